This design comes from an exercise in tuning for small area, a short achievable clock period and few clock cycles per item on the open sky130 flow, not from production work.
Where RTL was checked, it was by simulation tests only, not by an equivalence proof against the original.
Runs are listed by start time; runs that overlapped did not see each other's results, and the first one shown may already differ from the original design.
The series may have gaps, and a smaller design here may also do less where the tests do not look.
No functional check of the RTL was part of runs 5, 8, 10 and 12 to 14.
Power and IR drop assume default switching activity.

==> design/flow/design.v <==
module dffhr (d, r, clk, q);
  parameter WIDTH = 1;
  input 			r;
  input 			clk;
  input 	[WIDTH-1:0] 	d;
  output 	[WIDTH-1:0] 	q;
  reg 		[WIDTH-1:0] 	q;
  always @ (posedge clk) 
    if ( r ) 
      q <= {WIDTH{1'b0}};
    else
      q <= d;
endmodule  
module sha1_round (cv_in, w, round, cv_out);
   input [159:0] cv_in;
   input [31:0]  w;
   input [6:0]   round;
   output [159:0] cv_out;
   reg [31:0]     k;
   reg [31:0]     f;
   wire [31:0]    a_shift;
   wire [31:0]    b_shift;
   wire [31:0]    add_result;
   wire [31:0]    a = cv_in[159:128];
   wire [31:0]    b = cv_in[127:96];
   wire [31:0]    c = cv_in[95:64];
   wire [31:0]    d = cv_in[63:32];
   wire [31:0]    e = cv_in[31:0];
   always @(round)
     begin
        k = 32'd0;
        if ((round >= 7'd0) && (round <= 7'd19))
          k = 32'h5A827999;
        if ((round >= 7'd20) && (round <= 7'd39))
          k = 32'h6ED9EBA1;
        if ((round >= 7'd40) && (round <= 7'd59))
          k = 32'h8F1BBCDC;
        if ((round >= 7'd60) && (round <= 7'd79))
          k = 32'hCA62C1D6;
     end  
   always @(round or b or c or d)
     begin
        f = 32'd0;
        if ((round >= 7'd0) && (round <= 7'd19))
          f = ((b & c) | (~b & d));
        if ((round >= 7'd20) && (round <= 7'd39))
          f = (b ^ c ^ d);
        if ((round >= 7'd40) && (round <= 7'd59))
          f = ((b & c) | (b & d) | (c & d));
        if ((round >= 7'd60) && (round <= 7'd79))
          f = (b ^ c ^ d);
     end  
   assign a_shift = {a[26:0], a[31:27]};
   assign b_shift = {b[1:0], b[31:2]};
   assign add_result = (a_shift + ((f + k) + (e + w)));
   assign cv_out = {add_result, a, b_shift, c, d};
endmodule  
module sha1_exec(clk, reset, start, data_in, load_in, cv, 
  use_prev_cv, busy, out_valid, cv_next);
   input clk, reset;     
   input start;
   input [31:0] data_in;
   input load_in;
   input [159:0] cv;
   input use_prev_cv;
   output        busy;
   output        out_valid;
   output [159:0] cv_next;  
   reg            busy;         
   reg            out_valid;    
   reg [6:0]      rnd_cnt_d;    
   wire [6:0]     rnd_cnt_q;    
   wire [159:0]   rnd_d;        
   wire [159:0]   rnd_q;
   wire [159:0]   sha1_round_wire;   
   wire [159:0]   cv_d;         
   wire [159:0]   cv_q;         
   wire [159:0]   cv_next_d;    
   wire [159:0]   cv_next_q;
   parameter      IDLE = 2'b00;
   parameter      CALC = 2'b01;
   parameter      VALID_OUT = 2'b10;
   parameter      VALID_OUT2 = 2'b11;
   wire [1:0]     state; 
   reg [1:0]      next_state;
   wire [511:0]   w_d;
   wire [511:0]   w_q;
   wire [511:0]   w_temp;
   wire [31:0]    w;    
   wire [31:0]    w_gen_temp = w_temp[511:480] ^ w_temp[447:416] ^ 
                  w_temp[255:224] ^ w_temp[95:64];  
   wire [31:0]    w_gen = {w_gen_temp[30:0], w_gen_temp[31]};
   assign         w_d = ((load_in == 1'b1) ? w_temp :
                  ((rnd_cnt_q < 7'd15) ? w_temp : 
                  {w_gen, w_temp[479:0]}));
   assign w_temp = (state == CALC) ? {w_q[479:0], w_q[511:480]} : 
     ((load_in == 1'b1) ? {w_q[479:0], data_in} : w_q);
   assign w = w_q[511:480];
   sha1_round sha1_round(.cv_in(rnd_q), .w(w), .round(rnd_cnt_q),
                           .cv_out(sha1_round_wire));
   assign         rnd_d = ((state == CALC) ? sha1_round_wire : 
     (use_prev_cv == 1'b1) ? cv_next_q : cv);
   assign         cv_d = ((state == CALC) ? cv_q : 
     (use_prev_cv == 1'b1) ? cv_next_q : cv);
   assign         cv_next_d = (state == VALID_OUT) ? 
                                ({cv_q[159:128] + rnd_q[159:128],
                                  cv_q[127:96] + rnd_q[127:96],
                                  cv_q[95:64] + rnd_q[95:64],
                                  cv_q[63:32] + rnd_q[63:32],
                                  cv_q[31:0] + rnd_q[31:0]}) :
                                  (cv_next_q);
   assign         cv_next = cv_next_q;
   always @(state or start or rnd_cnt_q)
     begin
        out_valid = 1'b0;       
        busy = 1'b0;
        rnd_cnt_d = 7'b0000000;
        case (state)
          IDLE : begin
             out_valid = 1'b0;
             rnd_cnt_d = 7'b0000000;
             if (start) begin
                busy = 1'b1;
                next_state = CALC;
             end
             else begin
                busy = 1'b1;
                next_state = IDLE;
             end
          end  
          CALC : begin
             busy = 1'b1;
             out_valid = 1'b0;
             if (start) begin
                next_state = IDLE;
                rnd_cnt_d = 7'd0000000;
             end
             else if (rnd_cnt_q == 7'd79) begin
                next_state = VALID_OUT;
                rnd_cnt_d = 7'd0000000;
             end
             else begin
                next_state = CALC;
                rnd_cnt_d = rnd_cnt_q + 7'd0000001;
             end
          end  
          VALID_OUT : begin
             busy = 1'b1;
             out_valid = 1'b0;       
             if (start) begin
                next_state = IDLE;
                rnd_cnt_d = 7'd0000000;
             end else begin
                next_state = VALID_OUT2;
             end
          end     
          VALID_OUT2 : begin
             busy = 1'b0;
             out_valid = 1'b1;
             if (start) begin
                next_state = CALC;
             end
             else begin
                next_state = IDLE;
             end
          end
          default : begin
             next_state = IDLE;
          end
        endcase
     end          
   dffhr #(7) rnd_cnt_reg (.d(rnd_cnt_d), .q(rnd_cnt_q),
                           .clk(clk), .r(reset));
   dffhr #(2) state_reg (.d(next_state), .q(state), 
                         .clk(clk), .r(reset)); 
   dffhr #(512) w_reg (.d(w_d), .q(w_q), .clk(clk), .r(reset));
   dffhr #(160) cv_reg (.d(cv_d), .q(cv_q), .clk(clk), .r(reset));
   dffhr #(160) rnd_reg (.d(rnd_d), .q(rnd_q), .clk(clk), .r(reset));
   dffhr #(160) cv_next_reg (.d(cv_next_d), .q(cv_next_q),
                             .clk(clk), .r(reset));   
endmodule  
module sequencer (
	input clk_i,
	input rst_i,
	input [511:0] data_i,
	input start_i,
	input out_valid_i,
	output reg start_o,
	output reg load_o,
    output reg out_valid_o,
	output reg busy_o,
	output [31:0] data_o
);
	parameter      IDLE = 3'b000;
	parameter      TX = 3'b001;
	parameter      START = 3'b010;
	parameter      WAIT = 3'b011;
    parameter      DONE = 3'b100;
	reg [2:0]     state; 
	reg [2:0]      next_state;
	reg cnt_ce;
	reg cnt_tc;
	always @(posedge clk_i, negedge rst_i)
	begin
		if (rst_i == 1'b0) begin
			state <= IDLE;
		end else begin
			state <= next_state;
		end
	end
	always @(state, start_i, out_valid_i, cnt_tc) begin
		case (state)
				IDLE : begin
					if (start_i == 1'b1) begin
						next_state = TX;
					end else begin
						next_state = IDLE;
					end
				end  
				TX : begin
					if (cnt_tc == 1'b1) begin
						next_state = START;
					end else begin
						next_state = TX;
					end
				end  
				START : begin
					next_state = WAIT;
				end  
				WAIT : begin
					if (out_valid_i == 1'b1) begin
						next_state = DONE;
					end else begin
						next_state = WAIT;
					end
				end  
				DONE : begin
					if (start_i == 1'b0) begin
						next_state = IDLE;
					end else begin
						next_state = DONE;
					end
				end  
				default : begin
					next_state = IDLE;
				end
			endcase
	end
	always @(state)
	begin
		start_o = 1'b0;       
		load_o = 1'b0;
		cnt_ce = 1'b0;
        out_valid_o = 1'b0;
		busy_o = 1'b0;
		case (state)
				IDLE : begin
					start_o = 1'b0;       
					load_o = 1'b0;
					cnt_ce = 1'b0;
				end  
				TX : begin       
					load_o = 1'b1;
					cnt_ce = 1'b1;
					busy_o = 1'b1;
				end  
				START : begin
					start_o = 1'b1;  
					load_o = 1'b0;
					cnt_ce = 1'b0;
					busy_o = 1'b1;
				end  
				WAIT : begin
					start_o = 1'b0;  
					busy_o = 1'b1;
				end  
                DONE : begin
                    out_valid_o = 1'b1;  
				end  
				default : begin
					start_o = 1'b0;       
					load_o = 1'b0;
				end
			endcase
	end  
reg [3:0] cnt;
always @(posedge clk_i, negedge rst_i) begin
	if (rst_i == 0) begin
		cnt <= 4'hF;
		cnt_tc <= 1'b0;
	end else if (cnt_ce == 1'b1) begin
		cnt <= cnt - 1;
		if (cnt == 4'd1) begin
			cnt_tc <= 1'b1;
		end else begin
			cnt_tc <= 1'b0;
		end
	end
end
	assign data_o = data_i[cnt*32 +: 32];
endmodule
module top (
	input clk, 
	input rstn,
	input start,
	input use_prev_cv,
	input [511:0] data_i,
	input [159:0] cv,
	output busy,
	output out_valid,
	output [159:0] cv_next
	);
	wire load_int;
	wire start_int;
	wire out_valid_int;
	wire [31:0] data_int;
	sha1_exec sha1_exec (.clk(clk), .reset(~rstn), .start(start_int),
                        .data_in(data_int), .load_in(load_int),
                        .cv(cv), .use_prev_cv(use_prev_cv), .busy(), 
                        .out_valid(out_valid_int), .cv_next(cv_next));
	sequencer sequencer (.clk_i(clk), .rst_i(rstn), .data_i(data_i), .start_i(start),
						.out_valid_i(out_valid_int), .start_o(start_int), .load_o(load_int), .data_o(data_int), .out_valid_o(out_valid), .busy_o(busy));
endmodule
==> design/flow/run.sh <==
#!/bin/bash
# synth_recipe.tcl (not shown) runs the flow's synth.tcl, then flattens the netlist and writes it again
# the make line also repeats each setting of config.mk as NAME=value (left out here)
make -C /OpenROAD-flow-scripts/flow DESIGN_CONFIG=/design/flow/config.mk WORK_HOME=/design/flow/orfs CLKGATE_MAP_FILE= SYNTH_SCRIPT=/design/flow/synth_recipe.tcl finish
==> design/flow/config.mk <==
export PLATFORM = sky130hd
export DESIGN_NAME = top
export DESIGN_NICKNAME = top
export VERILOG_FILES = /design/flow/design.v
export SDC_FILE = /design/flow/constraint.sdc
export NUM_CORES = 4
export LEC_CHECK = 0
export CAP_MARGIN = 20
export CORE_MARGIN = 2
export CORE_UTILIZATION = 40
export SLEW_MARGIN = 20
==> design/flow/constraint.sdc <==
create_clock -name core_clock -period 6.0 [get_ports {clk}]
set_input_delay 1.2000 -clock core_clock [delete_from_list [all_inputs] [get_ports {clk}]]
set_output_delay 1.2000 -clock core_clock [all_outputs]
set_load 0.01 [all_outputs]
==> flow_summary.yaml, run 1 <==
clock_network:
  clockRootBuffer: "clkbuf_16"
  clk_pin_slew_ps: 60
  tritoncts_num_sinks: 1009
  h-tree-depth: 3
  cts_setup_buffers: 0
  cts_tree: "done"
  clock_latency_ps: 730
  cts_resized: 0
  cts_made_buffers: 111
  clockBufferDepth: 3
  ctsHoldBuffers: 0
critical_path:
  reg2regPathDepth: 21
  worstReg2RegStart: "sha1_exec.rnd_cnt_reg.q[0]"
  rrSetupSlack_ps: 490
  start_kind: "flop"
  end_kind: "flop"
  crit_type: "reg2reg"
  r2r-end: "sha1_exec.rnd_reg.q[157]"
  worstPathRequired_ps: 6590
  critPathArrivalTime_ps: 6110
  cp_max_fo: 6
power_and_ir_drop:
  power_mw: 22.8
  p_sw_mw: 8.32
  ir_drop_mv: 0.421
  pwr-share-comb: 0.338
  p_leak_nw: 26.0
  power.internal_mw: 14.4
  netSwitchingFraction: 0.365
  power_frac_clock: 0.320
  power_density_nw_per_um2: 334
  seq_power_share: 0.342
final_layout:
  layout-drive-gt1-share: 0.0839
  largest_reg_flops: 512
  largest-register: "sha1_exec.w_reg.q"
  final_area_um2: 68200
  area_growth_pct: 25.5
  seq_area_um2: 20300
  nNetsFinal: 8021
  fillers: 12800
  multi_input_area_um2: 31100
logic_synthesis:
  ys_ff_latch: 1009
  synth_edf_count: 0
  synth_most_common_cell: "nand2_1"
  synth.distinct_cells: 86
  syn_inst: 6400
  syn_area_per_cell_um2: 8.50
  async_flop_share: 0.00793
  synth_top_area_frac: 0.368
  synthFlopType: "dfxtp_1"
  yosysTopAreaCell: "dfxtp_1"
  synth_common_cells: "nand2_1 (1,216), dfxtp_1 (1,001), a21oi_1 (974), inv_1 (435), nor2_1 (388)"
  syn_nets: 7399
  yosysWarnings: 7
  syn-cell-area_um2: 54400
  netlist_top_cells_area: "dfxtp_1 (37%), a21oi_1 (9.0%), nand2_1 (8.4%)"
  seq_area_frac_synth: 0.372
floorplanning:
  dieArea_um2: 139000
  placementRows: 135
  die_x_um: 373
  core_region_area_um2: 135000
  die_h_um: 373
  initial_core_util: 0.402
  num_io_pins: 838
global_routing:
  use_met2: 0.503
  grt_use_met3: 0.0379
  track_usage: 0.309
  grt_use_met1: 0.424
  grt_pass1_wl_um: 319000
  antenna_found_initial: 38
  grt-busiest-layer: "met2"
  grt_max_degree: 195
  grt_overflow: 0
  grt_pass1_vias: 46200
drt:
  first_pass_iters: 8
  postRouteAntennaNets: 0
  routed_wl_um: 221000
  viasPerCell: 5.45
  drc: 0
  dr_total_vias: 48600
  drt_iter0_drc: 4361
  wl_per_cell_um: 24.8
timing:
  tns_ps: 0
  setup_viol: 0
  finalCriticalPeriod_ps: 5510
  slew_headroom: 0.312
  rsz0062_at_grt: "false"
  period_share: 0.918
  slew_violations: 0
  hold_viol_final: 0
  max_clock_freq_ghz: 0.181
  worst_pin_slew_ps: 1030
  finalClockSkew_ps: 37.6
  worst_slack_ps: 489
place:
  dpl.hpwl_um: 175000
  gp_congestion: 0.950
  portBuffers: 837
  preCtsSetupSlack_ps: 259
  dpl_cell_area_um2: 64300
flow_run:
  max-cap-violations: 0
worst_hold_path:
  hold_path.class: "reg2reg"
  hp-start: "sha1_exec.w_reg.q[159]"
  worstHoldPathCells: 2
  holdPathEnd: "sha1_exec.w_reg.q[191]"
status:
  outcome: "timing/DRC/antenna clean"
power groups by stage:
stage / logic [mW] / registers (mW) / clock network, mW
after floorplan: 5.18 / 7.49 / 0
after global placement: 7.69 / 7.91 / 0
after detailed placement: 7.66 / 7.92 / 0
after CTS: 7.70 / 7.78 / 7.41
after global routing: 8.24 / 7.84 / 7.68
final: 7.69 / 7.78 / 7.29
layout by cell type (no fill, tap or decap), drive strengths merged, types with 117 or more instances in the layout:
cell type,n
nand2,1216
dfxtp,1001
a21oi,975
clkdlybuf4s50,835
inv,443
nor2,388
o21ai,322
xnor2,209
ha,200
mux4,160
clkbuf,156
mux2,140
fa,123
xor2,117
stage by stage:
stage	hold WS, ps	util	instances
after detailed placement	443	0.475	8690
after global placement	438	0.475	8690
after global routing	456	0.504	8908
final	430	0.504	8917
after floorplan	432	-	6400
after CTS	436	0.504	8899
worst max path at each step:
stage,endpoint,from,cells after the start
finish,sha1_exec.rnd_reg.q[157],sha1_exec.rnd_cnt_reg.q[0],21
global route,sha1_exec.rnd_reg.q[159],sha1_exec.rnd_cnt_reg.q[0],21
CTS,sha1_exec.rnd_reg.q[157],sha1_exec.rnd_cnt_reg.q[0],21
detailed placement,sha1_exec.rnd_reg.q[157],sha1_exec.rnd_cnt_reg.q[0],21
global placement,sha1_exec.rnd_reg.q[157],sha1_exec.rnd_cnt_reg.q[0],21
floorplan,sha1_exec.rnd_reg.q[157],sha1_exec.rnd_cnt_reg.q[0],21
cell families (layout without fill, tap and decap cells):
group	after synthesis	in the layout	synth area share
AO/OA/AOI/OAI	1681	1681	0.178
adder cells (fa/ha/maj)	323	323	0.0913
AND/OR/NAND/NOR	1843	1843	0.137
other	0	18	0
XOR/XNOR	326	326	0.0525
flip-flops	1009	1009	0.372
buffers and inverters	829	1547	0.0575
multiplexers	389	389	0.112
final cells by class:
cell class | instances | share of cell area
clock buffers | 156 | 0.0469
inverters | 436 | 0.0241
multi-input cells | 4562 | 0.456
repair buffers | 902 | 0.132
clock inverters | 53 | 0.0107
diodes | 18 | 0.000660
well taps | 1781 | 0.0327
flip-flops and latches | 1009 | 0.297
worst max-delay path: stages (launching register included):
cell and delay [ps]:
dfxtp_1 350, ha_1 270, o21bai_1 280, o21ai_0 130, and2_1 270, nor2_2 280, inv_1 140, nor2_1 230
fa_1 480, fa_1 490, inv_1 50, ha_1 340, a21oi_1 270, o21ai_0 200, a31oi_1 190, o21ai_1 150
o311a_1 410, o31ai_2 340, a21boi_0 170, xor2_1 170, a21oi_1 150, nor2_1 50
layer usage:
metal  vias to the layer above  wire [um]  part of all wire
met1                     23600      99700              0.45
met2                      1522     102000              0.46
met3                       253      11400             0.051
met4                         6       7790             0.035
met5                         -         44           0.00020
li1                      23200          -                 -
Testbench counts, summed over its fixed seeds: cycles 48,480, blocks 480.
==> run 2, diff against run 1 <==
==> design/flow/design.v (replaced) <==
module sha1_round (
  input  [31:0] au,
  input  [31:0] av,
  input  [31:0] b,
  input  [31:0] c,
  input  [31:0] d,
  input  [31:0] zs,
  input  [31:0] zc,
  input         f_ch,      
  input         f_maj,     
  output [31:0] au_n,
  output [31:0] av_n
);
  wire [27:0] lo  = {1'b0, au[26:0]} + {1'b0, av[26:0]};
  wire [4:0]  th0 = au[31:27] + av[31:27];
  wire [4:0]  th1 = au[31:27] + av[31:27] + 5'd1;
  wire [4:0]  th  = lo[27] ? th1 : th0;
  wire [31:0] f = f_ch  ? ((b & c) | (~b & d)) :
                  f_maj ? ((b & c) | (b & d) | (c & d)) : (b ^ c ^ d);
  wire [31:0] u = {au[26:0], th};
  wire [31:0] v = {av[26:0], 5'b0};
  wire [31:0] s1 = zs ^ zc ^ v;
  wire [31:0] c1 = {(zs[30:0] & zc[30:0]) | (zs[30:0] & v[30:0]) | (zc[30:0] & v[30:0]), 1'b0};
  wire [31:0] s2 = s1 ^ c1 ^ f;
  wire [31:0] c2 = {(s1[30:0] & c1[30:0]) | (s1[30:0] & f[30:0]) | (c1[30:0] & f[30:0]), 1'b0};
  assign au_n = s2 ^ c2 ^ u;
  assign av_n = {(s2[30:0] & c2[30:0]) | (s2[30:0] & u[30:0]) | (c2[30:0] & u[30:0]), 1'b0};
endmodule
module top (
  input          clk,
  input          rstn,
  input          start,
  input          use_prev_cv,
  input  [511:0] data_i,
  input  [159:0] cv,
  output         busy,
  output         out_valid,
  output [159:0] cv_next
);
  reg         busy_r, valid_r;
  reg [6:0]   cnt;              
  reg         ph_ch, ph_maj;    
  reg [1:0]   phn;              
  reg         x_en;             
  reg         en4, en3, en2, last;
  reg [511:0] win;              
  reg [31:0]  au, av, b, c, d;  
  reg [31:0]  zs, zc;           
  reg [31:0]  ha, hb;           
  reg [159:0] res;              
  wire idle = ~busy_r & ~valid_r;
  assign busy = busy_r;
  assign out_valid = valid_r;
  assign cv_next = res;
  wire [159:0] hv = use_prev_cv ? res : cv;
  function [31:0] kconst(input [1:0] p);
    case (p)
      2'd0: kconst = 32'h5A827999;
      2'd1: kconst = 32'h6ED9EBA1;
      2'd2: kconst = 32'h8F1BBCDC;
      default: kconst = 32'hCA62C1D6;
    endcase
  endfunction
  wire [31:0] au_n, av_n;
  sha1_round u_rnd (.au(au), .av(av), .b(b), .c(c), .d(d), .zs(zs), .zc(zc),
                    .f_ch(ph_ch), .f_maj(ph_maj), .au_n(au_n), .av_n(av_n));
  wire [31:0] a_full = au + av;
  wire [31:0] wx = win[511-32*13 -: 32] ^ win[511-32*8 -: 32] ^
                   win[511-32*2 -: 32] ^ win[511 -: 32];
  wire [31:0] wn = {wx[30:0], wx[31]};
  wire [31:0] kn = kconst(phn);
  wire [31:0] xg = x_en ? hb : 32'd0;
  wire [31:0] w1 = win[511-32 -: 32];
  wire [31:0] p1 = d ^ w1 ^ xg;
  wire [31:0] q1 = {(d[30:0] & w1[30:0]) | (d[30:0] & xg[30:0]) | (w1[30:0] & xg[30:0]), 1'b0};
  wire [31:0] zs_n = p1 ^ q1 ^ kn;
  wire [31:0] zc_n = {(p1[30:0] & q1[30:0]) | (p1[30:0] & kn[30:0]) | (q1[30:0] & kn[30:0]), 1'b0};
  wire [31:0] e0 = hv[31:0];
  wire [31:0] w0 = data_i[511:480];
  wire [31:0] k0 = kconst(2'd0);
  wire [31:0] zs_0 = e0 ^ w0 ^ k0;
  wire [31:0] zc_0 = {(e0[30:0] & w0[30:0]) | (e0[30:0] & k0[30:0]) | (w0[30:0] & k0[30:0]), 1'b0};
  wire [31:0] fx = last ? b : {b[1:0], b[31:2]};
  wire [31:0] fy = fx + ha;
  wire [6:0] cnt_n = idle ? 7'd0 : cnt + 7'd1;
  reg  [31:0] ha_n;
  always @* begin
    case (cnt[1:0])
      2'd0: ha_n = hv[31:0];       
      2'd1: ha_n = hv[63:32];      
      2'd2: ha_n = hv[95:64];      
      default: ha_n = hv[127:96];  
    endcase
  end
  always @(posedge clk or negedge rstn)
    if (!rstn) begin
      busy_r  <= 1'b0;
      valid_r <= 1'b0;
    end else begin
      busy_r  <= (idle & start) | (busy_r & ~last);
      valid_r <= (busy_r & last) | (valid_r & start);
    end
  always @(posedge clk) begin
    cnt    <= cnt_n;
    ph_ch  <= cnt_n < 7'd20;
    ph_maj <= cnt_n >= 7'd40 && cnt_n < 7'd60;
    phn    <= cnt_n < 7'd19 ? 2'd0 : cnt_n < 7'd39 ? 2'd1 : cnt_n < 7'd59 ? 2'd2 : 2'd3;
    x_en   <= cnt_n == 7'd78;
    en4    <= cnt_n == 7'd77;
    en3    <= cnt_n == 7'd78;
    en2    <= cnt_n == 7'd79;
    last   <= cnt_n == 7'd80;
    ha     <= ha_n;
    hb     <= hv[159:128];
    if (idle) begin
      win <= data_i;
      au  <= hv[159:128];
      av  <= 32'd0;
      b   <= hv[127:96];
      c   <= hv[95:64];
      d   <= hv[63:32];
      zs  <= zs_0;
      zc  <= zc_0;
    end else begin
      win <= {win[479:0], wn};
      au  <= au_n;
      av  <= av_n;
      b   <= a_full;
      c   <= {b[1:0], b[31:2]};
      d   <= c;
      zs  <= zs_n;
      zc  <= zc_n;
    end
    if (busy_r) begin
      if (en4)  res[31:0]    <= fy;
      if (en3)  res[63:32]   <= fy;
      if (en2)  res[95:64]   <= fy;
      if (last) res[127:96]  <= fy;
      if (last) res[159:128] <= a_full;
    end
  end
endmodule
--- a/design/flow/config.mk
+++ b/design/flow/config.mk
@@ -9,3 +9,4 @@
 export CORE_MARGIN = 2
 export CORE_UTILIZATION = 40
+export SETUP_SLACK_MARGIN = 3
 export SLEW_MARGIN = 20
==> run 2 against run 1 <==
  * Still clean
  * Register-to-register slack better by 2300 ps
  * First-iteration DRC count down 35%
  * Core utilization rose by 3.6 points
  * Die area down 21%
  * Critical path depth is 9 lower
  * Via count shrank 28%
  * Final cell count is 22% lower
  * Synthesized cell count fell by 28%
  * Clock power fell by 6.4%
  * Power up 24%
  * Sequential cell count decreased by 34
  * Worst hold slack worse by 16 ps
==> flow_summary.yaml, run 2 <==
status:
  outcome: "timing/DRC/antenna clean"
final_layout:
  top_regs: "win x512, res x160"
  layout_commonest_cell: "nand2_1"
  largest-register: "win"
  final_area_um2: 57200
  fin_cells: 6917
  mostFrequentLayoutCells: "nand2_1 (1,752), clkdlybuf4s50_1 (828), dfxtp_1 (805)"
  largest_reg_flops: 512
  fillers: 9861
  layout-drive-gt1-share: 0.0857
  nNetsFinal: 6384
  area_growth_pct: 33.6
logic_synthesis:
  async_flop_share: 0.00205
  ys_ff_latch: 975
  synth_edf_count: 160
  synth_top_area_frac: 0.380
  synth.distinct_cells: 58
  netlist_top_cells_area: "dfxtp_1 (38%), nand2_1 (15%), edfxtp_1 (11%)"
  syn_nets: 5591
  yosysTopAreaCell: "dfxtp_1"
  synthFlopType: "dfxtp_1"
  syn_inst: 4619
  yosysWarnings: 1
  synth_most_common_cell: "nand2_1"
  seq_area_frac_synth: 0.494
  synth_common_cells: "nand2_1 (1,755), dfxtp_1 (813), clkbuf_1 (201), o21ai_0 (182)"
  syn-cell-area_um2: 42800
  syn_area_per_cell_um2: 9.26
critical_path:
  slowest_stage: "dfxtp_4"
  cp_max_fo: 4
  critPathArrivalTime_ps: 3650
  path_buf_inv: 1
  worstReg2RegStart: "last"
  worstPathRequired_ps: 6440
  rrSetupSlack_ps: 2790
  critical_path.max_stage_delay_ps: 390
  critical-path-top-delay-family: "compound AO/OA/AOI/OAI gates"
  reg2regPathDepth: 12
  r2r-end: "res[24]"
  worstPathCellList: "buf_8 -> mux2_4 -> ha_4 -> fa_2 -> a21o_1 -> a21oi_4 -> o21ai_4 -> a21boi_4 -> a211oi_4 -> or3_1 -> a21oi_2 -> xnor2_2"
  crit_type: "reg2reg"
  cp-startpoint: "last"
  start_kind: "flop"
  end_kind: "flop"
clock_network:
  clock_latency_ps: 720
  ctsHoldBuffers: 0
  clk_pin_slew_ps: 60
  clockBufferDepth: 3
  cts_tree: "done"
  tritoncts_num_sinks: 975
  h-tree-depth: 3
  clockRootBuffer: "clkbuf_16"
  cts_made_buffers: 107
floorplanning:
  placementRows: 119
  dieArea_um2: 110000
  num_io_pins: 838
  core_region_area_um2: 106000
  initial_core_util: 0.405
  die_x_um: 331
  die_h_um: 331
timing:
  worst_pin_slew_ps: 1150
  period_share: 0.536
  finalClockSkew_ps: 52.7
  rsz0062_at_grt: "true"
  setup_viol: 0
  max_clock_freq_ghz: 0.311
  worst_slack_ps: 2790
  slew_violations: 0
  finalCriticalPeriod_ps: 3210
  slew_headroom: 0.228
  tns_ps: 0
  hold_viol_final: 0
power_and_ir_drop:
  p_leak_nw: 25.6
  ir_drop_mv: 0.274
  power_density_nw_per_um2: 494
  power_mw: 28.3
worst_hold_path:
  hp-start: "win[415]"
  worstHoldPathCells: 2
  holdPathEnd: "win[447]"
  hold_path.class: "reg2reg"
place:
  gp_congestion: 0.982
  dpl_cell_area_um2: 52400
  portBuffers: 837
  dpl.hpwl_um: 146000
  preCtsSetupSlack_ps: 2200
  dpl.cell_count: 6649
global_routing:
  antenna_found_initial: 36
  grt_pass1_vias: 34300
  grt_max_degree: 191
  grt_pass1_wl_um: 249000
  track_usage: 0.324
  grt_overflow: 0
drt:
  dr_total_vias: 34700
  viasPerCell: 5.02
  first_pass_iters: 7
  routed_wl_um: 182000
  postRouteAntennaNets: 0
  drt_iter0_drc: 2848
  wl_per_cell_um: 26.4
  drc: 0
flow_run:
  max-cap-violations: 0
-- run 2: worst max-delay path by stage --
stage | endpoint | cells past startpoint
after floorplan | res[120] | 13
after global placement | res[122] | 11
after detailed placement | res[89] | 10
after CTS | au[4] | 15
after global routing | res[56] | 12
final | res[24] | 12
-- run 2: power by group --
| part | switching [mW] | internal [mW] | leakage (nW) | total, mW |
|---|---|---|---|---|
| Combinational | 7.13 | 5.24 | 15.4 | 12.4 |
| Clock | 2.87 | 3.95 | 1.79 | 6.82 |
| Sequential | 0.984 | 8.10 | 8.36 | 9.08 |
-- run 2: cell type report --
class	count	area, um^2	area share
Clock buffer	161	3160	0.0553
Inverter	176	661	0.0116
Sequential cell	975	21100	0.370
Timing Repair Buffer	909	9080	0.159
Multi-Input combinational cell	3243	20900	0.365
Clock inverter	43	469	0.00821
Tap cell	1391	1740	0.0304
Antenna cell	19	47.5	0.000832
-- run 2: cell families after synthesis --
family,after synthesis,synth area share
flops,975,0.494
simple gates,2030,0.187
fa+ha+maj,296,0.117
xor+xnor,171,0.0350
buf+inv,401,0.0355
compound gates,486,0.0674
mux,260,0.0638
-- run 2: layer usage --
layer  global-route usage  part of all wire  up-vias
li1                     -                 -    16500
met1                0.389              0.39    16800
met2                0.568              0.51     1163
met3               0.0622             0.058      301
met4                0.136             0.045       22
met5                    0           0.00072        -
-- run 2: through the flow --
stage,hold slack [ps],utilization
CTS,417,0.537
floorplan,399,-
global placement,402,0.496
global route,428,0.541
detailed placement,404,0.496
finish,415,0.541
-- run 2: worst reg2reg max path: stages (launching register included) --
cell      delay, ps
dfxtp_4         390
buf_8           140
mux2_4          320
ha_4            170
fa_2            350
a21o_1          200
a21oi_4         170
o21ai_4          90
a21boi_4        290
a211oi_4        150
or3_1           380
a21oi_2         180
xnor2_2         110
-- run 2: what timing repair did --
action	4_1_cts	5_1_grt
endpoints found under the setup margin	170	95
pin swaps	49	34
buffers inserted	30	15
hold endpoints to repair	0	0
gates resized for setup	96	52
Testbench counts for the RTL of run 2, summed over its fixed seeds: cycles 39,840, blocks 480.
==> run 3, diff against run 2 <==
--- a/design/flow/design.v
+++ b/design/flow/design.v
@@ -48,4 +48,6 @@
   reg [31:0]  zs, zc;           
   reg [31:0]  ha, hb;           
+  reg [31:0]  fx;               
+  reg         pre_last;         
   reg [159:0] res;              
   wire idle = ~busy_r & ~valid_r;
@@ -66,10 +68,19 @@
                     .f_ch(ph_ch), .f_maj(ph_maj), .au_n(au_n), .av_n(av_n));
   wire [31:0] a_full = au + av;
-  wire [31:0] wx = win[511-32*13 -: 32] ^ win[511-32*8 -: 32] ^
-                   win[511-32*2 -: 32] ^ win[511 -: 32];
-  wire [31:0] wn = {wx[30:0], wx[31]};
+  wire [31:0] wx = win[32*13 +: 32] ^ win[32*8 +: 32] ^ win[32*2 +: 32] ^
+                   win[31:0];
+  wire        use_gen = ~idle & (cnt >= 7'd14);
+  wire [3:0]  wsel = idle ? 4'd1 : cnt[3:0] + 4'd2;
+  reg  [31:0] wd;
+  integer n;
+  always @* begin
+    wd = 32'd0;
+    for (n = 1; n < 16; n = n + 1)
+      wd = wd | (data_i[511-32*n -: 32] & {32{~use_gen && wsel == n}});
+  end
+  wire [31:0] wn = wd | ({wx[30:0], wx[31]} & {32{use_gen}});
   wire [31:0] kn = kconst(phn);
   wire [31:0] xg = x_en ? hb : 32'd0;
-  wire [31:0] w1 = win[511-32 -: 32];
+  wire [31:0] w1 = win[511:480];
   wire [31:0] p1 = d ^ w1 ^ xg;
   wire [31:0] q1 = {(d[30:0] & w1[30:0]) | (d[30:0] & xg[30:0]) | (w1[30:0] & xg[30:0]), 1'b0};
@@ -81,5 +92,4 @@
   wire [31:0] zs_0 = e0 ^ w0 ^ k0;
   wire [31:0] zc_0 = {(e0[30:0] & w0[30:0]) | (e0[30:0] & k0[30:0]) | (w0[30:0] & k0[30:0]), 1'b0};
-  wire [31:0] fx = last ? b : {b[1:0], b[31:2]};
   wire [31:0] fy = fx + ha;
   wire [6:0] cnt_n = idle ? 7'd0 : cnt + 7'd1;
@@ -111,8 +121,10 @@
     en2    <= cnt_n == 7'd79;
     last   <= cnt_n == 7'd80;
+    pre_last <= cnt_n == 7'd79;
+    fx     <= pre_last ? a_full : {a_full[1:0], a_full[31:2]};
     ha     <= ha_n;
     hb     <= hv[159:128];
     if (idle) begin
-      win <= data_i;
+      win <= {wn, data_i[511:480], win[479:32]};
       au  <= hv[159:128];
       av  <= 32'd0;
@@ -123,5 +135,5 @@
       zc  <= zc_0;
     end else begin
-      win <= {win[479:0], wn};
+      win <= {wn, win[511:32]};
       au  <= au_n;
       av  <= av_n;
==> run 3 against run 2 <==
  * Final cell count down 16%
  * Power up 24%
  * Wire length down 11%
  * Worst setup slack better by 15 ps
  * Clock skew down 24 ps
  * Sequential cell count up 32
  * Sequential share of layout area up 2.4 points
  * Still clean
  * Largest cell class unchanged
  * Largest power group unchanged
  * Synthesized cell count down 24%
  * Critical endpoint is now au[0]
  * Non-clock buffer count up 38
==> flow_summary.yaml, run 3 <==
logic_synthesis:
  synth.distinct_cells: 67
  syn_nets: 4485
  synth_common_cells: "dfxtp_1 (845), nand2_1 (402), inv_1 (187), fa_1 (176)"
  synth_adder_area_share: 0.125
  muxShareOfSynthArea: 0.0648
  synthFlopType: "dfxtp_1"
  yosysTopAreaCell: "dfxtp_1"
  synth_top_family_by_area: "adder cells"
  syn-cell-area_um2: 40200
  ys_ff_latch: 1007
  yosysWarnings: 1
  synth_edf_count: 160
  seq_area_frac_synth: 0.542
  async_flop_share: 0.00199
  synth-simple-area-share: 0.0869
  syn_inst: 3512
  synth_top_area_frac: 0.421
  synth_compound_area_frac: 0.112
  synth_most_common_cell: "dfxtp_1"
  syn_area_per_cell_um2: 11.4
  synthXorXnorAreaFrac: 0.0370
  netlist_top_cells_area: "dfxtp_1 (42%), edfxtp_1 (12%), fa_1 (8.8%)"
final_layout:
  nNetsFinal: 5386
  seq_area_um2: 21800
  fin_cells: 5813
  mostFrequentLayoutCells: "clkdlybuf4s50_1 (834), dfxtp_1 (832), nand2_1 (400)"
  largest-register: "win"
  layout-drive-gt1-share: 0.116
  largest_reg_flops: 512
  top_regs: "win x512, res x160"
  layout_commonest_cell: "clkdlybuf4s50_1"
  area_growth_pct: 37.7
  fillers: 8657
  multi_input_area_um2: 18000
clock_network:
  cts_tree: "done"
  tritoncts_num_sinks: 1007
  ctsHoldBuffers: 0
  clockBufferDepth: 3
  cts_made_buffers: 104
  clockRootBuffer: "clkbuf_16"
  h-tree-depth: 3
  clock_latency_ps: 680
  clk_pin_slew_ps: 60
timing:
  finalCriticalPeriod_ps: 3200
  slew_violations: 0
  setup_viol: 0
  rsz0062_at_grt: "true"
  tns_ps: 0
  slew_headroom: 0.237
  period_share: 0.533
  worst_pin_slew_ps: 1140
  finalClockSkew_ps: 28.5
  hold_viol_final: 0
  max_clock_freq_ghz: 0.313
global_routing:
  track_usage: 0.305
  antenna_found_initial: 27
  grt_max_degree: 192
  grt_pass1_vias: 30800
  grt_pass1_wl_um: 225000
  grt_overflow: 0
drt:
  routed_wl_um: 162000
  first_pass_iters: 8
  drc: 0
  viasPerCell: 5.32
  wl_per_cell_um: 27.9
  dr_total_vias: 30900
  postRouteAntennaNets: 0
  drt_iter0_drc: 2962
power_and_ir_drop:
  p_leak_nw: 22.8
  ir_drop_mv: 0.297
  power_density_nw_per_um2: 632
floorplanning:
  initial_core_util: 0.402
  die_x_um: 321
  num_io_pins: 838
  dieArea_um2: 103000
  core_region_area_um2: 99900
  placementRows: 116
  die_h_um: 321
critical_path:
  critical-path-top-delay-family: "adder cells"
  cp_max_fo: 6
  slowest_stage: "xor2_2"
  path_buf_inv: 3
  critPathArrivalTime_ps: 3770
  crit_type: "reg2reg"
  critical_path.max_stage_delay_ps: 410
  start_kind: "flop"
  worstPathCellList: "ha_4 -> inv_2 -> fa_2 -> nor2b_2 -> o31a_1 -> o31a_1 -> o2111ai_2 -> and3_4 -> nor3_4 -> buf_12 -> buf_4 -> xor2_2 -> ha_1 -> nand2_1 -> nand2_1"
  worstPathRequired_ps: 6570
  end_kind: "flop"
place:
  dpl.hpwl_um: 124000
  portBuffers: 837
  dpl.cell_count: 5517
  gp_congestion: 0.945
worst_hold_path:
  hold_path.class: "reg2reg"
flow_run:
  max-cap-violations: 0
status:
  outcome: "timing/DRC/antenna clean"
run 3: final timing paths:
check	startpoint	end	slack, ps	cells after the start
worst max register to register	au[1]	au[0]	2800	15
max in group asynchronous	rstn	busy_r	5160	1
worst min-delay path	win[340]	win[308]	310	0
worst max-delay path	au[1]	au[0]	2800	15
worst min register to register	win[340]	win[308]	310	0
min in group asynchronous	rstn	valid_r	680	1
run 3: cell type report:
class | count | area share
flip-flops and latches | 1007 | 0.394
multi-input cells | 2165 | 0.326
repair buffers | 947 | 0.173
clock buffers | 148 | 0.0550
well taps | 1298 | 0.0294
inverters | 188 | 0.0128
clock inverters | 42 | 0.00936
diodes | 18 | 0.000814
run 3: kinds of logic after synthesis:
| family | Yosys count |
|---|---|
| AND/OR/NAND/NOR | 777 |
| flip-flops | 1007 |
| AO/OA/AOI/OAI | 665 |
| buffers and inverters | 348 |
| adder cells (fa/ha/maj) | 297 |
| XOR/XNOR | 169 |
| multiplexers | 249 |
run 3: power breakdown:
| group | switching, mW | leakage, nW | internal [mW] | total, mW |
|---|---|---|---|---|
| clock | 2.73 | 1.74 | 3.96 | 6.70 |
| sequential | 1.69 | 8.58 | 10.4 | 12.1 |
| combinational | 9.23 | 12.5 | 6.93 | 16.2 |
run 3: layer usage:
metal | global-route usage | share of wire | up-vias
li1 | - | - | 14100
met1 | 0.401 | 0.43 | 15200
met2 | 0.496 | 0.47 | 1332
met3 | 0.0618 | 0.070 | 270
met4 | 0.118 | 0.036 | 6
met5 | 0 | 0.00025 | -
run 3: timing repair:
action | 4_1_cts | 5_1_grt
gates resized for setup | 79 | 77
gates cloned | 10 | 0
endpoints found under the setup margin | 98 | 100
pin swaps | 52 | 33
setup buffers | 50 | 27
run 3: stage by stage:
step / hold WS [ps] / power, mW / area [um^2] / utilization / worst slack (ps)
after CTS: 308 / 34.4 / 54700 / 0.547 / 2750
final: 307 / 35.0 / 55300 / 0.554 / 2800
after global routing: 320 / 37.5 / 55300 / 0.554 / 2670
after floorplan: 310 / 21.3 / 40200 / - / 2990
after detailed placement: 312 / 27.1 / 50000 / 0.501 / 1830
after global placement: 310 / 26.9 / 50000 / 0.501 / 1790
Testbench counts for the RTL of run 3, summed over its fixed seeds: cycles 39,840, blocks 480.
==> run 4, diff against run 3 <==
==> design/flow/flow/run.sh (new file) <==
#!/bin/bash
# The standard ORFS layout (standard.sh, unchanged synthesis), with one
# change: the I/O port buffers that placement inserts are buf_1 cells
# (buffer_ports -buffer_cell) rather than the default choice; repair_design
# still resizes them where a port drives a large load.
# Full make/tool output goes to standard.log; ORFS also keeps per-step logs
# under orfs/logs/.
set -uo pipefail
export BUFFER_PORTS_ARGS="-buffer_cell sky130_fd_sc_hd__buf_1"
bash standard.sh finish > standard.log 2>&1
status=$?
tail -n 20 standard.log
exit $status
==> design/flow/standard.sh (new file) <==
#!/bin/bash
# synth_recipe.tcl (not shown) runs the flow's synth.tcl, then flattens the netlist and writes it again
# the make line also repeats each setting of config.mk as NAME=value (left out here)
make -C /OpenROAD-flow-scripts/flow DESIGN_CONFIG=/design/flow/config.mk WORK_HOME=/design/flow/orfs CLKGATE_MAP_FILE= SYNTH_SCRIPT=/design/flow/synth_recipe.tcl "${@:-finish}"
removed: design/flow/run.sh
==> run 4 against run 3 <==
  * Non-clock buffer count is 8 lower
  * Cell area is 9.7% lower
  * Wire length is 2.6% lower
  * Count of clock-buffer cells in the layout is 9 lower
  * Sequential share of layout area is 4.2 points higher
  * First-iteration DRC count is 3.7% lower
  * Register-to-register slack hardly changed
  * Sequential power hardly changed
  * Clock skew is 2.0 ps higher
  * Die area stayed put
  * Still clean on timing, DRC and antenna
==> flow_summary.yaml, run 4 <==
place:
  portBuffers: 837
  dpl.cell_count: 5521
  gp_congestion: 0.952
  dpl.hpwl_um: 121000
  preCtsSetupSlack_ps: 1640
  dpl_cell_area_um2: 44900
critical_path:
  critical_path.max_stage_delay_ps: 530
  critPathArrivalTime_ps: 3830
  crit_type: "reg2reg"
  worstPathRequired_ps: 6630
  start_kind: "flop"
  slowest_stage: "fa_2"
  end_kind: "flop"
  worstPathCellList: "ha_4 -> inv_2 -> fa_2 -> nor2b_2 -> o31a_1 -> o31a_1 -> o2111ai_2 -> and3_4 -> nor3_4 -> buf_12 -> mux2_4 -> fa_2 -> nand2_1 -> nand2_1"
  cp_max_fo: 6
timing:
  period_share: 0.534
  worst_pin_slew_ps: 1140
  worst_slack_ps: 2800
  slew_violations: 0
  rsz0062_at_grt: "true"
  tns_ps: 0
  max_clock_freq_ghz: 0.312
  finalClockSkew_ps: 30.6
  finalCriticalPeriod_ps: 3200
  hold_viol_final: 0
  hold-worst-slack_ps: 294
  setup_viol: 0
  slew_headroom: 0.241
logic_synthesis:
  seq_area_frac_synth: 0.542
  ys_ff_latch: 1007
  synth_most_common_cell: "dfxtp_1"
  synth_common_cells: "dfxtp_1 (845), nand2_1 (402), inv_1 (187), fa_1 (176)"
  netlist_top_cells_area: "dfxtp_1 (42%), edfxtp_1 (12%), fa_1 (8.8%)"
  syn_inst: 3512
  yosysWarnings: 1
  synth_top_area_frac: 0.421
  syn-cell-area_um2: 40200
  synth_compound_area_frac: 0.112
  syn_area_per_cell_um2: 11.4
  syn_nets: 4485
  muxShareOfSynthArea: 0.0648
  synth.distinct_cells: 67
  yosysTopAreaCell: "dfxtp_1"
  synthFlopType: "dfxtp_1"
  synth_edf_count: 160
  synth_adder_area_share: 0.125
  synth_top_family_by_area: "adder cells"
  synth-simple-area-share: 0.0869
  async_flop_share: 0.00199
  synthXorXnorAreaFrac: 0.0370
drt:
  dr_wl_met2_um: 73700
  dr_wl_met3_um: 9890
  drt_iter0_drc: 2851
  drc: 0
  viasPerCell: 5.31
  top_layer_used: "met5"
  dr_total_vias: 30800
  wl_per_cell_um: 27.2
  routed_wl_um: 158000
  first_pass_iters: 6
  routedLengthMet1_um: 68200
  postRouteAntennaNets: 0
final_layout:
  final_area_um2: 49900
  top_regs: "win x512, res x160"
  largest_reg_flops: 512
  fin_util: 0.500
  area_growth_pct: 24.3
  nNetsFinal: 5377
  fillers: 9127
  fin_cells: 5809
  largest-register: "win"
  layout-drive-gt1-share: 0.118
  mostFrequentLayoutCells: "buf_1 (836), dfxtp_1 (830), nand2_1 (399)"
  layout_commonest_cell: "buf_1"
power_and_ir_drop:
  power_mw: 34.8
  p_leak_nw: 20.5
  ir_drop_mv: 0.343
  power_density_nw_per_um2: 697
worst_hold_path:
  hold_path.class: "in2async"
global_routing:
  track_usage: 0.299
  antenna_found_initial: 24
  grt_pass1_vias: 30800
  grt_overflow: 0
  grt_pass1_wl_um: 219000
  grt_max_degree: 87
floorplanning:
  initial_core_util: 0.402
  die_h_um: 321
  die_x_um: 321
  num_io_pins: 838
  core_region_area_um2: 99900
  placementRows: 116
  dieArea_um2: 103000
clock_network:
  clockBufferDepth: 3
  clock_latency_ps: 700
  cts_tree: "done"
  tritoncts_num_sinks: 1007
  cts_made_buffers: 104
  h-tree-depth: 3
  clockRootBuffer: "clkbuf_16"
  ctsHoldBuffers: 0
  clk_pin_slew_ps: 60
status:
  outcome: "timing/DRC/antenna clean"
flow_run:
  max-cap-violations: 0
==> run 4: where the power goes <==
| group | total [mW] | leakage, nW | internal (mW) | switching [mW] |
|---|---|---|---|---|
| Clock | 6.50 | 1.70 | 3.71 | 2.79 |
| Sequential | 12.1 | 8.58 | 10.4 | 1.68 |
| Combinational | 16.2 | 10.2 | 6.69 | 9.53 |
| Total | 34.8 | 20.5 | 20.8 | 14.0 |
==> run 4: logic make-up (layout without fill, tap and decap cells) <==
group,after synthesis,in the layout
other cells,0,17
xor+xnor,169,169
buf+inv,348,1323
simple gates,777,784
mux,249,249
compound gates,665,665
flops,1007,1007
fa+ha+maj,297,297
==> run 4: worst max-delay path, delay by kind of cell (launching register included) <==
| family | cells | cell delay, ps |
|---|---|---|
| buf+inv | 2 | 190 |
| simple gates | 5 | 670 |
| mux | 1 | 320 |
| compound gates | 3 | 590 |
| fa+ha+maj | 3 | 1020 |
| flops | 1 | 350 |
==> run 4: layout make-up <==
cell class                 instances  area, um^2  area share
antenna                           17        42.5    0.000852
clock buffer                     139        2970      0.0594
clock inverter                    57         507      0.0101
inverter                         188         708      0.0142
multi-input combinational       2164       18100       0.362
sequential                      1007       21800       0.437
tap                             1298        1620      0.0325
timing repair buffer             939        4200      0.0841
==> run 4: worst paths after layout <==
| kind | start | endpoint | slack [ps] | cells after the start |
|---|---|---|---|---|
| hold / removal | rstn | valid_r | 290 | 1 |
| setup / recovery | au[1] | au[1] | 2800 | 14 |
| max in group asynchronous | rstn | busy_r | 5560 | 1 |
| min in group core_clock | win[102] | win[70] | 320 | 0 |
| setup reg to reg | au[1] | au[1] | 2800 | 14 |
| hold reg to reg | win[102] | win[70] | 320 | 0 |
==> run 4: what timing repair did <==
action                     in CTS  in global routing
setup buffers                  50                 17
gates resized for setup        87                 68
setup endpoints to repair      92                102
pin swaps                      48                 35
gates cloned                    8                  0
==> run 4: layer usage <==
layer  GRT usage  up-vias
met5           0        -
met4       0.129        2
met3      0.0495      249
met2       0.485     1270
met1       0.395    15200
li1            -    14100
==> run 5, diff against run 4 <==
--- a/design/flow/design.v
+++ b/design/flow/design.v
@@ -10,13 +10,14 @@
   input         f_maj,     
   output [31:0] au_n,
-  output [31:0] av_n
+  output [31:0] av_n,
+  output [4:0]  a_top      
 );
   wire [27:0] lo  = {1'b0, au[26:0]} + {1'b0, av[26:0]};
+  wire        cl  = lo[27];
   wire [4:0]  th0 = au[31:27] + av[31:27];
   wire [4:0]  th1 = au[31:27] + av[31:27] + 5'd1;
-  wire [4:0]  th  = lo[27] ? th1 : th0;
+  assign a_top = cl ? th1 : th0;
   wire [31:0] f = f_ch  ? ((b & c) | (~b & d)) :
                   f_maj ? ((b & c) | (b & d) | (c & d)) : (b ^ c ^ d);
-  wire [31:0] u = {au[26:0], th};
   wire [31:0] v = {av[26:0], 5'b0};
   wire [31:0] s1 = zs ^ zc ^ v;
@@ -24,6 +25,13 @@
   wire [31:0] s2 = s1 ^ c1 ^ f;
   wire [31:0] c2 = {(s1[30:0] & c1[30:0]) | (s1[30:0] & f[30:0]) | (c1[30:0] & f[30:0]), 1'b0};
-  assign au_n = s2 ^ c2 ^ u;
-  assign av_n = {(s2[30:0] & c2[30:0]) | (s2[30:0] & u[30:0]) | (c2[30:0] & u[30:0]), 1'b0};
+  wire [31:0] u  = {au[26:0], 5'b0};
+  wire [31:0] s3 = s2 ^ c2 ^ u;
+  wire [31:0] c3 = {(s2[30:0] & c2[30:0]) | (s2[30:0] & u[30:0]) | (c2[30:0] & u[30:0]), 1'b0};
+  wire [4:0]  x0 = s2[4:0] ^ c2[4:0] ^ th0;
+  wire [4:0]  x1 = s2[4:0] ^ c2[4:0] ^ th1;
+  wire [4:0]  y0 = (s2[4:0] & c2[4:0]) | (s2[4:0] & th0) | (c2[4:0] & th0);
+  wire [4:0]  y1 = (s2[4:0] & c2[4:0]) | (s2[4:0] & th1) | (c2[4:0] & th1);
+  assign au_n = {s3[31:5], cl ? x1 : x0};
+  assign av_n = {c3[31:6], cl ? y1 : y0, 1'b0};
 endmodule
 module top (
@@ -65,7 +73,10 @@
   endfunction
   wire [31:0] au_n, av_n;
+  wire [4:0]  a_top;
   sha1_round u_rnd (.au(au), .av(av), .b(b), .c(c), .d(d), .zs(zs), .zc(zc),
-                    .f_ch(ph_ch), .f_maj(ph_maj), .au_n(au_n), .av_n(av_n));
-  wire [31:0] a_full = au + av;
+                    .f_ch(ph_ch), .f_maj(ph_maj), .au_n(au_n), .av_n(av_n),
+                    .a_top(a_top));
+  wire [26:0] a_low = au[26:0] + av[26:0];
+  wire [31:0] a_full = {a_top, a_low};
   wire [31:0] wx = win[32*13 +: 32] ^ win[32*8 +: 32] ^ win[32*2 +: 32] ^
                    win[31:0];
==> run 5 against run 4 <==
  * Clock skew fell by 3.9 ps
  * Final cell count shrank 0.15%
  * Worst hold slack gained 13 ps
  * Cell area is 0.63% lower
  * Largest cell class unchanged
==> flow_summary.yaml, run 5 <==
logic_synthesis:
  synth_most_common_cell: "dfxtp_1"
  netlist_top_cells_area: "dfxtp_1 (42%), edfxtp_1 (12%), fa_1 (8.5%)"
  synth_adder_area_share: 0.124
  synth_common_cells: "dfxtp_1 (845), nand2_1 (393), inv_1 (195), fa_1 (172), mux2i_1 (163)"
  syn_inst: 3534
  synthFlopType: "dfxtp_1"
  yosysWarnings: 1
  muxShareOfSynthArea: 0.0657
  synth_compound_area_frac: 0.117
  syn_nets: 4508
  yosysTopAreaCell: "dfxtp_1"
  synth_edf_count: 160
  synth-simple-area-share: 0.0836
  ys_ff_latch: 1007
  syn_area_per_cell_um2: 11.4
  synth.distinct_cells: 72
  synth_top_area_frac: 0.419
  synth_top_family_by_area: "adder cells"
  syn-cell-area_um2: 40400
  synthXorXnorAreaFrac: 0.0374
  seq_area_frac_synth: 0.539
  async_flop_share: 0.00199
drt:
  routedLengthMet1_um: 68200
  postRouteAntennaNets: 0
  dr_total_vias: 30800
  top_layer_used: "met5"
  drt_iter0_drc: 2616
  first_pass_iters: 6
  viasPerCell: 5.31
  wl_per_cell_um: 27.2
  drc: 0
  dr_wl_met2_um: 71600
  routed_wl_um: 158000
  dr_wl_met3_um: 10900
timing:
  slew_headroom: 0.290
  hold_viol_final: 0
  finalClockSkew_ps: 26.7
  worst_pin_slew_ps: 1070
  slew_violations: 0
  period_share: 0.506
  tns_ps: 0
  setup_viol: 0
  worst_slack_ps: 2960
  rsz0062_at_grt: "true"
  max_clock_freq_ghz: 0.329
  finalCriticalPeriod_ps: 3040
  hold-worst-slack_ps: 307
critical_path:
  reg2regPathDepth: 10
  rrSetupSlack_ps: 2960
  start_kind: "flop"
  end_kind: "flop"
  worstPathCellList: "ha_2 -> xor2_4 -> nor2_1 -> nand2_2 -> nor2_4 -> buf_4 -> a222oi_1 -> nand2_1 -> a221oi_4 -> nand3_1"
  critical-path-top-delay-family: "compound AO/OA/AOI/OAI gates"
  critical_path.max_stage_delay_ps: 560
  worstPathRequired_ps: 6530
  cp_max_fo: 32
  path_buf_inv: 1
  crit_type: "reg2reg"
  critPathArrivalTime_ps: 3570
  slowest_stage: "a222oi_1"
  critical_path_depth: 10
worst_hold_path:
  hold_path.class: "in2async"
power_and_ir_drop:
  ir_drop_mv: 0.398
  netSwitchingFraction: 0.394
  power_mw: 34.6
  p_sw_mw: 13.6
  power_density_nw_per_um2: 697
  power.internal_mw: 21.0
  p_leak_nw: 20.4
  power_frac_clock: 0.193
  seq_power_share: 0.351
  pwr-share-comb: 0.456
floorplanning:
  initial_core_util: 0.403
  dieArea_um2: 104000
  core_region_area_um2: 100000
  placementRows: 116
  die_x_um: 322
  die_h_um: 322
  num_io_pins: 838
clock_network:
  cts_tree: "done"
  tritoncts_num_sinks: 1007
  h-tree-depth: 3
  clockBufferDepth: 3
  ctsHoldBuffers: 0
  cts_made_buffers: 104
  clockRootBuffer: "clkbuf_16"
  clk_pin_slew_ps: 60
  clock_latency_ps: 680
place:
  gp_congestion: 0.970
  preCtsSetupSlack_ps: 1850
  dpl.hpwl_um: 124000
  portBuffers: 837
global_routing:
  grt_max_degree: 196
  grt_pass1_wl_um: 218000
  antenna_found_initial: 24
  grt_overflow: 0
  track_usage: 0.297
  grt_pass1_vias: 30100
final_layout:
  nNetsFinal: 5370
  largest_reg_flops: 512
  mostFrequentLayoutCells: "buf_1 (836), dfxtp_1 (835), nand2_1 (389)"
  largest-register: "win"
  layout_commonest_cell: "buf_1"
  area_growth_pct: 22.8
  top_regs: "win x512, res x160"
  fin_util: 0.495
  layout-drive-gt1-share: 0.103
status:
  outcome: "timing/DRC/antenna clean"
flow_run:
  max-cap-violations: 0
==> run 5: changes by cell type in the layout (fill, tap and decap cells not counted), sizes merged, moves of 9 or more <==
cell / previous run / this run
a22oi: 123 / 1
a221oi: 36 / 129
a22o: 3 / 65
xnor2: 117 / 154
xor2: 52 / 17
nand4: 40 / 6
nor2: 127 / 159
a222oi: 63 / 32
buf: 937 / 909
a21oi: 129 / 140
inv: 194 / 203
nand2: 402 / 393
o21a: 10 / 19
==> run 5: worst reg2reg max path: stages, from the launching register on <==
cell,delay (ps)
dfxtp_2,430
ha_2,290
xor2_4,240
nor2_1,80
nand2_2,190
nor2_4,80
buf_4,280
a222oi_1,580
nand2_1,200
a221oi_4,410
nand3_1,120
==> run 5: timing repair <==
action	4_1_cts	5_1_grt
gates resized for setup	69	47
cloned	1	0
setup buffers	24	12
endpoints found under the hold margin	0	0
pin swaps	24	21
setup endpoints to repair	161	113
==> run 5: per-layer routing <==
layer  track usage  vias up
met1         0.398    15100
met4         0.136        2
met5             0        -
met2         0.464     1386
met3        0.0563      278
li1              -    14000
==> run 5: cell type report <==
cell class | instances | area, um^2
diodes | 14 | 35.0
clock buffers | 135 | 2910
clock inverters | 63 | 668
fillers | 9220 | 50500
inverters | 198 | 748
multi-input cells | 2173 | 17900
flip-flops and latches | 1007 | 21800
well taps | 1298 | 1620
repair buffers | 912 | 3920
==> run 5: logic make-up after synthesis <==
group,Yosys count
flip-flops,1007
AND/OR/NAND/NOR,770
AO/OA/AOI/OAI,680
buffers and inverters,355
adder cells (fa/ha/maj),298
multiplexers,253
XOR/XNOR,171
==> run 5: through the flow <==
| step | std cells | cell area [um^2] |
|---|---|---|
| 2_1_floorplan | 3534 | 40400 |
| 3_3_place_gp | 5548 | 45000 |
| 3_5_place_dp | 5551 | 45100 |
| 4_1_cts | 5774 | 49300 |
| 5_1_grt | 5798 | 49600 |
| 6_report | 5800 | 49600 |
==> run 5: power by group through the flow <==
stage,logic [mW],clock network (mW),registers [mW]
2_1_floorplan,9.97,0,11.5
3_3_place_gp,14.5,0,12.2
3_5_place_dp,14.7,0,12.3
4_1_cts,15.5,6.78,12.2
5_1_grt,17.6,7.08,12.4
6_report,15.8,6.68,12.2
==> run 5: final timing paths <==
check	start	to
worst max-delay path	cnt[1]	win[497]
worst min-delay path	rstn	valid_r
worst max register to register	cnt[1]	win[497]
worst min register to register	win[361]	win[329]
max in group asynchronous	rstn	busy_r
min in group core_clock	win[361]	win[329]
==> run 6, diff against run 5 <==
--- a/design/flow/design.v
+++ b/design/flow/design.v
@@ -58,4 +58,6 @@
   reg [31:0]  fx;               
   reg         pre_last;         
+  reg [15:1]  tok;              
+  reg         use_gen;          
   reg [159:0] res;              
   wire idle = ~busy_r & ~valid_r;
@@ -81,6 +83,4 @@
   wire [31:0] wx = win[32*13 +: 32] ^ win[32*8 +: 32] ^ win[32*2 +: 32] ^
                    win[31:0];
-  wire        use_gen = ~idle & (cnt >= 7'd14);
-  wire [3:0]  wsel = idle ? 4'd1 : cnt[3:0] + 4'd2;
   reg  [31:0] wd;
   integer n;
@@ -88,5 +88,5 @@
     wd = 32'd0;
     for (n = 1; n < 16; n = n + 1)
-      wd = wd | (data_i[511-32*n -: 32] & {32{~use_gen && wsel == n}});
+      wd = wd | (data_i[511-32*n -: 32] & {32{tok[n]}});
   end
   wire [31:0] wn = wd | ({wx[30:0], wx[31]} & {32{use_gen}});
@@ -114,11 +114,18 @@
     endcase
   end
+  wire busy_n  = (idle & start) | (busy_r & ~last);
+  wire valid_n = (busy_r & last) | (valid_r & start);
+  wire idle_n  = ~busy_n & ~valid_n;
   always @(posedge clk or negedge rstn)
     if (!rstn) begin
       busy_r  <= 1'b0;
       valid_r <= 1'b0;
+      tok     <= 15'd1;
+      use_gen <= 1'b0;
     end else begin
-      busy_r  <= (idle & start) | (busy_r & ~last);
-      valid_r <= (busy_r & last) | (valid_r & start);
+      busy_r  <= busy_n;
+      valid_r <= valid_n;
+      tok     <= idle_n ? 15'd1 : {tok[14:1], 1'b0};
+      use_gen <= ~idle_n & (use_gen | tok[15]);
     end
   always @(posedge clk) begin
--- a/design/flow/config.mk
+++ b/design/flow/config.mk
@@ -9,4 +9,6 @@
 export CORE_MARGIN = 2
 export CORE_UTILIZATION = 40
+export CTS_CLUSTER_DIAMETER = 60
+export CTS_CLUSTER_SIZE = 30
 export SETUP_SLACK_MARGIN = 3
 export SLEW_MARGIN = 20
==> run 6 against run 5 <==
  * Critical path type unchanged
  * Area after synthesis rose by 1.3%
  * Largest cell class unchanged
  * Highest routed layer unchanged
  * Count of clock-buffer cells in the layout decreased by 51
  * Cell area decreased by 1.3%
  * Largest power group unchanged
  * Wire length up 6.7%
  * Sequential share of layout area grew 1.4 points
  * Synthesized cell count grew 0.85%
  * Power decreased by 7.1%
  * Global-route usage rose by 1.4 points
==> flow_summary.yaml, run 6 <==
final_layout:
  area_growth_pct: 19.7
  layout-drive-gt1-share: 0.0904
  top_regs: "win x512, res x160"
  multi_input_area_um2: 17700
  largest-register: "win"
  nNetsFinal: 5349
  seq_area_um2: 22200
  fin_util: 0.482
  largest_reg_flops: 512
  mostFrequentLayoutCells: "dfxtp_1 (836), buf_1 (836), nand2_1 (364)"
  fin_cells: 5837
  fillers: 9617
critical_path:
  path_buf_inv: 2
  cp_max_fo: 4
  slowest_stage: "xnor2_1"
  start_kind: "flop"
  worstPathRequired_ps: 6390
  rrSetupSlack_ps: 3030
  crit_type: "reg2reg"
  critPathArrivalTime_ps: 3360
  critical_path.max_stage_delay_ps: 420
  end_kind: "flop"
  critical-path-top-delay-family: "compound AO/OA/AOI/OAI gates"
  worstPathCellList: "ha_4 -> inv_2 -> fa_2 -> nor2b_4 -> o211ai_2 -> a211oi_4 -> o41a_4 -> buf_4 -> nor3b_1 -> nor2_1 -> xnor2_1"
drt:
  viasPerCell: 5.30
  dr_total_vias: 30900
  first_pass_iters: 6
  wl_per_cell_um: 28.8
  routed_wl_um: 168000
  drc: 0
  drt_iter0_drc: 2713
  postRouteAntennaNets: 0
logic_synthesis:
  synth_most_common_cell: "dfxtp_1"
  synth_common_cells: "dfxtp_1 (845), nand2_1 (364), inv_1 (197), a22oi_1 (183), fa_1 (172)"
  synth_edf_count: 160
  yosysWarnings: 1
  synth_top_family_by_area: "adder cells"
  seq_area_frac_synth: 0.542
  yosysTopAreaCell: "dfxtp_1"
  synth_top_area_frac: 0.413
  netlist_top_cells_area: "dfxtp_1 (41%), edfxtp_1 (12%), fa_1 (8.4%)"
  synth_adder_area_share: 0.123
  async_flop_share: 0.0176
  syn-cell-area_um2: 40900
  syn_nets: 4537
  synth_compound_area_frac: 0.119
  synth-simple-area-share: 0.0801
  muxShareOfSynthArea: 0.0647
  syn_inst: 3564
  syn_area_per_cell_um2: 11.5
  ys_ff_latch: 1023
  synth.distinct_cells: 83
  synthXorXnorAreaFrac: 0.0374
  synthFlopType: "dfxtp_1"
place:
  dpl.cell_count: 5633
  gp_congestion: 0.932
  portBuffers: 837
  dpl.hpwl_um: 133000
worst_hold_path:
  hold_path.class: "reg2reg"
timing:
  finalCriticalPeriod_ps: 2970
  max_clock_freq_ghz: 0.337
  setup_viol: 0
  rsz0062_at_grt: "false"
  slew_headroom: 0.261
  finalClockSkew_ps: 37.2
  hold_viol_final: 0
  period_share: 0.495
  tns_ps: 0
  slew_violations: 0
  worst_pin_slew_ps: 1100
clock_network:
  clockBufferDepth: 3
  cts_made_buffers: 75
  clock_latency_ps: 660
  clk_pin_slew_ps: 100
  tritoncts_num_sinks: 1023
  h-tree-depth: 3
  ctsHoldBuffers: 0
  cts_tree: "done"
  clockRootBuffer: "clkbuf_16"
floorplanning:
  core_region_area_um2: 102000
  die_h_um: 324
  dieArea_um2: 105000
  num_io_pins: 838
  die_x_um: 324
  initial_core_util: 0.403
  placementRows: 117
global_routing:
  grt_pass1_wl_um: 225000
  grt_pass1_vias: 29800
  antenna_found_initial: 60
  track_usage: 0.311
  grt_max_degree: 87
  grt_overflow: 0
power_and_ir_drop:
  power_density_nw_per_um2: 657
  p_leak_nw: 20.2
  power_mw: 32.2
  ir_drop_mv: 0.377
status:
  outcome: "timing/DRC/antenna clean"
flow_run:
  max-cap-violations: 0
-- run 6: changes by cell type in the layout (fill, tap and decap cells not counted), sizes merged, moves of 15 or more --
cell	before	now
diode	14	32
a22o	65	5
a221oi	129	7
a22oi	1	183
xor2	17	52
dfrtp	2	17
nand4	6	32
clkbuf	138	85
inv	203	223
xnor2	154	118
a211o	3	37
nand2	393	364
nor2	159	121
-- run 6: layout make-up --
| class | instances | area share |
|---|---|---|
| flip-flops and latches | 1023 | 0.453 |
| multi-input cells | 2171 | 0.362 |
| repair buffers | 907 | 0.0760 |
| clock buffers | 84 | 0.0410 |
| well taps | 1368 | 0.0350 |
| clock inverters | 54 | 0.0153 |
| inverters | 198 | 0.0152 |
| diodes | 32 | 0.00164 |
-- run 6: final timing paths --
kind	end	startpoint	cells past startpoint
setup reg to reg	res[18]	fx[0]	11
min in group asynchronous	tok[3]	rstn	2
hold / removal	win[84]	win[116]	0
setup / recovery	res[18]	fx[0]	11
hold reg to reg	win[84]	win[116]	0
max in group asynchronous	tok[1]	rstn	2
-- run 6: metrics by stage --
stage                     area (um^2)  hold WS [ps]  setup WS (ps)
after CTS                       48500           300           2980
after floorplan                 40900           310           3190
after global routing            49000           292           2960
after detailed placement        45500           312           2500
after global placement          45500           310           2480
final                           49000           295           3030
-- run 6: worst reg2reg max path, cell delays in order (launching register included) --
cell,delay [ps]
dfxtp_2,340
ha_4,150
inv_2,40
fa_2,360
nor2b_4,140
o211ai_2,120
a211oi_4,360
o41a_4,250
buf_4,150
nor3b_1,300
nor2_1,110
xnor2_1,420
-- run 6: cells by family after synthesis --
kind of cell | after synthesis
buffers and inverters | 370
AOI/OAI and AO/OA | 719
xor gates and xnor gates | 170
DFF | 1023
and+or+nand+nor | 731
adders and majority gates | 298
muxes | 253
-- run 6: what timing repair did --
item	in CTS	in global routing
setup buffers	19	15
gates cloned	0	0
endpoints found under the hold margin	0	0
setup endpoints to repair	66	116
pin swaps	13	26
resized for setup	25	43
-- run 6: where the power goes --
group          switching [mW]  internal (mW)  total, mW
clock                    2.91           2.72       5.63
combinational            8.16           6.21       14.4
sequential               1.79           10.4       12.2
-- run 6: layer usage --
metal | routed length [um] | up-vias | part of all wire | track usage
met4 | 8540 | 6 | 0.051 | 0.171
met3 | 10900 | 310 | 0.065 | 0.0534
met2 | 80800 | 1381 | 0.48 | 0.515
met5 | 34 | - | 0.00020 | 0
met1 | 68000 | 15200 | 0.40 | 0.386
li1 | - | 14000 | - | -
Testbench counts for the RTL of run 6, summed over its fixed seeds: cycles 39,840, blocks 480.
==> run 7, diff against run 6 <==
--- a/design/flow/config.mk
+++ b/design/flow/config.mk
@@ -9,6 +9,6 @@
 export CORE_MARGIN = 2
 export CORE_UTILIZATION = 40
-export CTS_CLUSTER_DIAMETER = 60
-export CTS_CLUSTER_SIZE = 30
+export CTS_CLUSTER_DIAMETER = 80
+export CTS_CLUSTER_SIZE = 24
 export SETUP_SLACK_MARGIN = 3
 export SLEW_MARGIN = 20
==> run 7 against run 6 <==
  * Critical path type unchanged
  * Wire length shrank 0.40%
  * Still clean on timing, DRC and antenna
  * Largest power group unchanged
  * Sequential share of layout area rose by 1.1 points
  * Sequential power about the same
  * Combinational power about the same
  * Clock power decreased by 26%
==> flow_summary.yaml, run 7 <==
drt:
  viasPerCell: 5.32
  drt_iter0_drc: 2736
  dr_total_vias: 30800
  routed_wl_um: 168000
  postRouteAntennaNets: 0
  first_pass_iters: 9
  drc: 0
  wl_per_cell_um: 29.0
timing:
  rsz0062_at_grt: "true"
  hold_viol_final: 0
  setup_viol: 0
  period_share: 0.497
  tns_ps: 0
  max_clock_freq_ghz: 0.335
  worst_pin_slew_ps: 1230
  slew_headroom: 0.182
  slew_violations: 0
  finalCriticalPeriod_ps: 2980
  finalClockSkew_ps: 49.0
global_routing:
  antenna_found_initial: 59
  grt_pass1_vias: 29600
  grt_overflow: 0
  grt_max_degree: 87
  track_usage: 0.309
  grt_pass1_wl_um: 224000
place:
  portBuffers: 837
  dpl.hpwl_um: 133000
  dpl_cell_area_um2: 45500
  gp_congestion: 0.932
  dpl.cell_count: 5633
final_layout:
  fin_util: 0.470
  largest_reg_flops: 512
  layout-drive-gt1-share: 0.0753
  layout_commonest_cell: "dfxtp_1"
  area_growth_pct: 16.8
  final_area_um2: 47800
  mostFrequentLayoutCells: "dfxtp_1 (839), buf_1 (836), nand2_1 (364)"
  top_regs: "win x512, res x160"
  nNetsFinal: 5324
  largest-register: "win"
  fin_cells: 5783
clock_network:
  cts_made_buffers: 53
  clockBufferDepth: 3
  tritoncts_num_sinks: 1023
  clk_pin_slew_ps: 100
  clock_latency_ps: 690
  clockRootBuffer: "clkbuf_16"
  ctsHoldBuffers: 0
  h-tree-depth: 2
  cts_tree: "done"
logic_synthesis:
  async_flop_share: 0.0176
  seq_area_frac_synth: 0.542
  synthFlopType: "dfxtp_1"
  synth_edf_count: 160
  synth.distinct_cells: 83
  synth_most_common_cell: "dfxtp_1"
  synth_top_area_frac: 0.413
  syn_nets: 4537
  syn_area_per_cell_um2: 11.5
  syn_inst: 3564
  ys_ff_latch: 1023
  yosysWarnings: 1
  yosysTopAreaCell: "dfxtp_1"
  synth_common_cells: "dfxtp_1 (845), nand2_1 (364), inv_1 (197), a22oi_1 (183), fa_1 (172)"
  syn-cell-area_um2: 40900
  netlist_top_cells_area: "dfxtp_1 (41%), edfxtp_1 (12%), fa_1 (8.4%)"
critical_path:
  critPathArrivalTime_ps: 3400
  cp-startpoint: "fx[0]"
  slowest_stage: "dfxtp_2"
  worstPathRequired_ps: 6420
  r2r-end: "res[92]"
  timing.critical_path.mode_cell: "a211oi_4"
  cp_max_fo: 4
  worstPathCellList: "ha_4 -> inv_2 -> fa_2 -> nor2b_4 -> o211ai_2 -> a211oi_4 -> o41a_4 -> a211oi_4 -> or2_4 -> a21o_4 -> a211o_1"
  crit_type: "reg2reg"
  rrSetupSlack_ps: 3020
  reg2regPathDepth: 11
  end_kind: "flop"
  critical_path.max_stage_delay_ps: 360
  start_kind: "flop"
  worstReg2RegStart: "fx[0]"
power_and_ir_drop:
  power_density_nw_per_um2: 640
  p_leak_nw: 19.7
  ir_drop_mv: 0.321
  power_mw: 30.6
floorplanning:
  die_x_um: 324
  die_h_um: 324
  placementRows: 117
  num_io_pins: 838
  dieArea_um2: 105000
  core_region_area_um2: 102000
  initial_core_util: 0.403
worst_hold_path:
  holdPathEnd: "win[269]"
  worstHoldPathCells: 0
  hp-start: "win[301]"
  hold_path.class: "reg2reg"
status:
  outcome: "timing/DRC/antenna clean"
flow_run:
  max-cap-violations: 0
[run 7: changes by cell type in the layout (fill, tap and decap cells not counted), moves of 3 or more]
| cell | previous run | this run |
|---|---|---|
| buf_4 | 66 | 63 |
| clkbuf_1 | 4 | 13 |
| clkbuf_16 | 79 | 56 |
| clkinv_4 | 4 | 1 |
| clkinv_8 | 15 | 3 |
| dfxtp_1 | 836 | 839 |
| dfxtp_2 | 7 | 4 |
| inv_12 | 7 | 1 |
| inv_6 | 8 | 1 |
| o21ai_1 | 3 | 7 |
[run 7: report_power, final]
part,switching [mW],internal [mW],total [mW]
combinational,8.12,6.14,14.3
clock,2.36,1.79,4.15
sequential,1.79,10.4,12.2
[run 7: what timing repair did]
item | 4_1_cts | 5_1_grt
pin swaps | 14 | 18
setup buffers | 22 | 9
gates cloned | 0 | 0
setup endpoints to repair | 73 | 98
resized for setup | 30 | 28
[run 7: worst max-delay path by stage]
stage / to / depth (start not counted)
floorplan: ha[23] / 6
CTS: res[28] / 11
finish: res[92] / 11
global route: au[1] / 10
detailed placement: res[95] / 9
global placement: res[95] / 9
[run 7: cell type report]
type	count	area, um^2
fillers	9739	53800
clock buffers	71	1480
repair buffers	904	3700
inverters	198	743
multi-input cells	2171	17700
diodes	31	77.6
clock inverters	17	185
flip-flops and latches	1023	22200
well taps	1368	1710
[run 7: kinds of logic (layout without fill, tap and decap cells)]
group                    after synthesis  in the layout  share of synthesized area
AO/OA/AOI/OAI                        719            719                      0.119
XOR/XNOR                             170            170                     0.0374
adder cells (fa/ha/maj)              298            298                      0.123
buffers and inverters                370           1190                     0.0342
flip-flops                          1023           1023                      0.542
multiplexers                         253            253                     0.0647
other                                  0             31                          0
AND/OR/NAND/NOR                      731            731                     0.0801
[run 7: critical path: cells and delay by family (launching register included)]
| family | cells | cell delay [ps] |
|---|---|---|
| AO/OA/AOI/OAI | 6 | 1390 |
| adder cells (fa/ha/maj) | 2 | 510 |
| AND/OR/NAND/NOR | 2 | 420 |
| flip-flops | 1 | 360 |
| buffers and inverters | 1 | 40 |
[run 7: per-layer routing]
metal	GRT usage	up-vias	share of wire
met3	0.0465	289	0.065
met4	0.185	2	0.057
met2	0.505	1342	0.48
met5	0	-	0.000054
met1	0.386	15200	0.40
li1	-	13900	-
[run 7: per-stage QoR]
step,hold slack [ps],worst slack [ps]
6_report,323,3020
3_3_place_gp,310,2480
2_1_floorplan,310,3190
4_1_cts,325,2980
5_1_grt,327,2940
3_5_place_dp,312,2500
==> run 8, diff against run 7 <==
--- a/design/flow/design.v
+++ b/design/flow/design.v
@@ -105,13 +105,15 @@
   wire [31:0] fy = fx + ha;
   wire [6:0] cnt_n = idle ? 7'd0 : cnt + 7'd1;
-  reg  [31:0] ha_n;
+  reg  [31:0] ha_c;
   always @* begin
     case (cnt[1:0])
-      2'd0: ha_n = hv[31:0];       
-      2'd1: ha_n = hv[63:32];      
-      2'd2: ha_n = hv[95:64];      
-      default: ha_n = hv[127:96];  
+      2'd0: ha_c = cv[31:0];       
+      2'd1: ha_c = cv[63:32];      
+      2'd2: ha_c = cv[95:64];      
+      default: ha_c = cv[127:96];  
     endcase
   end
+  wire [31:0] ha_r = (cnt[1:0] == 2'd0) ? res[31:0] : res[63:32];
+  wire [31:0] ha_n = use_prev_cv ? ha_r : ha_c;
   wire busy_n  = (idle & start) | (busy_r & ~last);
   wire valid_n = (busy_r & last) | (valid_r & start);
@@ -163,8 +165,5 @@
     end
     if (busy_r) begin
-      if (en4)  res[31:0]    <= fy;
-      if (en3)  res[63:32]   <= fy;
-      if (en2)  res[95:64]   <= fy;
-      if (last) res[127:96]  <= fy;
+      if (en4 | en3 | en2 | last) res[127:0] <= {fy, res[127:32]};
       if (last) res[159:128] <= a_full;
     end
==> run 8 against run 7 <==
  * Area after synthesis increased by 0.76%
  * Combinational power decreased by 4%
  * Critical path type unchanged
  * Worst hold slack got worse by 0.88 ps
  * Highest routed layer unchanged
  * Maximum frequency decreased by 2.0%
==> flow_summary.yaml, run 8 <==
global_routing:
  antenna_found_initial: 32
  grt_pass1_wl_um: 217000
  grt_overflow: 0
  grt_pass1_vias: 30100
  track_usage: 0.285
  grt_max_degree: 134
power_and_ir_drop:
  p_leak_nw: 19.9
  ir_drop_mv: 0.341
  power_density_nw_per_um2: 623
floorplanning:
  die_h_um: 325
  dieArea_um2: 106000
  num_io_pins: 838
  core_region_area_um2: 102000
  placementRows: 117
  die_x_um: 325
  initial_core_util: 0.404
critical_path:
  crit_type: "reg2reg"
  cp_max_fo: 5
  start_kind: "flop"
  slowest_stage: "xnor2_1"
  critical-path-top-delay-family: "XOR/XNOR gates"
  worstPathCellList: "ha_1 -> nand4_1 -> nor2_1 -> a211oi_4 -> buf_4 -> o21ai_0 -> a21o_1 -> a21oi_1 -> xnor2_1"
  path_buf_inv: 1
  critical_path.max_stage_delay_ps: 780
  worstPathRequired_ps: 6330
  critPathArrivalTime_ps: 3370
  end_kind: "flop"
place:
  dpl_cell_area_um2: 45700
  preCtsSetupSlack_ps: 2510
  gp_congestion: 0.991
  portBuffers: 837
  dpl.hpwl_um: 122000
timing:
  setup_viol: 0
  worst_pin_slew_ps: 1150
  hold-worst-slack_ps: 322
  period_share: 0.507
  worst_slack_ps: 2960
  finalClockSkew_ps: 43.2
  tns_ps: 0
  rsz0062_at_grt: "true"
  hold_viol_final: 0
  finalCriticalPeriod_ps: 3040
  slew_violations: 0
  max_clock_freq_ghz: 0.329
  slew_headroom: 0.227
clock_network:
  clockBufferDepth: 3
  cts_made_buffers: 55
  clockRootBuffer: "clkbuf_16"
  h-tree-depth: 2
  clock_latency_ps: 680
  clk_pin_slew_ps: 90
  cts_tree: "done"
  ctsHoldBuffers: 0
  tritoncts_num_sinks: 1023
drt:
  first_pass_iters: 10
  drc: 0
  viasPerCell: 5.33
  postRouteAntennaNets: 0
  routed_wl_um: 156000
  wl_per_cell_um: 27.1
  drt_iter0_drc: 3199
  dr_total_vias: 30700
logic_synthesis:
  seq_area_frac_synth: 0.538
  ys_ff_latch: 1023
  netlist_top_cells_area: "dfxtp_1 (41%), edfxtp_1 (12%), fa_1 (8.4%)"
  yosysTopAreaCell: "dfxtp_1"
  synthFlopType: "dfxtp_1"
  synth_edf_count: 160
  syn-cell-area_um2: 41200
  yosysWarnings: 1
  async_flop_share: 0.0176
  synth_top_area_frac: 0.410
  syn_inst: 3585
  syn_nets: 4558
  synth.distinct_cells: 68
  synth_common_cells: "dfxtp_1 (845), nand2_1 (379), a22oi_1 (189), inv_1 (185), fa_1 (172)"
  synth_most_common_cell: "dfxtp_1"
  syn_area_per_cell_um2: 11.5
final_layout:
  largest_reg_flops: 512
  top_regs: "win x512, res x160"
  nNetsFinal: 5315
  fillers: 9724
  final_area_um2: 48000
  layout-drive-gt1-share: 0.0763
  largest-register: "win"
  layout_commonest_cell: "buf_1"
  area_growth_pct: 16.4
  fin_util: 0.470
  mostFrequentLayoutCells: "buf_1 (836), dfxtp_1 (831), nand2_1 (378)"
status:
  outcome: "timing/DRC/antenna clean"
worst_hold_path:
  hold_path.class: "reg2reg"
flow_run:
  max-cap-violations: 0
-- run 8: logic make-up (layout without fill, tap and decap cells) --
family,Yosys count,count (layout),share of synthesized area
adder cells (fa/ha/maj),298,298,0.122
buffers and inverters,375,1168,0.0344
flip-flops,1023,1023,0.538
AND/OR/NAND/NOR,721,721,0.0774
other,0,14,0
XOR/XNOR,175,175,0.0380
multiplexers,265,265,0.0678
AO/OA/AOI/OAI,728,728,0.123
-- run 8: cell type report --
type	instances	area (um^2)	area share
flip-flops and latches	1023	22200	0.463
multi-input cells	2187	17900	0.374
repair buffers	887	3630	0.0756
well taps	1368	1710	0.0357
clock buffers	68	1460	0.0304
inverters	188	706	0.0147
clock inverters	25	287	0.00597
diodes	14	35.0	0.000730
-- run 8: worst paths after layout --
path	from	to	slack, ps	cells after the start
setup / recovery	av[6]	res[140]	2960	9
hold reg to reg	win[206]	win[174]	320	0
min in group asynchronous	rstn	valid_r	480	2
hold / removal	win[206]	win[174]	320	0
setup reg to reg	av[6]	res[140]	2960	9
max in group asynchronous	rstn	tok[1]	5210	2
-- run 8: through the flow --
| step | std cells | power, mW |
|---|---|---|
| 2_1_floorplan | 3585 | 20.2 |
| 3_3_place_gp | 5637 | 24.6 |
| 3_5_place_dp | 5637 | 24.8 |
| 4_1_cts | 5739 | 29.7 |
| 5_1_grt | 5758 | 32.2 |
| 6_report | 5760 | 29.9 |
-- run 8: what timing repair did --
action	in CTS	in global routing
buffers inserted	9	7
pin swaps	11	16
resized for setup	30	33
setup endpoints to repair	59	43
-- run 8: routing by layer --
metal  track usage  up-vias  share of wire
li1              -    14000              -
met1         0.384    15000           0.43
met2         0.462     1445           0.46
met3        0.0448      286          0.069
met4         0.107        6          0.040
met5             0        -        0.00028
-- run 8: where the power goes --
part / total [mW] / switching [mW] / internal (mW)
logic: 13.7 / 7.64 / 6.10
registers: 11.9 / 1.74 / 10.1
clock network: 4.29 / 2.41 / 1.88
total: 29.9 / 11.8 / 18.1
-- run 8: worst reg2reg max path: stages, from the launching register on --
cell      delay, ps
dfxtp_1         350
ha_1            430
nand4_1         120
nor2_1          200
a211oi_4         70
buf_4           150
o21ai_0         350
a21o_1          180
a21oi_1          70
xnor2_1         780
==> run 9, diff against run 8 <==
--- a/design/flow/design.v
+++ b/design/flow/design.v
@@ -105,15 +105,13 @@
   wire [31:0] fy = fx + ha;
   wire [6:0] cnt_n = idle ? 7'd0 : cnt + 7'd1;
-  reg  [31:0] ha_c;
+  reg  [31:0] ha_n;
   always @* begin
     case (cnt[1:0])
-      2'd0: ha_c = cv[31:0];       
-      2'd1: ha_c = cv[63:32];      
-      2'd2: ha_c = cv[95:64];      
-      default: ha_c = cv[127:96];  
+      2'd0: ha_n = hv[31:0];       
+      2'd1: ha_n = hv[63:32];      
+      2'd2: ha_n = hv[95:64];      
+      default: ha_n = hv[127:96];  
     endcase
   end
-  wire [31:0] ha_r = (cnt[1:0] == 2'd0) ? res[31:0] : res[63:32];
-  wire [31:0] ha_n = use_prev_cv ? ha_r : ha_c;
   wire busy_n  = (idle & start) | (busy_r & ~last);
   wire valid_n = (busy_r & last) | (valid_r & start);
@@ -165,5 +163,8 @@
     end
     if (busy_r) begin
-      if (en4 | en3 | en2 | last) res[127:0] <= {fy, res[127:32]};
+      if (en4)  res[31:0]    <= fy;
+      if (en3)  res[63:32]   <= fy;
+      if (en2)  res[95:64]   <= fy;
+      if (last) res[127:96]  <= fy;
       if (last) res[159:128] <= a_full;
     end
--- a/design/flow/config.mk
+++ b/design/flow/config.mk
@@ -8,5 +8,5 @@
 export CAP_MARGIN = 20
 export CORE_MARGIN = 2
-export CORE_UTILIZATION = 40
+export CORE_UTILIZATION = 55
 export CTS_CLUSTER_DIAMETER = 80
 export CTS_CLUSTER_SIZE = 24
==> run 9 against run 8 <==
  * Synthesized cell count is 0.59% lower
  * Via count is 3.3% higher
  * Area after synthesis is 0.75% lower
  * Largest power group unchanged
  * Wire length is 5.4% higher
==> flow_summary.yaml, run 9 <==
status:
  outcome: "timing/DRC/antenna clean"
logic_synthesis:
  synth_edf_count: 160
  synth.distinct_cells: 83
  synth_most_common_cell: "dfxtp_1"
  syn_area_per_cell_um2: 11.5
  syn-cell-area_um2: 40900
  synth_top_area_frac: 0.413
  yosysTopAreaCell: "dfxtp_1"
  netlist_top_cells_area: "dfxtp_1 (41%), edfxtp_1 (12%), fa_1 (8.4%)"
  ys_ff_latch: 1023
  async_flop_share: 0.0176
  synthFlopType: "dfxtp_1"
  seq_area_frac_synth: 0.542
  syn_nets: 4537
  syn_inst: 3564
  synth_common_cells: "dfxtp_1 (845), nand2_1 (364), inv_1 (197), a22oi_1 (183), fa_1 (172)"
  yosysWarnings: 1
global_routing:
  grt_overflow: 0
  antenna_found_initial: 80
  grt_pass1_wl_um: 224000
  track_usage: 0.417
  grt_pass1_vias: 30100
  grt_max_degree: 150
critical_path:
  end_kind: "flop"
  cp-startpoint: "au[1]"
  worstPathCellList: "ha_2 -> inv_1 -> fa_2 -> nor2b_2 -> o31a_1 -> o211ai_2 -> a31oi_4 -> o211ai_1 -> xnor2_4 -> buf_4 -> mux2_2"
  worstPathRequired_ps: 6550
  critical-path-top-delay-family: "compound AO/OA/AOI/OAI gates"
  crit_type: "reg2reg"
  start_kind: "flop"
  critical_path.max_stage_delay_ps: 380
  path_buf_inv: 2
  cp_max_fo: 4
  worstReg2RegStart: "au[1]"
  slowest_stage: "dfxtp_1"
  critPathArrivalTime_ps: 3510
floorplanning:
  die_x_um: 277
  dieArea_um2: 76600
  core_region_area_um2: 74100
  initial_core_util: 0.552
  die_h_um: 277
  num_io_pins: 838
  placementRows: 100
worst_hold_path:
  hold_path.class: "reg2reg"
  hp-start: "win[333]"
clock_network:
  h-tree-depth: 2
  clockRootBuffer: "clkbuf_16"
  tritoncts_num_sinks: 1023
  ctsHoldBuffers: 0
  cts_made_buffers: 52
  clk_pin_slew_ps: 100
  cts_tree: "done"
  clock_latency_ps: 670
  clockBufferDepth: 3
final_layout:
  mostFrequentLayoutCells: "dfxtp_1 (838), buf_1 (836), nand2_1 (364)"
  nNetsFinal: 5309
  layout_commonest_cell: "dfxtp_1"
  fin_cells: 5394
  final_area_um2: 47200
  fillers: 6335
  area_growth_pct: 15.3
  top_regs: "win x512, res x160"
  largest_reg_flops: 512
  seq_area_um2: 22200
  fin_util: 0.637
  layout-drive-gt1-share: 0.0714
  multi_input_area_um2: 17700
  largest-register: "win"
drt:
  drt_iter0_drc: 3668
  first_pass_iters: 7
  dr_total_vias: 31700
  routed_wl_um: 164000
  drc: 0
  viasPerCell: 5.88
  postRouteAntennaNets: 0
  wl_per_cell_um: 30.5
timing:
  tns_ps: 0
  hold-worst-slack_ps: 327
  period_share: 0.493
  hold_viol_final: 0
  slew_headroom: 0.286
  finalClockSkew_ps: 27.8
  finalCriticalPeriod_ps: 2960
  worst_slack_ps: 3040
  setup_viol: 0
  max_clock_freq_ghz: 0.338
  slew_violations: 0
  worst_pin_slew_ps: 1070
  rsz0062_at_grt: "true"
place:
  dpl.cell_count: 5233
  preCtsSetupSlack_ps: 2660
  dpl_cell_area_um2: 45000
  gp_congestion: 1.00
  portBuffers: 837
  dpl.hpwl_um: 131000
flow_run:
  max-cap-violations: 0
power_and_ir_drop:
  p_leak_nw: 19.6
  power_density_nw_per_um2: 642
  ir_drop_mv: 0.353
  power_mw: 30.3
[run 9: changes by cell type after synthesis, sizes merged, moves of 21 or more]
cell,delta
a222oi,-32
o22ai,+31
mux2,-27
nor3,+28
a21oi,+29
clkbuf,-21
a21o,-40
a211oi,-22
[run 9: path summary, 6_finish.rpt]
| check | endpoint | slack [ps] | depth (start not counted) |
|---|---|---|---|
| setup / recovery | fx[31] | 3040 | 11 |
| min in group asynchronous | valid_r | 510 | 2 |
| hold / removal | win[301] | 330 | 0 |
| hold reg to reg | win[301] | 330 | 0 |
| setup reg to reg | fx[31] | 3040 | 11 |
| max in group asynchronous | tok[1] | 5150 | 2 |
[run 9: layout make-up]
type / count / share of cell area
Clock inverter: 15 / 0.00342
Tap cell: 969 / 0.0257
Sequential cell: 1023 / 0.471
Inverter: 198 / 0.0158
Timing Repair Buffer: 890 / 0.0762
Multi-Input combinational cell: 2171 / 0.375
Antenna cell: 55 / 0.00292
Clock buffer: 73 / 0.0308
[run 9: repair_timing]
action / in CTS / in global routing
pin swaps: 15 / 11
setup buffers: 12 / 6
gates resized for setup: 29 / 24
setup endpoints to repair: 60 / 83
[run 9: kinds of logic after synthesis]
kind of cell    synth area share
simple gates              0.0801
buf+inv                   0.0342
compound gates             0.119
mux                       0.0647
fa+ha+maj                  0.123
xor+xnor                  0.0374
flops                      0.542
[run 9: where the power goes]
part	internal, mW	total [mW]	switching [mW]
clock network	1.75	4.08	2.33
logic	6.01	14.0	8.04
registers	10.4	12.2	1.81
[run 9: worst reg2reg max path: stages, from the launching register on]
cell and delay [ps]:
dfxtp_1 380, ha_2 230, inv_1 70, fa_2 370
nor2b_2 140, o31a_1 260, o211ai_2 170, a31oi_4 290
o211ai_1 240, xnor2_4 260, buf_4 200, mux2_2 260
[run 9: routing by layer]
metal  wire, um  vias to the layer above  track usage
li1           -                    13900            -
met1      63700                    15600        0.540
met2      73400                     1808        0.645
met3      15500                      380       0.0878
met4      11800                       24        0.259
met5        170                        -            0
Testbench counts for the RTL of run 9, summed over its fixed seeds: cycles 39,840, blocks 480.
==> run 10, diff against run 9 <==
--- a/design/flow/design.v
+++ b/design/flow/design.v
@@ -50,12 +50,11 @@
   reg         ph_ch, ph_maj;    
   reg [1:0]   phn;              
-  reg         x_en;             
-  reg         en4, en3, en2, last;
+  reg         en4, en3, en2, en1, last;
+  reg         fx_plain;         
   reg [511:0] win;              
   reg [31:0]  au, av, b, c, d;  
   reg [31:0]  zs, zc;           
-  reg [31:0]  ha, hb;           
+  reg [31:0]  ha;               
   reg [31:0]  fx;               
-  reg         pre_last;         
   reg [15:1]  tok;              
   reg         use_gen;          
@@ -92,24 +91,18 @@
   wire [31:0] wn = wd | ({wx[30:0], wx[31]} & {32{use_gen}});
   wire [31:0] kn = kconst(phn);
-  wire [31:0] xg = x_en ? hb : 32'd0;
-  wire [31:0] w1 = win[511:480];
-  wire [31:0] p1 = d ^ w1 ^ xg;
-  wire [31:0] q1 = {(d[30:0] & w1[30:0]) | (d[30:0] & xg[30:0]) | (w1[30:0] & xg[30:0]), 1'b0};
-  wire [31:0] zs_n = p1 ^ q1 ^ kn;
-  wire [31:0] zc_n = {(p1[30:0] & q1[30:0]) | (p1[30:0] & kn[30:0]) | (q1[30:0] & kn[30:0]), 1'b0};
-  wire [31:0] e0 = hv[31:0];
-  wire [31:0] w0 = data_i[511:480];
-  wire [31:0] k0 = kconst(2'd0);
-  wire [31:0] zs_0 = e0 ^ w0 ^ k0;
-  wire [31:0] zc_0 = {(e0[30:0] & w0[30:0]) | (e0[30:0] & k0[30:0]) | (w0[30:0] & k0[30:0]), 1'b0};
+  wire [31:0] ze = idle ? hv[31:0] : d;
+  wire [31:0] zw = idle ? data_i[511:480] : win[511:480];
+  wire [31:0] zs_n = ze ^ zw ^ kn;
+  wire [31:0] zc_n = {(ze[30:0] & zw[30:0]) | (ze[30:0] & kn[30:0]) | (zw[30:0] & kn[30:0]), 1'b0};
   wire [31:0] fy = fx + ha;
   wire [6:0] cnt_n = idle ? 7'd0 : cnt + 7'd1;
   reg  [31:0] ha_n;
   always @* begin
-    case (cnt[1:0])
-      2'd0: ha_n = hv[31:0];       
-      2'd1: ha_n = hv[63:32];      
-      2'd2: ha_n = hv[95:64];      
-      default: ha_n = hv[127:96];  
+    case (cnt)
+      7'd76: ha_n = hv[31:0];
+      7'd77: ha_n = hv[63:32];
+      7'd78: ha_n = hv[95:64];
+      7'd79: ha_n = hv[127:96];
+      default: ha_n = hv[159:128];
     endcase
   end
@@ -123,4 +116,5 @@
       tok     <= 15'd1;
       use_gen <= 1'b0;
+      phn     <= 2'd0;
     end else begin
       busy_r  <= busy_n;
@@ -128,4 +122,6 @@
       tok     <= idle_n ? 15'd1 : {tok[14:1], 1'b0};
       use_gen <= ~idle_n & (use_gen | tok[15]);
+      phn     <= idle_n ? 2'd0 :
+                 cnt_n < 7'd19 ? 2'd0 : cnt_n < 7'd39 ? 2'd1 : cnt_n < 7'd59 ? 2'd2 : 2'd3;
     end
   always @(posedge clk) begin
@@ -133,14 +129,14 @@
     ph_ch  <= cnt_n < 7'd20;
     ph_maj <= cnt_n >= 7'd40 && cnt_n < 7'd60;
-    phn    <= cnt_n < 7'd19 ? 2'd0 : cnt_n < 7'd39 ? 2'd1 : cnt_n < 7'd59 ? 2'd2 : 2'd3;
-    x_en   <= cnt_n == 7'd78;
     en4    <= cnt_n == 7'd77;
     en3    <= cnt_n == 7'd78;
     en2    <= cnt_n == 7'd79;
-    last   <= cnt_n == 7'd80;
-    pre_last <= cnt_n == 7'd79;
-    fx     <= pre_last ? a_full : {a_full[1:0], a_full[31:2]};
+    en1    <= cnt_n == 7'd80;
+    last   <= cnt_n == 7'd81;
+    fx_plain <= cnt_n == 7'd79 || cnt_n == 7'd80;
+    fx     <= fx_plain ? a_full : {a_full[1:0], a_full[31:2]};
     ha     <= ha_n;
-    hb     <= hv[159:128];
+    zs     <= zs_n;
+    zc     <= zc_n;
     if (idle) begin
       win <= {wn, data_i[511:480], win[479:32]};
@@ -150,6 +146,4 @@
       c   <= hv[95:64];
       d   <= hv[63:32];
-      zs  <= zs_0;
-      zc  <= zc_0;
     end else begin
       win <= {wn, win[511:32]};
@@ -159,6 +153,4 @@
       c   <= {b[1:0], b[31:2]};
       d   <= c;
-      zs  <= zs_n;
-      zc  <= zc_n;
     end
     if (busy_r) begin
@@ -166,6 +158,6 @@
       if (en3)  res[63:32]   <= fy;
       if (en2)  res[95:64]   <= fy;
-      if (last) res[127:96]  <= fy;
-      if (last) res[159:128] <= a_full;
+      if (en1)  res[127:96]  <= fy;
+      if (last) res[159:128] <= fy;
     end
   end
==> run 10 against run 9 <==
  * Critical endpoint is now au[1]
  * Largest power group unchanged
  * Clock skew is 2.2 ps lower
  * Worst setup slack worse by 240 ps
  * Wire length decreased by 5.6%
  * Area after synthesis decreased by 6.3%
  * Via count down 3.7%
==> flow_summary.yaml, run 10 <==
status:
  outcome: "timing/DRC/antenna clean"
floorplanning:
  die_h_um: 268
  die_x_um: 268
  core_region_area_um2: 68800
  placementRows: 96
  dieArea_um2: 71800
  initial_core_util: 0.557
  num_io_pins: 838
clock_network:
  clk_pin_slew_ps: 100
  h-tree-depth: 2
  tritoncts_num_sinks: 993
  cts_made_buffers: 50
  cts_tree: "done"
  clock_latency_ps: 650
  clockBufferDepth: 3
  clockRootBuffer: "clkbuf_16"
logic_synthesis:
  ys_ff_latch: 993
  synth_most_common_cell: "dfxtp_1"
  yosysWarnings: 1
  syn_area_per_cell_um2: 11.7
  syn-cell-area_um2: 38300
  synthXorXnorAreaFrac: 0.0417
  synth_compound_area_frac: 0.124
  yosysTopAreaCell: "dfxtp_1"
  seq_area_frac_synth: 0.563
  async_flop_share: 0.0201
  synth.distinct_cells: 67
  synth-simple-area-share: 0.0657
  synth_adder_area_share: 0.104
  synth_top_family_by_area: "compound AO/OA/AOI/OAI gates"
  synth_top_area_frac: 0.425
  syn_nets: 4197
  synth_common_cells: "dfxtp_1 (813), nand2_1 (230), mux2i_1 (201), a22oi_1 (190), inv_1 (190)"
  netlist_top_cells_area: "dfxtp_1 (42%), edfxtp_1 (13%), fa_1 (7.4%)"
  synth_edf_count: 160
  muxShareOfSynthArea: 0.0666
  syn_inst: 3288
  synthFlopType: "dfxtp_1"
place:
  dpl.hpwl_um: 121000
  dpl_cell_area_um2: 42400
  portBuffers: 837
  gp_congestion: 1.06
worst_hold_path:
  hp-start: "win[295]"
  holdPathEnd: "win[263]"
  worstHoldPathCells: 0
  hold_path.class: "reg2reg"
final_layout:
  final_area_um2: 44600
  mostFrequentLayoutCells: "buf_1 (836), dfxtp_1 (806), nand2_1 (228)"
  nNetsFinal: 4981
  largest_reg_flops: 512
  largest-register: "win"
  top_regs: "win x512, res x160"
  fin_util: 0.648
  area_growth_pct: 16.3
  fillers: 5529
  layout_commonest_cell: "buf_1"
  layout-drive-gt1-share: 0.0656
timing:
  period_share: 0.532
  finalCriticalPeriod_ps: 3190
  worst_pin_slew_ps: 1400
  hold_viol_final: 0
  tns_ps: 0
  rsz0062_at_grt: "true"
  slew_headroom: 0.0648
  setup_viol: 0
  finalClockSkew_ps: 25.6
  slew_violations: 0
  max_clock_freq_ghz: 0.313
drt:
  dr_total_vias: 30600
  drt_iter0_drc: 4118
  routed_wl_um: 155000
  first_pass_iters: 9
  wl_per_cell_um: 30.7
  drc: 0
  postRouteAntennaNets: 0
  viasPerCell: 6.05
critical_path:
  critPathArrivalTime_ps: 3690
  reg2regPathDepth: 14
  worstPathRequired_ps: 6500
  critical-path-top-delay-family: "compound AO/OA/AOI/OAI gates"
  worstPathCellList: "ha_4 -> inv_2 -> fa_2 -> and2b_1 -> o31ai_2 -> a22oi_2 -> a31oi_2 -> o31a_1 -> o21a_2 -> o21ai_4 -> buf_12 -> mux2i_4 -> xor2_1 -> mux2i_1"
  crit_type: "reg2reg"
  rrSetupSlack_ps: 2810
  end_kind: "flop"
  path_buf_inv: 2
  cp_max_fo: 5
  slowest_stage: "dfxtp_2"
  r2r-end: "au[1]"
  critical_path.max_stage_delay_ps: 370
  worstReg2RegStart: "av[1]"
  start_kind: "flop"
global_routing:
  antenna_found_initial: 40
  grt_max_degree: 177
  grt_pass1_wl_um: 211000
  track_usage: 0.418
  grt_pass1_vias: 29400
  grt_overflow: 0
power_and_ir_drop:
  p_leak_nw: 18.5
  ir_drop_mv: 0.348
  power_mw: 28.9
  power_density_nw_per_um2: 648
flow_run:
  max-cap-violations: 0
==> run 10: how the worst max path moves through the flow <==
stage | cells past startpoint | slack [ps] | from | to
after global routing | 14 | 2720 | av[1] | au[1]
after floorplan | 13 | 3010 | av[1] | au[4]
final | 14 | 2810 | av[1] | au[1]
after CTS | 14 | 2850 | au[1] | au[3]
after global placement | 7 | 2420 | use_prev_cv | zs[14]
after detailed placement | 7 | 2360 | use_prev_cv | zs[14]
==> run 10: power breakdown <==
part	internal, mW	switching (mW)	leakage, nW	total, mW
registers	10.1	1.55	8.52	11.6
logic	5.64	7.70	9.21	13.3
clock network	1.69	2.22	0.753	3.91
total	17.4	11.5	18.5	28.9
==> run 10: cells by family (layout without fill, tap and decap cells) <==
kind of cell,count (synthesis),count (layout)
DFF,993,993
AOI/OAI and AO/OA,730,730
and+or+nand+nor,550,551
buffers and inverters,358,1169
muxes,249,249
adders and majority gates,233,233
xor gates and xnor gates,175,175
other,0,24
==> run 10: metrics by stage <==
| step | std cells | worst slack [ps] | hold slack [ps] |
|---|---|---|---|
| floorplan | 3288 | 3010 | 310 |
| global placement | 4931 | 2420 | 310 |
| detailed placement | 4931 | 2360 | 312 |
| CTS | 5020 | 2850 | 324 |
| global route | 5049 | 2720 | 326 |
| finish | 5055 | 2810 | 325 |
==> run 10: final cells by class <==
type | count | area (um^2) | area share
Sequential cell | 993 | 21600 | 0.485
Multi-Input combinational cell | 1938 | 15800 | 0.355
Timing Repair Buffer | 898 | 3660 | 0.0820
Clock buffer | 67 | 1370 | 0.0306
Tap cell | 931 | 1160 | 0.0261
Inverter | 191 | 717 | 0.0161
Clock inverter | 13 | 179 | 0.00401
Antenna cell | 24 | 60.1 | 0.00135
==> run 10: timing repair <==
item,CTS,global route
endpoints found under the setup margin,113,115
gates cloned,0,1
pin swaps,19,27
setup buffers,9,8
hold buffers,0,0
resized for setup,35,45
==> run 10: metal layers <==
| metal | track usage | vias to the layer above | part of all wire |
|---|---|---|---|
| met2 | 0.661 | 2058 | 0.46 |
| met4 | 0.232 | 16 | 0.061 |
| met3 | 0.0850 | 392 | 0.098 |
| met5 | 0 | - | 0.00059 |
| met1 | 0.541 | 15000 | 0.38 |
| li1 | - | 13100 | - |
==> run 11, diff against run 10 <==
--- a/design/flow/design.v
+++ b/design/flow/design.v
@@ -91,8 +91,12 @@
   wire [31:0] wn = wd | ({wx[30:0], wx[31]} & {32{use_gen}});
   wire [31:0] kn = kconst(phn);
-  wire [31:0] ze = idle ? hv[31:0] : d;
-  wire [31:0] zw = idle ? data_i[511:480] : win[511:480];
-  wire [31:0] zs_n = ze ^ zw ^ kn;
-  wire [31:0] zc_n = {(ze[30:0] & zw[30:0]) | (ze[30:0] & kn[30:0]) | (zw[30:0] & kn[30:0]), 1'b0};
+  wire [31:0] w1 = win[511:480];
+  wire [31:0] zs_n = d ^ w1 ^ kn;
+  wire [31:0] zc_n = {(d[30:0] & w1[30:0]) | (d[30:0] & kn[30:0]) | (w1[30:0] & kn[30:0]), 1'b0};
+  wire [31:0] e0 = hv[31:0];
+  wire [31:0] w0 = data_i[511:480];
+  wire [31:0] k0 = kconst(2'd0);
+  wire [31:0] zs_0 = e0 ^ w0 ^ k0;
+  wire [31:0] zc_0 = {(e0[30:0] & w0[30:0]) | (e0[30:0] & k0[30:0]) | (w0[30:0] & k0[30:0]), 1'b0};
   wire [31:0] fy = fx + ha;
   wire [6:0] cnt_n = idle ? 7'd0 : cnt + 7'd1;
@@ -116,5 +120,4 @@
       tok     <= 15'd1;
       use_gen <= 1'b0;
-      phn     <= 2'd0;
     end else begin
       busy_r  <= busy_n;
@@ -122,6 +125,4 @@
       tok     <= idle_n ? 15'd1 : {tok[14:1], 1'b0};
       use_gen <= ~idle_n & (use_gen | tok[15]);
-      phn     <= idle_n ? 2'd0 :
-                 cnt_n < 7'd19 ? 2'd0 : cnt_n < 7'd39 ? 2'd1 : cnt_n < 7'd59 ? 2'd2 : 2'd3;
     end
   always @(posedge clk) begin
@@ -129,4 +130,5 @@
     ph_ch  <= cnt_n < 7'd20;
     ph_maj <= cnt_n >= 7'd40 && cnt_n < 7'd60;
+    phn    <= cnt_n < 7'd19 ? 2'd0 : cnt_n < 7'd39 ? 2'd1 : cnt_n < 7'd59 ? 2'd2 : 2'd3;
     en4    <= cnt_n == 7'd77;
     en3    <= cnt_n == 7'd78;
@@ -137,6 +139,4 @@
     fx     <= fx_plain ? a_full : {a_full[1:0], a_full[31:2]};
     ha     <= ha_n;
-    zs     <= zs_n;
-    zc     <= zc_n;
     if (idle) begin
       win <= {wn, data_i[511:480], win[479:32]};
@@ -146,4 +146,6 @@
       c   <= hv[95:64];
       d   <= hv[63:32];
+      zs  <= zs_0;
+      zc  <= zc_0;
     end else begin
       win <= {wn, win[511:32]};
@@ -153,4 +155,6 @@
       c   <= {b[1:0], b[31:2]};
       d   <= c;
+      zs  <= zs_n;
+      zc  <= zc_n;
     end
     if (busy_r) begin
--- a/design/flow/config.mk
+++ b/design/flow/config.mk
@@ -8,5 +8,5 @@
 export CAP_MARGIN = 20
 export CORE_MARGIN = 2
-export CORE_UTILIZATION = 55
+export CORE_UTILIZATION = 40
 export CTS_CLUSTER_DIAMETER = 80
 export CTS_CLUSTER_SIZE = 24
==> run 11 against run 10 <==
  * Still clean
  * Via count down 2.2%
  * Maximum frequency is 7.4% higher
  * Largest power group unchanged
  * Sequential share of layout area shrank 1.7 points
  * Sequential cell count stayed put
  * Register-to-register slack improved by 220 ps
  * Combinational power is essentially flat
  * Count of clock-buffer cells in the layout fell by 3
==> flow_summary.yaml, run 11 <==
logic_synthesis:
  ys_ff_latch: 993
  syn_nets: 4388
  netlist_top_cells_area: "dfxtp_1 (41%), edfxtp_1 (12%), fa_1 (7.1%)"
  muxShareOfSynthArea: 0.0649
  yosysTopAreaCell: "dfxtp_1"
  syn_inst: 3445
  synth_edf_count: 160
  synth_adder_area_share: 0.111
  async_flop_share: 0.0181
  synth_top_family_by_area: "compound AO/OA/AOI/OAI gates"
  synth_most_common_cell: "dfxtp_1"
  synth.distinct_cells: 76
  synth_compound_area_frac: 0.132
  synth_common_cells: "dfxtp_1 (815), nand2_1 (275), mux2i_1 (217), o21ai_0 (198), inv_1 (195)"
  synth_top_area_frac: 0.414
  synth-simple-area-share: 0.0704
  seq_area_frac_synth: 0.547
  synthFlopType: "dfxtp_1"
  yosysWarnings: 1
  syn-cell-area_um2: 39400
  syn_area_per_cell_um2: 11.4
  synthXorXnorAreaFrac: 0.0389
global_routing:
  antenna_found_initial: 23
  grt_max_degree: 131
  grt_pass1_vias: 29200
  grt_overflow: 0
  track_usage: 0.295
  grt_pass1_wl_um: 214000
timing:
  max_clock_freq_ghz: 0.336
  worst_pin_slew_ps: 1110
  finalClockSkew_ps: 40.7
  tns_ps: 0
  setup_viol: 0
  period_share: 0.495
  slew_violations: 0
  hold_viol_final: 0
  rsz0062_at_grt: "true"
  finalCriticalPeriod_ps: 2970
  slew_headroom: 0.257
floorplanning:
  num_io_pins: 838
  dieArea_um2: 101000
  die_h_um: 318
  initial_core_util: 0.402
  die_x_um: 318
  core_region_area_um2: 98000
  placementRows: 115
power_and_ir_drop:
  seq_power_share: 0.400
  power_density_nw_per_um2: 630
  p_leak_nw: 19.2
  power_frac_clock: 0.140
  netSwitchingFraction: 0.394
  pwr-share-comb: 0.460
  power.internal_mw: 17.6
  p_sw_mw: 11.5
  ir_drop_mv: 0.316
worst_hold_path:
  hold_path.class: "reg2reg"
  hp-start: "win[474]"
drt:
  drt_iter0_drc: 2838
  drc: 0
  routed_wl_um: 154000
  viasPerCell: 5.38
  postRouteAntennaNets: 0
  first_pass_iters: 7
  dr_total_vias: 29900
  wl_per_cell_um: 27.8
critical_path:
  worstReg2RegStart: "au[1]"
  crit_end: "au[1]"
  cp-startpoint: "au[1]"
  cp_max_fo: 4
  start_kind: "flop"
  crit_type: "reg2reg"
  end_kind: "flop"
  reg2regPathDepth: 14
  rrSetupSlack_ps: 3030
  critPathArrivalTime_ps: 3480
  r2r-end: "au[1]"
  worstPathRequired_ps: 6510
clock_network:
  cts_tree: "done"
  h-tree-depth: 2
  clockBufferDepth: 3
  clockRootBuffer: "clkbuf_16"
  tritoncts_num_sinks: 993
  clock_latency_ps: 670
  clk_pin_slew_ps: 100
  cts_made_buffers: 53
final_layout:
  mostFrequentLayoutCells: "buf_1 (835), dfxtp_1 (794), nand2_1 (274)"
  fillers: 9275
  largest_reg_flops: 512
  largest-register: "win"
  nNetsFinal: 5161
  area_growth_pct: 17.2
  top_regs: "win x512, res x160"
  fin_util: 0.472
  layout_commonest_cell: "buf_1"
  layout-drive-gt1-share: 0.0713
place:
  dpl.hpwl_um: 123000
  gp_congestion: 0.942
  portBuffers: 837
status:
  outcome: "timing/DRC/antenna clean"
flow_run:
  max-cap-violations: 0
-- run 11: changes by cell type in the layout (fill, tap and decap cells not counted), sizes merged, moves of 14 or more --
cell | before | now
nand2 | 230 | 276
ha | 91 | 128
o21ai | 183 | 202
a31o | 0 | 18
mux2i | 201 | 217
a21oi | 143 | 128
mux2 | 48 | 34
-- run 11: layer usage --
metal,wire length (um),GRT usage
met2,72000,0.482
met3,10700,0.0494
met4,6230,0.112
met1,65200,0.392
met5,27,0
-- run 11: cells by family after synthesis --
kind of cell,after synthesis
multiplexers,251
buffers and inverters,369
AND/OR/NAND/NOR,613
flip-flops,993
adder cells (fa/ha/maj),268
XOR/XNOR,172
AO/OA/AOI/OAI,779
-- run 11: worst min-delay path by stage --
stage               end  cells after the start
2_1_floorplan    win[0]                      0
5_1_grt        win[279]                      0
3_5_place_dp   win[154]                      0
3_3_place_gp   win[327]                      0
6_report       win[442]                      0
4_1_cts        win[271]                      0
-- run 11: metrics by stage --
stage / std cells / hold slack [ps] / total power [mW] / area, um^2 / setup WS, ps
finish: 5549 / 325 / 29.1 / 46200 / 3030
global route: 5547 / 330 / 31.3 / 46200 / 2990
CTS: 5526 / 326 / 28.7 / 45800 / 2930
detailed placement: 5430 / 312 / 24.2 / 43900 / 2110
global placement: 5430 / 310 / 24.0 / 43900 / 2230
floorplan: 3445 / 310 / 19.7 / 39400 / 3030
-- run 11: layout make-up --
cell class	instances	area, um^2	share of cell area
clock buffer	64	1420	0.0307
sequential	993	21600	0.468
inverter	195	732	0.0158
tap	1287	1610	0.0348
multi-input combinational	2083	16900	0.366
timing repair buffer	892	3660	0.0792
antenna	13	32.5	0.000704
clock inverter	22	230	0.00498
-- run 11: power groups by stage --
| stage | sequential, mW | combinational, mW | clock (mW) |
|---|---|---|---|
| final | 11.7 | 13.4 | 4.07 |
| after global routing | 11.9 | 15.0 | 4.40 |
| after CTS | 11.7 | 12.9 | 4.14 |
| after detailed placement | 11.8 | 12.4 | 0 |
| after global placement | 11.7 | 12.3 | 0 |
| after floorplan | 11.1 | 8.55 | 0 |
-- run 11: what timing repair did --
item / in CTS / in global routing
endpoints found under the setup margin: 158 / 102
setup buffers: 10 / 10
gates resized for setup: 47 / 61
pin swaps: 11 / 19
endpoints found under the hold margin: 0 / 0
hold buffers: 0 / 0
-- run 11: critical path, stage by stage, from the launching register on --
cell and delay [ps]:
dfxtp_2 340, ha_2 190, inv_2 60, fa_2 230, nor2b_4 60, o31ai_4 240, a211oi_2 100, buf_4 170
a211oi_2 240, nand4_1 190, a31oi_4 250, buf_12 160, mux2i_4 310, xor2_1 180, mux2i_1 100
Testbench counts for the RTL of run 11, summed over its fixed seeds: cycles 40,320, blocks 480.
==> run 12, diff against run 11 <==
--- a/design/flow/design.v
+++ b/design/flow/design.v
@@ -57,5 +57,5 @@
   reg [31:0]  ha;               
   reg [31:0]  fx;               
-  reg [15:1]  tok;              
+  reg [15:0]  tok;              
   reg         use_gen;          
   reg [159:0] res;              
@@ -86,17 +86,12 @@
   always @* begin
     wd = 32'd0;
-    for (n = 1; n < 16; n = n + 1)
+    for (n = 0; n < 16; n = n + 1)
       wd = wd | (data_i[511-32*n -: 32] & {32{tok[n]}});
   end
   wire [31:0] wn = wd | ({wx[30:0], wx[31]} & {32{use_gen}});
   wire [31:0] kn = kconst(phn);
-  wire [31:0] w1 = win[511:480];
-  wire [31:0] zs_n = d ^ w1 ^ kn;
-  wire [31:0] zc_n = {(d[30:0] & w1[30:0]) | (d[30:0] & kn[30:0]) | (w1[30:0] & kn[30:0]), 1'b0};
-  wire [31:0] e0 = hv[31:0];
-  wire [31:0] w0 = data_i[511:480];
-  wire [31:0] k0 = kconst(2'd0);
-  wire [31:0] zs_0 = e0 ^ w0 ^ k0;
-  wire [31:0] zc_0 = {(e0[30:0] & w0[30:0]) | (e0[30:0] & k0[30:0]) | (w0[30:0] & k0[30:0]), 1'b0};
+  wire [31:0] ze = idle ? hv[31:0] : d;
+  wire [31:0] zs_n = ze ^ wn ^ kn;
+  wire [31:0] zc_n = {(ze[30:0] & wn[30:0]) | (ze[30:0] & kn[30:0]) | (wn[30:0] & kn[30:0]), 1'b0};
   wire [31:0] fy = fx + ha;
   wire [6:0] cnt_n = idle ? 7'd0 : cnt + 7'd1;
@@ -118,11 +113,14 @@
       busy_r  <= 1'b0;
       valid_r <= 1'b0;
-      tok     <= 15'd1;
+      tok     <= 16'd1;
       use_gen <= 1'b0;
+      phn     <= 2'd0;
     end else begin
       busy_r  <= busy_n;
       valid_r <= valid_n;
-      tok     <= idle_n ? 15'd1 : {tok[14:1], 1'b0};
+      tok     <= idle_n ? 16'd1 : {tok[14:0], 1'b0};
       use_gen <= ~idle_n & (use_gen | tok[15]);
+      phn     <= idle_n ? 2'd0 :
+                 cnt_n < 7'd19 ? 2'd0 : cnt_n < 7'd39 ? 2'd1 : cnt_n < 7'd59 ? 2'd2 : 2'd3;
     end
   always @(posedge clk) begin
@@ -130,5 +128,4 @@
     ph_ch  <= cnt_n < 7'd20;
     ph_maj <= cnt_n >= 7'd40 && cnt_n < 7'd60;
-    phn    <= cnt_n < 7'd19 ? 2'd0 : cnt_n < 7'd39 ? 2'd1 : cnt_n < 7'd59 ? 2'd2 : 2'd3;
     en4    <= cnt_n == 7'd77;
     en3    <= cnt_n == 7'd78;
@@ -139,6 +136,8 @@
     fx     <= fx_plain ? a_full : {a_full[1:0], a_full[31:2]};
     ha     <= ha_n;
+    zs     <= zs_n;
+    zc     <= zc_n;
+    win    <= {wn, win[511:32]};
     if (idle) begin
-      win <= {wn, data_i[511:480], win[479:32]};
       au  <= hv[159:128];
       av  <= 32'd0;
@@ -146,8 +145,5 @@
       c   <= hv[95:64];
       d   <= hv[63:32];
-      zs  <= zs_0;
-      zc  <= zc_0;
     end else begin
-      win <= {wn, win[511:32]};
       au  <= au_n;
       av  <= av_n;
@@ -155,6 +151,4 @@
       c   <= {b[1:0], b[31:2]};
       d   <= c;
-      zs  <= zs_n;
-      zc  <= zc_n;
     end
     if (busy_r) begin
==> run 12 against run 11 <==
  * Sequential share of layout area is 0.66 points higher
  * Global-route usage shrank 0.26 points
  * Maximum frequency shrank 11%
  * Cell area fell by 1.3%
  * Wire length decreased by 3.2%
  * Non-clock buffer count up 27
  * Final cell count fell by 1.9%
  * Largest cell class unchanged
==> flow_summary.yaml, run 12 <==
logic_synthesis:
  netlist_top_cells_area: "dfxtp_1 (42%), edfxtp_1 (13%), fa_1 (7.4%)"
  synth.distinct_cells: 66
  synth_adder_area_share: 0.103
  synth_common_cells: "dfxtp_1 (813), nand2_1 (241), o21ai_0 (201), a22oi_1 (194), inv_1 (187)"
  synth-simple-area-share: 0.0711
  syn_inst: 3306
  synth_most_common_cell: "dfxtp_1"
  syn_area_per_cell_um2: 11.6
  synth_top_area_frac: 0.425
  synthXorXnorAreaFrac: 0.0384
  synth_edf_count: 160
  async_flop_share: 0.0211
  syn_nets: 4211
  yosysWarnings: 1
  synth_compound_area_frac: 0.130
  yosysTopAreaCell: "dfxtp_1"
  seq_area_frac_synth: 0.564
  synthFlopType: "dfxtp_1"
  synth_top_family_by_area: "compound AO/OA/AOI/OAI gates"
  syn-cell-area_um2: 38300
  muxShareOfSynthArea: 0.0605
  ys_ff_latch: 994
global_routing:
  grt_max_degree: 95
  grt_pass1_wl_um: 205000
  grt_use_met1: 0.381
  grt_pass1_vias: 28300
  antenna_found_initial: 39
  grt_overflow: 0
  track_usage: 0.292
  use_met2: 0.476
  grt-busiest-layer: "met2"
  grt_use_met3: 0.0467
critical_path:
  slowest_stage: "a221o_1"
  start_kind: "flop"
  end_kind: "flop"
  crit_type: "reg2reg"
  critical_path.max_stage_delay_ps: 370
  path_buf_inv: 1
  cp_max_fo: 5
  worstPathRequired_ps: 6410
  critical-path-top-delay-family: "compound AO/OA/AOI/OAI gates"
  reg2regPathDepth: 12
  cp-startpoint: "fx[5]"
  critPathArrivalTime_ps: 3740
  r2r-end: "res[127]"
  worstPathCellList: "ha_4 -> o21a_1 -> o211a_1 -> a211oi_2 -> o211ai_1 -> a211o_1 -> a31o_1 -> a221o_1 -> a41oi_2 -> o21bai_2 -> xnor2_2 -> buf_6"
  worstReg2RegStart: "fx[5]"
  crit_end: "res[127]"
  critical_path_depth: 12
  rrSetupSlack_ps: 2670
final_layout:
  nNetsFinal: 5030
  fillers: 8935
  largest-register: "win"
  layout_commonest_cell: "buf_1"
  layout-drive-gt1-share: 0.0837
  largest_reg_flops: 512
  seq_area_um2: 21700
  area_growth_pct: 19.1
  mostFrequentLayoutCells: "buf_1 (836), dfxtp_1 (795), nand2_1 (239)"
  fin_cells: 5444
  fin_util: 0.480
  top_regs: "win x512, res x160"
  multi_input_area_um2: 16100
clock_network:
  h-tree-depth: 2
  clockRootBuffer: "clkbuf_16"
  clock_latency_ps: 660
  clk_pin_slew_ps: 110
  cts_tree: "done"
  clockBufferDepth: 3
  tritoncts_num_sinks: 994
  cts_made_buffers: 52
  ctsHoldBuffers: 0
status:
  outcome: "timing/DRC/antenna clean"
drt:
  drt_iter0_drc: 2893
  drc: 0
  routed_wl_um: 149000
  first_pass_iters: 6
  postRouteAntennaNets: 0
  wl_per_cell_um: 27.4
  viasPerCell: 5.38
  dr_total_vias: 29300
power_and_ir_drop:
  power_mw: 29.8
  ir_drop_mv: 0.346
  p_leak_nw: 18.5
  power_density_nw_per_um2: 654
place:
  dpl.hpwl_um: 117000
  dpl.cell_count: 5292
  gp_congestion: 0.989
  portBuffers: 837
floorplanning:
  placementRows: 113
  num_io_pins: 838
  die_h_um: 313
  dieArea_um2: 98300
  initial_core_util: 0.403
  core_region_area_um2: 95000
  die_x_um: 313
timing:
  worst_pin_slew_ps: 1130
  hold_viol_final: 0
  period_share: 0.555
  slew_headroom: 0.246
  max_clock_freq_ghz: 0.300
  setup_viol: 0
  slew_violations: 0
  rsz0062_at_grt: "true"
  hold-worst-slack_ps: 321
  finalClockSkew_ps: 45.7
  finalCriticalPeriod_ps: 3330
  tns_ps: 0
worst_hold_path:
  worstHoldPathCells: 0
  hold_path.class: "reg2reg"
flow_run:
  max-cap-violations: 0
## run 12: final cells by class
type / instances / area share
sequential: 994 / 0.475
multi-input combinational: 1971 / 0.353
timing repair buffer: 919 / 0.0850
tap: 1265 / 0.0347
clock buffer: 67 / 0.0311
inverter: 187 / 0.0154
clock inverter: 20 / 0.00496
antenna: 21 / 0.00115
## run 12: per-layer routing
layer  share of wire  routed length, um  up-vias
li1                -                  -    13200
met1            0.41              61400    14400
met2            0.47              69600     1386
met3           0.070              10400      271
met4           0.052               7700        2
met5        0.000094                 14        -
## run 12: how the worst min path moves through the flow
| stage | start | endpoint | slack, ps |
|---|---|---|---|
| after detailed placement | win[140] | win[108] | 310 |
| after global routing | win[117] | win[85] | 320 |
| after floorplan | win[32] | win[0] | 310 |
| final | win[477] | win[445] | 320 |
| after CTS | win[406] | win[374] | 330 |
| after global placement | win[500] | win[468] | 310 |
## run 12: logic make-up after synthesis
group,after synthesis
flops,994
compound gates,760
simple gates,589
buf+inv,343
fa+ha+maj,229
mux,226
xor+xnor,165
## run 12: per-stage QoR
step | cell area (um^2) | setup WS, ps
2_1_floorplan | 38300 | 2990
3_3_place_gp | 42900 | 2300
3_5_place_dp | 42900 | 2190
4_1_cts | 45200 | 2580
5_1_grt | 45600 | 2610
6_report | 45600 | 2670
## run 12: where the power goes
| part | switching [mW] | total, mW | internal [mW] |
|---|---|---|---|
| Combinational | 8.34 | 14.3 | 5.94 |
| Clock | 2.27 | 4.08 | 1.81 |
| Sequential | 1.38 | 11.5 | 10.1 |
## run 12: repair_timing
action	CTS	global route
resized for setup	79	58
cloned	1	1
setup endpoints to repair	104	105
buffers inserted	29	13
pin swaps	44	45
==> run 13, diff against run 12 <==
--- a/design/flow/config.mk
+++ b/design/flow/config.mk
@@ -11,4 +11,4 @@
 export CTS_CLUSTER_DIAMETER = 80
 export CTS_CLUSTER_SIZE = 24
-export SETUP_SLACK_MARGIN = 3
+export SETUP_SLACK_MARGIN = 3.25
 export SLEW_MARGIN = 20
==> run 13 against run 12 <==
  * Synthesized cell count is the same
  * Largest power group unchanged
  * Still clean on timing, DRC and antenna
  * Maximum frequency is 1.7% lower
  * Critical path depth unchanged
  * Core utilization is 1.1 points higher
  * Register-to-register slack got worse by 60 ps
  * Wire length increased by 3.5%
  * Worst setup slack worse by 58 ps
  * Highest routed layer unchanged
  * Sequential cell count is the same
  * Global-route usage is 1.1 points higher
  * Sequential share of layout area is 0.95 points lower
  * Area after synthesis unchanged
  * Power rose by 2.8%
==> flow_summary.yaml, run 13 <==
status:
  outcome: "timing/DRC/antenna clean"
critical_path:
  start_kind: "flop"
  critPathArrivalTime_ps: 3820
  end_kind: "flop"
  worstPathRequired_ps: 6430
  cp_max_fo: 5
  crit_type: "reg2reg"
  rrSetupSlack_ps: 2610
logic_synthesis:
  synth_edf_count: 160
  synth_top_area_frac: 0.425
  async_flop_share: 0.0211
  ys_ff_latch: 994
  syn-cell-area_um2: 38300
  seq_area_frac_synth: 0.564
  synth.distinct_cells: 66
  syn_nets: 4211
  netlist_top_cells_area: "dfxtp_1 (42%), edfxtp_1 (13%), fa_1 (7.4%)"
  synth_common_cells: "dfxtp_1 (813), nand2_1 (241), o21ai_0 (201), a22oi_1 (194), inv_1 (187)"
  syn_area_per_cell_um2: 11.6
  yosysTopAreaCell: "dfxtp_1"
  synthFlopType: "dfxtp_1"
  syn_inst: 3306
  synth_most_common_cell: "dfxtp_1"
  yosysWarnings: 1
power_and_ir_drop:
  power_frac_clock: 0.138
  power.internal_mw: 18.5
  ir_drop_mv: 0.433
  p_leak_nw: 18.9
  power_density_nw_per_um2: 658
  p_sw_mw: 12.2
  pwr-share-comb: 0.486
  seq_power_share: 0.376
  netSwitchingFraction: 0.398
timing:
  setup_viol: 0
  max_clock_freq_ghz: 0.295
  slew_violations: 0
  finalCriticalPeriod_ps: 3390
  rsz0062_at_grt: "true"
  hold_viol_final: 0
  period_share: 0.565
  worst_pin_slew_ps: 1140
  slew_headroom: 0.235
  finalClockSkew_ps: 43.3
  worst_slack_ps: 2610
  tns_ps: 0
drt:
  drc: 0
  postRouteAntennaNets: 0
  first_pass_iters: 9
  viasPerCell: 5.41
  drt_iter0_drc: 2556
  dr_total_vias: 29700
  routed_wl_um: 154000
  wl_per_cell_um: 28.1
place:
  gp_congestion: 0.968
  portBuffers: 837
  dpl_cell_area_um2: 43000
  preCtsSetupSlack_ps: 1680
  dpl.cell_count: 5296
  dpl.hpwl_um: 120000
clock_network:
  h-tree-depth: 2
  cts_made_buffers: 54
  tritoncts_num_sinks: 994
  clockRootBuffer: "clkbuf_16"
  clockBufferDepth: 3
  clock_latency_ps: 680
  clk_pin_slew_ps: 100
  ctsHoldBuffers: 0
  cts_tree: "done"
final_layout:
  layout_commonest_cell: "buf_1"
  mostFrequentLayoutCells: "buf_1 (836), dfxtp_1 (772), nand2_1 (233)"
  nNetsFinal: 5067
  fin_cells: 5484
  final_area_um2: 46700
  layout-drive-gt1-share: 0.113
  largest_reg_flops: 512
  area_growth_pct: 21.8
  top_regs: "win x512, res x160"
  fin_util: 0.491
  largest-register: "win"
floorplanning:
  die_x_um: 313
  num_io_pins: 838
  core_region_area_um2: 95000
  dieArea_um2: 98300
  die_h_um: 313
  placementRows: 113
  initial_core_util: 0.403
global_routing:
  track_usage: 0.303
  grt_max_degree: 82
  grt_pass1_vias: 28900
  grt_pass1_wl_um: 212000
  antenna_found_initial: 43
  grt_overflow: 0
flow_run:
  max-cap-violations: 0
worst_hold_path:
  hold_path.class: "reg2reg"
## run 13: final timing paths
| check | startpoint | end | cells past startpoint |
|---|---|---|---|
| worst min-delay path | win[243] | win[211] | 0 |
| worst min register to register | win[243] | win[211] | 0 |
| max in group asynchronous | rstn | tok[13] | 2 |
| worst max register to register | fx[5] | res[31] | 12 |
| worst max-delay path | fx[5] | res[31] | 12 |
| min in group asynchronous | rstn | valid_r | 2 |
## run 13: metrics by stage
stage / hold slack, ps / total power [mW]
global placement: 310 / 24.1
finish: 315 / 30.7
global route: 322 / 32.9
floorplan: 310 / 19.6
detailed placement: 312 / 24.4
CTS: 322 / 29.8
## run 13: cell type report
class / count / area, um^2
fillers: 8770 / 48400
flip-flops and latches: 994 / 21700
multi-input cells: 1969 / 16600
repair buffers: 956 / 4230
well taps: 1265 / 1580
clock buffers: 70 / 1460
inverters: 187 / 702
clock inverters: 22 / 292
diodes: 21 / 52.6
## run 13: logic make-up (layout without fill, tap and decap cells)
logic type / Yosys count / in the layout / share of synthesized area
other: 0 / 21 / 0
xor gates and xnor gates: 165 / 165 / 0.0384
DFF: 994 / 994 / 0.564
buffers and inverters: 343 / 1235 / 0.0336
adders and majority gates: 229 / 229 / 0.103
AOI/OAI and AO/OA: 760 / 760 / 0.130
and+or+nand+nor: 589 / 589 / 0.0711
muxes: 226 / 226 / 0.0605
## run 13: power groups by stage
| stage | Clock [mW] | Combinational (mW) | Sequential (mW) |
|---|---|---|---|
| after global routing | 4.55 | 16.5 | 11.8 |
| after detailed placement | 0 | 12.7 | 11.6 |
| after floorplan | 0 | 8.45 | 11.1 |
| final | 4.23 | 14.9 | 11.5 |
| after CTS | 4.31 | 14.0 | 11.5 |
| after global placement | 0 | 12.5 | 11.5 |
## run 13: metal layers
metal	GRT usage	vias to the layer above	share of wire
met5	0	-	0.00014
met4	0.155	4	0.060
met3	0.0523	333	0.070
met2	0.497	1502	0.47
met1	0.385	14500	0.41
li1	-	13300	-
## run 13: critical path, cell delays in order, from the launching register on
cell,delay (ps)
dfxtp_2,350
ha_4,240
o21a_4,210
o211a_1,220
a211oi_2,290
o211ai_1,210
a211o_1,340
a31o_1,270
a221o_1,380
a41oi_2,210
o21bai_1,110
xnor2_2,160
buf_6,150
## run 13: what timing repair did
action / 4_1_cts / 5_1_grt
setup buffers: 38 / 37
resized for setup: 163 / 114
setup endpoints to repair: 201 / 187
pin swaps: 56 / 62
==> run 14, diff against run 13 <==
--- a/design/flow/design.v
+++ b/design/flow/design.v
@@ -57,5 +57,5 @@
   reg [31:0]  ha;               
   reg [31:0]  fx;               
-  reg [15:0]  tok;              
+  reg [15:1]  tok;              
   reg         use_gen;          
   reg [159:0] res;              
@@ -86,5 +86,5 @@
   always @* begin
     wd = 32'd0;
-    for (n = 0; n < 16; n = n + 1)
+    for (n = 1; n < 16; n = n + 1)
       wd = wd | (data_i[511-32*n -: 32] & {32{tok[n]}});
   end
@@ -92,6 +92,7 @@
   wire [31:0] kn = kconst(phn);
   wire [31:0] ze = idle ? hv[31:0] : d;
-  wire [31:0] zs_n = ze ^ wn ^ kn;
-  wire [31:0] zc_n = {(ze[30:0] & wn[30:0]) | (ze[30:0] & kn[30:0]) | (wn[30:0] & kn[30:0]), 1'b0};
+  wire [31:0] zw = idle ? data_i[511:480] : win[511:480];
+  wire [31:0] zs_n = ze ^ zw ^ kn;
+  wire [31:0] zc_n = {(ze[30:0] & zw[30:0]) | (ze[30:0] & kn[30:0]) | (zw[30:0] & kn[30:0]), 1'b0};
   wire [31:0] fy = fx + ha;
   wire [6:0] cnt_n = idle ? 7'd0 : cnt + 7'd1;
@@ -113,5 +114,5 @@
       busy_r  <= 1'b0;
       valid_r <= 1'b0;
-      tok     <= 16'd1;
+      tok     <= 15'd1;
       use_gen <= 1'b0;
       phn     <= 2'd0;
@@ -119,5 +120,5 @@
       busy_r  <= busy_n;
       valid_r <= valid_n;
-      tok     <= idle_n ? 16'd1 : {tok[14:0], 1'b0};
+      tok     <= idle_n ? 15'd1 : {tok[14:1], 1'b0};
       use_gen <= ~idle_n & (use_gen | tok[15]);
       phn     <= idle_n ? 2'd0 :
@@ -138,6 +139,6 @@
     zs     <= zs_n;
     zc     <= zc_n;
-    win    <= {wn, win[511:32]};
     if (idle) begin
+      win <= {wn, data_i[511:480], win[479:32]};
       au  <= hv[159:128];
       av  <= 32'd0;
@@ -146,4 +147,5 @@
       d   <= hv[63:32];
     end else begin
+      win <= {wn, win[511:32]};
       au  <= au_n;
       av  <= av_n;
--- a/design/flow/config.mk
+++ b/design/flow/config.mk
@@ -11,4 +11,4 @@
 export CTS_CLUSTER_DIAMETER = 80
 export CTS_CLUSTER_SIZE = 24
-export SETUP_SLACK_MARGIN = 3.25
+export SETUP_SLACK_MARGIN = 3
 export SLEW_MARGIN = 20
==> run 14 against run 13 <==
  * Count of clock-buffer cells in the layout is 2 higher
  * Via count decreased by 0.49%
  * Global-route usage up 1.4 points
  * Highest routed layer unchanged
  * Maximum frequency increased by 4.9%
  * First-iteration DRC count rose by 19%
  * Worst hold slack better by 8.4 ps
  * Largest cell class unchanged
  * Critical path type unchanged
  * Synthesized cell count down 0.54%
  * Final cell count decreased by 1.3%
  * Cell area is 2.8% lower
  * Critical endpoint is now au[4]
  * Core utilization is 1.4 points lower
==> flow_summary.yaml, run 14 <==
critical_path:
  worstPathRequired_ps: 6580
  worstPathCellList: "ha_4 -> inv_2 -> fa_2 -> and2b_1 -> o31ai_2 -> a22oi_2 -> a31oi_2 -> o31a_1 -> o21a_2 -> o21ai_4 -> buf_12 -> and3_4 -> xor3_1 -> mux2i_1"
  worstReg2RegStart: "av[1]"
  cp_max_fo: 5
  critPathArrivalTime_ps: 3810
  start_kind: "flop"
  slowest_stage: "dfxtp_4"
  critical_path.max_stage_delay_ps: 370
  end_kind: "flop"
  reg2regPathDepth: 14
  crit_type: "reg2reg"
  r2r-end: "au[4]"
  rrSetupSlack_ps: 2770
drt:
  viasPerCell: 5.46
  postRouteAntennaNets: 0
  routed_wl_um: 162000
  wl_per_cell_um: 30.0
  drt_iter0_drc: 3038
  drc: 0
  first_pass_iters: 7
  dr_total_vias: 29500
final_layout:
  final_area_um2: 45300
  largest_reg_flops: 512
  layout_commonest_cell: "buf_1"
  top_regs: "win x512, res x160"
  fin_cells: 5413
  largest-register: "win"
  mostFrequentLayoutCells: "buf_1 (836), dfxtp_1 (806), nand2_1 (227)"
  layout-drive-gt1-share: 0.0721
  nNetsFinal: 4993
  area_growth_pct: 18.3
place:
  gp_congestion: 1.01
  dpl_cell_area_um2: 42800
  dpl.cell_count: 5258
  dpl.hpwl_um: 126000
  portBuffers: 837
logic_synthesis:
  yosysTopAreaCell: "dfxtp_1"
  synth_edf_count: 160
  synth.distinct_cells: 67
  syn-cell-area_um2: 38300
  netlist_top_cells_area: "dfxtp_1 (42%), edfxtp_1 (13%), fa_1 (7.4%)"
  synth_common_cells: "dfxtp_1 (813), nand2_1 (230), mux2i_1 (201), a22oi_1 (190), inv_1 (190)"
  synthFlopType: "dfxtp_1"
  syn_inst: 3288
  synth_most_common_cell: "dfxtp_1"
  seq_area_frac_synth: 0.563
  yosysWarnings: 1
  synth_top_area_frac: 0.425
  syn_nets: 4197
  syn_area_per_cell_um2: 11.7
  ys_ff_latch: 993
  async_flop_share: 0.0201
floorplanning:
  die_x_um: 314
  core_region_area_um2: 95000
  die_h_um: 314
  initial_core_util: 0.404
  num_io_pins: 838
  placementRows: 113
  dieArea_um2: 98300
timing:
  worst_pin_slew_ps: 1160
  period_share: 0.538
  hold_viol_final: 0
  slew_headroom: 0.229
  rsz0062_at_grt: "true"
  max_clock_freq_ghz: 0.310
  tns_ps: 0
  finalCriticalPeriod_ps: 3230
  setup_viol: 0
  finalClockSkew_ps: 53.1
  slew_violations: 0
global_routing:
  antenna_found_initial: 60
  track_usage: 0.317
  grt_max_degree: 114
  grt_pass1_wl_um: 218000
  grt_overflow: 0
  grt_pass1_vias: 28700
power_and_ir_drop:
  ir_drop_mv: 0.319
  p_leak_nw: 18.6
  power_density_nw_per_um2: 642
  power_mw: 29.1
clock_network:
  ctsHoldBuffers: 0
  clockRootBuffer: "clkbuf_16"
  clock_latency_ps: 680
  cts_made_buffers: 53
  clockBufferDepth: 3
  tritoncts_num_sinks: 993
  cts_tree: "done"
  clk_pin_slew_ps: 90
  h-tree-depth: 2
worst_hold_path:
  holdPathEnd: "win[124]"
  worstHoldPathCells: 0
  hold_path.class: "reg2reg"
  hp-start: "win[156]"
flow_run:
  max-cap-violations: 0
status:
  outcome: "timing/DRC/antenna clean"
## run 14: cell count changes in the layout (fill, tap and decap cells not counted), moves of 18 or more
cell      change
a21oi_2      -18
ha_1         +22
a222oi_1     +32
dfxtp_2      -31
a22o_1       -29
a21oi_1      +33
buf_6        -23
buf_4        -29
dfxtp_1      +34
a221oi_1     -26
## run 14: worst max-delay path by stage
stage / start / endpoint / slack, ps / cells after the start
finish: av[1] / au[4] / 2770 / 14
CTS: av[1] / au[4] / 2800 / 14
global route: au[1] / au[4] / 2680 / 14
global placement: use_prev_cv / ha[15] / 2380 / 6
detailed placement: use_prev_cv / ha[15] / 2420 / 6
floorplan: av[1] / au[4] / 3010 / 13
## run 14: power by group
group	total, mW	internal, mW	switching (mW)	leakage, nW
combinational	13.3	5.77	7.53	9.26
sequential	11.6	10.1	1.53	8.51
clock	4.19	1.87	2.32	0.834
## run 14: cells by family (layout without fill, tap and decap cells)
logic type | count (synthesis) | count (layout) | synth area share
DFF | 993 | 993 | 0.563
AOI/OAI and AO/OA | 730 | 730 | 0.124
and+or+nand+nor | 550 | 554 | 0.0657
buffers and inverters | 358 | 1183 | 0.0351
muxes | 249 | 249 | 0.0666
adders and majority gates | 233 | 233 | 0.104
xor gates and xnor gates | 175 | 175 | 0.0417
other | 0 | 31 | 0
## run 14: what timing repair did
item / in CTS / in global routing
gates cloned: 1 / 3
gates resized for setup: 47 / 46
pin swaps: 23 / 19
endpoints found under the setup margin: 108 / 132
setup buffers: 19 / 12
## run 14: worst max-delay path, delay by kind of cell (launching register included)
kind / cells / cell delay (ps)
AOI/OAI and AO/OA: 6 / 1200
xor gates and xnor gates: 1 / 300
adders and majority gates: 2 / 470
buffers and inverters: 2 / 200
DFF: 1 / 370
muxes: 1 / 150
and+or+nand+nor: 2 / 470
## run 14: per-stage QoR
step / worst slack [ps] / util / hold WS, ps
2_1_floorplan: 3010 / - / 310
3_3_place_gp: 2380 / 0.450 / 310
3_5_place_dp: 2420 / 0.450 / 312
4_1_cts: 2800 / 0.473 / 327
5_1_grt: 2680 / 0.477 / 319
6_report: 2770 / 0.477 / 324
## run 14: cell type report
cell class	instances	area (um^2)
fill	8873	49700
sequential	993	21600
multi-input combinational	1941	15900
timing repair buffer	904	3750
tap	1265	1580
clock buffer	72	1510
inverter	191	717
clock inverter	16	208
antenna	31	77.6
## run 14: per-layer routing
metal,wire length [um],up-vias,global-route usage
met5,51,-,0
met4,8430,8,0.162
met1,64400,14600,0.402
met2,78100,1529,0.526
met3,11400,294,0.0469
li1,-,13100,-
==> run 15, diff against run 14 <==
--- a/design/flow/design.v
+++ b/design/flow/design.v
@@ -91,8 +91,12 @@
   wire [31:0] wn = wd | ({wx[30:0], wx[31]} & {32{use_gen}});
   wire [31:0] kn = kconst(phn);
-  wire [31:0] ze = idle ? hv[31:0] : d;
-  wire [31:0] zw = idle ? data_i[511:480] : win[511:480];
-  wire [31:0] zs_n = ze ^ zw ^ kn;
-  wire [31:0] zc_n = {(ze[30:0] & zw[30:0]) | (ze[30:0] & kn[30:0]) | (zw[30:0] & kn[30:0]), 1'b0};
+  wire [31:0] w1 = win[511:480];
+  wire [31:0] zs_n = d ^ w1 ^ kn;
+  wire [31:0] zc_n = {(d[30:0] & w1[30:0]) | (d[30:0] & kn[30:0]) | (w1[30:0] & kn[30:0]), 1'b0};
+  wire [31:0] e0 = hv[31:0];
+  wire [31:0] w0 = data_i[511:480];
+  wire [31:0] k0 = kconst(2'd0);
+  wire [31:0] zs_0 = e0 ^ w0 ^ k0;
+  wire [31:0] zc_0 = {(e0[30:0] & w0[30:0]) | (e0[30:0] & k0[30:0]) | (w0[30:0] & k0[30:0]), 1'b0};
   wire [31:0] fy = fx + ha;
   wire [6:0] cnt_n = idle ? 7'd0 : cnt + 7'd1;
@@ -116,5 +120,4 @@
       tok     <= 15'd1;
       use_gen <= 1'b0;
-      phn     <= 2'd0;
     end else begin
       busy_r  <= busy_n;
@@ -122,6 +125,4 @@
       tok     <= idle_n ? 15'd1 : {tok[14:1], 1'b0};
       use_gen <= ~idle_n & (use_gen | tok[15]);
-      phn     <= idle_n ? 2'd0 :
-                 cnt_n < 7'd19 ? 2'd0 : cnt_n < 7'd39 ? 2'd1 : cnt_n < 7'd59 ? 2'd2 : 2'd3;
     end
   always @(posedge clk) begin
@@ -129,4 +130,5 @@
     ph_ch  <= cnt_n < 7'd20;
     ph_maj <= cnt_n >= 7'd40 && cnt_n < 7'd60;
+    phn    <= cnt_n < 7'd19 ? 2'd0 : cnt_n < 7'd39 ? 2'd1 : cnt_n < 7'd59 ? 2'd2 : 2'd3;
     en4    <= cnt_n == 7'd77;
     en3    <= cnt_n == 7'd78;
@@ -137,6 +139,4 @@
     fx     <= fx_plain ? a_full : {a_full[1:0], a_full[31:2]};
     ha     <= ha_n;
-    zs     <= zs_n;
-    zc     <= zc_n;
     if (idle) begin
       win <= {wn, data_i[511:480], win[479:32]};
@@ -146,4 +146,6 @@
       c   <= hv[95:64];
       d   <= hv[63:32];
+      zs  <= zs_0;
+      zc  <= zc_0;
     end else begin
       win <= {wn, win[511:32]};
@@ -153,4 +155,6 @@
       c   <= {b[1:0], b[31:2]};
       d   <= c;
+      zs  <= zs_n;
+      zc  <= zc_n;
     end
     if (busy_r) begin
--- a/design/flow/config.mk
+++ b/design/flow/config.mk
@@ -11,4 +11,4 @@
 export CTS_CLUSTER_DIAMETER = 80
 export CTS_CLUSTER_SIZE = 24
-export SETUP_SLACK_MARGIN = 3
+export SETUP_SLACK_MARGIN = 3.15
 export SLEW_MARGIN = 20
==> run 15 against run 14 <==
  * Still clean
  * Maximum frequency up 11%
  * Non-clock buffer count up 15
  * Area after synthesis up 2.9%
  * Critical path type unchanged
  * Critical endpoint is now au[1]
  * Largest cell class unchanged
==> flow_summary.yaml, run 15 <==
status:
  outcome: "timing/DRC/antenna clean"
timing:
  hold-worst-slack_ps: 322
  slew_violations: 0
  tns_ps: 0
  period_share: 0.484
  slew_headroom: 0.291
  max_clock_freq_ghz: 0.344
  hold_viol_final: 0
  finalCriticalPeriod_ps: 2900
  setup_viol: 0
  worst_pin_slew_ps: 1060
  finalClockSkew_ps: 44.9
  rsz0062_at_grt: "true"
drt:
  drc: 0
  dr_total_vias: 30500
  first_pass_iters: 8
  wl_per_cell_um: 28.2
  drt_iter0_drc: 3189
  postRouteAntennaNets: 0
  viasPerCell: 5.47
  routed_wl_um: 157000
critical_path:
  rrSetupSlack_ps: 3100
  cp_max_fo: 6
  worstReg2RegStart: "au[13]"
  r2r-end: "au[1]"
  critPathArrivalTime_ps: 3440
  start_kind: "flop"
  worstPathRequired_ps: 6540
  cp-startpoint: "au[13]"
  crit_type: "reg2reg"
  crit_end: "au[1]"
  reg2regPathDepth: 9
  end_kind: "flop"
clock_network:
  h-tree-depth: 2
  tritoncts_num_sinks: 993
  clockBufferDepth: 3
  clockRootBuffer: "clkbuf_16"
  clock_latency_ps: 680
  cts_tree: "done"
  cts_made_buffers: 53
  clk_pin_slew_ps: 100
logic_synthesis:
  syn-cell-area_um2: 39400
  synth_common_cells: "dfxtp_1 (815), nand2_1 (275), mux2i_1 (217), o21ai_0 (198), inv_1 (195)"
  ys_ff_latch: 993
  syn_inst: 3445
  syn_nets: 4388
  yosysWarnings: 1
  seq_area_frac_synth: 0.547
  synth_top_area_frac: 0.414
  synth.distinct_cells: 76
  synth_edf_count: 160
  syn_area_per_cell_um2: 11.4
  synth_most_common_cell: "dfxtp_1"
  yosysTopAreaCell: "dfxtp_1"
  synthFlopType: "dfxtp_1"
  netlist_top_cells_area: "dfxtp_1 (41%), edfxtp_1 (12%), fa_1 (7.1%)"
  async_flop_share: 0.0181
final_layout:
  area_growth_pct: 18.8
  fillers: 9195
  top_regs: "win x512, res x160"
  largest_reg_flops: 512
  mostFrequentLayoutCells: "buf_1 (835), dfxtp_1 (785), nand2_1 (274)"
  final_area_um2: 46800
  nNetsFinal: 5189
  largest-register: "win"
  layout-drive-gt1-share: 0.0872
  layout_commonest_cell: "buf_1"
  fin_util: 0.478
floorplanning:
  num_io_pins: 838
  die_h_um: 318
  core_region_area_um2: 98000
  dieArea_um2: 101000
  die_x_um: 318
  initial_core_util: 0.402
  placementRows: 115
power_and_ir_drop:
  pwr-share-comb: 0.470
  power_frac_clock: 0.139
  seq_power_share: 0.391
  ir_drop_mv: 0.367
  power_density_nw_per_um2: 640
  p_leak_nw: 19.4
  power.internal_mw: 18.1
  netSwitchingFraction: 0.396
  p_sw_mw: 11.9
global_routing:
  antenna_found_initial: 32
  grt_pass1_vias: 29700
  track_usage: 0.300
  grt_pass1_wl_um: 217000
  grt_overflow: 0
  grt_max_degree: 205
place:
  portBuffers: 837
  dpl.hpwl_um: 124000
  gp_congestion: 0.936
  dpl_cell_area_um2: 43900
flow_run:
  max-cap-violations: 0
worst_hold_path:
  hp-start: "win[347]"
  hold_path.class: "reg2reg"
## run 15: changes by cell type after synthesis, sizes merged, moves of 6 or more
cell and change:
nor2 +8, a21oi -15, a31o +18, a22oi -11
mux2i +16, mux2 -14, ha +37, nand2 +46
buf +7, nand3 +6, o21ai +19
## run 15: final cells by class
cell class | instances | area [um^2] | area share
multi-input combinational | 2084 | 17200 | 0.368
timing repair buffer | 919 | 3870 | 0.0826
sequential | 993 | 21700 | 0.462
tap | 1287 | 1610 | 0.0344
antenna | 18 | 45.0 | 0.000962
clock inverter | 18 | 216 | 0.00462
inverter | 195 | 732 | 0.0156
clock buffer | 67 | 1480 | 0.0317
## run 15: kinds of logic after synthesis
kind of cell / synth area share
DFF: 0.547
AOI/OAI and AO/OA: 0.132
and+or+nand+nor: 0.0704
buffers and inverters: 0.0352
adders and majority gates: 0.111
muxes: 0.0649
xor gates and xnor gates: 0.0389
## run 15: per-stage QoR
step	total power [mW]	cells	worst slack (ps)
finish	30.0	5581	3100
detailed placement	24.3	5431	2300
CTS	29.5	5541	3050
global route	32.1	5575	2980
global placement	24.1	5431	2370
floorplan	19.7	3445	3190
## run 15: metal layers
layer / GRT usage / wire length, um / up-vias / share of wire
met1: 0.396 / 65800 / 15000 / 0.42
met2: 0.495 / 73600 / 1558 / 0.47
met4: 0.106 / 6230 / 8 / 0.040
met3: 0.0518 / 11600 / 297 / 0.074
li1: - / - / 13700 / -
met5: 0 / 61 / - / 0.00039
## run 15: power groups by stage
stage	Clock [mW]	Sequential (mW)	Combinational [mW]
2_1_floorplan	0	11.1	8.56
3_3_place_gp	0	11.7	12.4
3_5_place_dp	0	11.8	12.5
4_1_cts	4.24	11.7	13.5
5_1_grt	4.48	12.0	15.6
6_report	4.17	11.7	14.1
## run 15: how the worst min path moves through the flow
stage	to	slack [ps]	cells past startpoint
2_1_floorplan	win[0]	310	0
3_3_place_gp	win[364]	310	0
3_5_place_dp	win[105]	310	0
4_1_cts	win[310]	320	0
5_1_grt	win[287]	330	0
6_report	win[315]	320	0
## run 15: critical path, stage by stage (launching register included)
cell and delay (ps):
dfxtp_4 380, ha_4 250, and3_4 210, a311o_2 460, a211oi_4 240, nand4_1 180, a31oi_4 380, mux2i_4 380
xor2_1 200, mux2i_1 90
## run 15: repair_timing
item / in CTS / in global routing
setup endpoints to repair: 179 / 137
hold buffers: 0 / 0
cloned: 1 / 0
gates resized for setup: 104 / 75
pin swaps: 32 / 24
setup buffers: 24 / 22
Testbench counts for the RTL of run 15, summed over its fixed seeds: cycles 40,320, blocks 480.
==> run 16, diff against run 15 <==
--- a/design/flow/config.mk
+++ b/design/flow/config.mk
@@ -11,4 +11,5 @@
 export CTS_CLUSTER_DIAMETER = 80
 export CTS_CLUSTER_SIZE = 24
-export SETUP_SLACK_MARGIN = 3.15
+export PLACE_DENSITY = 0.75
+export SETUP_SLACK_MARGIN = 3
 export SLEW_MARGIN = 20
==> run 16 against run 15 <==
  * Cell area fell by 1.0%
  * Sequential share of layout area rose by 0.42 points
  * Clock skew grew 5.8 ps
  * Maximum frequency down 2.9%
  * Combinational power decreased by 5%
  * Highest routed layer unchanged
  * Worst setup slack got worse by 87 ps
  * Via count rose by 1.4%
  * Area after synthesis did not move
  * Sequential cell count stayed put
  * Worst hold slack lost 23 ps
  * Final cell count is 0.23% lower
==> flow_summary.yaml, run 16 <==
final_layout:
  layout_commonest_cell: "buf_1"
  fin_cells: 5568
  mostFrequentLayoutCells: "buf_1 (836), dfxtp_1 (792), nand2_1 (275)"
  final_area_um2: 46400
  multi_input_area_um2: 17000
  largest-register: "win"
  area_growth_pct: 17.6
  fillers: 9091
  nNetsFinal: 5173
  top_regs: "win x512, res x160"
  seq_area_um2: 21600
  largest_reg_flops: 512
  layout-drive-gt1-share: 0.0751
place:
  gp_congestion: 0.986
  preCtsSetupSlack_ps: 2270
  dpl_cell_area_um2: 43900
  dpl.cell_count: 5434
  portBuffers: 837
  dpl.hpwl_um: 125000
critical_path:
  worstPathRequired_ps: 6590
  start_kind: "flop"
  cp_max_fo: 38
  crit_type: "reg2reg"
  end_kind: "flop"
  critPathArrivalTime_ps: 3580
power_and_ir_drop:
  pwr-share-comb: 0.459
  power_frac_clock: 0.139
  power_density_nw_per_um2: 629
  p_sw_mw: 11.5
  seq_power_share: 0.402
  p_leak_nw: 19.2
  power.internal_mw: 17.7
  netSwitchingFraction: 0.394
  ir_drop_mv: 0.335
logic_synthesis:
  syn_inst: 3445
  yosysWarnings: 1
  async_flop_share: 0.0181
  yosysTopAreaCell: "dfxtp_1"
  ys_ff_latch: 993
  synth_most_common_cell: "dfxtp_1"
  synth_common_cells: "dfxtp_1 (815), nand2_1 (275), mux2i_1 (217), o21ai_0 (198), inv_1 (195)"
  seq_area_frac_synth: 0.547
  netlist_top_cells_area: "dfxtp_1 (41%), edfxtp_1 (12%), fa_1 (7.1%)"
  synth_top_area_frac: 0.414
  synth_edf_count: 160
  syn_nets: 4388
  syn_area_per_cell_um2: 11.4
  synthFlopType: "dfxtp_1"
  synth.distinct_cells: 76
  syn-cell-area_um2: 39400
timing:
  hold_viol_final: 0
  worst_pin_slew_ps: 1140
  tns_ps: 0
  finalClockSkew_ps: 50.8
  setup_viol: 0
  slew_violations: 0
  rsz0062_at_grt: "false"
  worst_slack_ps: 3010
  slew_headroom: 0.243
  period_share: 0.499
  finalCriticalPeriod_ps: 2990
  max_clock_freq_ghz: 0.334
clock_network:
  clockBufferDepth: 3
  cts_made_buffers: 52
  cts_tree: "done"
  h-tree-depth: 2
  ctsHoldBuffers: 0
  clockRootBuffer: "clkbuf_16"
  tritoncts_num_sinks: 993
  clock_latency_ps: 690
  clk_pin_slew_ps: 100
drt:
  first_pass_iters: 7
  postRouteAntennaNets: 0
  dr_total_vias: 31000
  drt_iter0_drc: 3364
  viasPerCell: 5.56
  drc: 0
  wl_per_cell_um: 28.5
  routed_wl_um: 159000
floorplanning:
  die_h_um: 318
  die_x_um: 318
  core_region_area_um2: 98000
  dieArea_um2: 101000
  initial_core_util: 0.402
  num_io_pins: 838
  placementRows: 115
status:
  outcome: "timing/DRC/antenna clean"
global_routing:
  track_usage: 0.303
  grt_overflow: 0
  grt_pass1_vias: 30000
  grt_pass1_wl_um: 219000
  antenna_found_initial: 40
  grt_max_degree: 208
flow_run:
  max-cap-violations: 0
worst_hold_path:
  hold_path.class: "reg2reg"
[run 16: cell count changes in the layout (fill, tap and decap cells not counted), moves of 4 or more]
cell,previous run,this run
buf_4,69,58
clkbuf_1,7,14
dfxtp_1,785,792
ha_1,107,114
a21oi_1,112,118
dfxtp_4,11,5
ha_4,15,10
a21oi_2,13,9
clkbuf_8,4,0
o21ai_1,7,3
[run 16: cell families after synthesis]
| group | count (synthesis) | share of synthesized area |
|---|---|---|
| AND/OR/NAND/NOR | 613 | 0.0704 |
| multiplexers | 251 | 0.0649 |
| flip-flops | 993 | 0.547 |
| adder cells (fa/ha/maj) | 268 | 0.111 |
| buffers and inverters | 369 | 0.0352 |
| XOR/XNOR | 172 | 0.0389 |
| AO/OA/AOI/OAI | 779 | 0.132 |
[run 16: final timing paths]
kind,from,to,slack (ps),cells after the start
worst max-delay path,cnt[4],ha[16],3010,9
max in group asynchronous,rstn,tok[8],4980,2
worst max register to register,cnt[4],ha[16],3010,9
min in group asynchronous,rstn,valid_r,450,1
worst min-delay path,win[396],win[364],300,0
worst min register to register,win[396],win[364],300,0
[run 16: critical path, cell delays in order (launching register included)]
cell,delay [ps]
dfxtp_1,390
nor2_1,80
and4_1,200
buf_4,270
nand2_1,130
buf_4,460
and4_4,530
buf_4,450
nor3_1,110
a21oi_1,170
[run 16: area by class of cell]
class                   count  area share
diodes                     18    0.000972
clock buffers              68      0.0303
clock inverters            19     0.00494
inverters                 195      0.0158
multi-input cells        2085       0.367
flip-flops and latches    993       0.467
well taps                1287      0.0347
repair buffers            903      0.0797
[run 16: power by group through the flow]
stage / registers (mW) / clock network, mW / logic, mW
2_1_floorplan: 11.1 / 0 / 8.55
3_5_place_dp: 11.8 / 0 / 12.3
4_1_cts: 11.7 / 4.12 / 12.9
5_1_grt: 12.0 / 4.35 / 14.9
6_report: 11.7 / 4.06 / 13.4
3_3_place_gp: 11.7 / 0 / 12.0
[run 16: layer usage]
| layer | GRT usage | part of all wire | routed length [um] |
|---|---|---|---|
| met5 | 0 | 0.00053 | 85 |
| met4 | 0.173 | 0.061 | 9750 |
| met3 | 0.0503 | 0.078 | 12400 |
| met2 | 0.497 | 0.47 | 75000 |
| met1 | 0.379 | 0.39 | 61700 |
[run 16: through the flow]
step / power [mW] / utilization / hold WS (ps)
after floorplan: 19.7 / - / 310
after global placement: 23.6 / 0.448 / 310
after detailed placement: 24.1 / 0.448 / 312
after CTS: 28.7 / 0.468 / 313
after global routing: 31.2 / 0.473 / 323
final: 29.2 / 0.473 / 299
[run 16: what timing repair did]
action                                  4_1_cts  5_1_grt
endpoints found under the setup margin      149      142
gates resized for setup                      50       77
setup buffers                                 8       19
gates cloned                                  0        2
pin swaps                                    10       28
==> run 17, diff against run 16 <==
--- a/design/flow/config.mk
+++ b/design/flow/config.mk
@@ -11,5 +11,5 @@
 export CTS_CLUSTER_DIAMETER = 80
 export CTS_CLUSTER_SIZE = 24
-export PLACE_DENSITY = 0.75
+export PLACE_DENSITY = 0.85
 export SETUP_SLACK_MARGIN = 3
 export SLEW_MARGIN = 20
==> run 17 against run 16 <==
  * Global-route usage hardly changed
  * Cell area is 0.16% higher
  * Combinational power is 4% higher
  * Core utilization is 0.074 points higher
  * Critical path depth is 3 higher
  * Worst setup slack better by 48 ps
==> flow_summary.yaml, run 17 <==
global_routing:
  grt_max_degree: 154
  grt_pass1_vias: 30500
  grt_pass1_wl_um: 220000
  antenna_found_initial: 38
  grt_overflow: 0
  track_usage: 0.304
power_and_ir_drop:
  p_sw_mw: 11.9
  pwr-share-comb: 0.469
  ir_drop_mv: 0.335
  power.internal_mw: 17.9
  seq_power_share: 0.393
  power_frac_clock: 0.137
  power_mw: 29.8
  netSwitchingFraction: 0.400
  p_leak_nw: 19.2
  power_density_nw_per_um2: 642
timing:
  hold-worst-slack_ps: 320
  finalCriticalPeriod_ps: 2940
  worst_pin_slew_ps: 1160
  hold_viol_final: 0
  tns_ps: 0
  setup_viol: 0
  worst_slack_ps: 3060
  slew_headroom: 0.228
  finalClockSkew_ps: 55.4
  max_clock_freq_ghz: 0.340
  rsz0062_at_grt: "true"
  period_share: 0.491
  slew_violations: 0
final_layout:
  final_area_um2: 46400
  area_growth_pct: 17.8
  layout_commonest_cell: "buf_1"
  seq_area_um2: 21600
  fillers: 8867
  fin_cells: 5565
  layout-drive-gt1-share: 0.0760
  largest_reg_flops: 512
  largest-register: "win"
  nNetsFinal: 5174
  fin_util: 0.474
  mostFrequentLayoutCells: "buf_1 (835), dfxtp_1 (791), nand2_1 (275)"
  multi_input_area_um2: 17000
  top_regs: "win x512, res x160"
floorplanning:
  die_h_um: 318
  num_io_pins: 838
  core_region_area_um2: 98000
  placementRows: 115
  initial_core_util: 0.402
  die_x_um: 318
  dieArea_um2: 101000
place:
  dpl.cell_count: 5435
  preCtsSetupSlack_ps: 2230
  dpl.hpwl_um: 127000
  dpl_cell_area_um2: 43900
  gp_congestion: 0.982
  portBuffers: 837
worst_hold_path:
  hold_path.class: "reg2reg"
  worstHoldPathCells: 0
critical_path:
  crit_end: "fx[19]"
  path_buf_inv: 2
  worstPathRequired_ps: 6610
  critical_path_depth: 12
  worstReg2RegStart: "au[2]"
  start_kind: "flop"
  reg2regPathDepth: 12
  slowest_stage: "dfxtp_1"
  r2r-end: "fx[19]"
  worstPathCellList: "inv_1 -> fa_2 -> nor2b_2 -> o31ai_4 -> a211oi_2 -> buf_4 -> a2111oi_4 -> a21oi_1 -> a31oi_1 -> xnor2_2 -> nor2_1 -> a21oi_1"
  crit_type: "reg2reg"
  rrSetupSlack_ps: 3060
  critical-path-top-delay-family: "compound AO/OA/AOI/OAI gates"
  end_kind: "flop"
  critPathArrivalTime_ps: 3550
  critical_path.max_stage_delay_ps: 440
  cp_max_fo: 3
  timing.critical_path.mode_cell: "a21oi_1"
  cp-startpoint: "au[2]"
logic_synthesis:
  syn_area_per_cell_um2: 11.4
  async_flop_share: 0.0181
  synth_top_area_frac: 0.414
  seq_area_frac_synth: 0.547
  ys_ff_latch: 993
  syn-cell-area_um2: 39400
  syn_inst: 3445
  synth_edf_count: 160
  synth_most_common_cell: "dfxtp_1"
  netlist_top_cells_area: "dfxtp_1 (41%), edfxtp_1 (12%), fa_1 (7.1%)"
  yosysWarnings: 1
  syn_nets: 4388
  synthFlopType: "dfxtp_1"
  synth_common_cells: "dfxtp_1 (815), nand2_1 (275), mux2i_1 (217), o21ai_0 (198), inv_1 (195)"
  yosysTopAreaCell: "dfxtp_1"
  synth.distinct_cells: 76
status:
  outcome: "timing/DRC/antenna clean"
clock_network:
  clock_latency_ps: 680
  tritoncts_num_sinks: 993
  cts_made_buffers: 53
  clk_pin_slew_ps: 100
  clockBufferDepth: 3
  clockRootBuffer: "clkbuf_16"
  ctsHoldBuffers: 0
  cts_tree: "done"
  h-tree-depth: 2
drt:
  viasPerCell: 5.65
  drt_iter0_drc: 3794
  routed_wl_um: 160000
  wl_per_cell_um: 28.8
  dr_total_vias: 31400
  first_pass_iters: 9
  postRouteAntennaNets: 0
  drc: 0
flow_run:
  max-cap-violations: 0
## run 17: cell counts after synthesis
No cell type changed its count.
## run 17: power groups by stage
stage                     logic, mW  registers (mW)  clock network, mW
after floorplan                8.55            11.1                  0
after global routing           15.3            12.0               4.35
after global placement         12.3            11.7                  0
after detailed placement       12.6            11.8                  0
final                          14.0            11.7               4.10
after CTS                      13.2            11.7               4.14
## run 17: how the worst min path moves through the flow
stage,start,end,slack (ps)
2_1_floorplan,win[32],win[0],310
3_3_place_gp,win[346],win[314],310
3_5_place_dp,win[118],win[86],310
4_1_cts,win[399],win[367],320
5_1_grt,win[399],win[367],320
6_report,win[399],win[367],320
## run 17: cell type report
cell class | count | share of cell area
antenna | 13 | 0.000701
timing repair buffer | 905 | 0.0808
sequential | 993 | 0.466
multi-input combinational | 2083 | 0.366
inverter | 195 | 0.0158
clock buffer | 71 | 0.0311
clock inverter | 18 | 0.00488
tap | 1287 | 0.0347
## run 17: kinds of logic after synthesis
| group | Yosys count | share of synthesized area |
|---|---|---|
| compound gates | 779 | 0.132 |
| fa+ha+maj | 268 | 0.111 |
| buf+inv | 369 | 0.0352 |
| flops | 993 | 0.547 |
| xor+xnor | 172 | 0.0389 |
| mux | 251 | 0.0649 |
| simple gates | 613 | 0.0704 |
## run 17: worst register-to-register path: cells and delay by family (launching register included)
family                     cells  cell delay (ps)
AOI/OAI and AO/OA              6             1100
adders and majority gates      1              410
DFF                            1              440
xor gates and xnor gates       1              390
and+or+nand+nor                2              300
buffers and inverters          2              270
## run 17: per-layer routing
layer,up-vias,global-route usage,part of all wire
met4,8,0.163,0.065
met5,-,0,0.00030
met3,492,0.0583,0.092
met2,2164,0.503,0.47
li1,13700,-,-
met1,15100,0.374,0.38
## run 17: what timing repair did
action,4_1_cts,5_1_grt
endpoints found under the setup margin,148,96
pin swaps,11,24
resized for setup,52,85
setup buffers,10,18
==> run 18, diff against run 17 <==
--- a/design/flow/config.mk
+++ b/design/flow/config.mk
@@ -8,8 +8,7 @@
 export CAP_MARGIN = 20
 export CORE_MARGIN = 2
-export CORE_UTILIZATION = 40
+export CORE_UTILIZATION = 47
 export CTS_CLUSTER_DIAMETER = 80
 export CTS_CLUSTER_SIZE = 24
-export PLACE_DENSITY = 0.85
 export SETUP_SLACK_MARGIN = 3
 export SLEW_MARGIN = 20
==> run 18 against run 17 <==
  * Sequential power hardly changed
  * Critical path depth is 1 lower
  * Sequential cell count stayed put
  * Maximum frequency is 1.8% lower
  * Clock power is 5% lower
  * Global-route usage is 4.9 points higher
  * Cell area is 0.68% lower
  * Wire length decreased by 1.2%
  * Non-clock buffer count decreased by 1
  * Core utilization up 7.9 points
  * Sequential share of layout area grew 0.25 points
  * Via count fell by 2.8%
  * Critical path type unchanged
  * Critical endpoint is now au[4]
==> flow_summary.yaml, run 18 <==
logic_synthesis:
  muxShareOfSynthArea: 0.0649
  synth_compound_area_frac: 0.132
  yosysTopAreaCell: "dfxtp_1"
  async_flop_share: 0.0181
  syn_inst: 3445
  synthXorXnorAreaFrac: 0.0389
  yosysWarnings: 1
  syn-cell-area_um2: 39400
  ys_ff_latch: 993
  synth_top_family_by_area: "compound AO/OA/AOI/OAI gates"
  netlist_top_cells_area: "dfxtp_1 (41%), edfxtp_1 (12%), fa_1 (7.1%)"
  synth.distinct_cells: 76
  synth_common_cells: "dfxtp_1 (815), nand2_1 (275), mux2i_1 (217), o21ai_0 (198), inv_1 (195)"
  synth-simple-area-share: 0.0704
  synth_adder_area_share: 0.111
  synth_edf_count: 160
  synth_top_area_frac: 0.414
  synth_most_common_cell: "dfxtp_1"
  synthFlopType: "dfxtp_1"
  seq_area_frac_synth: 0.547
  syn_nets: 4388
  syn_area_per_cell_um2: 11.4
timing:
  rsz0062_at_grt: "true"
  slew_violations: 0
  finalClockSkew_ps: 29.8
  max_clock_freq_ghz: 0.334
  worst_pin_slew_ps: 1090
  period_share: 0.499
  setup_viol: 0
  hold-worst-slack_ps: 312
  finalCriticalPeriod_ps: 3000
  tns_ps: 0
  hold_viol_final: 0
  slew_headroom: 0.276
drt:
  drc: 0
  routed_wl_um: 158000
  postRouteAntennaNets: 0
  dr_total_vias: 30600
  drt_iter0_drc: 3066
  wl_per_cell_um: 29.4
  first_pass_iters: 8
  viasPerCell: 5.69
global_routing:
  grt_max_degree: 157
  antenna_found_initial: 56
  grt_overflow: 0
  track_usage: 0.353
  grt_pass1_wl_um: 214000
  grt_pass1_vias: 28700
final_layout:
  layout-drive-gt1-share: 0.0738
  largest_reg_flops: 512
  largest-register: "win"
  layout_commonest_cell: "buf_1"
  fin_util: 0.553
  fillers: 7572
  nNetsFinal: 5172
  top_regs: "win x512, res x160"
  mostFrequentLayoutCells: "buf_1 (836), dfxtp_1 (799), nand2_1 (274)"
  area_growth_pct: 17.0
critical_path:
  end_kind: "flop"
  worstPathRequired_ps: 6520
  cp_max_fo: 4
  critPathArrivalTime_ps: 3510
  crit_type: "reg2reg"
  start_kind: "flop"
floorplanning:
  placementRows: 106
  dieArea_um2: 86200
  num_io_pins: 838
  initial_core_util: 0.473
  die_x_um: 294
  core_region_area_um2: 83400
  die_h_um: 294
place:
  portBuffers: 837
  gp_congestion: 0.991
  dpl.hpwl_um: 126000
power_and_ir_drop:
  power_density_nw_per_um2: 636
  power_mw: 29.3
  p_leak_nw: 19.2
  ir_drop_mv: 0.332
clock_network:
  clk_pin_slew_ps: 100
  cts_tree: "done"
  clock_latency_ps: 640
  tritoncts_num_sinks: 993
  clockBufferDepth: 3
  cts_made_buffers: 51
  clockRootBuffer: "clkbuf_16"
  ctsHoldBuffers: 0
  h-tree-depth: 2
flow_run:
  max-cap-violations: 0
worst_hold_path:
  hold_path.class: "reg2reg"
status:
  outcome: "timing/DRC/antenna clean"
-- run 18: cell count changes in the layout (fill, tap and decap cells not counted), moves of 3 or more --
cell | before | now
dfxtp_4 | 9 | 2
dfxtp_1 | 791 | 799
a21oi_1 | 119 | 116
diode_2 | 13 | 31
clkbuf_16 | 55 | 51
and2_4 | 3 | 0
and2_2 | 3 | 6
clkbuf_1 | 15 | 12
-- run 18: layout make-up --
type / count / area [um^2] / area share
sequential: 993 / 21600 / 0.469
multi-input combinational: 2084 / 17100 / 0.370
timing repair buffer: 904 / 3740 / 0.0810
clock buffer: 66 / 1360 / 0.0295
tap: 1080 / 1350 / 0.0293
inverter: 195 / 732 / 0.0159
clock inverter: 14 / 161 / 0.00350
antenna: 31 / 77.6 / 0.00168
-- run 18: power breakdown --
group / internal [mW] / switching [mW] / total [mW]
Clock: 1.65 / 2.25 / 3.91
Sequential: 10.1 / 1.57 / 11.6
Combinational: 5.93 / 7.85 / 13.8
Total: 17.7 / 11.7 / 29.3
-- run 18: worst paths after layout --
path                          from       to  slack, ps  cells past startpoint
min                        win[45]  win[13]        310                      0
max                         av[10]    au[4]       3000                     11
max reg2reg                 av[10]    au[4]       3000                     11
max in group asynchronous     rstn   tok[1]       5210                      2
min in group asynchronous     rstn  valid_r        510                      2
min reg2reg                win[45]  win[13]        310                      0
-- run 18: timing repair --
| action | 4_1_cts | 5_1_grt |
|---|---|---|
| hold endpoints to repair | 0 | 0 |
| gates resized for setup | 42 | 94 |
| gates cloned | 0 | 1 |
| buffers inserted | 6 | 22 |
| setup endpoints to repair | 152 | 135 |
| pin swaps | 8 | 34 |
-- run 18: logic make-up (layout without fill, tap and decap cells) --
family,after synthesis,in the layout
AOI/OAI and AO/OA,779,779
xor gates and xnor gates,172,172
adders and majority gates,268,268
buffers and inverters,369,1179
DFF,993,993
muxes,251,251
other,0,31
and+or+nand+nor,613,614
-- run 18: worst max-delay path, cell delays in order, from the launching register on --
cell	delay (ps)
dfxtp_2	350
ha_4	260
a21oi_4	160
o21ai_2	70
a311o_1	390
buf_6	140
a2111oi_4	480
a211oi_2	160
o41a_1	450
nand2_4	140
xor2_1	160
mux2i_1	90
-- run 18: through the flow --
| step | setup WS, ps | std cells | instance area, um^2 |
|---|---|---|---|
| 2_1_floorplan | 3030 | 3445 | 39400 |
| 3_3_place_gp | 2400 | 5227 | 43700 |
| 3_5_place_dp | 2280 | 5227 | 43700 |
| 4_1_cts | 2970 | 5313 | 45400 |
| 5_1_grt | 2940 | 5364 | 46100 |
| 6_report | 3000 | 5367 | 46100 |
-- run 18: layer usage --
| layer | vias up | wire length (um) | track usage |
|---|---|---|---|
| li1 | 13700 | - | - |
| met1 | 15100 | 65500 | 0.477 |
| met2 | 1582 | 74200 | 0.568 |
| met3 | 260 | 11500 | 0.0446 |
| met4 | 6 | 6790 | 0.159 |
| met5 | - | 34 | 0 |
==> run 19, diff against run 18 <==
--- a/design/flow/config.mk
+++ b/design/flow/config.mk
@@ -8,5 +8,5 @@
 export CAP_MARGIN = 20
 export CORE_MARGIN = 2
-export CORE_UTILIZATION = 47
+export CORE_UTILIZATION = 35
 export CTS_CLUSTER_DIAMETER = 80
 export CTS_CLUSTER_SIZE = 24
==> run 19 against run 18 <==
  * Area after synthesis unchanged
  * Count of clock-buffer cells in the layout up 5
  * Combinational power barely moved
  * Still clean on timing, DRC and antenna
  * Sequential cell count unchanged
  * First-iteration DRC count is 12% lower
  * Register-to-register slack gained 70 ps
  * Sequential power about the same
  * Critical path depth stayed put
  * Largest cell class unchanged
  * Synthesized cell count stayed put
  * Maximum frequency grew 2.4%
  * Power increased by 0.88%
  * Highest routed layer unchanged
  * Sequential share of layout area decreased by 0.61 points
==> flow_summary.yaml, run 19 <==
global_routing:
  grt_overflow: 0
  grt_max_degree: 180
  antenna_found_initial: 35
  grt_pass1_wl_um: 221000
  track_usage: 0.269
  grt_pass1_vias: 29800
timing:
  finalCriticalPeriod_ps: 2920
  finalClockSkew_ps: 45.5
  tns_ps: 0
  max_clock_freq_ghz: 0.342
  setup_viol: 0
  hold-worst-slack_ps: 319
  worst_slack_ps: 3080
  slew_violations: 0
  hold_viol_final: 0
  rsz0062_at_grt: "true"
  slew_headroom: 0.293
  period_share: 0.487
  worst_pin_slew_ps: 1060
final_layout:
  final_area_um2: 46800
  fillers: 10800
  layout_commonest_cell: "buf_1"
  largest-register: "win"
  area_growth_pct: 18.6
  largest_reg_flops: 512
  top_regs: "win x512, res x160"
  fin_cells: 5783
  layout-drive-gt1-share: 0.0761
  fin_util: 0.417
  mostFrequentLayoutCells: "buf_1 (836), dfxtp_1 (793), nand2_1 (275)"
  nNetsFinal: 5173
logic_synthesis:
  syn-cell-area_um2: 39400
  yosysWarnings: 1
  synth_most_common_cell: "dfxtp_1"
  syn_nets: 4388
  synthFlopType: "dfxtp_1"
  yosysTopAreaCell: "dfxtp_1"
  ys_ff_latch: 993
  async_flop_share: 0.0181
  syn_inst: 3445
  synth.distinct_cells: 76
  synth_top_area_frac: 0.414
  seq_area_frac_synth: 0.547
  synth_common_cells: "dfxtp_1 (815), nand2_1 (275), mux2i_1 (217), o21ai_0 (198), inv_1 (195)"
  syn_area_per_cell_um2: 11.4
  synth_edf_count: 160
  netlist_top_cells_area: "dfxtp_1 (41%), edfxtp_1 (12%), fa_1 (7.1%)"
worst_hold_path:
  hp-start: "win[303]"
  holdPathEnd: "win[271]"
  worstHoldPathCells: 0
  hold_path.class: "reg2reg"
floorplanning:
  dieArea_um2: 115000
  die_h_um: 340
  num_io_pins: 838
  initial_core_util: 0.352
  core_region_area_um2: 112000
  die_x_um: 340
  placementRows: 123
clock_network:
  clk_pin_slew_ps: 90
  h-tree-depth: 2
  clock_latency_ps: 690
  ctsHoldBuffers: 0
  cts_made_buffers: 56
  tritoncts_num_sinks: 993
  clockRootBuffer: "clkbuf_16"
  clockBufferDepth: 3
  cts_tree: "done"
status:
  outcome: "timing/DRC/antenna clean"
place:
  dpl_cell_area_um2: 44200
  portBuffers: 837
  gp_congestion: 0.975
  dpl.cell_count: 5653
  preCtsSetupSlack_ps: 2220
  dpl.hpwl_um: 127000
critical_path:
  start_kind: "flop"
  worstPathRequired_ps: 6420
  rrSetupSlack_ps: 3080
  end_kind: "flop"
  cp_max_fo: 5
  reg2regPathDepth: 11
  critPathArrivalTime_ps: 3340
  worstReg2RegStart: "ha[9]"
  r2r-end: "res[30]"
  crit_type: "reg2reg"
drt:
  first_pass_iters: 8
  postRouteAntennaNets: 0
  drc: 0
  viasPerCell: 5.25
  dr_total_vias: 30400
  routed_wl_um: 161000
  wl_per_cell_um: 27.9
  drt_iter0_drc: 2693
power_and_ir_drop:
  p_leak_nw: 19.3
  ir_drop_mv: 0.384
  power_density_nw_per_um2: 633
  power_mw: 29.6
flow_run:
  max-cap-violations: 0
run 19: how the worst max path moves through the flow:
stage                     to  slack, ps  cells past startpoint  start
detailed placement   res[94]       2220                     12  ha[0]
CTS                   fx[14]       3000                      9  av[2]
global route           b[31]       2970                     13  av[1]
floorplan           res[127]       3030                      9  ha[6]
finish               res[30]       3080                     11  ha[9]
global placement     res[94]       2310                     12  ha[0]
run 19: worst max-delay path: stages, from the launching register on:
cell and delay (ps):
dfxtp_1 320, ha_1 360, a21o_1 200, a21oi_2 170
nor2_1 80, nor3_2 170, a21oi_2 80, buf_4 170
o41ai_4 390, o21ai_2 140, a311oi_2 400, xnor2_2 170
run 19: per-layer routing:
layer | global-route usage | vias to the layer above | part of all wire
li1 | - | 13700 | -
met1 | 0.346 | 14900 | 0.41
met2 | 0.457 | 1503 | 0.48
met3 | 0.0487 | 278 | 0.073
met4 | 0.0890 | 6 | 0.038
met5 | 0 | - | 0.00027
run 19: cell families (layout without fill, tap and decap cells):
family	after synthesis	in the layout	synth area share
xor+xnor	172	172	0.0389
mux	251	251	0.0649
other cells	0	15	0
fa+ha+maj	268	268	0.111
simple gates	613	613	0.0704
compound gates	779	779	0.132
buf+inv	369	1192	0.0352
flops	993	993	0.547
run 19: power by group:
part | internal [mW] | switching (mW) | total (mW) | leakage, nW
sequential | 10.1 | 1.59 | 11.7 | 8.51
clock | 1.91 | 2.44 | 4.35 | 0.900
combinational | 5.83 | 7.72 | 13.6 | 9.89
run 19: layout make-up:
class,instances,area (um^2),area share
inverters,195,732,0.0157
diodes,15,37.5,0.000803
well taps,1500,1880,0.0401
flip-flops and latches,993,21600,0.463
repair buffers,901,3690,0.0789
multi-input cells,2083,17000,0.363
clock buffers,71,1540,0.0330
clock inverters,25,287,0.00613
run 19: timing repair:
action,CTS,global route
hold endpoints to repair,0,0
resized for setup,45,74
buffers inserted,10,9
endpoints found under the setup margin,141,120
pin swaps,9,29
==> run 20, diff against run 19 <==
--- a/design/flow/config.mk
+++ b/design/flow/config.mk
@@ -11,4 +11,4 @@
 export CTS_CLUSTER_DIAMETER = 80
 export CTS_CLUSTER_SIZE = 24
-export SETUP_SLACK_MARGIN = 3
+export SETUP_SLACK_MARGIN = 3.1
 export SLEW_MARGIN = 20
==> run 20 against run 19 <==
  * Still clean
  * Sequential power is essentially flat
  * Sequential share of layout area shrank 0.30 points
  * Power grew 0.76%
  * Count of clock-buffer cells in the layout shrank 1
  * Clock power is essentially flat
  * Area after synthesis is the same
  * Cell area grew 0.75%
  * Clock skew is essentially flat
  * Maximum frequency grew 0.92%
  * Non-clock buffer count grew 16
  * Sequential cell count is the same
==> flow_summary.yaml, run 20 <==
status:
  outcome: "timing/DRC/antenna clean"
floorplanning:
  num_io_pins: 838
  core_region_area_um2: 112000
  die_x_um: 340
  initial_core_util: 0.352
  placementRows: 123
  die_h_um: 340
  dieArea_um2: 115000
logic_synthesis:
  yosysTopAreaCell: "dfxtp_1"
  syn_inst: 3445
  synth_most_common_cell: "dfxtp_1"
  synth.distinct_cells: 76
  seq_area_frac_synth: 0.547
  async_flop_share: 0.0181
  synth_common_cells: "dfxtp_1 (815), nand2_1 (275), mux2i_1 (217), o21ai_0 (198), inv_1 (195)"
  synthFlopType: "dfxtp_1"
  syn_area_per_cell_um2: 11.4
  syn-cell-area_um2: 39400
  synth_edf_count: 160
  ys_ff_latch: 993
  synth_top_area_frac: 0.414
  netlist_top_cells_area: "dfxtp_1 (41%), edfxtp_1 (12%), fa_1 (7.1%)"
  syn_nets: 4388
  yosysWarnings: 1
timing:
  setup_viol: 0
  period_share: 0.483
  rsz0062_at_grt: "true"
  finalCriticalPeriod_ps: 2900
  tns_ps: 0
  max_clock_freq_ghz: 0.345
  hold-worst-slack_ps: 315
  finalClockSkew_ps: 45.2
  worst_pin_slew_ps: 1170
  slew_violations: 0
  slew_headroom: 0.217
  hold_viol_final: 0
power_and_ir_drop:
  p_leak_nw: 19.4
  netSwitchingFraction: 0.397
  power_mw: 29.8
  ir_drop_mv: 0.358
  pwr-share-comb: 0.461
  seq_power_share: 0.393
  p_sw_mw: 11.8
  power_density_nw_per_um2: 633
  power.internal_mw: 18.0
  power_frac_clock: 0.146
drt:
  dr_total_vias: 30400
  dr_wl_met3_um: 10600
  wl_per_cell_um: 28.2
  viasPerCell: 5.26
  dr_wl_met2_um: 78500
  top_layer_used: "met5"
  routed_wl_um: 164000
  drc: 0
  drt_iter0_drc: 2786
  first_pass_iters: 9
  postRouteAntennaNets: 0
  routedLengthMet1_um: 67000
global_routing:
  grt_overflow: 0
  grt_pass1_vias: 30100
  track_usage: 0.273
  grt_pass1_wl_um: 223000
  grt_max_degree: 145
  antenna_found_initial: 25
final_layout:
  layout-drive-gt1-share: 0.0859
  seq_area_um2: 21600
  top_regs: "win x512, res x160"
  nNetsFinal: 5190
  largest-register: "win"
  layout_commonest_cell: "buf_1"
  multi_input_area_um2: 17200
  fillers: 10900
  final_area_um2: 47100
  largest_reg_flops: 512
  area_growth_pct: 19.5
  mostFrequentLayoutCells: "buf_1 (836), dfxtp_1 (784), nand2_1 (275)"
  fin_cells: 5791
clock_network:
  tritoncts_num_sinks: 993
  clk_pin_slew_ps: 100
  ctsHoldBuffers: 0
  h-tree-depth: 2
  clockBufferDepth: 3
  clock_latency_ps: 700
  cts_made_buffers: 55
  clockRootBuffer: "clkbuf_16"
  cts_tree: "done"
critical_path:
  critical_path.max_stage_delay_ps: 380
  worstReg2RegStart: "au[1]"
  critPathArrivalTime_ps: 3470
  start_kind: "flop"
  path_buf_inv: 3
  slowest_stage: "o41a_1"
  cp-startpoint: "au[1]"
  worstPathCellList: "ha_4 -> inv_2 -> fa_2 -> nor2b_4 -> o31ai_4 -> a211oi_2 -> buf_4 -> buf_4 -> a2111oi_4 -> a211oi_2 -> o41a_1 -> nand2_4 -> xor2_1 -> mux2i_1"
  critical-path-top-delay-family: "compound AO/OA/AOI/OAI gates"
  worstPathRequired_ps: 6570
  end_kind: "flop"
  cp_max_fo: 4
  crit_type: "reg2reg"
place:
  portBuffers: 837
  dpl_cell_area_um2: 44200
  gp_congestion: 0.955
  dpl.cell_count: 5654
  dpl.hpwl_um: 129000
flow_run:
  max-cap-violations: 0
worst_hold_path:
  hp-start: "win[306]"
  hold_path.class: "reg2reg"
## run 20: cell counts after synthesis
Identical to the previous run, type by type.
## run 20: worst reg2reg max path: stages (launching register included)
cell and delay, ps:
dfxtp_4 370, ha_4 160, inv_2 50, fa_2 240, nor2b_4 60, o31ai_4 240
a211oi_2 100, buf_4 170, buf_4 140, a2111oi_4 300, a211oi_2 150, o41a_1 380
nand2_4 160, xor2_1 170, mux2i_1 90
## run 20: metrics by stage
stage | util | worst slack, ps
final | 0.420 | 3100
after global routing | 0.420 | 2990
after CTS | 0.415 | 3090
after detailed placement | 0.394 | 2260
after global placement | 0.394 | 2340
after floorplan | - | 3100
## run 20: cells by family (layout without fill, tap and decap cells)
| group | after synthesis | in the layout | share of synthesized area |
|---|---|---|---|
| xor+xnor | 172 | 172 | 0.0389 |
| simple gates | 613 | 615 | 0.0704 |
| other cells | 0 | 8 | 0 |
| fa+ha+maj | 268 | 268 | 0.111 |
| flops | 993 | 993 | 0.547 |
| mux | 251 | 251 | 0.0649 |
| compound gates | 779 | 779 | 0.132 |
| buf+inv | 369 | 1205 | 0.0352 |
## run 20: path summary, 6_finish.rpt
| kind | slack, ps | depth (start not counted) | to |
|---|---|---|---|
| max in group asynchronous | 4930 | 2 | tok[12] |
| min in group asynchronous | 530 | 1 | tok[2] |
| min reg2reg | 310 | 0 | win[274] |
| max reg2reg | 3100 | 14 | au[4] |
| max | 3100 | 14 | au[4] |
| min | 310 | 0 | win[274] |
## run 20: what timing repair did
| action | 4_1_cts | 5_1_grt |
|---|---|---|
| buffers inserted | 21 | 13 |
| gates cloned | 2 | 0 |
| pin swaps | 16 | 37 |
| gates resized for setup | 60 | 100 |
| endpoints found under the setup margin | 187 | 139 |
## run 20: power groups by stage
stage	clock (mW)	sequential (mW)	combinational, mW
final	4.37	11.7	13.7
after global routing	4.68	12.0	15.2
after CTS	4.46	11.7	13.2
after detailed placement	0	11.8	12.6
after global placement	0	11.7	12.4
after floorplan	0	11.1	8.56
## run 20: layout make-up
type	instances	share of cell area
Antenna cell	8	0.000425
Clock buffer	70	0.0315
Clock inverter	23	0.00712
Inverter	195	0.0155
Multi-Input combinational cell	2085	0.364
Sequential cell	993	0.460
Tap cell	1500	0.0398
Timing Repair Buffer	917	0.0818
## run 20: metal layers
| metal | up-vias | track usage |
|---|---|---|
| li1 | 13700 | - |
| met1 | 15000 | 0.347 |
| met2 | 1452 | 0.465 |
| met3 | 312 | 0.0415 |
| met4 | 2 | 0.110 |
| met5 | - | 0 |
==> run 21, diff against run 20 <==
--- a/design/flow/config.mk
+++ b/design/flow/config.mk
@@ -9,6 +9,6 @@
 export CORE_MARGIN = 2
 export CORE_UTILIZATION = 35
-export CTS_CLUSTER_DIAMETER = 80
-export CTS_CLUSTER_SIZE = 24
-export SETUP_SLACK_MARGIN = 3.1
+export CTS_CLUSTER_DIAMETER = 90
+export CTS_CLUSTER_SIZE = 27
+export SETUP_SLACK_MARGIN = 3
 export SLEW_MARGIN = 20
==> run 21 against run 20 <==
  * Worst setup slack got worse by 130 ps
  * Critical endpoint is now res[19]
  * Register-to-register slack got worse by 130 ps
  * Largest power group unchanged
  * Power fell by 2.0%
  * Still clean
==> flow_summary.yaml, run 21 <==
logic_synthesis:
  synth_adder_area_share: 0.111
  synth_edf_count: 160
  synth_compound_area_frac: 0.132
  synthFlopType: "dfxtp_1"
  synthXorXnorAreaFrac: 0.0389
  synth-simple-area-share: 0.0704
  netlist_top_cells_area: "dfxtp_1 (41%), edfxtp_1 (12%), fa_1 (7.1%)"
  synth_top_area_frac: 0.414
  muxShareOfSynthArea: 0.0649
  syn_nets: 4388
  ys_ff_latch: 993
  synth_common_cells: "dfxtp_1 (815), nand2_1 (275), mux2i_1 (217), o21ai_0 (198), inv_1 (195)"
  synth.distinct_cells: 76
  syn_inst: 3445
  yosysWarnings: 1
  yosysTopAreaCell: "dfxtp_1"
  syn_area_per_cell_um2: 11.4
  synth_most_common_cell: "dfxtp_1"
  synth_top_family_by_area: "compound AO/OA/AOI/OAI gates"
  seq_area_frac_synth: 0.547
  async_flop_share: 0.0181
  syn-cell-area_um2: 39400
final_layout:
  final_area_um2: 46600
  layout_commonest_cell: "buf_1"
  nNetsFinal: 5178
  mostFrequentLayoutCells: "buf_1 (836), dfxtp_1 (793), nand2_1 (275)"
  top_regs: "win x512, res x160"
  largest_reg_flops: 512
  fillers: 10800
  largest-register: "win"
  area_growth_pct: 18.1
  layout-drive-gt1-share: 0.0746
drt:
  wl_per_cell_um: 27.9
  drc: 0
  viasPerCell: 5.23
  dr_total_vias: 30300
  drt_iter0_drc: 2820
  postRouteAntennaNets: 0
  routed_wl_um: 161000
  first_pass_iters: 6
power_and_ir_drop:
  power_mw: 29.2
  p_sw_mw: 11.7
  pwr-share-comb: 0.465
  netSwitchingFraction: 0.399
  power_density_nw_per_um2: 627
  p_leak_nw: 19.2
  seq_power_share: 0.399
  power_frac_clock: 0.135
  ir_drop_mv: 0.379
  power.internal_mw: 17.6
clock_network:
  clockRootBuffer: "clkbuf_16"
  cts_tree: "done"
  clock_latency_ps: 690
  h-tree-depth: 2
  clockBufferDepth: 3
  cts_made_buffers: 48
  tritoncts_num_sinks: 993
  clk_pin_slew_ps: 110
global_routing:
  grt_max_degree: 180
  track_usage: 0.270
  antenna_found_initial: 37
  grt_pass1_wl_um: 221000
  grt_pass1_vias: 29800
  grt_overflow: 0
floorplanning:
  die_x_um: 340
  num_io_pins: 838
  placementRows: 123
  dieArea_um2: 115000
  initial_core_util: 0.352
  die_h_um: 340
  core_region_area_um2: 112000
flow_run:
  max-cap-violations: 0
timing:
  slew_headroom: 0.315
  period_share: 0.505
  slew_violations: 0
  hold-worst-slack_ps: 323
  rsz0062_at_grt: "true"
  finalCriticalPeriod_ps: 3030
  tns_ps: 0
  hold_viol_final: 0
  finalClockSkew_ps: 53.9
  setup_viol: 0
  max_clock_freq_ghz: 0.330
  worst_pin_slew_ps: 1030
place:
  dpl.hpwl_um: 127000
  gp_congestion: 0.975
  portBuffers: 837
  dpl_cell_area_um2: 44200
critical_path:
  r2r-end: "res[19]"
  cp_max_fo: 5
  start_kind: "flop"
  crit_type: "reg2reg"
  worstPathRequired_ps: 6370
  end_kind: "flop"
  worstReg2RegStart: "ha[4]"
  reg2regPathDepth: 8
  rrSetupSlack_ps: 2970
  critPathArrivalTime_ps: 3400
worst_hold_path:
  hold_path.class: "reg2reg"
  holdPathEnd: "win[445]"
  hp-start: "win[477]"
  worstHoldPathCells: 0
status:
  outcome: "timing/DRC/antenna clean"
## run 21: final cells by class
class	instances	area [um^2]	area share
sequential	993	21600	0.465
inverter	195	732	0.0157
clock inverter	19	250	0.00537
tap	1500	1880	0.0403
clock buffer	61	1290	0.0277
multi-input combinational	2083	17000	0.364
antenna	19	47.5	0.00102
timing repair buffer	914	3770	0.0809
## run 21: through the flow
stage | instances | setup WS (ps) | utilization
2_1_floorplan | 3445 | 3030 | -
5_1_grt | 5776 | 2880 | 0.415
6_report | 5784 | 2970 | 0.415
3_3_place_gp | 5653 | 2310 | 0.394
3_5_place_dp | 5653 | 2220 | 0.394
4_1_cts | 5747 | 3000 | 0.411
## run 21: power by group through the flow
stage          logic, mW  registers [mW]  clock network, mW
6_report            13.6            11.7               3.95
5_1_grt             15.2            11.9               4.26
4_1_cts             13.1            11.7               4.05
3_5_place_dp        12.5            11.8                  0
3_3_place_gp        12.3            11.7                  0
2_1_floorplan       8.55            11.1                  0
## run 21: timing repair
action                     4_1_cts  5_1_grt
hold buffers                     0        0
pin swaps                       13       27
setup endpoints to repair      144      129
setup buffers                   14       18
gates resized for setup         45       77
## run 21: worst max path at each step
stage | start | to | slack [ps]
floorplan | ha[6] | res[127] | 3030
global placement | ha[0] | res[94] | 2310
detailed placement | ha[0] | res[94] | 2220
CTS | au[1] | au[0] | 3000
global route | ha[4] | res[19] | 2880
finish | ha[4] | res[19] | 2970
## run 21: critical path, cell delays in order, from the launching register on
cell and delay [ps]:
dfxtp_1 330, ha_1 340, o21a_1 200, o21ai_0 190
nand2b_1 170, a41oi_4 310, a21boi_4 140, o221ai_4 300
a21boi_0 730
## run 21: cell families (layout without fill, tap and decap cells)
| kind of cell | after synthesis | in the layout |
|---|---|---|
| other cells | 0 | 19 |
| mux | 251 | 251 |
| flops | 993 | 993 |
| simple gates | 613 | 613 |
| fa+ha+maj | 268 | 268 |
| compound gates | 779 | 779 |
| buf+inv | 369 | 1189 |
| xor+xnor | 172 | 172 |
## run 21: per-layer routing
metal,GRT usage,share of wire
met5,0,0.00027
met4,0.101,0.045
met3,0.0478,0.072
met2,0.453,0.47
met1,0.347,0.41

## port drivers added, routing unchanged
In the flow no input, the clock included, has a driving cell. The finished layouts below were timed again as built, in two steps.
Step 1: set_driving_cell puts a clkbuf_16 on clk and a buf_2 on each other input, an assumption about the parent block.
Step 2, shift: input delay + t, output delay - t, t = (earliest + latest rising clock arrival at the registers) / 2. This alone moves slack from input paths to output paths.
a / b / c = ideal ports / drivers / drivers and shift; a / b = the first two.
run	t (ns)	setup slack, ns	worst setup path after step 2
run 1	0.792	0.489 / 0.489 / 0.489	register to register
run 2	0.764	2.787 / 2.787 / 2.413	input to register
run 3	0.745	2.802 / 2.802 / 2.449	input to register
run 4	0.750	2.795 / 2.795 / 2.398	input to register
run 5	0.734	2.963 / 2.963 / 2.542	input to register
run 6	0.718	3.029 / 3.029 / 2.519	input to register
run 7	0.740	3.018 / 3.018 / 2.540	input to register
run 8	0.730	2.958 / 2.958 / 2.618	input to register
run 9	0.724	3.044 / 3.044 / 2.568	input to register
run 10	0.712	2.807 / 2.807 / 2.571	input to register
run 11	0.716	3.028 / 3.028 / 2.456	input to register
run 12	0.706	2.670 / 2.670 / 2.435	input to register
run 13	0.721	2.612 / 2.612 / 2.559	input to register
run 14	0.722	2.770 / 2.770 / 2.425	input to register
run 15	0.729	3.095 / 3.095 / 2.423	input to register
run 16	0.741	3.009 / 3.009 / 2.401	input to register
run 17	0.728	3.057 / 3.057 / 2.421	input to register
run 18	0.702	3.004 / 3.004 / 2.446	input to register
run 19	0.750	3.075 / 3.075 / 2.559	input to register
run 20	0.756	3.102 / 3.102 / 2.417	input to register
run 21	0.740	2.969 / 2.969 / 2.520	input to register
After both steps every run listed still meets setup and hold. For run 20, which loses most, drivers alone change the setup slack by 0.000 ns; drivers and shift together by -0.685 ns.
